Context: an optimization exercise on an open-source flow, tuned for a short achievable clock period and few clock cycles. The choices shown serve that exercise and are no tape-out recipe. Only simulation tests tie the RTL to the original design; equivalence was not proved. The runs stand in the order in which they began. Some may have run side by side, so a run need not build on the results above it, and the first need not be the original design. The series may have gaps, and a smaller design here may also do less where the tests do not look. Power and IR drop assume default switching activity.

### flow/config.mk
export PLATFORM = sky130hd
export DESIGN_NAME = cpu_core
export DESIGN_NICKNAME = cpu_core
export VERILOG_FILES = /design/flow/design.v
export SDC_FILE = /design/flow/constraint.sdc
export NUM_CORES = 4
export LEC_CHECK = 0
export CAP_MARGIN = 20
export CORE_MARGIN = 2
export CORE_UTILIZATION = 45
export PLACE_DENSITY = 0.6
export SLEW_MARGIN = 20
### flow/constraint.sdc
create_clock -name core_clock -period 10.5 [get_ports {clk}]
set_input_delay 2.1000 -clock core_clock [delete_from_list [all_inputs] [get_ports {clk}]]
set_output_delay 2.1000 -clock core_clock [all_outputs]
set_load 0.01 [all_outputs]
### flow/design.v
`default_nettype none
module pc
#(
  parameter                                                     NB_PC         = 32               
) 
(
  output wire [NB_PC                                  - 1 : 0]  o_pc                                ,  
  input  wire [NB_PC                                  - 1 : 0]  i_pc                                ,  
  input  wire                                                   i_write_en                          ,  
  input  wire                                                   i_reset                             ,  
  input  wire                                                   clock     
)                                                                                                   ;
  reg       [NB_PC                                    - 1 : 0]  output_pc                           ; 
  always @(posedge clock) 
  begin
    if (i_reset) 
    begin
      output_pc  <= {NB_PC{1'b0}}                                                                   ;
    end
    else if (i_write_en) 
    begin
      output_pc  <= i_pc                                                                            ;
    end
  end
  assign o_pc    = output_pc                                                                         ;
endmodule
`default_nettype none
module adder
#(
  parameter                                                     NB_ADDER      = 32                
) 
(
  output wire [NB_ADDER                               - 1 : 0]  o_result                            ,
  input  wire [NB_ADDER                               - 1 : 0]  i_data_a                            ,  
  input  wire [NB_ADDER                               - 1 : 0]  i_data_b     
)                                                                                                   ;
  assign o_result = i_data_a + i_data_b                                                             ;
endmodule
`default_nettype none
module mux_2to1
#(
  parameter                                                     NB_MUX        = 32                
) 
(
  output wire [NB_MUX                                 - 1 : 0]  o_mux                               ,  
  input  wire [NB_MUX                                 - 1 : 0]  i_data_a                            , 
  input  wire [NB_MUX                                 - 1 : 0]  i_data_b                            , 
  input  wire                                                   i_data_sel  
)                                                                                                   ;
  localparam                                                    DATA_A        = 1'b0                ;
  localparam                                                    DATA_B        = 1'b1                ;
  reg       [NB_MUX                                   - 1 : 0]  output_mux                          ;
  always @(*) 
  begin
    output_mux = {NB_MUX{1'b0}}                                                                     ;
    case (i_data_sel)
      DATA_A                                                                                        : 
      begin
        output_mux = i_data_a                                                                       ; 
      end
      DATA_B                                                                                        : 
      begin
        output_mux = i_data_b                                                                       ; 
      end
    endcase
  end
  assign o_mux    = output_mux                                                                      ;
endmodule
`default_nettype none
module mux_3to1
#(
  parameter                                                     NB_MUX        = 32                  ,
  parameter                                                     NB_SELECT     = 2     
) 
(
  output wire [NB_MUX                                 - 1 : 0]  o_mux                               ,  
  input  wire [NB_MUX                                 - 1 : 0]  i_data_a                            , 
  input  wire [NB_MUX                                 - 1 : 0]  i_data_b                            , 
  input  wire [NB_MUX                                 - 1 : 0]  i_data_c                            , 
  input  wire [NB_SELECT                              - 1 : 0]  i_data_sel  
)                                                                                                   ;
  localparam                                                    DATA_A        = 2'b00               ;
  localparam                                                    DATA_B        = 2'b01               ;
  localparam                                                    DATA_C        = 2'b10               ;
  reg       [NB_MUX                                   - 1 : 0]  output_mux                          ;
  always @(*) 
  begin
    output_mux     = {NB_MUX{1'b0}}                                                                 ;
    case (i_data_sel)
      DATA_A                                                                                        : 
      begin
        output_mux = i_data_a                                                                       ; 
      end
      DATA_B                                                                                        : 
      begin
        output_mux = i_data_b                                                                       ; 
      end
      DATA_C                                                                                        :
      begin
        output_mux = i_data_c                                                                       ; 
      end
    endcase
  end
  assign o_mux     = output_mux                                                                     ;
endmodule
`default_nettype none
module mux_4to1
#(
  parameter                                                     NB_MUX        = 32                  ,
  parameter                                                     NB_SELECT     = 2     
) 
(
  output wire [NB_MUX                                 - 1 : 0]  o_mux                               ,  
  input  wire [NB_MUX                                 - 1 : 0]  i_data_a                            , 
  input  wire [NB_MUX                                 - 1 : 0]  i_data_b                            , 
  input  wire [NB_MUX                                 - 1 : 0]  i_data_c                            , 
  input  wire [NB_MUX                                 - 1 : 0]  i_data_d                            ,
  input  wire [NB_SELECT                              - 1 : 0]  i_data_sel  
)                                                                                                   ;
  localparam                                                    DATA_A        = 2'b00               ;
  localparam                                                    DATA_B        = 2'b01               ;
  localparam                                                    DATA_C        = 2'b10               ;
  localparam                                                    DATA_D        = 2'b11               ;
  reg       [NB_MUX                                   - 1 : 0]  output_mux                          ;
  always @(*) 
  begin
    output_mux     = {NB_MUX{1'b0}}                                                                 ;
    case (i_data_sel)
      DATA_A                                                                                        : 
      begin
        output_mux = i_data_a                                                                       ; 
      end
      DATA_B                                                                                        : 
      begin
        output_mux = i_data_b                                                                       ; 
      end
      DATA_C                                                                                        :
      begin
        output_mux = i_data_c                                                                       ; 
      end
      DATA_D                                                                                        :
      begin
        output_mux = i_data_d                                                                       ; 
      end
    endcase
  end
  assign o_mux     = output_mux                                                                     ;
endmodule
`default_nettype none
module if_id_reg
#(
  parameter                                                     NB_INSTR      = 32                  ,      
  parameter                                                     NB_PC         = 32                  ,
  parameter                                                     NB_OP_CODE    = 6                   ,
  parameter                                                     NB_ADDR       = $clog2(NB_INSTR)    ,
  parameter                                                     NB_FUNC3      = 3                   ,
  parameter                                                     NB_FUNC7      = 7                   
) 
(
  output wire [NB_PC                                  - 1 : 0]  o_pc                                , 
  output wire [NB_PC                                  - 1 : 0]  o_pc_next                           ,  
  output wire [NB_INSTR                               - 1 : 0]  o_instruction                       ,  
  output wire [NB_OP_CODE                             - 1 : 0]  o_opcode                            ,
  output wire [NB_ADDR                                - 1 : 0]  o_rd_addr                           ,
  output wire [NB_FUNC3                               - 1 : 0]  o_func3                             ,
  output wire [NB_ADDR                                - 1 : 0]  o_rs1_addr                          ,
  output wire [NB_ADDR                                - 1 : 0]  o_rs2_addr                          ,
  output wire [NB_FUNC7                               - 1 : 0]  o_func7                             ,
  input  wire [NB_INSTR                               - 1 : 0]  i_instruction                       ,       
  input  wire [NB_PC                                  - 1 : 0]  i_pc                                , 
  input  wire [NB_PC                                  - 1 : 0]  i_pc_next                           , 
  input  wire                                                   i_flush                             , 
  input  wire                                                   i_enable                            , 
  input  wire                                                   i_rst                               , 
  input  wire                                                   clock                                   
);
  localparam                                                    OP_CODE_INDEX    = 0                ;
  localparam                                                    RD_ADDR_INDEX    = 7                ;
  localparam                                                    FUNC3_INDEX      = 12               ;
  localparam                                                    RS1_ADDR_INDEX   = 15               ;
  localparam                                                    RS2_ADDR_INDEX   = 20               ;
  localparam                                                    FUNC7_INDEX      = 25               ;
  reg       [NB_PC                                    - 1 : 0]  pc_out                              ;
  reg       [NB_PC                                    - 1 : 0]  pc_next_out                         ;
  reg       [NB_INSTR                                 - 1 : 0]  instruction_out                     ;
  reg       [NB_OP_CODE                               - 1 : 0]  opcode_out                          ;
  reg       [NB_ADDR                                  - 1 : 0]  rd_addr_out                         ;
  reg       [NB_FUNC3                                 - 1 : 0]  func3_out                           ;
  reg       [NB_ADDR                                  - 1 : 0]  rs1_addr_out                        ;
  reg       [NB_ADDR                                  - 1 : 0]  rs2_addr_out                        ;
  reg       [NB_FUNC7                                 - 1 : 0]  func7_out                           ;
  always @(posedge clock) 
  begin
    if (i_rst || i_flush) 
    begin
      pc_out          <= {NB_PC{1'b0}}                                                              ;
      pc_next_out     <= {NB_PC{1'b0}}                                                              ;
      instruction_out <= {NB_INSTR{1'b0}}                                                           ;
      opcode_out      <= {NB_OP_CODE{1'b0}}                                                         ;
      rd_addr_out     <= {NB_ADDR{1'b0}}                                                            ;
      func3_out       <= {NB_FUNC3{1'b0}}                                                           ;
      rs1_addr_out    <= {NB_ADDR{1'b0}}                                                            ;
      rs2_addr_out    <= {NB_ADDR{1'b0}}                                                            ;
      func7_out       <= {NB_FUNC7{1'b0}}                                                           ;
    end
    else if (i_enable) 
    begin
      pc_out          <= i_pc                                                                       ;
      pc_next_out     <= i_pc_next                                                                  ;
      instruction_out <= i_instruction                                                              ;
      opcode_out      <= i_instruction[OP_CODE_INDEX  +: NB_OP_CODE ]                               ;
      rd_addr_out     <= i_instruction[RD_ADDR_INDEX  +: NB_ADDR    ]                               ;
      func3_out       <= i_instruction[FUNC3_INDEX    +: NB_FUNC3   ]                               ;
      rs1_addr_out    <= i_instruction[RS1_ADDR_INDEX +: NB_ADDR    ]                               ;
      rs2_addr_out    <= i_instruction[RS2_ADDR_INDEX +: NB_ADDR    ]                               ;
      func7_out       <= i_instruction[FUNC7_INDEX    +: NB_FUNC7   ]                               ;
    end
  end
  assign o_pc           = pc_out                                                                    ;
  assign o_pc_next      = pc_next_out                                                               ;
  assign o_instruction  = instruction_out                                                           ;
  assign o_opcode       = opcode_out                                                                ;
  assign o_rd_addr      = rd_addr_out                                                               ;
  assign o_func3        = func3_out                                                                 ;
  assign o_rs1_addr     = rs1_addr_out                                                              ;
  assign o_rs2_addr     = rs2_addr_out                                                              ;
  assign o_func7        = func7_out                                                                 ;
endmodule
`default_nettype none
module regfile
#(
  parameter                                                     NB_DATA       = 32                  ,
  parameter                                                     NB_ADDRESS    = $clog2(NB_DATA)
) 
(
  output wire [NB_DATA                                - 1 : 0]  o_data_a                            ,  
  output wire [NB_DATA                                - 1 : 0]  o_data_b                            ,
  input  wire [NB_ADDRESS                             - 1 : 0]  i_read_address_a                    ,
  input  wire [NB_ADDRESS                             - 1 : 0]  i_read_address_b                    , 
  input  wire [NB_ADDRESS                             - 1 : 0]  i_write_address                     , 
  input  wire [NB_DATA                                - 1 : 0]  i_write_data                        ,
  input  wire                                                   i_write_enable                      ,
  input  wire                                                   i_reset                             , 
  input  wire                                                   clock       
)                                                                                                   ;
  localparam                                                    REGFILE_DEPTH = 2**NB_ADDRESS       ;   
  reg       [NB_DATA                                  - 1 : 0]  regs    [REGFILE_DEPTH - 1 : 0]     ;
  integer                                                       index                               ;
  always @(posedge clock) 
  begin
    if (i_reset) 
    begin
      for (index = 0; index < REGFILE_DEPTH; index = index + 1)
      begin
        regs[index]                  <= {NB_DATA{1'b0}}                                          ;
      end
    end
    else 
    begin
      if (i_write_enable)
      begin
        if (i_write_address != {NB_ADDRESS{1'b0}}) 
        begin 
          regs[i_write_address]      <= i_write_data                                             ;
        end
      end
    end
  end
  assign o_data_a                           = regs[i_read_address_a]                             ;
  assign o_data_b                           = regs[i_read_address_b]                             ;
endmodule
`default_nettype none
module imm_gen
#(
  parameter                                                     NB_DATA       = 32                  
) 
(
  output wire [NB_DATA                                - 1 : 0]  o_immediate                        ,
  input wire  [NB_DATA                                - 1 : 0]  i_instruction 
)                                                                                                   ;
  localparam                                                    NB_OPCODE = 7                       ;
  localparam                                                    R_TYPE    = 7'b0110011              ;   
  localparam                                                    I_TYPE_1  = 7'b0010011              ;   
  localparam                                                    I_TYPE_2  = 7'b0000011              ;   
  localparam                                                    I_TYPE_3  = 7'b1100111              ;   
  localparam                                                    S_TYPE    = 7'b0100011              ;   
  localparam                                                    B_TYPE    = 7'b1100011              ;   
  localparam                                                    U_TYPE    = 7'b0110111              ;   
  localparam                                                    J_TYPE    = 7'b1101111              ;   
  reg       [NB_DATA                                  - 1 : 0]  output_immediate                    ;   
  always @(*) 
  begin
    case (i_instruction[NB_OPCODE - 1 : 0])
        R_TYPE                                                                                      :
        begin
          output_immediate = {NB_DATA{1'b0}}                                                        ; 
        end
        I_TYPE_1, I_TYPE_2, I_TYPE_3                                                                : 
        begin
          output_immediate = {{20{i_instruction[31]}}, i_instruction[31:20]}                        ;
        end
        S_TYPE                                                                                      : 
        begin
          output_immediate = {{20{i_instruction[31]}}, i_instruction[31:25], i_instruction[11:7]}   ;
        end
        B_TYPE                                                                                      : 
        begin
          output_immediate = {{19{i_instruction[31]}}, i_instruction[31], i_instruction[7], i_instruction[30:25], i_instruction[11:8], 1'b0}; 
        end
        U_TYPE, 7'b0010111                                                                          :
        begin
          output_immediate = {i_instruction[31:12], 12'b0}                                          ; 
        end
        J_TYPE                                                                                      :
        begin
          output_immediate = {{11{i_instruction[31]}}, i_instruction[31], i_instruction[19:12], i_instruction[20], i_instruction[30:21], 1'b0} ;  
        end
        default: 
        begin
          output_immediate = {NB_DATA{1'b0}}                                                        ; 
        end
    endcase
  end
  assign o_immediate = output_immediate                                                             ;
endmodule
`default_nettype none
module base_integer_ctrl_unit
#(
  parameter                                                     NB_CTRL       = 9                   ,  
  parameter                                                     NB_OPCODE     = 7                   ,  
  parameter                                                     NB_FUNC3      = 3                      
) 
(
  output wire [NB_CTRL                                - 1 : 0]  o_ctrl                              ,
  input wire  [NB_OPCODE                              - 1 : 0]  i_opcode                            ,
  input wire  [NB_FUNC3                               - 1 : 0]  i_func3                                
)                                                                                                   ;
  localparam                                                    I_TYPE_1          = 7'b0010011      ;  
  localparam                                                    I_TYPE_2          = 7'b0000011      ;  
  localparam                                                    I_TYPE_3          = 7'b1100111      ;  
  localparam                                                    R_TYPE            = 7'b0110011      ;  
  localparam                                                    J_TYPE            = 7'b1101111      ;  
  localparam                                                    S_TYPE            = 7'b0100011      ;  
  localparam                                                    B_TYPE            = 7'b1100011      ;  
  localparam                                                    U_TYPE_1          = 7'b0110111      ;  
  localparam                                                    U_TYPE_2          = 7'b0010111      ;  
  localparam                                                    REG_WRITE_INDEX   = 0               ; 
  localparam                                                    MEM_READ_INDEX    = 1               ;
  localparam                                                    MEM_WRITE_INDEX   = 2               ;
  localparam                                                    ALU_SRC_INDEX     = 3               ;
  localparam                                                    MEM_TO_REG_INDEX  = 4               ;
  localparam                                                    ALU_OP_INDEX      = 5               ;
  localparam                                                    DATA_SIZE_INDEX   = 7               ;
  localparam                                                    LB_SB            = 3'b000           ;
  localparam                                                    LH_SH            = 3'b001           ;
  localparam                                                    LW_SW            = 3'b010           ;
  localparam                                                    LBU              = 3'b100           ;
  localparam                                                    LHU              = 3'b101           ;
  localparam                                                    BYTE             = 2'b01            ;
  localparam                                                    HALF             = 2'b10            ;
  localparam                                                    WORD             = 2'b11            ;
  localparam                                                    NONE             = 2'b00            ;
  reg       [NB_CTRL                                  - 1 : 0]  ctrl_out                            ;
  always @(*) 
  begin
    ctrl_out = {NB_CTRL{1'b0}}                                                                      ;
    case (i_func3)
      LB_SB   : ctrl_out[DATA_SIZE_INDEX + 1 : DATA_SIZE_INDEX] = BYTE                              ;  
      LH_SH   : ctrl_out[DATA_SIZE_INDEX + 1 : DATA_SIZE_INDEX] = HALF                              ;  
      LW_SW   : ctrl_out[DATA_SIZE_INDEX + 1 : DATA_SIZE_INDEX] = WORD                              ;  
      LBU     : ctrl_out[DATA_SIZE_INDEX + 1 : DATA_SIZE_INDEX] = BYTE                              ;  
      LHU     : ctrl_out[DATA_SIZE_INDEX + 1 : DATA_SIZE_INDEX] = HALF                              ;  
      default : ctrl_out[DATA_SIZE_INDEX + 1 : DATA_SIZE_INDEX] = NONE                              ;  
    endcase 
    case (i_opcode)
      R_TYPE                                                                                        : 
      begin
        ctrl_out[REG_WRITE_INDEX                ] = 1'b1                                            ;  
        ctrl_out[ALU_OP_INDEX + 1 : ALU_OP_INDEX] = 2'b10                                           ;  
      end
      I_TYPE_1                                                                                      : 
      begin
        ctrl_out[REG_WRITE_INDEX                ] = 1'b1                                            ;  
        ctrl_out[ALU_SRC_INDEX                  ] = 1'b1                                            ;  
        ctrl_out[ALU_OP_INDEX + 1 : ALU_OP_INDEX] = 2'b11                                           ;  
      end
      I_TYPE_2                                                                                      : 
      begin
        ctrl_out[REG_WRITE_INDEX                ] = 1'b1                                            ;  
        ctrl_out[MEM_READ_INDEX                 ] = 1'b1                                            ;  
        ctrl_out[ALU_SRC_INDEX                  ] = 1'b1                                            ;  
        ctrl_out[MEM_TO_REG_INDEX               ] = 1'b1                                            ;  
      end
      S_TYPE                                                                                        : 
      begin
        ctrl_out[MEM_WRITE_INDEX                ] = 1'b1                                            ;  
        ctrl_out[ALU_SRC_INDEX                  ] = 1'b1                                            ;  
      end
      U_TYPE_1, U_TYPE_2                                                                            : 
      begin
        ctrl_out[REG_WRITE_INDEX                ] = 1'b1                                            ;  
        ctrl_out[ALU_SRC_INDEX                  ] = 1'b1                                            ;  
      end
      J_TYPE                                                                                        :
      begin
        ctrl_out[REG_WRITE_INDEX                ] = 1'b1                                            ;  
        ctrl_out[ALU_OP_INDEX + 1 : ALU_OP_INDEX] = 2'b00                                           ;  
      end
      I_TYPE_3                                                                                      :
      begin
        ctrl_out[REG_WRITE_INDEX                ] = 1'b1                                            ;  
        ctrl_out[ALU_SRC_INDEX                  ] = 1'b1                                            ;  
        ctrl_out[ALU_OP_INDEX + 1 : ALU_OP_INDEX] = 2'b00                                           ;  
      end
      default                                                                                       : 
      begin
        ctrl_out                                  = {NB_CTRL{1'b0}}                                 ;  
      end
    endcase
  end
  assign o_ctrl           = ctrl_out                                                                ;
endmodule
`default_nettype none
module hazard_detection_unit
#(
  parameter                                                     NB_ADDR       = 5                                            
) 
(
  output wire                                                   o_write_enable                      ,
  output wire                                                   o_control_mux                       ,
  input wire                                                    i_id_ex_mem_read                    ,
  input wire [NB_ADDR                                 - 1 : 0]  i_id_ex_rd                          ,
  input wire [NB_ADDR                                 - 1 : 0]  i_if_id_rs1                         ,
  input wire [NB_ADDR                                 - 1 : 0]  i_if_id_rs2                            
)                                                                                                   ;
  reg                                                           write_enable_out                    ;
  reg                                                           control_mux_out                     ;
  always @(*) 
  begin
    write_enable_out = 1'b1                                                                         ; 
    control_mux_out  = 1'b0                                                                         ;
    if (i_id_ex_mem_read && ((i_id_ex_rd == i_if_id_rs1) || (i_id_ex_rd == i_if_id_rs2))) 
    begin
      write_enable_out = 1'b0                                                                       ;
      control_mux_out  = 1'b1                                                                       ;
    end
  end
  assign o_write_enable   = write_enable_out                                                        ;
  assign o_control_mux    = control_mux_out                                                         ;
endmodule
`default_nettype none
module jump_hazard_detection_unit
#(
  parameter                                                     NB_OPCODE     = 7                   ,
  parameter                                                     NB_ADDR       = 5                                            
) 
(
  output wire                                                   o_write_enable                      ,
  input wire [NB_OPCODE                               - 1 : 0]  i_opcode                            ,
  input wire                                                    i_ex_reg_write                      ,
  input wire [NB_ADDR                                 - 1 : 0]  i_ex_rd                             ,
  input wire [NB_ADDR                                 - 1 : 0]  i_id_rs1                            ,
  input wire [NB_ADDR                                 - 1 : 0]  i_id_rs2                            ,
  input wire                                                    i_mem_mem_read                      ,  
  input wire [NB_ADDR                                 - 1 : 0]  i_mem_rd                            ,  
  input wire                                                    clock                                  
)                                                                                                   ;
  localparam                                                    I_TYPE_3      = 7'b1100111          ;
  localparam                                                    B_TYPE        = 7'b1100011          ;
  reg                                                           write_enable_out                    ;
  always @(*) 
  begin
    write_enable_out = 1'b1                                                                         ;
    if (i_opcode == I_TYPE_3) 
    begin
      if ((i_ex_reg_write && (i_ex_rd == i_id_rs1)) || (i_mem_mem_read && (i_mem_rd == i_id_rs1))) 
      begin
        write_enable_out = 1'b0                                                                     ;
      end
    end
    if (i_opcode == B_TYPE) 
    begin
      if ((i_ex_reg_write && ((i_ex_rd == i_id_rs1) || (i_ex_rd == i_id_rs2))) ||
          (i_mem_mem_read && ((i_mem_rd == i_id_rs1) || (i_mem_rd == i_id_rs2)))) 
      begin
        write_enable_out = 1'b0                                                                     ;
      end
    end
  end
  assign o_write_enable   = write_enable_out                                                        ;
endmodule
`default_nettype none
module jump_ctrl_unit
#(
  parameter                                                     NB_PC         = 32                  ,
  parameter                                                     NB_OPCODE     = 7                   ,
  parameter                                                     NB_PC_SRC     = 2                                            
) 
(
  output wire [NB_PC_SRC                              - 1 : 0]  o_pc_src                            ,
  output wire                                                   o_reg_write                         ,
  output wire                                                   o_flush                             ,
  input wire [NB_OPCODE                               - 1 : 0]  i_opcode                            ,
  input wire                                                    i_stall                                
)                                                                                                   ;
  localparam                                                    J_TYPE        = 7'b1101111          ;
  localparam                                                    I_TYPE_3      = 7'b1100111          ;
  reg       [NB_PC_SRC                                - 1 : 0]  pc_src_out                          ;
  reg                                                           reg_write_out                       ;
  reg                                                           flush_out                           ;
  always @(*) 
  begin
    pc_src_out          = 2'b00                                                                     ;
    reg_write_out       = 1'b0                                                                      ;
    flush_out           = 1'b0                                                                      ;
    if (~i_stall) 
    begin
      case (i_opcode)
        J_TYPE: 
        begin
          pc_src_out    = 2'b01                                                                     ;
          reg_write_out = 1'b1                                                                      ;
          flush_out     = 1'b1                                                                      ;
        end
        I_TYPE_3: 
        begin
          pc_src_out    = 2'b10                                                                     ;
          reg_write_out = 1'b1                                                                      ;
          flush_out     = 1'b1                                                                      ;
        end
        default: 
        begin
          pc_src_out    = 2'b00                                                                     ;
          reg_write_out = 1'b0                                                                      ;
          flush_out     = 1'b0                                                                      ;
        end
      endcase
    end
  end
  assign o_pc_src       = pc_src_out                                                                ;
  assign o_reg_write    = reg_write_out                                                             ;
  assign o_flush        = flush_out                                                                 ;
endmodule
`default_nettype none
module id_forwarding_unit
#(
  parameter                                                     NB_ADDR       = 5                   ,
  parameter                                                     NB_FORWARD    = 2                                            
) 
(
  output wire [NB_FORWARD                             - 1 : 0]  o_forward_a                         ,
  output wire [NB_FORWARD                             - 1 : 0]  o_forward_b                         ,
  input wire [NB_ADDR                                 - 1 : 0]  i_id_rs1                            ,
  input wire [NB_ADDR                                 - 1 : 0]  i_id_rs2                            ,
  input wire [NB_ADDR                                 - 1 : 0]  i_mem_rd                            ,
  input wire [NB_ADDR                                 - 1 : 0]  i_wb_rd                             ,
  input wire                                                    i_mem_reg_write                     ,
  input wire                                                    i_wb_reg_write                      ,
  input wire                                                    i_mem_mem_read                         
)                                                                                                   ;
  reg       [NB_FORWARD                               - 1 : 0]  forward_a_out                       ;
  reg       [NB_FORWARD                               - 1 : 0]  forward_b_out                       ;
  always @(*) 
  begin
    forward_a_out = 2'b00                                                                           ;
    forward_b_out = 2'b00                                                                           ;
    if (i_mem_reg_write && (i_mem_rd != 0) && (i_mem_rd == i_id_rs1) && ~i_mem_mem_read) 
    begin
      forward_a_out = 2'b01                                                                         ;
    end 
    else if (i_wb_reg_write && (i_wb_rd != 0) && (i_wb_rd == i_id_rs1)) 
    begin
      forward_a_out = 2'b10                                                                         ;
    end
    if (i_mem_reg_write && (i_mem_rd != 0) && (i_mem_rd == i_id_rs2) && ~i_mem_mem_read) 
    begin
      forward_b_out = 2'b01                                                                         ;
    end 
    else if (i_wb_reg_write && (i_wb_rd != 0) && (i_wb_rd == i_id_rs2)) 
    begin
      forward_b_out = 2'b10                                                                         ;
    end
  end
  assign o_forward_a      = forward_a_out                                                           ;
  assign o_forward_b      = forward_b_out                                                           ;
endmodule
`default_nettype none
module id_ex_reg
#(
  parameter                                                     NB_DATA       = 32                  ,               
  parameter                                                     NB_CTRL       = 9                   ,
  parameter                                                     NB_INSTR      = 32                  ,
  parameter                                                     NB_PC         = 32                  ,
  parameter                                                     NB_OP_CODE    = 6                   ,
  parameter                                                     NB_ADDR       = $clog2(NB_INSTR)    ,
  parameter                                                     NB_FUNC3      = 3                   ,
  parameter                                                     NB_FUNC7      = 7                   ,
  parameter                                                     NB_ALU_OP     = 2                   ,
  parameter                                                     NB_DATA_SIZE  = 6                                            
) 
(
  output wire                                                   o_reg_write                         ,
  output wire                                                   o_mem_read                          ,
  output wire                                                   o_mem_write                         ,
  output wire                                                   o_alu_source                        ,
  output wire                                                   o_mem_to_reg                        ,
  output wire [NB_ALU_OP                              - 1 : 0]  o_alu_op                            ,
  output wire [NB_DATA_SIZE                           - 1 : 0]  o_data_size                         , 
  output wire [NB_DATA                                - 1 : 0]  o_rs1_data                          ,  
  output wire [NB_DATA                                - 1 : 0]  o_rs2_data                          ,  
  output wire [NB_DATA                                - 1 : 0]  o_immediate                         ,  
  output wire [NB_ADDR                                - 1 : 0]  o_rd_addr                           ,
  output wire [NB_FUNC3                               - 1 : 0]  o_func3                             ,
  output wire [NB_ADDR                                - 1 : 0]  o_rs1_addr                          ,
  output wire [NB_ADDR                                - 1 : 0]  o_rs2_addr                          ,
  output wire [NB_FUNC7                               - 1 : 0]  o_func7                             ,
  input wire [NB_CTRL                                 - 1 : 0]  i_control                           , 
  input wire [NB_DATA                                 - 1 : 0]  i_rs1_data                          , 
  input wire [NB_DATA                                 - 1 : 0]  i_rs2_data                          , 
  input wire [NB_DATA                                 - 1 : 0]  i_immediate                         , 
  input wire [NB_ADDR                                 - 1 : 0]  i_rd_addr                           ,
  input wire [NB_FUNC3                                - 1 : 0]  i_func3                             ,
  input wire [NB_ADDR                                 - 1 : 0]  i_rs1_addr                          ,
  input wire [NB_ADDR                                 - 1 : 0]  i_rs2_addr                          ,
  input wire [NB_FUNC7                                - 1 : 0]  i_func7                             ,
  input wire                                                    i_flush                             ,
  input wire                                                    i_enable                            ,  
  input wire                                                    clock                                  
)                                                                                                   ;
  localparam                                                    REG_WRITE_INDEX   = 0               ;
  localparam                                                    MEM_READ_INDEX    = 1               ;
  localparam                                                    MEM_WRITE_INDEX   = 2               ;
  localparam                                                    ALU_SOURCE_INDEX  = 3               ;
  localparam                                                    MEM_TO_REG_INDEX  = 4               ;
  localparam                                                    ALU_OP_INDEX      = 5               ;
  localparam                                                    DATA_SIZE_INDEX   = 7               ;
  reg                                                           reg_write_out                       ;
  reg                                                           mem_read_out                        ;
  reg                                                           mem_write_out                       ;
  reg                                                           alu_source_out                      ;
  reg                                                           mem_to_reg_out                      ;
  (* fsm_encoding = "none" *) reg [NB_ALU_OP                                - 1 : 0]  alu_op_out                          ;
  reg       [NB_DATA_SIZE                             - 1 : 0]  data_size_out                       ; 
  reg       [NB_DATA                                  - 1 : 0]  rs1_data_out                        ;  
  reg       [NB_DATA                                  - 1 : 0]  rs2_data_out                        ;  
  reg       [NB_DATA                                  - 1 : 0]  immediate_out                       ;  
  reg       [NB_ADDR                                  - 1 : 0]  rd_addr_out                         ;
  reg       [NB_FUNC3                                 - 1 : 0]  func3_out                           ;
  reg       [NB_ADDR                                  - 1 : 0]  rs1_addr_out                        ;
  reg       [NB_ADDR                                  - 1 : 0]  rs2_addr_out                        ;
  reg       [NB_FUNC7                                 - 1 : 0]  func7_out                           ;
  always @(posedge clock) 
  begin
    if (i_flush) 
    begin
      reg_write_out       <= 1'b0                                                                   ;
      mem_read_out        <= 1'b0                                                                   ;
      mem_write_out       <= 1'b0                                                                   ;
      alu_source_out      <= 1'b0                                                                   ;
      mem_to_reg_out      <= 1'b0                                                                   ;
      alu_op_out          <= {NB_ALU_OP   {1'b0}}                                                   ;
      data_size_out       <= {NB_DATA_SIZE{1'b0}}                                                   ;
      rs1_data_out        <= {NB_DATA     {1'b0}}                                                   ;
      rs2_data_out        <= {NB_DATA     {1'b0}}                                                   ;
      immediate_out       <= {NB_DATA     {1'b0}}                                                   ;
      rd_addr_out         <= {NB_ADDR     {1'b0}}                                                   ;
      func3_out           <= {NB_FUNC3    {1'b0}}                                                   ;
      rs1_addr_out        <= {NB_ADDR     {1'b0}}                                                   ;
      rs2_addr_out        <= {NB_ADDR     {1'b0}}                                                   ;
      func7_out           <= {NB_FUNC7    {1'b0}}                                                   ;
    end
    else if (i_enable) 
    begin
      reg_write_out       <= i_control[REG_WRITE_INDEX                      ]                       ;
      mem_read_out        <= i_control[MEM_READ_INDEX                       ]                       ;
      mem_write_out       <= i_control[MEM_WRITE_INDEX                      ]                       ;
      alu_source_out      <= i_control[ALU_SOURCE_INDEX                     ]                       ;
      mem_to_reg_out      <= i_control[MEM_TO_REG_INDEX                     ]                       ;
      alu_op_out          <= i_control[ALU_OP_INDEX    + 1 : ALU_OP_INDEX   ]                       ;
      data_size_out       <= i_control[DATA_SIZE_INDEX + 1 : DATA_SIZE_INDEX]                       ;
      rs1_data_out        <= i_rs1_data                                                             ;
      rs2_data_out        <= i_rs2_data                                                             ;
      immediate_out       <= i_immediate                                                            ;
      rd_addr_out         <= i_rd_addr                                                              ;
      func3_out           <= i_func3                                                                ;
      rs1_addr_out        <= i_rs1_addr                                                             ;
      rs2_addr_out        <= i_rs2_addr                                                             ;
      func7_out           <= i_func7                                                                ;
    end
  end
  assign o_reg_write      = reg_write_out                                                           ;
  assign o_mem_read       = mem_read_out                                                            ;
  assign o_mem_write      = mem_write_out                                                           ;
  assign o_alu_source     = alu_source_out                                                          ;
  assign o_mem_to_reg     = mem_to_reg_out                                                          ;
  assign o_alu_op         = alu_op_out                                                              ;
  assign o_data_size      = data_size_out                                                           ;
  assign o_rs1_data       = rs1_data_out                                                            ;
  assign o_rs2_data       = rs2_data_out                                                            ;
  assign o_immediate      = immediate_out                                                           ;
  assign o_rd_addr        = rd_addr_out                                                             ;
  assign o_func3          = func3_out                                                               ;
  assign o_rs1_addr       = rs1_addr_out                                                            ;
  assign o_rs2_addr       = rs2_addr_out                                                            ;
  assign o_func7          = func7_out                                                               ;
endmodule
`default_nettype none
module alu_ctrl_unit
#(
  parameter                                                     NB_ALU_OP     = 2                   ,
  parameter                                                     NB_OP_CODE    = 6                   ,
  parameter                                                     NB_FUNCT7     = 7                   ,
  parameter                                                     NB_FUNCT3     = 3
)
(
  output wire [NB_OP_CODE                             - 1 : 0]  o_alu_op_code                       ,  
  input  wire [NB_ALU_OP                              - 1 : 0]  i_alu_op                            ,  
  input  wire [NB_FUNCT7                              - 1 : 0]  i_funct7                            ,  
  input  wire [NB_FUNCT3                              - 1 : 0]  i_funct3                               
)                                                                                                   ;                                                                                       
  localparam                                                    ADD_OP            = 6'b100000       ;   
  localparam                                                    SUB_OP            = 6'b100010       ;
  localparam                                                    AND_OP            = 6'b100100       ;
  localparam                                                    OR_OP             = 6'b100101       ;
  localparam                                                    XOR_OP            = 6'b100110       ;
  localparam                                                    SRA_OP            = 6'b000011       ;
  localparam                                                    SRL_OP            = 6'b000010       ;
  localparam                                                    NOR_OP            = 6'b100111       ;
  localparam                                                    SLL_OP            = 6'b000000       ;
  localparam                                                    SLT_OP            = 6'b000100       ;
  localparam                                                    SLTU_OP           = 6'b000101       ;
  localparam                                                    LD_ST_INSTR       = 2'b00           ;
  localparam                                                    BEQ_INSTR         = 2'b01           ;
  localparam                                                    R_TYPE_INSTR      = 2'b10           ;
  localparam                                                    I_TYPE_INSTR      = 2'b11           ;
  localparam                                                    FUNCT3R_ADD_SUB   = 3'b000          ;
  localparam                                                    FUNCT3R_SLL       = 3'b001          ;
  localparam                                                    FUNCT3R_SLT       = 3'b010          ;
  localparam                                                    FUNCT3R_SLTU      = 3'b011          ;
  localparam                                                    FUNCT3R_XOR       = 3'b100          ;
  localparam                                                    FUNCT3R_SRL_SRA   = 3'b101          ;
  localparam                                                    FUNCT3R_OR        = 3'b110          ;
  localparam                                                    FUNCT3R_AND       = 3'b111          ;
  localparam                                                    FUNCT7R_ADD_SRL   = 7'b0000000      ;
  localparam                                                    FUNCT7R_SUB_SRA   = 7'b0100000      ;
  localparam                                                    FUNCT3I_ADDI      = 3'b000          ;
  localparam                                                    FUNCT3I_SLTI      = 3'b010          ;
  localparam                                                    FUNCT3I_SLTIU     = 3'b011          ;
  localparam                                                    FUNCT3I_XORI      = 3'b100          ;
  localparam                                                    FUNCT3I_ORI       = 3'b110          ;
  localparam                                                    FUNCT3I_ANDI      = 3'b111          ;
  localparam                                                    FUNCT3I_SLLI      = 3'b001          ;
  localparam                                                    FUNCT3I_SRLI_SRAI = 3'b101          ;
  localparam                                                    FUNCT7I_SRLI      = 7'b0000000      ;
  localparam                                                    FUNCT7I_SRAI      = 7'b0100000      ;
  reg       [NB_OP_CODE                               - 1 : 0] output_alu_op                        ;
  always @(*) 
  begin
    output_alu_op     = ADD_OP                                                                      ;  
    case (i_alu_op)
      LD_ST_INSTR                                                                                   : 
      begin 
       output_alu_op  = ADD_OP                                                                      ;
      end
      BEQ_INSTR                                                                                     :
      begin 
       output_alu_op  = SUB_OP                                                                      ;
      end
      R_TYPE_INSTR                                                                                  : 
      begin  
        case (i_funct3)
           FUNCT3R_ADD_SUB : output_alu_op = (i_funct7 == FUNCT7R_ADD_SRL) ? ADD_OP : SUB_OP        ;
           FUNCT3R_SLL     : output_alu_op = SLL_OP                                                 ;
           FUNCT3R_SLT     : output_alu_op = SLT_OP                                                 ;  
           FUNCT3R_SLTU    : output_alu_op = SLTU_OP                                                ;
           FUNCT3R_XOR     : output_alu_op = XOR_OP                                                 ;
           FUNCT3R_SRL_SRA : output_alu_op = (i_funct7 == FUNCT7R_ADD_SRL) ? SRL_OP : SRA_OP        ;
           FUNCT3R_OR      : output_alu_op = OR_OP                                                  ;
           FUNCT3R_AND     : output_alu_op = AND_OP                                                 ;
        endcase
      end
      I_TYPE_INSTR                                                                                  :
      begin  
        case (i_funct3)
          FUNCT3I_ADDI      : output_alu_op = ADD_OP                                                ;
          FUNCT3I_SLTI      : output_alu_op = SLT_OP                                                ;
          FUNCT3I_SLTIU     : output_alu_op = SLTU_OP                                               ;
          FUNCT3I_XORI      : output_alu_op = XOR_OP                                                ;
          FUNCT3I_ORI       : output_alu_op = OR_OP                                                 ;
          FUNCT3I_ANDI      : output_alu_op = AND_OP                                                ;
          FUNCT3I_SLLI      : output_alu_op = SLL_OP                                                ;
          FUNCT3I_SRLI_SRAI : output_alu_op = (i_funct7 == FUNCT7I_SRLI) ? SRL_OP : SRA_OP          ;
        endcase
      end
    endcase
  end
  assign o_alu_op_code = output_alu_op                                                               ;
endmodule
`default_nettype none
module ex_forwarding_unit
#(
  parameter                                                     NB_ADDR       = 5                   ,
  parameter                                                     NB_FORWARD    = 2                                            
) 
(
  output wire [NB_FORWARD                             - 1 : 0]  o_forward_a                         ,
  output wire [NB_FORWARD                             - 1 : 0]  o_forward_b                         ,
  input wire  [NB_ADDR                                - 1 : 0]  i_ex_rs1                            ,
  input wire  [NB_ADDR                                - 1 : 0]  i_ex_rs2                            ,
  input wire  [NB_ADDR                                - 1 : 0]  i_mem_rd                            ,
  input wire  [NB_ADDR                                - 1 : 0]  i_wb_rd                             ,
  input wire                                                    i_mem_reg_write                     ,
  input wire                                                    i_wb_reg_write                         
)                                                                                                   ;
  reg         [NB_FORWARD                             - 1 : 0]  forward_a_out                       ;
  reg         [NB_FORWARD                             - 1 : 0]  forward_b_out                       ;
  always @(*) 
  begin
    forward_a_out = 2'b00                                                                           ;
    forward_b_out = 2'b00                                                                           ;
    if (i_mem_reg_write && (i_mem_rd != 0) && (i_mem_rd == i_ex_rs1)) 
    begin
      forward_a_out = 2'b01                                                                         ;
    end 
    else if (i_wb_reg_write && (i_wb_rd != 0) && !(i_mem_reg_write && (i_mem_rd != 0) && (i_mem_rd == i_ex_rs1)) && (i_wb_rd == i_ex_rs1)) 
    begin
      forward_a_out = 2'b10                                                                         ;
    end
    if (i_mem_reg_write && (i_mem_rd != 0) && (i_mem_rd == i_ex_rs2)) 
    begin
      forward_b_out = 2'b01                                                                         ;
    end 
    else if (i_wb_reg_write && (i_wb_rd != 0) && !(i_mem_reg_write && (i_mem_rd != 0) && (i_mem_rd == i_ex_rs2)) && (i_wb_rd == i_ex_rs2)) 
    begin
      forward_b_out = 2'b10                                                                         ;
    end
  end
  assign o_forward_a      = forward_a_out                                                           ;
  assign o_forward_b      = forward_b_out                                                           ;
endmodule
`default_nettype none
module alu 
#(
  parameter                                                     NB_DATA       = 32                  ,
  parameter                                                     NB_OP_CODE    = 6                      
)           
(       
  output wire [NB_DATA                                - 1 : 0]  o_result                            ,   
  output wire                                                   o_zero                              ,   
  output wire                                                   o_carry                             ,   
  input  wire [NB_DATA                                - 1 : 0]  i_data_a                            ,   
  input  wire [NB_DATA                                - 1 : 0]  i_data_b                            ,   
  input  wire [NB_OP_CODE                             - 1 : 0]  i_op_code                               
)                                                                                                   ;
  localparam                                                    ADD_OP = 6'b100000                  ;   
  localparam                                                    SUB_OP = 6'b100010                  ;
  localparam                                                    AND_OP = 6'b100100                  ;
  localparam                                                    OR_OP  = 6'b100101                  ;
  localparam                                                    XOR_OP = 6'b100110                  ;
  localparam                                                    SRA_OP = 6'b000011                  ;
  localparam                                                    SRL_OP = 6'b000010                  ;
  localparam                                                    NOR_OP = 6'b100111                  ;
  localparam                                                    SLL_OP = 6'b000000                  ;
  localparam                                                    SLT_OP = 6'b000100                  ;
  localparam                                                    SLTU_OP= 6'b000101                  ;
  reg       [NB_DATA                                      : 0]  result                              ;
  always @(*) 
  begin        
    case (i_op_code)
      ADD_OP  : result = {1'b0, i_data_a} + {1'b0, i_data_b}                                        ; 
      SUB_OP  : result = {1'b0, i_data_a} - {1'b0, i_data_b}                                        ; 
      AND_OP  : result = {1'b0, (i_data_a & i_data_b)}                                              ; 
      OR_OP   : result = {1'b0, (i_data_a | i_data_b)}                                              ; 
      XOR_OP  : result = {1'b0, (i_data_a ^ i_data_b)}                                              ; 
      SRA_OP  : result = {1'b0, ($signed(i_data_a) >>> i_data_b[$clog2(NB_DATA)-1:0])}              ; 
      SRL_OP  : result = {1'b0, (i_data_a >>  i_data_b[$clog2(NB_DATA)-1:0])}                       ; 
      NOR_OP  : result = {1'b0, ~(i_data_a | i_data_b)}                                             ; 
      SLL_OP  : result = {1'b0, (i_data_a << i_data_b[4:0])}                                        ; 
      SLT_OP  : result = {{NB_DATA{1'b0}}, ($signed(i_data_a) < $signed(i_data_b) ? 1'b1 : 1'b0)} ; 
      SLTU_OP : result = {{NB_DATA{1'b0}}, (i_data_a < i_data_b ? 1'b1 : 1'b0)}                   ; 
      default : result = {(NB_DATA+1){1'b0}}                                                        ; 
    endcase                             
  end
  assign o_zero   = ~(|result)                                                                      ;
  assign o_carry  = ((i_op_code == ADD_OP && result[NB_DATA])                                      || 
                     (i_op_code == SUB_OP && ~result[NB_DATA]))                                     ;
  assign o_result = result[NB_DATA - 1 : 0]                                                         ; 
endmodule
`default_nettype none
module ex_mem_reg
#(
  parameter                                                     NB_PC         = 32                  ,
  parameter                                                     NB_DATA       = 32                  ,
  parameter                                                     NB_ADDR       = 5                   ,
  parameter                                                     NB_FUNC3      = 3                   ,
  parameter                                                     NB_DATA_SIZE  = 2                                           
) 
(
  output wire                                                   o_reg_write                         ,
  output wire                                                   o_mem_read                          ,
  output wire                                                   o_mem_write                         ,
  output wire                                                   o_mem_to_reg                        ,
  output wire [NB_DATA_SIZE                           - 1 : 0]  o_data_size                         ,
  output wire [NB_DATA                                - 1 : 0]  o_alu                               ,
  output wire [NB_DATA                                - 1 : 0]  o_data2                             ,
  output wire [NB_ADDR                                - 1 : 0]  o_rd_addr                           ,
  output wire [NB_FUNC3                               - 1 : 0]  o_func3                             ,
  input wire                                                    i_reg_write                         ,
  input wire                                                    i_mem_read                          ,
  input wire                                                    i_mem_write                         ,
  input wire                                                    i_mem_to_reg                        ,
  input wire [NB_DATA_SIZE                            - 1 : 0]  i_data_size                         ,
  input wire [NB_DATA                                 - 1 : 0]  i_alu                               ,
  input wire [NB_DATA                                 - 1 : 0]  i_data2                             ,
  input wire [NB_ADDR                                 - 1 : 0]  i_rd_addr                           ,
  input wire [NB_FUNC3                                - 1 : 0]  i_func3                             ,
  input wire                                                    i_enable                            ,
  input wire                                                    i_flush                             ,
  input wire                                                    clock                                  
)                                                                                                   ;
  reg                                                           reg_write_out                       ;
  reg                                                           mem_read_out                        ;
  reg                                                           mem_write_out                       ;
  reg                                                           mem_to_reg_out                      ;
  reg        [NB_DATA_SIZE                            - 1 : 0]  data_size_out                       ;
  reg        [NB_DATA                                 - 1 : 0]  alu_out                             ;
  reg        [NB_DATA                                 - 1 : 0]  data2_out                           ;
  reg        [NB_ADDR                                 - 1 : 0]  rd_addr_out                         ;
  reg        [NB_FUNC3                                - 1 : 0]  func3_out                           ;
  always @(posedge clock) 
  begin
    if (i_flush) 
    begin
      reg_write_out       <= 1'b0                                                                   ;
      mem_read_out        <= 1'b0                                                                   ;
      mem_write_out       <= 1'b0                                                                   ;
      mem_to_reg_out      <= 1'b0                                                                   ;
      data_size_out       <= {NB_DATA_SIZE{1'b0}}                                                   ;
      alu_out             <= {NB_DATA     {1'b0}}                                                   ;
      data2_out           <= {NB_DATA     {1'b0}}                                                   ;
      rd_addr_out         <= {NB_ADDR     {1'b0}}                                                   ;
      func3_out           <= {NB_FUNC3    {1'b0}}                                                   ;
    end
    else if (i_enable) 
    begin
      reg_write_out       <= i_reg_write                                                            ;
      mem_read_out        <= i_mem_read                                                             ;
      mem_write_out       <= i_mem_write                                                            ;
      mem_to_reg_out      <= i_mem_to_reg                                                           ;
      data_size_out       <= i_data_size                                                            ;
      alu_out             <= i_alu                                                                  ;
      data2_out           <= i_data2                                                                ;
      rd_addr_out         <= i_rd_addr                                                              ;
      func3_out           <= i_func3                                                                ;
    end
  end
  assign o_reg_write      = reg_write_out                                                           ;
  assign o_mem_read       = mem_read_out                                                            ;
  assign o_mem_write      = mem_write_out                                                           ;
  assign o_mem_to_reg     = mem_to_reg_out                                                          ;
  assign o_data_size      = data_size_out                                                           ;
  assign o_alu            = alu_out                                                                 ;
  assign o_data2          = data2_out                                                               ;
  assign o_rd_addr        = rd_addr_out                                                             ;
  assign o_func3          = func3_out                                                               ;
endmodule
`default_nettype none
module mem_wb_reg
#(
  parameter                                                     NB_PC         = 32                  ,
  parameter                                                     NB_DATA       = 32                  ,
  parameter                                                     NB_ADDR       = 5                   ,
  parameter                                                     NB_FUNC3      = 3                                            
) 
(
  output wire                                                   o_reg_write                         ,
  output wire                                                   o_mem_to_reg                        ,
  output wire [NB_DATA                                - 1 : 0]  o_data                              ,
  output wire [NB_DATA                                - 1 : 0]  o_alu                               ,
  output wire [NB_ADDR                                - 1 : 0]  o_rd_addr                           ,
  output wire [NB_FUNC3                               - 1 : 0]  o_func3                             ,
  input wire                                                    i_reg_write                         ,
  input wire                                                    i_mem_to_reg                        ,
  input wire [NB_DATA                                 - 1 : 0]  i_data                              ,
  input wire [NB_DATA                                 - 1 : 0]  i_alu                               ,
  input wire [NB_ADDR                                 - 1 : 0]  i_rd_addr                           ,
  input wire [NB_FUNC3                                - 1 : 0]  i_func3                             ,
  input wire                                                    i_enable                            ,
  input wire                                                    i_rst                               ,
  input wire                                                    clock                                  
)                                                                                                   ;
  reg                                                           reg_write_out                       ;
  reg                                                           mem_to_reg_out                      ;
  reg       [NB_DATA                                  - 1 : 0]  data_out                            ;
  reg       [NB_DATA                                  - 1 : 0]  alu_out                             ;
  reg       [NB_ADDR                                  - 1 : 0]  rd_addr_out                         ;
  reg       [NB_FUNC3                                 - 1 : 0]  func3_out                           ;
  always @(posedge clock) 
  begin
    if (i_rst)
    begin
      reg_write_out  <= 1'b0                                                                        ;
      mem_to_reg_out <= 1'b0                                                                        ;
    end
    else if (i_enable) 
    begin
      reg_write_out       <= i_reg_write                                                            ;
      mem_to_reg_out      <= i_mem_to_reg                                                           ;
      data_out            <= i_data                                                                 ;
      alu_out             <= i_alu                                                                  ;
      rd_addr_out         <= i_rd_addr                                                              ;
      func3_out           <= i_func3                                                                ;
    end
  end
  assign o_reg_write      = reg_write_out                                                           ;
  assign o_mem_to_reg     = mem_to_reg_out                                                          ;
  assign o_data           = data_out                                                                ;
  assign o_alu            = alu_out                                                                 ;
  assign o_rd_addr        = rd_addr_out                                                             ;
  assign o_func3          = func3_out                                                               ;
endmodule
`default_nettype none
module data_mem_output_unit
#(
  parameter                                                     NB_DATA       = 32                  ,
  parameter                                                     NB_FUNC3      = 3                                            
) 
(
  output wire [NB_DATA                                - 1 : 0]  o_data                              ,
  input  wire [NB_DATA                                - 1 : 0]  i_data                              ,
  input  wire [NB_FUNC3                               - 1 : 0]  i_func3                                
)                                                                                                   ;
  localparam                                                    LB_SB            = 3'b000           ;
  localparam                                                    LH_SH            = 3'b001           ;
  localparam                                                    LW_SW            = 3'b010           ;
  localparam                                                    LBU              = 3'b100           ;
  localparam                                                    LHU              = 3'b101           ;
  localparam                                                    NB_BYTE          = 8                ;
  localparam                                                    NB_HALF          = 16               ;
  localparam                                                    NB_WORD          = 32               ;
  reg       [NB_DATA                                  - 1 : 0]  data_out                            ;
  always @(*) 
  begin
    data_out = i_data                                                                               ;
    case (i_func3)
      LB_SB   : data_out = {{(NB_DATA - NB_BYTE){i_data[7 ]}}, i_data[7  : 0]}                      ;
      LH_SH   : data_out = {{(NB_DATA - NB_HALF){i_data[15]}}, i_data[15 : 0]}                      ;
      LW_SW   : data_out = i_data                                                                   ;
      LBU     : data_out = {{(NB_DATA - NB_BYTE){1'b0      }}, i_data[7  : 0]}                      ;
      LHU     : data_out = {{(NB_DATA - NB_HALF){1'b0      }}, i_data[15 : 0]}                      ;
      default : data_out = i_data                                                                   ;
    endcase
  end
  assign o_data           = data_out                                                                ;
endmodule
module cpu_core
#(
  parameter                                                     NB_PC           = 32                ,  
  parameter                                                     NB_INSTRUCTION  = 32                ,  
  parameter                                                     NB_DATA         = 32                ,  
  parameter                                                     NB_REG          = 32                ,  
  parameter                                                     IMEM_ADDR_WIDTH = 10                ,  
  parameter                                                     DMEM_ADDR_WIDTH = 10                   
)
(
  output wire [IMEM_ADDR_WIDTH                        - 1 : 0]  o_imem_addr                         ,  
  output wire [DMEM_ADDR_WIDTH                        - 1 : 0]  o_dmem_addr                         ,  
  output wire                                                     o_dmem_we                           ,  
  output wire [NB_DATA                                - 1 : 0]  o_dmem_wdata                        ,  
  input wire  [NB_INSTRUCTION                         - 1 : 0]  i_imem_data                         ,  
  input wire  [NB_DATA                                - 1 : 0]  i_dmem_rdata                        ,  
  input wire                                                     i_en                                ,  
  input wire                                                     i_rst                               ,  
  input wire                                                     clk                                    
)                                                                                                    ;
  localparam                                                    NB_REGFILE_ADDR  = 5                ;
  localparam                                                    NB_CTRL          = 9                ;
  localparam                                                    NB_ALU_OP        = 2                ;
  localparam                                                    NB_ALU_OP_CODE   = 6                ;
  localparam                                                    NB_FUNC3         = 3                ;
  localparam                                                    NB_FUNC7         = 7                ;
  localparam                                                    NB_DATA_SIZE     = 6                ;  
  localparam                                                    NB_FORWARD       = 2                ;
  localparam                                                    B_TYPE           = 7'b1100011       ;  
  localparam                                                    BEQ              = 3'b000           ;
  localparam                                                    BNE              = 3'b001           ;
  localparam                                                    BLT              = 3'b100           ;
  localparam                                                    BGE              = 3'b101           ;
  localparam                                                    BLTU             = 3'b110           ;
  localparam                                                    BGEU             = 3'b111           ;
  localparam                                                    PC_SRC_PLUS4     = 2'b00            ;  
  localparam                                                    PC_SRC_JAL       = 2'b01            ;  
  localparam                                                    PC_SRC_JALR      = 2'b10            ;  
  localparam                                                    PC_SRC_BRANCH    = 2'b11            ;  
  wire [NB_PC          - 1 : 0]  pc_out                                                             ;  
  wire [NB_PC          - 1 : 0]  pc_plus4                                                           ;  
  wire [NB_PC          - 1 : 0]  pc_next_mux                                                        ;  
  wire [NB_INSTRUCTION - 1 : 0]  imem_rdata                                                         ;  
  wire [NB_PC          - 1 : 0]  ifid_pc                                                            ;
  wire [NB_PC          - 1 : 0]  ifid_pc_next                                                       ;
  wire [NB_INSTRUCTION - 1 : 0]  ifid_instr                                                         ;
  wire [NB_REGFILE_ADDR- 1 : 0]  ifid_rd_addr                                                       ;
  wire [NB_FUNC3       - 1 : 0]  ifid_func3                                                         ;
  wire [NB_REGFILE_ADDR- 1 : 0]  ifid_rs1_addr                                                      ;
  wire [NB_REGFILE_ADDR- 1 : 0]  ifid_rs2_addr                                                      ;
  wire [NB_FUNC7       - 1 : 0]  ifid_func7                                                         ;
  wire [6                   : 0]  ifid_opcode_7b                                                     ;
  assign ifid_opcode_7b = ifid_instr[6:0]                                                           ;
  wire [NB_REG         - 1 : 0]  rs1_data_raw                                                       ;  
  wire [NB_REG         - 1 : 0]  rs2_data_raw                                                       ;  
  wire [NB_DATA        - 1 : 0]  imm_ext                                                            ;  
  wire [NB_CTRL        - 1 : 0]  ctrl_signals                                                       ;  
  wire                            haz_write_enable                                                   ;  
  wire                            haz_ctrl_mux                                                       ;  
  wire                            jhaz_write_enable                                                  ;  
  wire                            stall                                                              ;  
  assign stall = ~haz_write_enable | ~jhaz_write_enable                                             ;
  wire [1                   : 0]  jump_pc_src                                                        ;
  wire                            jump_reg_write                                                     ;
  wire                            jump_flush                                                         ;
  wire [NB_PC          - 1 : 0]  id_pc_imm                                                          ;
  wire [NB_PC          - 1 : 0]  id_rs1_imm                                                         ;
  wire [NB_FORWARD     - 1 : 0]  id_fwd_a                                                           ;
  wire [NB_FORWARD     - 1 : 0]  id_fwd_b                                                           ;
  wire [NB_REG         - 1 : 0]  id_rs1_fwd                                                         ;  
  wire [NB_REG         - 1 : 0]  id_rs2_fwd                                                         ;  
  reg                             branch_taken_reg                                                   ;
  wire                            branch_taken                                                       ;
  assign branch_taken = branch_taken_reg                                                             ;
  wire [1                   : 0]  pc_src                                                             ;
  assign pc_src = branch_taken          ? PC_SRC_BRANCH :
                  (jump_pc_src == 2'b01) ? PC_SRC_JAL    :
                  (jump_pc_src == 2'b10) ? PC_SRC_JALR   :
                                           PC_SRC_PLUS4   ;
  wire                            flush_ifid                                                         ;
  assign flush_ifid = (branch_taken | jump_flush) & i_en                                            ;
  wire                            idex_reg_write                                                     ;
  wire                            idex_mem_read                                                      ;
  wire                            idex_mem_write                                                     ;
  wire                            idex_alu_source                                                    ;
  wire                            idex_mem_to_reg                                                    ;
  wire [NB_ALU_OP      - 1 : 0]  idex_alu_op                                                        ;
  wire [NB_DATA_SIZE   - 1 : 0]  idex_data_size                                                     ;
  wire [NB_DATA        - 1 : 0]  idex_rs1_data                                                      ;
  wire [NB_DATA        - 1 : 0]  idex_rs2_data                                                      ;
  wire [NB_DATA        - 1 : 0]  idex_immediate                                                     ;
  wire [NB_REGFILE_ADDR- 1 : 0]  idex_rd_addr                                                       ;
  wire [NB_FUNC3       - 1 : 0]  idex_func3                                                         ;
  wire [NB_REGFILE_ADDR- 1 : 0]  idex_rs1_addr                                                      ;
  wire [NB_REGFILE_ADDR- 1 : 0]  idex_rs2_addr                                                      ;
  wire [NB_FUNC7       - 1 : 0]  idex_func7                                                         ;
  wire                            idex_flush                                                         ;
  assign idex_flush = (stall & i_en) | i_rst                                                        ;  
  wire [NB_ALU_OP_CODE - 1 : 0]  alu_opcode                                                         ;  
  wire [NB_DATA        - 1 : 0]  alu_result                                                         ;  
  wire                            alu_zero                                                           ;  
  wire                            alu_carry                                                          ;  
  wire [NB_FORWARD     - 1 : 0]  ex_fwd_a                                                           ;  
  wire [NB_FORWARD     - 1 : 0]  ex_fwd_b                                                           ;  
  wire [NB_DATA        - 1 : 0]  ex_alu_a                                                           ;  
  wire [NB_DATA        - 1 : 0]  ex_alu_b_pre                                                       ;  
  wire [NB_DATA        - 1 : 0]  ex_alu_b                                                           ;  
  wire                            exmem_reg_write                                                    ;
  wire                            exmem_mem_read                                                     ;
  wire                            exmem_mem_write                                                    ;
  wire                            exmem_mem_to_reg                                                   ;
  wire [1                   : 0]  exmem_data_size                                                    ;  
  wire [NB_DATA        - 1 : 0]  exmem_alu                                                          ;
  wire [NB_DATA        - 1 : 0]  exmem_data2                                                        ;  
  wire [NB_REGFILE_ADDR- 1 : 0]  exmem_rd_addr                                                      ;
  wire [NB_FUNC3       - 1 : 0]  exmem_func3                                                        ;
  wire [NB_DATA        - 1 : 0]  dmem_rdata_cpu                                                     ;  
  wire                            memwb_reg_write                                                    ;
  wire                            memwb_mem_to_reg                                                   ;
  wire [NB_DATA        - 1 : 0]  memwb_data                                                         ;  
  wire [NB_DATA        - 1 : 0]  memwb_alu                                                          ;  
  wire [NB_REGFILE_ADDR- 1 : 0]  memwb_rd_addr                                                      ;
  wire [NB_FUNC3       - 1 : 0]  memwb_func3                                                        ;
  wire [NB_DATA        - 1 : 0]  wb_mem_data                                                        ;  
  wire [NB_DATA        - 1 : 0]  wb_result                                                          ;  
  wire                            regfile_wr_en                                                      ;
  wire [NB_REGFILE_ADDR- 1 : 0]  regfile_wr_addr                                                    ;
  wire [NB_DATA        - 1 : 0]  regfile_wr_data                                                    ;
  wire  pc_wen    = i_en & ~stall                                                                    ;  
  wire  ifid_en   = i_en & ~stall                                                                    ;  
  wire  idex_en   = ifid_en                                                                          ;  
  wire  exmem_en  = i_en                                                                             ;  
  wire  memwb_en  = i_en                                                                             ;  
  wire  reset_all = i_rst                                                                            ;
  pc #(
    .NB_PC        (NB_PC)
  ) u_pc (
    .o_pc         (pc_out),
    .i_pc         (pc_next_mux),
    .i_write_en   (pc_wen),
    .i_reset      (reset_all),
    .clock        (clk)
  );
  adder #(
    .NB_ADDER     (NB_PC)
  ) u_pc4_adder (
    .o_result     (pc_plus4),
    .i_data_a     (pc_out),
    .i_data_b     ({{(NB_PC-3){1'b0}}, 3'd4})
  );
  assign imem_rdata  = i_imem_data                                                                  ;
  assign o_imem_addr = pc_out[IMEM_ADDR_WIDTH+1:2]                                                  ;
  mux_4to1 #(
    .NB_MUX       (NB_PC)
  ) u_pc_mux (
    .o_mux        (pc_next_mux),
    .i_data_a     (pc_plus4),     
    .i_data_b     (id_pc_imm),    
    .i_data_c     (id_rs1_imm),   
    .i_data_d     (id_pc_imm),    
    .i_data_sel   (pc_src)
  );
  if_id_reg #(
    .NB_INSTR     (NB_INSTRUCTION),
    .NB_PC        (NB_PC)
  ) u_if_id (
    .o_pc         (ifid_pc),
    .o_pc_next    (ifid_pc_next),
    .o_instruction(ifid_instr),
    .o_opcode     (),             
    .o_rd_addr    (ifid_rd_addr),
    .o_func3      (ifid_func3),
    .o_rs1_addr   (ifid_rs1_addr),
    .o_rs2_addr   (ifid_rs2_addr),
    .o_func7      (ifid_func7),
    .i_instruction(imem_rdata),
    .i_pc         (pc_out),
    .i_pc_next    (pc_plus4),
    .i_flush      (flush_ifid),
    .i_enable     (ifid_en),
    .i_rst        (reset_all),
    .clock        (clk)
  );
  regfile #(
    .NB_DATA      (NB_REG)
  ) u_regfile (
    .o_data_a         (rs1_data_raw),
    .o_data_b         (rs2_data_raw),
    .i_read_address_a (ifid_rs1_addr),
    .i_read_address_b (ifid_rs2_addr),
    .i_write_address  (regfile_wr_addr),
    .i_write_data     (regfile_wr_data),
    .i_write_enable   (regfile_wr_en),
    .i_reset          (reset_all),
    .clock            (clk)
  );
  imm_gen #(
    .NB_DATA      (NB_DATA)
  ) u_imm_gen (
    .o_immediate  (imm_ext),
    .i_instruction(ifid_instr)
  );
  base_integer_ctrl_unit #(
    .NB_CTRL      (NB_CTRL),
    .NB_OPCODE    (7),
    .NB_FUNC3     (NB_FUNC3)
  ) u_ctrl_unit (
    .o_ctrl       (ctrl_signals),
    .i_opcode     (ifid_opcode_7b),
    .i_func3      (ifid_func3)
  );
  hazard_detection_unit #(
    .NB_ADDR      (NB_REGFILE_ADDR)
  ) u_hazard (
    .o_write_enable   (haz_write_enable),
    .o_control_mux    (haz_ctrl_mux),
    .i_id_ex_mem_read (idex_mem_read),
    .i_id_ex_rd       (idex_rd_addr),
    .i_if_id_rs1      (ifid_rs1_addr),
    .i_if_id_rs2      (ifid_rs2_addr)
  );
  jump_hazard_detection_unit #(
    .NB_OPCODE    (7),
    .NB_ADDR      (NB_REGFILE_ADDR)
  ) u_jump_hazard (
    .o_write_enable   (jhaz_write_enable),
    .i_opcode         (ifid_opcode_7b),
    .i_ex_reg_write   (idex_reg_write),
    .i_ex_rd          (idex_rd_addr),
    .i_id_rs1         (ifid_rs1_addr),
    .i_id_rs2         (ifid_rs2_addr),
    .i_mem_mem_read   (exmem_mem_read),
    .i_mem_rd         (exmem_rd_addr),
    .clock            (clk)
  );
  jump_ctrl_unit #(
    .NB_PC        (NB_PC),
    .NB_OPCODE    (7)
  ) u_jump_ctrl (
    .o_pc_src     (jump_pc_src),
    .o_reg_write  (jump_reg_write),
    .o_flush      (jump_flush),
    .i_opcode     (ifid_opcode_7b),
    .i_stall      (stall)
  );
  id_forwarding_unit #(
    .NB_ADDR      (NB_REGFILE_ADDR)
  ) u_id_fwd (
    .o_forward_a      (id_fwd_a),
    .o_forward_b      (id_fwd_b),
    .i_id_rs1         (ifid_rs1_addr),
    .i_id_rs2         (ifid_rs2_addr),
    .i_mem_rd         (exmem_rd_addr),
    .i_wb_rd          (memwb_rd_addr),
    .i_mem_reg_write  (exmem_reg_write),
    .i_wb_reg_write   (memwb_reg_write),
    .i_mem_mem_read   (exmem_mem_read)
  );
  mux_3to1 #(
    .NB_MUX       (NB_REG)
  ) u_id_fwd_mux_a (
    .o_mux        (id_rs1_fwd),
    .i_data_a     (rs1_data_raw),   
    .i_data_b     (exmem_alu),      
    .i_data_c     (wb_result),      
    .i_data_sel   (id_fwd_a)
  );
  mux_3to1 #(
    .NB_MUX       (NB_REG)
  ) u_id_fwd_mux_b (
    .o_mux        (id_rs2_fwd),
    .i_data_a     (rs2_data_raw),   
    .i_data_b     (exmem_alu),      
    .i_data_c     (wb_result),      
    .i_data_sel   (id_fwd_b)
  );
  adder #(
    .NB_ADDER     (NB_PC)
  ) u_branch_adder (
    .o_result     (id_pc_imm),
    .i_data_a     (ifid_pc),
    .i_data_b     (imm_ext)
  );
  adder #(
    .NB_ADDER     (NB_PC)
  ) u_jalr_adder (
    .o_result     (id_rs1_imm),
    .i_data_a     (id_rs1_fwd),
    .i_data_b     (imm_ext)
  );
  always @(*)
  begin
    branch_taken_reg = 1'b0                                                                         ;
    if (ifid_opcode_7b == B_TYPE && ~stall && i_en)
    begin
      case (ifid_func3)
        BEQ     : branch_taken_reg = (id_rs1_fwd == id_rs2_fwd)                                    ;
        BNE     : branch_taken_reg = (id_rs1_fwd != id_rs2_fwd)                                    ;
        BLT     : branch_taken_reg = ($signed(id_rs1_fwd) <  $signed(id_rs2_fwd))                  ;
        BGE     : branch_taken_reg = ($signed(id_rs1_fwd) >= $signed(id_rs2_fwd))                  ;
        BLTU    : branch_taken_reg = (id_rs1_fwd <  id_rs2_fwd)                                    ;
        BGEU    : branch_taken_reg = (id_rs1_fwd >= id_rs2_fwd)                                    ;
        default : branch_taken_reg = 1'b0                                                          ;
      endcase
    end
  end
  id_ex_reg #(
    .NB_DATA      (NB_DATA),
    .NB_CTRL      (NB_CTRL)
  ) u_id_ex (
    .o_reg_write  (idex_reg_write),
    .o_mem_read   (idex_mem_read),
    .o_mem_write  (idex_mem_write),
    .o_alu_source (idex_alu_source),
    .o_mem_to_reg (idex_mem_to_reg),
    .o_alu_op     (idex_alu_op),
    .o_data_size  (idex_data_size),
    .o_rs1_data   (idex_rs1_data),
    .o_rs2_data   (idex_rs2_data),
    .o_immediate  (idex_immediate),
    .o_rd_addr    (idex_rd_addr),
    .o_func3      (idex_func3),
    .o_rs1_addr   (idex_rs1_addr),
    .o_rs2_addr   (idex_rs2_addr),
    .o_func7      (idex_func7),
    .i_control    (((ifid_opcode_7b == 7'b1101111) || (ifid_opcode_7b == 7'b1100111)) ? (ctrl_signals | 9'b000001000) : ctrl_signals),  
    .i_rs1_data   ((ifid_opcode_7b == 7'b0010111 ||
                      ifid_opcode_7b == 7'b1101111 ||
                      ifid_opcode_7b == 7'b1100111) ? ifid_pc :
                     (ifid_opcode_7b == 7'b0110111) ? {NB_DATA{1'b0}} : id_rs1_fwd),  
    .i_rs2_data   (id_rs2_fwd),
    .i_immediate  ((ifid_opcode_7b == 7'b1101111 ||
                      ifid_opcode_7b == 7'b1100111) ? 32'd4 : imm_ext),  
    .i_rd_addr    (ifid_rd_addr),
    .i_func3      (ifid_func3),
    .i_rs1_addr   ((ifid_opcode_7b == 7'b0010111 || ifid_opcode_7b == 7'b0110111 ||
                      ifid_opcode_7b == 7'b1101111 || ifid_opcode_7b == 7'b1100111) ? {NB_REGFILE_ADDR{1'b0}} : ifid_rs1_addr),  
    .i_rs2_addr   (ifid_rs2_addr),
    .i_func7      (ifid_func7),
    .i_flush      (idex_flush),
    .i_enable     (idex_en),
    .clock        (clk)
  );
  alu_ctrl_unit #(
    .NB_ALU_OP    (NB_ALU_OP),
    .NB_OP_CODE   (NB_ALU_OP_CODE),
    .NB_FUNCT7    (NB_FUNC7),
    .NB_FUNCT3    (NB_FUNC3)
  ) u_alu_ctrl (
    .o_alu_op_code(alu_opcode),
    .i_alu_op     (idex_alu_op),
    .i_funct7     (idex_func7),
    .i_funct3     (idex_func3)
  );
  ex_forwarding_unit #(
    .NB_ADDR      (NB_REGFILE_ADDR)
  ) u_ex_fwd (
    .o_forward_a      (ex_fwd_a),
    .o_forward_b      (ex_fwd_b),
    .i_ex_rs1         (idex_rs1_addr),
    .i_ex_rs2         (idex_rs2_addr),
    .i_mem_rd         (exmem_rd_addr),
    .i_wb_rd          (memwb_rd_addr),
    .i_mem_reg_write  (exmem_reg_write),
    .i_wb_reg_write   (memwb_reg_write)
  );
  mux_3to1 #(
    .NB_MUX       (NB_DATA)
  ) u_ex_fwd_mux_a (
    .o_mux        (ex_alu_a),
    .i_data_a     (idex_rs1_data),   
    .i_data_b     (exmem_alu),       
    .i_data_c     (wb_result),       
    .i_data_sel   (ex_fwd_a)
  );
  mux_3to1 #(
    .NB_MUX       (NB_DATA)
  ) u_ex_fwd_mux_b (
    .o_mux        (ex_alu_b_pre),
    .i_data_a     (idex_rs2_data),   
    .i_data_b     (exmem_alu),       
    .i_data_c     (wb_result),       
    .i_data_sel   (ex_fwd_b)
  );
  mux_2to1 #(
    .NB_MUX       (NB_DATA)
  ) u_alu_src_mux (
    .o_mux        (ex_alu_b),
    .i_data_a     (ex_alu_b_pre),    
    .i_data_b     (idex_immediate),  
    .i_data_sel   (idex_alu_source)
  );
  alu #(
    .NB_DATA      (NB_DATA),
    .NB_OP_CODE   (NB_ALU_OP_CODE)
  ) u_alu (
    .o_result     (alu_result),
    .o_zero       (alu_zero),
    .o_carry      (alu_carry),
    .i_data_a     (ex_alu_a),
    .i_data_b     (ex_alu_b),
    .i_op_code    (alu_opcode)
  );
  ex_mem_reg #(
    .NB_DATA      (NB_DATA),
    .NB_ADDR      (NB_REGFILE_ADDR),
    .NB_FUNC3     (NB_FUNC3),
    .NB_DATA_SIZE (2)
  ) u_ex_mem (
    .o_reg_write  (exmem_reg_write),
    .o_mem_read   (exmem_mem_read),
    .o_mem_write  (exmem_mem_write),
    .o_mem_to_reg (exmem_mem_to_reg),
    .o_data_size  (exmem_data_size),
    .o_alu        (exmem_alu),
    .o_data2      (exmem_data2),
    .o_rd_addr    (exmem_rd_addr),
    .o_func3      (exmem_func3),
    .i_reg_write  (idex_reg_write),
    .i_mem_read   (idex_mem_read),
    .i_mem_write  (idex_mem_write),
    .i_mem_to_reg (idex_mem_to_reg),
    .i_data_size  (idex_data_size[1:0]),   
    .i_alu        (alu_result),
    .i_data2      (ex_alu_b_pre),          
    .i_rd_addr    (idex_rd_addr),
    .i_func3      (idex_func3),
    .i_enable     (exmem_en),
    .i_flush      (reset_all),
    .clock        (clk)
  );
  assign dmem_rdata_cpu = i_dmem_rdata                                                              ;
  assign o_dmem_addr    = exmem_alu[DMEM_ADDR_WIDTH-1:0]                                            ;
  assign o_dmem_we      = i_en & exmem_mem_write                                                    ;
  assign o_dmem_wdata   = exmem_data2                                                               ;
  mem_wb_reg #(
    .NB_DATA      (NB_DATA),
    .NB_ADDR      (NB_REGFILE_ADDR),
    .NB_FUNC3     (NB_FUNC3)
  ) u_mem_wb (
    .o_reg_write  (memwb_reg_write),
    .o_mem_to_reg (memwb_mem_to_reg),
    .o_data       (memwb_data),
    .o_alu        (memwb_alu),
    .o_rd_addr    (memwb_rd_addr),
    .o_func3      (memwb_func3),
    .i_reg_write  (exmem_reg_write),
    .i_mem_to_reg (exmem_mem_to_reg),
    .i_data       (dmem_rdata_cpu),
    .i_alu        (exmem_alu),
    .i_rd_addr    (exmem_rd_addr),
    .i_func3      (exmem_func3),
    .i_enable     (memwb_en),
    .i_rst        (reset_all),
    .clock        (clk)
  );
  data_mem_output_unit #(
    .NB_DATA      (NB_DATA),
    .NB_FUNC3     (NB_FUNC3)
  ) u_dmem_out (
    .o_data       (wb_mem_data),
    .i_data       (memwb_data),
    .i_func3      (memwb_func3)
  );
  mux_2to1 #(
    .NB_MUX       (NB_DATA)
  ) u_wb_mux (
    .o_mux        (wb_result),
    .i_data_a     (memwb_alu),     
    .i_data_b     (wb_mem_data),   
    .i_data_sel   (memwb_mem_to_reg)
  );
  assign regfile_wr_en   = memwb_reg_write & i_en                                                   ;
  assign regfile_wr_addr = memwb_rd_addr                                                            ;
  assign regfile_wr_data = wb_result                                                                ;
endmodule
### flow/run.sh
#!/bin/bash
# synth_recipe.tcl (not shown) runs the flow's synth.tcl, then flattens the netlist and writes it again
# the make line also repeats each setting of config.mk as NAME=value (left out here)
make -C /OpenROAD-flow-scripts/flow DESIGN_CONFIG=/design/flow/config.mk WORK_HOME=/design/flow/orfs CLKGATE_MAP_FILE= SYNTH_SCRIPT=/design/flow/synth_recipe.tcl finish
==> reports/metrics.yaml, run 1 <==
gpl.final_weighted_congestion: 1.02
design.die.area_mm2: 0.183
area_delta_synth_final_pct: 12.4
ctsResizeCount: 0
n_fill_cell: 15510
drive_above_1_share_pct: 19.8
crit_path_max_incr_delay_ps: 1040
relative_contribution_of_the_clock_network_to_total_power_pct: 39.2
floorplan.core_area_mm2: 0.178
worst_r2r_setup_slack_ps: 750
critPathLaunchType: "register"
chipHeight_um: 428
postCtsHoldBufs: 0
power_switching_share_pct: 29.2
finalHoldViolCount: 0
cell_accounting_for_the_most_synthesized_area: "edfxtp_1"
power.density_mw_per_mm2: 161
synth_area_leaders: "edfxtp_1, mux4_2, dfxtp_1"
htree_levels: 4
synth.yosys.seq_area_share_pct: 48.4
maxClockFrequency_ghz: 0.103
route.detailed.drc: 0
synthFlopType: "edfxtp_1"
routed-via-count: 64592
final_min_period_over_clock_period_pct: 92.9
area.sequential_mm2: 0.0392
timing.slew.headroom_pct: 16.1
global_route.overflow_total: 0
ant_nets: 0
wl_per_cell_um: 36.2
finalSetupTns_ps: 0
multi_input_area_mm2: 0.0396
clock_tree.buffer_depth: 3
worstPathMaxFanout: 47
design_power_total_w: 0.0147
timing.final.setup_violations: 0
worstPathArrival_ps: 10430
antenna_found_initial: 14
clk_pin_slew_ps: 70
dp_cells: 9122
drt_pass1_iterations: 8
wl_um: 341000
critical-path-top-cell-by-count: "a211oi_1"
tritoncts.num_buffers: 159
dp_hpwl_um: 221000
tightestPinTransition_ps: 1250
critPathSlowestCell: "a211oi_1"
starting_density_pct: 45.3
cts_tree: "yes"
worst_setup_path_end_kind: "register"
rsz_0062_raised_after_global_routing: "false"
timing.max_cap.violations: 0
netlist_instances: 7028
cts_setup_buffers: 0
via_per_inst: 6.86
yosysWarnings: 20
status: "no timing/DRC/antenna violations"
synth_top_cell_area_share_pct: 40.7
cts.sink_count: 1406
regToRegEndpoint: "u_pc.output_pc[26]"
io-pin-count: 120
final-instance-count-excl-fill: 9419
timing.hold.worst.start: "u_ex_mem.func3_out[0]"
finalCriticalPeriod_ps: 9750
postLayoutCoreUtil_pct: 50.9
grt_pass1_vias: 61952
worstSetupPathType: "reg2reg"
worst_ir_drop_vdd_mv: 0.186
number_of_placement_rows: 155
grt_first_pass_wirelength_um: 475000
switching_power_w: 0.00428
power.internal_w: 0.0104
ff2ff_path_depth: 30
hold_path.class: "reg2reg"
hold_path_depth: 0
number_of_nets_in_the_finished_design: 7159
synth.ff_latch_count: 1406
worst-endpoint-required_ps: 11180
post_synth_instance_area_mm2: 0.0809
synth_async_sr_flop_share_pct: 0
globalRouteTotalUtil_pct: 36.5
maximum_number_of_pins_on_one_net_before_global_route_repair: 156
drtIter0Drc: 10690
number_of_pins_with_negative_max_slew_slack_in_the_final_report: 0
combPwrFrac_pct: 17.0
min_to: "u_mem_wb.func3_out[0]"
yosysUniqueCellTypes: 95
synth-edff-count: 1096
relative_contribution_of_sequential_cells_to_total_power_pct: 43.8
dieWidth_um: 428
syn_avg_cell_area_um2: 11.5
clock-root-buffer: "clkbuf_16"
power.leakage_nw: 32.6
clock-skew-final_ps: 61.8
source_to_sink_clock_delay_at_the_later_pin_of_the_worst_skew_pair_ps: 850
port_buffers: 119
cell type report:
type	count	share of cell area (%)
inverter	138	0.571
timing repair buffer	368	3.76
clock inverter	83	1.05
clock buffer	210	4.78
multi-input combinational	4855	43.5
tap	2355	3.24
sequential	1406	43.1
antenna	4	0.0110
placed cells by master, fill, tap and decap left out, types with 31 or more instances in the layout:
master | synthesis | final
nor3_1 | 120 | 116
nand3_1 | 96 | 96
nand2_1 | 502 | 469
mux2i_1 | 220 | 212
dfxtp_1 | 310 | 299
nor2b_1 | 51 | 51
a31oi_1 | 33 | 32
a21oi_1 | 423 | 413
a211oi_1 | 130 | 130
mux4_2 | 646 | 646
nand2b_4 | 0 | 31
xnor2_1 | 69 | 69
clkbuf_16 | 0 | 164
clkbuf_1 | 509 | 39
ha_1 | 161 | 161
and3_1 | 42 | 42
mux2_2 | 79 | 79
inv_1 | 128 | 127
a221oi_1 | 47 | 46
edfxtp_1 | 1096 | 1096
clkdlybuf4s50_1 | 0 | 117
o21ai_0 | 244 | 243
o211ai_1 | 45 | 45
a21o_1 | 56 | 56
nor2_1 | 1391 | 1387
conb_1 | 1 | 32
buf_4 | 30 | 223
metal layers:
metal  vias up  GRT usage [%]  wire length (µm)
met3       989           9.66             44800
met1     32534           50.0            128000
met4        14           20.9             22500
li1      26101              -                 -
met5         -              0                87
met2      4954           52.6            145000
stage by stage:
step | hold WS, ps | cell area (µm²) | setup slack, ps
final | 416 | 90900 | 747
after detailed placement | 422 | 85600 | 1060
after global routing | 431 | 90900 | 203
after CTS | 426 | 90900 | 994
after floorplan | 403 | 81000 | 1510
after global placement | 418 | 85500 | 987
cell usage after synthesis, drive strengths merged, types with 17 or more instances:
| cell type | instances |
|---|---|
| a211oi | 130 |
| a21o | 56 |
| a21oi | 423 |
| a221oi | 54 |
| a22oi | 21 |
| a31oi | 34 |
| and3 | 42 |
| buf | 151 |
| clkbuf | 509 |
| dfxtp | 310 |
| edfxtp | 1096 |
| ha | 161 |
| inv | 135 |
| mux2 | 79 |
| mux2i | 221 |
| mux4 | 646 |
| nand2 | 503 |
| nand2b | 60 |
| nand3 | 96 |
| nand4 | 24 |
| nor2 | 1392 |
| nor2b | 51 |
| nor3 | 120 |
| o211ai | 48 |
| o21ai | 249 |
| o21bai | 27 |
| o221ai | 28 |
| o22ai | 17 |
| o31ai | 19 |
| xnor2 | 69 |
| xor2 | 29 |
power by group through the flow:
stage / combinational (W) / clock (W) / sequential (W)
after floorplan: 0.00152 / 0 / 0.00640
after global placement: 0.00239 / 0 / 0.00651
after CTS: 0.00242 / 0.00576 / 0.00641
after global routing: 0.00258 / 0.00596 / 0.00643
final: 0.00250 / 0.00574 / 0.00642
after detailed placement: 0.00241 / 0 / 0.00653
worst max path at each step:
stage | startpoint | endpoint | slack, ps | cells after the start
after floorplan | register | u_pc.output_pc[26] | 1510 | 33
after global placement | register | u_pc.output_pc[26] | 990 | 30
after detailed placement | register | u_pc.output_pc[26] | 1060 | 30
after CTS | register | u_pc.output_pc[26] | 990 | 30
after global routing | register | u_pc.output_pc[26] | 200 | 31
final | register | u_pc.output_pc[26] | 750 | 30
flip-flops by register name (all words and copies together) (netlist names), 32 cells and up, named ones only:
signal	cells
u_pc.output_pc	32
u_id_ex.rs2_data_out	32
u_mem_wb.alu_out	32
u_id_ex.immediate_out	32
u_ex_mem.data2_out	32
u_if_id.pc_out	32
u_regfile.regs	1024
u_mem_wb.data_out	32
u_if_id.instruction_out	32
u_id_ex.rs1_data_out	32
u_ex_mem.alu_out	32
logic make-up after synthesis:
logic type	after synthesis	synth area share, %
multiplexers	946	21.8
buffers and inverters	798	3.96
adder cells (fa/ha/maj)	164	2.57
AO/OA/AOI/OAI	1245	9.95
flip-flops	1406	48.4
other	1	0.00464
AND/OR/NAND/NOR	2369	12.2
XOR/XNOR	99	1.09
worst max-delay path, delay by kind of cell (launching register included):
| family | cells | cell delay (ps) |
|---|---|---|
| buffers and inverters | 4 | 1200 |
| muxes | 3 | 1380 |
| xor gates and xnor gates | 1 | 60 |
| AOI/OAI and AO/OA | 15 | 4610 |
| adders and majority gates | 2 | 650 |
| DFF | 1 | 580 |
| and+or+nand+nor | 5 | 1050 |
Testbench counts, summed over its fixed seeds: cycles 14,381.
==> inputs of run 2 (changes only) <==
==> flow/design.v (replaced) <==
`default_nettype none
module cpu_core
(
  output wire [9:0]   o_imem_addr ,
  output wire [9:0]   o_dmem_addr ,
  output wire         o_dmem_we   ,
  output wire [31:0]  o_dmem_wdata,
  input  wire [31:0]  i_imem_data ,
  input  wire [31:0]  i_dmem_rdata,
  input  wire         i_en        ,
  input  wire         i_rst       ,
  input  wire         clk
);
  reg  [31:0] pc_f;                        
  reg  [31:0] ex_a, ex_b;                  
  reg  [31:0] ex_sd;                       
  reg  [31:0] ex_pre;                      
  reg  [31:0] ex_tgt;                      
  reg  [4:0]  ex_rd;
  reg         ex_wen;                      
  reg  [31:1] ex_wsel;                     
  reg         ex_st;
  reg         ex_ld_b, ex_ld_h, ex_ld_w, ex_ld_bu, ex_ld_hu;
  reg         ex_use_pre;
  reg         ex_jal, ex_jalr;
  reg         ex_beq, ex_bne, ex_blt, ex_bge, ex_bltu, ex_bgeu;
  reg         op_add, op_sub, op_sll, op_slt, op_sltu, op_xor, op_srl, op_sra, op_or, op_and;
  reg  [31:0] regs [1:31];
  wire        eq     = (ex_a == ex_b);
  wire        ltu    = (ex_a <  ex_b);
  wire        lt     = ($signed(ex_a) < $signed(ex_b));
  wire        taken  = ex_jal | ex_jalr |
                       (ex_beq  &  eq ) | (ex_bne  & ~eq ) |
                       (ex_blt  &  lt ) | (ex_bge  & ~lt ) |
                       (ex_bltu &  ltu) | (ex_bgeu & ~ltu);
  wire [31:0] sum    = ex_a + ex_b;
  wire [31:0] diff   = ex_a - ex_b;
  wire [31:0] shl    = ex_a << ex_b[4:0];
  wire [31:0] shr    = ex_a >> ex_b[4:0];
  wire [31:0] sha    = $signed(ex_a) >>> ex_b[4:0];
  wire [31:0] alu    = ({32{op_add }} & sum        ) |
                       ({32{op_sub }} & diff       ) |
                       ({32{op_sll }} & shl        ) |
                       ({32{op_srl }} & shr        ) |
                       ({32{op_sra }} & sha        ) |
                       ({32{op_xor }} & (ex_a ^ ex_b)) |
                       ({32{op_or  }} & (ex_a | ex_b)) |
                       ({32{op_and }} & (ex_a & ex_b)) |
                       {31'd0, (op_slt & lt) | (op_sltu & ltu)};
  wire [31:0] rdw    = i_dmem_rdata;
  wire [31:0] ldv    = ({32{ex_ld_w }} & rdw                          ) |
                       ({32{ex_ld_b }} & {{24{rdw[7]}},  rdw[7:0]}    ) |
                       ({32{ex_ld_h }} & {{16{rdw[15]}}, rdw[15:0]}   ) |
                       ({32{ex_ld_bu}} & {24'd0,         rdw[7:0]}    ) |
                       ({32{ex_ld_hu}} & {16'd0,         rdw[15:0]}   );
  wire [31:0] res    = ldv | alu | ({32{ex_use_pre}} & ex_pre);
  wire [31:0] tgt    = ex_jalr ? sum : ex_tgt;
  wire [31:0] fa     = taken ? tgt : pc_f;
  wire [11:0] jlo    = ex_a[11:0] + ex_b[11:0];
  assign o_imem_addr = taken ? (ex_jalr ? jlo[11:2] : ex_tgt[11:2]) : pc_f[11:2];
  assign o_dmem_addr  = ex_a[9:0] + ex_b[9:0];
  assign o_dmem_we    = i_en & ex_st;
  assign o_dmem_wdata = ex_sd;
  wire [31:0] ins    = i_imem_data;
  wire [4:0]  opc    = ins[6:2];
  wire [2:0]  f3     = ins[14:12];
  wire [4:0]  rd     = ins[11:7];
  wire [4:0]  rs1    = ins[19:15];
  wire [4:0]  rs2    = ins[24:20];
  wire        alt    = ins[30];
  wire        is_lui   = (opc == 5'b01101);
  wire        is_auipc = (opc == 5'b00101);
  wire        is_jal   = (opc == 5'b11011);
  wire        is_jalr  = (opc == 5'b11001);
  wire        is_br    = (opc == 5'b11000);
  wire        is_ld    = (opc == 5'b00000);
  wire        is_st    = (opc == 5'b01000);
  wire        is_opi   = (opc == 5'b00100);
  wire        is_op    = (opc == 5'b01100);
  wire        is_alu   = is_op | is_opi;
  wire [31:0] imm_i  = {{20{ins[31]}}, ins[31:20]};
  wire [31:0] imm_s  = {{20{ins[31]}}, ins[31:25], ins[11:7]};
  wire [31:0] imm_b  = {{19{ins[31]}}, ins[31], ins[7], ins[30:25], ins[11:8], 1'b0};
  wire [31:0] imm_u  = {ins[31:12], 12'd0};
  wire [31:0] imm_j  = {{11{ins[31]}}, ins[31], ins[19:12], ins[20], ins[30:21], 1'b0};
  wire        writes = is_lui | is_auipc | is_jal | is_jalr | is_ld | is_alu;
  wire        wen    = writes & (rd != 5'd0);
  wire [31:0] rf [0:31];
  assign rf[0] = 32'd0;
  genvar gi;
  generate
    for (gi = 1; gi < 32; gi = gi + 1) begin : g_rf
      assign rf[gi] = regs[gi];
    end
  endgenerate
  wire        fwd1   = ex_wen & (ex_rd == rs1);
  wire        fwd2   = ex_wen & (ex_rd == rs2);
  wire [31:0] rv1    = fwd1 ? res : rf[rs1];
  wire [31:0] rv2    = fwd2 ? res : rf[rs2];
  wire [31:0] fa_imm = is_br ? imm_b : is_jal ? imm_j : imm_u;
  wire [31:0] fa_rel = fa + fa_imm;
  wire [31:0] fa_4   = fa + 32'd4;
  integer k;
  always @(posedge clk) begin
    if (i_rst) begin
      pc_f       <= 32'd0;
      ex_wen     <= 1'b0;
      ex_wsel    <= 31'd0;
      ex_st      <= 1'b0;
      ex_ld_b    <= 1'b0;
      ex_ld_h    <= 1'b0;
      ex_ld_w    <= 1'b0;
      ex_ld_bu   <= 1'b0;
      ex_ld_hu   <= 1'b0;
      ex_use_pre <= 1'b0;
      ex_jal     <= 1'b0;
      ex_jalr    <= 1'b0;
      ex_beq     <= 1'b0;
      ex_bne     <= 1'b0;
      ex_blt     <= 1'b0;
      ex_bge     <= 1'b0;
      ex_bltu    <= 1'b0;
      ex_bgeu    <= 1'b0;
      op_add     <= 1'b0;
      op_sub     <= 1'b0;
      op_sll     <= 1'b0;
      op_slt     <= 1'b0;
      op_sltu    <= 1'b0;
      op_xor     <= 1'b0;
      op_srl     <= 1'b0;
      op_sra     <= 1'b0;
      op_or      <= 1'b0;
      op_and     <= 1'b0;
    end else if (i_en) begin
      pc_f       <= fa_4;
      ex_wen     <= wen;
      for (k = 1; k < 32; k = k + 1)
        ex_wsel[k] <= wen & (rd == k);
      ex_st      <= is_st;
      ex_ld_b    <= is_ld & (f3 == 3'b000);
      ex_ld_h    <= is_ld & (f3 == 3'b001);
      ex_ld_w    <= is_ld & (f3 == 3'b010);
      ex_ld_bu   <= is_ld & (f3 == 3'b100);
      ex_ld_hu   <= is_ld & (f3 == 3'b101);
      ex_use_pre <= is_lui | is_auipc | is_jal | is_jalr;
      ex_jal     <= is_jal;
      ex_jalr    <= is_jalr;
      ex_beq     <= is_br & (f3 == 3'b000);
      ex_bne     <= is_br & (f3 == 3'b001);
      ex_blt     <= is_br & (f3 == 3'b100);
      ex_bge     <= is_br & (f3 == 3'b101);
      ex_bltu    <= is_br & (f3 == 3'b110);
      ex_bgeu    <= is_br & (f3 == 3'b111);
      op_add     <= (is_opi & (f3 == 3'b000)) | (is_op & (f3 == 3'b000) & ~alt);
      op_sub     <= is_op & (f3 == 3'b000) & alt;
      op_sll     <= is_alu & (f3 == 3'b001);
      op_slt     <= is_alu & (f3 == 3'b010);
      op_sltu    <= is_alu & (f3 == 3'b011);
      op_xor     <= is_alu & (f3 == 3'b100);
      op_srl     <= is_alu & (f3 == 3'b101) & ~alt;
      op_sra     <= is_alu & (f3 == 3'b101) & alt;
      op_or      <= is_alu & (f3 == 3'b110);
      op_and     <= is_alu & (f3 == 3'b111);
    end
  end
  always @(posedge clk) begin
    if (i_en) begin
      ex_rd  <= rd;
      ex_a   <= rv1;
      ex_b   <= (is_op | is_br) ? rv2 : (is_st ? imm_s : imm_i);
      ex_sd  <= rv2;
      ex_pre <= is_lui ? imm_u : is_auipc ? fa_rel : fa_4;
      ex_tgt <= fa_rel;
    end
  end
  always @(posedge clk) begin
    for (k = 1; k < 32; k = k + 1) begin
      if (i_rst)
        regs[k] <= 32'd0;
      else if (i_en & ex_wsel[k])
        regs[k] <= res;
    end
  end
endmodule
--- a/flow/config.mk
+++ b/flow/config.mk
@@ -7,2 +7,3 @@
 export LEC_CHECK = 0
+export ABC_CLOCK_PERIOD_IN_PS = 4000
 export CAP_MARGIN = 20
@@ -11,2 +12,4 @@
 export PLACE_DENSITY = 0.6
+export SETUP_SLACK_MARGIN = 5
 export SLEW_MARGIN = 20
+export TNS_END_PERCENT = 100
==> reports/metrics.yaml, run 2 <==
worst-path-buf-inv: 6  # +2
number_of_nets_in_the_finished_design: 7767  # +8.5%
critPathLaunchType: "register"
worst_ir_drop_vdd_mv: 0.173  # -6.9%
post_synth_xor_area_fraction_pct: 1.60  # +0.51 points
routed-via-count: 70837  # +9.7%
switching_power_w: 0.00363  # -15%
synth_top_cell_area_share_pct: 32.8  # -7.9 points
synth_area_leaders: "dfxtp_1, a211oi_1, edfxtp_1"
dp_cells: 9098  # -0.26%
synth.yosys.seq_area_share_pct: 40.3  # -8.1 points
io-pin-count: 120  # unchanged
dp_hpwl_um: 222000  # +0.58%
wl_um: 367000  # +7.6%
ant_nets: 0  # unchanged
maxClockFrequency_ghz: 0.165  # +61%
clock-skew-final_ps: 32.7  # -29.1 ps
via_per_inst: 7.37  # +7.4%
design.die.area_mm2: 0.150  # -18%
grt_first_pass_wirelength_um: 502000  # +5.7%
dpl_cell_area_mm2: 0.0694  # -19%
critPathSlowestCell: "or4_4"
globalRoute.busiestLayer: "met2"
final_cell_mix: "nor2_1, dfxtp_1, a211oi_1"
crit_path_max_incr_delay_ps: 590  # -450 ps
tritoncts.num_buffers: 141  # -11%
worst_setup_path_end_kind: "primary output"
number_of_pins_with_negative_max_slew_slack_in_the_final_report: 0  # unchanged
number_of_placement_rows: 140  # -9.7%
worst_r2r_setup_slack_ps: 4470  # +3720 ps
relative_contribution_of_sequential_cells_to_total_power_pct: 41.5  # -2.3 points
path_cells: "inv_2 -> ha_4 -> or4_4 -> nor2_4 -> and4_4 -> mux2_4 -> a31oi_4 -> buf_6 -> buf_6 -> nor2_8 -> buf_4 -> buf_6 -> nand2_2 -> nand2_2 -> buf_6"
critical-path-top-delay-family: "simple AND/OR/NAND/NOR gates"
post_synth_most_frequent_cells: "nor2_1, dfxtp_1, a211oi_1, clkbuf_1, a22oi_1"
synth_compound_gate_area_share_pct: 32.2  # +22 points
tightestPinTransition_ps: 1350  # +99.6 ps
global_route.overflow_total: 0  # unchanged
cts_tree: "yes"
drive_above_1_share_pct: 16.1  # -3.8 points
n_fill_cell: 13455  # -13%
layout_commonest_cell: "nor2_1"
dieWidth_um: 387  # -9.6%
synth-edff-count: 165  # -85%
min_to: "ex_st"
worstSetupPathType: "reg2out"
power.internal_w: 0.00845  # -19%
netlist_instances: 7651  # +8.9%
hold_path.class: "reg2reg"
ff2ff_path_depth: 25  # -17%
maximum_number_of_pins_on_one_net_before_global_route_repair: 222  # +42%
timing.final.setup_violations: 0  # unchanged
cell_accounting_for_the_most_synthesized_area: "dfxtp_1"
timing.hold.worst.start: "ex_st"
clock_tree.buffer_depth: 3  # unchanged
post_synth_instance_area_mm2: 0.0660  # -18%
final_min_period_over_clock_period_pct: 57.9  # -35 points
grt.met1_usage_pct: 55.6  # +5.6 points
worstPathArrival_ps: 3980  # -6450 ps
finalHoldViolCount: 0  # unchanged
drtIter0Drc: 13738  # +29%
clk_pin_slew_ps: 60  # about the same
area_delta_synth_final_pct: 18.3
regToRegStartpoint: "ex_b[0]"
power_switching_share_pct: 30.1  # +0.89 points
post_route_cell_area_mm2: 0.0781  # -14%
hold_path_depth: 2  # +2
antenna_found_initial: 20  # +6
route.detailed.drc: 0  # unchanged
timing.max_cap.violations: 0  # unchanged
synth.area.mux_share_pct: 3.24  # -19 points
power.leakage_nw: 25.9  # -20%
finalSetupTns_ps: 0  # unchanged
chipHeight_um: 387  # -9.6%
synth_top_family_by_area: "compound AO/OA/AOI/OAI gates"
combPwrFrac_pct: 17.1  # about the same
syn_avg_cell_area_um2: 8.62  # -25%
postCtsHoldBufs: 0  # unchanged
synthSimpleGateAreaFrac_pct: 14.6  # +2.4 points
final-instance-count-excl-fill: 9615  # +2.1%
yosysWarnings: 2  # -90%
grt.met3_usage_pct: 16.5  # +6.8 points
starting_density_pct: 45.3  # about the same
relative_contribution_of_the_clock_network_to_total_power_pct: 41.4  # +2.2 points
synthFlopType: "dfxtp_1"
timing.slew.headroom_pct: 10.0  # -6.1 points
worst-endpoint-required_ps: 8400  # -2780 ps
regMostFlops: "regs"
synth_async_sr_flop_share_pct: 0  # unchanged
critical-path-top-cell-by-count: "buf_6"
port_buffers: 117  # -1.7%
cts.sink_count: 1246  # -11%
rsz_0062_raised_after_global_routing: "true"
most_numerous_cell_in_the_yosys_netlist: "nor2_1"
met2_usage_grt_pct: 67.4  # +15 points
htree_levels: 4  # unchanged
worstPathMaxFanout: 5  # -89%
clock-root-buffer: "clkbuf_16"
grt_pass1_vias: 63808  # +3.0%
yosys.area_share.adder_pct: 2.44  # -0.13 points
drt_pass1_iterations: 12  # +4
source_to_sink_clock_delay_at_the_later_pin_of_the_worst_skew_pair_ps: 800  # -50 ps
largest_register_ff_count: 992  # -3.1%
status: "no timing/DRC/antenna violations"
gpl.final_weighted_congestion: 1.02  # +0.13%
finalCriticalPeriod_ps: 6080  # -3680 ps
regToRegEndpoint: "ex_pre[31]"
yosysUniqueCellTypes: 109  # +15%
synth.ff_latch_count: 1246  # -11%
globalRouteTotalUtil_pct: 46.5  # +10 points
design_power_total_w: 0.0121  # -18%
power.density_mw_per_mm2: 155  # -4.1%
floorplan.core_area_mm2: 0.146  # -18%
wl_per_cell_um: 38.1  # +5.4%
==> run 2: metal layers <==
layer  up-vias  wire length (µm)
met5         -                91
met4        10             39500
met3      2038             51500
met2      6165            147000
met1     33589            129000
li1      29035                 -
==> run 2: cell type report <==
| type | count | area [µm²] | share of cell area (%) |
|---|---|---|---|
| Timing Repair inverter | 1 | 5.00 | 0.00641 |
| Inverter | 139 | 536 | 0.686 |
| Antenna cell | 17 | 42.5 | 0.0545 |
| Timing Repair Buffer | 608 | 5310 | 6.80 |
| Clock buffer | 201 | 4000 | 5.12 |
| Multi-Input combinational cell | 5437 | 38600 | 49.5 |
| Sequential cell | 1246 | 26600 | 34.1 |
| Clock inverter | 49 | 572 | 0.732 |
| Tap cell | 1917 | 2400 | 3.07 |
==> run 2: worst max path at each step <==
stage                  start  slack, ps  cells after the start              to
floorplan            ex_b[2]       4690                     30      ex_pre[29]
global placement    ex_a[31]       3160                     21      ex_pre[31]
detailed placement  ex_a[31]       3080                     21      ex_pre[31]
CTS                  ex_b[0]       4330                     14  o_imem_addr[2]
global route         ex_b[0]       4370                     12  o_imem_addr[5]
finish              ex_a[12]       4420                     15  o_imem_addr[4]
==> run 2: metrics by stage <==
step	setup WS [ps]	utilization, %	hold slack (ps)
floorplan	4690	-	432
global placement	3160	47.6	440
detailed placement	3080	47.7	458
CTS	4330	52.5	466
global route	4370	53.6	492
finish	4420	53.6	461
==> run 2: kinds of logic (layout without fill, tap and decap cells) <==
logic type	Yosys count	count (layout)
compound gates	2821	2821
xor+xnor	119	119
fa+ha+maj	127	127
buf+inv	972	998
flops	1246	1246
mux	184	184
other cells	0	17
simple gates	2182	2186
==> run 2: timing repair <==
action | CTS | global route
buffers inserted | 139 | 101
gates resized for setup | 316 | 168
cloned | 8 | 2
pin swaps | 91 | 109
setup endpoints to repair | 419 | 140
==> run 2: power by group through the flow <==
stage	logic (W)	registers [W]	clock network (W)
finish	0.00207	0.00502	0.00500
global route	0.00212	0.00502	0.00518
CTS	0.00181	0.00501	0.00498
detailed placement	0.00156	0.00512	0
global placement	0.00155	0.00512	0
floorplan	0.000960	0.00507	0
==> run 2: tightest hold or removal path, delay by kind of cell (launching register included) <==
| family | cells | cell delay (ps) |
|---|---|---|
| AOI/OAI and AO/OA | 1 | 50 |
| DFF | 1 | 310 |
| and+or+nand+nor | 1 | 50 |
Testbench counts for the RTL of run 2, summed over its fixed seeds: cycles 11,918.
==> inputs of run 3 (changes only) <==
==> flow/design.v (replaced) <==
`default_nettype none
module add_w
#(
  parameter W = 32
)
(
  output wire [W-1:0] o_sum,
  input  wire [W-1:0] i_a  ,
  input  wire [W-1:0] i_b
);
  assign o_sum = i_a + i_b;
endmodule
`default_nettype none
module rf_read
(
  output wire [31:0]      o_data,
  input  wire [31*32-1:0] i_regs,    
  input  wire [4:0]       i_sel
);
  wire [31:0] rf [0:31];
  assign rf[0] = 32'd0;
  genvar gi;
  generate
    for (gi = 1; gi < 32; gi = gi + 1) begin : g_rf
      assign rf[gi] = i_regs[gi*32-1 -: 32];
    end
  endgenerate
  assign o_data = rf[i_sel];
endmodule
`default_nettype none
module ex_cmp
(
  output wire        o_eq ,
  output wire        o_lt ,
  output wire        o_ltu,
  input  wire [31:0] i_a  ,
  input  wire [31:0] i_b
);
  assign o_eq  = (i_a == i_b);
  assign o_ltu = (i_a <  i_b);
  assign o_lt  = ($signed(i_a) < $signed(i_b));
endmodule
module ex_alu
(
  output wire [31:0] o_y   ,
  output wire [31:0] o_sum ,
  input  wire [31:0] i_a   ,
  input  wire [31:0] i_b   ,
  input  wire        i_lt  ,
  input  wire        i_ltu ,
  input  wire        i_add , i_sub, i_sll, i_slt, i_sltu, i_xor, i_srl, i_sra, i_or, i_and
);
  wire [31:0] sum  = i_a + i_b;
  wire [31:0] diff = i_a - i_b;
  wire [31:0] shl  = i_a << i_b[4:0];
  wire [31:0] shr  = i_a >> i_b[4:0];
  wire [31:0] sha  = $signed(i_a) >>> i_b[4:0];
  assign o_sum = sum;
  assign o_y   = ({32{i_add }} & sum          ) |
                 ({32{i_sub }} & diff         ) |
                 ({32{i_sll }} & shl          ) |
                 ({32{i_srl }} & shr          ) |
                 ({32{i_sra }} & sha          ) |
                 ({32{i_xor }} & (i_a ^ i_b)  ) |
                 ({32{i_or  }} & (i_a | i_b)  ) |
                 ({32{i_and }} & (i_a & i_b)  ) |
                 {31'd0, (i_slt & i_lt) | (i_sltu & i_ltu)};
endmodule
`default_nettype none
module cpu_core
(
  output wire [9:0]   o_imem_addr ,
  output wire [9:0]   o_dmem_addr ,
  output wire         o_dmem_we   ,
  output wire [31:0]  o_dmem_wdata,
  input  wire [31:0]  i_imem_data ,
  input  wire [31:0]  i_dmem_rdata,
  input  wire         i_en        ,
  input  wire         i_rst       ,
  input  wire         clk
);
  reg  [31:0] pc_f;                        
  reg  [31:0] ex_a, ex_b;                  
  reg  [31:0] ex_sd;                       
  reg  [9:0]  ex_abase;                    
  reg  [9:0]  ex_aoff;                     
  reg  [31:0] ex_pre;                      
  reg  [31:0] ex_alt;                      
  reg  [4:0]  ex_rd;
  reg         ex_wen;                      
  reg  [31:1] ex_wsel;                     
  reg         ex_st;
  reg         ex_ld_b, ex_ld_h, ex_ld_w, ex_ld_bu, ex_ld_hu;
  reg         ex_use_pre;
  reg         ex_jalr;
  reg         ex_jslow;                    
  reg         ex_pt;                       
  reg         ex_beq, ex_bne, ex_blt, ex_bge, ex_bltu, ex_bgeu;
  reg         op_add, op_sub, op_sll, op_slt, op_sltu, op_xor, op_srl, op_sra, op_or, op_and;
  reg  [31:0] regs [1:31];
  reg  [63:0] bh_v;                        
  reg  [63:0] bh_t;                        
  reg  [5:0]  ex_bidx;                     
  reg         ex_br;                       
  wire        eq, lt, ltu;
  ex_cmp u_cmp (.o_eq(eq), .o_lt(lt), .o_ltu(ltu), .i_a(ex_a), .i_b(ex_b));
  wire        cond   = (ex_beq  &  eq ) | (ex_bne  & ~eq ) |
                       (ex_blt  &  lt ) | (ex_bge  & ~lt ) |
                       (ex_bltu &  ltu) | (ex_bgeu & ~ltu);
  wire        mispred = ex_jslow | (cond ^ ex_pt);
  wire [31:0] sum, alu;
  ex_alu u_alu (.o_y(alu), .o_sum(sum), .i_a(ex_a), .i_b(ex_b), .i_lt(lt), .i_ltu(ltu),
                .i_add(op_add), .i_sub(op_sub), .i_sll(op_sll), .i_slt(op_slt), .i_sltu(op_sltu),
                .i_xor(op_xor), .i_srl(op_srl), .i_sra(op_sra), .i_or(op_or), .i_and(op_and));
  wire [31:0] rdw    = i_dmem_rdata;
  wire [31:0] ldv    = ({32{ex_ld_w }} & rdw                          ) |
                       ({32{ex_ld_b }} & {{24{rdw[7]}},  rdw[7:0]}    ) |
                       ({32{ex_ld_h }} & {{16{rdw[15]}}, rdw[15:0]}   ) |
                       ({32{ex_ld_bu}} & {24'd0,         rdw[7:0]}    ) |
                       ({32{ex_ld_hu}} & {16'd0,         rdw[15:0]}   );
  wire [31:0] res    = ldv | alu | ({32{ex_use_pre}} & ex_pre);
  wire [31:0] fix_pc = ex_jalr ? sum : ex_alt;
  assign o_imem_addr  = pc_f[11:2];
  add_w #(.W(10)) u_dadd (.o_sum(o_dmem_addr), .i_a(ex_abase), .i_b(ex_aoff));
  assign o_dmem_we    = i_en & ex_st;
  assign o_dmem_wdata = ex_sd;
  wire [31:0] ins    = i_imem_data;
  wire [4:0]  opc    = ins[6:2];
  wire [2:0]  f3     = ins[14:12];
  wire [4:0]  rd     = ins[11:7];
  wire [4:0]  rs1    = ins[19:15];
  wire [4:0]  rs2    = ins[24:20];
  wire        alt    = ins[30];
  wire        is_lui   = (opc == 5'b01101);
  wire        is_auipc = (opc == 5'b00101);
  wire        is_jal   = (opc == 5'b11011);
  wire        is_jalr  = (opc == 5'b11001);
  wire        is_br    = (opc == 5'b11000);
  wire        is_ld    = (opc == 5'b00000);
  wire        is_st    = (opc == 5'b01000);
  wire        is_opi   = (opc == 5'b00100);
  wire        is_op    = (opc == 5'b01100);
  wire        is_alu   = is_op | is_opi;
  wire [31:0] imm_i  = {{20{ins[31]}}, ins[31:20]};
  wire [31:0] imm_s  = {{20{ins[31]}}, ins[31:25], ins[11:7]};
  wire [31:0] imm_b  = {{19{ins[31]}}, ins[31], ins[7], ins[30:25], ins[11:8], 1'b0};
  wire [31:0] imm_u  = {ins[31:12], 12'd0};
  wire [31:0] imm_j  = {{11{ins[31]}}, ins[31], ins[19:12], ins[20], ins[30:21], 1'b0};
  wire        writes = is_lui | is_auipc | is_jal | is_jalr | is_ld | is_alu;
  wire        wen    = writes & (rd != 5'd0);
  wire        v      = ~mispred;           
  wire [31*32-1:0] rflat;
  genvar gi;
  generate
    for (gi = 1; gi < 32; gi = gi + 1) begin : g_rf
      assign rflat[gi*32-1 -: 32] = regs[gi];
    end
  endgenerate
  wire [31:0] rf1, rf2;
  rf_read u_rd1 (.o_data(rf1), .i_regs(rflat), .i_sel(rs1));
  rf_read u_rd2 (.o_data(rf2), .i_regs(rflat), .i_sel(rs2));
  wire        fwd1   = ex_wen & (ex_rd == rs1);
  wire        fwd2   = ex_wen & (ex_rd == rs2);
  wire [31:0] rv1    = fwd1 ? res : rf1;
  wire [31:0] rv2    = fwd2 ? res : rf2;
  wire [31:0] pc_4, pc_b, pc_j, pc_u, pc_jr;
  assign pc_4 = pc_f + 32'd4;
  add_w #(.W(32)) u_pcb (.o_sum(pc_b), .i_a(pc_f), .i_b(imm_b));
  add_w #(.W(32)) u_pcj (.o_sum(pc_j), .i_a(pc_f), .i_b(imm_j));
  add_w #(.W(32)) u_pcu (.o_sum(pc_u), .i_a(pc_f), .i_b(imm_u));
  wire        br_st  = ins[31] | (f3 == 3'b001) | (f3 == 3'b101) | (f3 == 3'b111);
  wire [5:0]  bidx   = pc_f[7:2];
  wire        br_pt  = is_br & (bh_v[bidx] ? bh_t[bidx] : br_st);
  wire        jfast  = is_jalr & fwd1 & ex_use_pre;
  add_w #(.W(32)) u_pcjr (.o_sum(pc_jr), .i_a(ex_pre), .i_b(imm_i));
  wire [31:0] pc_pred = is_jal ? pc_j : br_pt ? pc_b : jfast ? pc_jr : pc_4;
  wire [31:0] pc_next = mispred ? fix_pc : pc_pred;
  wire [9:0]  ls_off = is_st ? {ins[29:25], ins[11:7]} : ins[29:20];
  integer k;
  always @(posedge clk) begin
    if (i_rst) begin
      pc_f       <= 32'd0;
      ex_wen     <= 1'b0;
      ex_wsel    <= 31'd0;
      ex_st      <= 1'b0;
      ex_ld_b    <= 1'b0;
      ex_ld_h    <= 1'b0;
      ex_ld_w    <= 1'b0;
      ex_ld_bu   <= 1'b0;
      ex_ld_hu   <= 1'b0;
      ex_use_pre <= 1'b0;
      ex_jalr    <= 1'b0;
      ex_jslow   <= 1'b0;
      ex_pt      <= 1'b0;
      ex_br      <= 1'b0;
      ex_beq     <= 1'b0;
      ex_bne     <= 1'b0;
      ex_blt     <= 1'b0;
      ex_bge     <= 1'b0;
      ex_bltu    <= 1'b0;
      ex_bgeu    <= 1'b0;
      op_add     <= 1'b0;
      op_sub     <= 1'b0;
      op_sll     <= 1'b0;
      op_slt     <= 1'b0;
      op_sltu    <= 1'b0;
      op_xor     <= 1'b0;
      op_srl     <= 1'b0;
      op_sra     <= 1'b0;
      op_or      <= 1'b0;
      op_and     <= 1'b0;
    end else if (i_en) begin
      pc_f       <= pc_next;
      ex_wen     <= v & wen;
      for (k = 1; k < 32; k = k + 1)
        ex_wsel[k] <= v & wen & (rd == k);
      ex_st      <= v & is_st;
      ex_ld_b    <= v & is_ld & (f3 == 3'b000);
      ex_ld_h    <= v & is_ld & (f3 == 3'b001);
      ex_ld_w    <= v & is_ld & (f3 == 3'b010);
      ex_ld_bu   <= v & is_ld & (f3 == 3'b100);
      ex_ld_hu   <= v & is_ld & (f3 == 3'b101);
      ex_use_pre <= v & (is_lui | is_auipc | is_jal | is_jalr);
      ex_jalr    <= v & is_jalr;
      ex_jslow   <= v & is_jalr & ~jfast;
      ex_pt      <= v & br_pt;
      ex_br      <= v & is_br;
      ex_beq     <= v & is_br & (f3 == 3'b000);
      ex_bne     <= v & is_br & (f3 == 3'b001);
      ex_blt     <= v & is_br & (f3 == 3'b100);
      ex_bge     <= v & is_br & (f3 == 3'b101);
      ex_bltu    <= v & is_br & (f3 == 3'b110);
      ex_bgeu    <= v & is_br & (f3 == 3'b111);
      op_add     <= v & ((is_opi & (f3 == 3'b000)) | (is_op & (f3 == 3'b000) & ~alt));
      op_sub     <= v & is_op & (f3 == 3'b000) & alt;
      op_sll     <= v & is_alu & (f3 == 3'b001);
      op_slt     <= v & is_alu & (f3 == 3'b010);
      op_sltu    <= v & is_alu & (f3 == 3'b011);
      op_xor     <= v & is_alu & (f3 == 3'b100);
      op_srl     <= v & is_alu & (f3 == 3'b101) & ~alt;
      op_sra     <= v & is_alu & (f3 == 3'b101) & alt;
      op_or      <= v & is_alu & (f3 == 3'b110);
      op_and     <= v & is_alu & (f3 == 3'b111);
    end
  end
  always @(posedge clk) begin
    if (i_en) begin
      ex_rd   <= rd;
      ex_a    <= rv1;
      ex_b    <= (is_op | is_br) ? rv2 : imm_i;
      ex_sd   <= rv2;
      ex_pre  <= is_lui ? imm_u : is_auipc ? pc_u : pc_4;
      ex_alt  <= br_pt ? pc_4 : pc_b;
      ex_bidx <= bidx;
    end
  end
  always @(posedge clk) begin
    for (k = 0; k < 64; k = k + 1) begin
      if (i_rst) begin
        bh_v[k] <= 1'b0;
        bh_t[k] <= 1'b0;
      end else if (i_en & ex_br & (ex_bidx == k)) begin
        bh_v[k] <= 1'b1;
        bh_t[k] <= cond;
      end
    end
  end
  always @(posedge clk) begin
    if (i_en & (is_ld | is_st)) begin
      ex_abase <= rv1[9:0];
      ex_aoff  <= ls_off;
    end
  end
  always @(posedge clk) begin
    for (k = 1; k < 32; k = k + 1) begin
      if (i_rst)
        regs[k] <= 32'd0;
      else if (i_en & ex_wsel[k])
        regs[k] <= res;
    end
  end
endmodule
==> flow/flow/run.sh (new file) <==
#!/bin/bash
# Standard ORFS layout (standard.sh, unchanged synthesis), with a larger setup-slack
# margin for the resizer's repair_timing steps so that timing is optimised past the 10.5 ns
# constraint. The clock period and I/O constraints are the design's.
set -euo pipefail
bash standard.sh SETUP_SLACK_MARGIN=6 finish > run_standard.log 2>&1
==> flow/standard.sh (new file) <==
#!/bin/bash
# synth_recipe.tcl (not shown) runs the flow's synth.tcl, then flattens the netlist and writes it again
# the make line also repeats each setting of config.mk as NAME=value (left out here)
make -C /OpenROAD-flow-scripts/flow DESIGN_CONFIG=/design/flow/config.mk WORK_HOME=/design/flow/orfs CLKGATE_MAP_FILE= SYNTH_SCRIPT=/design/flow/synth_recipe.tcl "${@:-finish}"
--- a/flow/config.mk
+++ b/flow/config.mk
@@ -7,9 +7,8 @@
 export LEC_CHECK = 0
-export ABC_CLOCK_PERIOD_IN_PS = 4000
 export CAP_MARGIN = 20
 export CORE_MARGIN = 2
-export CORE_UTILIZATION = 45
+export CORE_UTILIZATION = 60
 export PLACE_DENSITY = 0.6
-export SETUP_SLACK_MARGIN = 5
 export SLEW_MARGIN = 20
+export SYNTH_HIERARCHICAL = 1
 export TNS_END_PERCENT = 100
removed: flow/run.sh
==> reports/metrics.yaml, run 3 <==
synth_top_cell_area_share_pct: 28.9  # -3.9 points
global_route.overflow_total: 0  # unchanged
clock_tree.buffer_depth: 3  # unchanged
worst_r2r_setup_slack_ps: 5520  # +1050 ps
worst-path-buf-inv: 3  # -3
number_of_nets_in_the_finished_design: 10326  # +33%
biggestRegsByFlops: "regs x992, bh_t x64, bh_v x64"
netlist_instances: 10085  # +32%
worstSetupPathDepth: 10  # -5
grt_pass1_vias: 82968  # +30%
finalCriticalPeriod_ps: 4990  # -1090 ps
critPathLaunchType: "primary input"
synth.yosys.seq_area_share_pct: 35.7  # -4.6 points
dp_cells: 11236  # +23%
number_of_placement_rows: 137  # -2.1%
path_cells: "dlymetal6s2s_1 -> clkbuf_16 -> and3b_4 -> buf_4 -> nand3_1 -> nand4_1 -> nor4_2 -> nand4_1 -> nor2_1 -> a21oi_4"
io-pin-count: 120  # unchanged
power.density_mw_per_mm2: 134  # -13%
final-instance-count-excl-fill: 12042  # +25%
wl_per_cell_um: 34.7  # -9.0%
drt_pass1_iterations: 12  # unchanged
tritoncts.num_buffers: 151  # +7.1%
synth_async_sr_flop_share_pct: 0  # unchanged
dp_hpwl_um: 223000  # +0.73%
switching_power_w: 0.00413  # +14%
layout_commonest_cell: "nor2_1"
chipHeight_um: 378  # -2.3%
ant_nets: 0  # unchanged
finalSetupTns_ps: 0  # unchanged
syn_avg_cell_area_um2: 8.33  # -3.4%
combPwrFrac_pct: 18.2  # +1.1 points
number_of_pins_with_negative_max_slew_slack_in_the_final_report: 2  # +2
worst_ir_drop_vdd_mv: 0.146  # -16%
rsz_0062_raised_after_global_routing: "true"
worstSetupPathType: "in2reg"
timing.final.setup_violations: 0  # unchanged
drive_above_1_share_pct: 18.9  # +2.9 points
regToRegStartpoint: "ex_b[14]"
via_per_inst: 7.73  # +4.9%
worst-endpoint-required_ps: 11050  # +2650 ps
wl_um: 418000  # +14%
maxClockFrequency_ghz: 0.201  # +22%
floorplan.core_area_mm2: 0.139  # -4.4%
port_buffers: 117  # unchanged
critPathLaunch: "i_imem_data[15]"
regMostFlops: "regs"
power.internal_w: 0.00949  # +12%
power_switching_share_pct: 30.3  # +0.28 points
worstPathMaxFanout: 18  # +13
timing.slew.headroom_pct: -16.7  # -27 points
clock-skew-final_ps: 51.5  # +18.8 ps
clock-root-buffer: "clkbuf_16"
dpl_cell_area_mm2: 0.0854  # +23%
maximum_number_of_pins_on_one_net_before_global_route_repair: 212  # -4.5%
yosysUniqueCellTypes: 112  # +2.8%
design.die.area_mm2: 0.143  # -4.5%
post_route_cell_area_mm2: 0.102  # +30%
worst_setup_path_end_kind: "register"
worstPathArrival_ps: 5540  # +1560 ps
grt_first_pass_wirelength_um: 570000  # +14%
critical-path-top-delay-family: "simple AND/OR/NAND/NOR gates"
clk_pin_slew_ps: 60  # about the same
post_synth_most_frequent_cells: "nor2_1, dfxtp_1, a211oi_1, clkbuf_1, a21oi_1"
design_power_total_w: 0.0136  # +13%
route.detailed.drc: 0  # unchanged
timing.hold.worst.start: "bh_v[49]"
relative_contribution_of_the_clock_network_to_total_power_pct: 40.9  # -0.5 points
cts.sink_count: 1402  # +13%
starting_density_pct: 60.3  # +15 points
drtIter0Drc: 18037  # +31%
status: "failed layout checks"
synth_area_leaders: "dfxtp_1, a211oi_1, nor2_1"
cts_tree: "yes"
critical-path-top-cell-by-count: "nand4_1"
timing.max_cap.violations: 1  # +1
critPathSlowestCell: "nor4_2"
dieWidth_um: 378  # -2.3%
crit_end: "ex_a[18]"
finalHoldViolCount: 0  # unchanged
htree_levels: 4  # unchanged
layout.failed_checks: "capacitance limit, slew limit"
relative_contribution_of_sequential_cells_to_total_power_pct: 40.9  # -0.6 points
gpl.final_weighted_congestion: 1.01  # -1.3%
final_cell_mix: "nor2_1, dfxtp_1, a211oi_1"
hold_path.class: "reg2reg"
post_synth_instance_area_mm2: 0.0840  # +27%
most_numerous_cell_in_the_yosys_netlist: "nor2_1"
synth-edff-count: 191  # +16%
ff2ff_path_depth: 22  # -12%
crit_path_max_incr_delay_ps: 1050  # +460 ps
antenna_found_initial: 48  # +140%
source_to_sink_clock_delay_at_the_later_pin_of_the_worst_skew_pair_ps: 850  # +50 ps
synth.ff_latch_count: 1402  # +13%
area_delta_synth_final_pct: 21.1
yosysWarnings: 9  # +7
power.leakage_nw: 37.7  # +46%
cell_accounting_for_the_most_synthesized_area: "dfxtp_1"
regToRegEndpoint: "pc_f[7]"
final_min_period_over_clock_period_pct: 47.5  # -10 points
routed-via-count: 93055  # +31%
globalRouteTotalUtil_pct: 54.4  # +7.9 points
synthFlopType: "dfxtp_1"
largest_register_ff_count: 992  # unchanged
tightestPinTransition_ps: 1720  # +374 ps
[run 3: area by class of cell]
cell class,count,area [µm²]
multi-input cells,7476,53700
fillers,10371,37500
flip-flops and latches,1402,30000
repair buffers,789,9690
clock buffers,217,4350
well taps,1876,2350
clock inverters,54,748
inverters,170,668
diodes,58,145
[run 3: per-stage QoR]
step	util, %	hold slack [ps]	setup WS [ps]
3_5_place_dp	61.4	450	3630
5_1_grt	72.9	479	5520
6_report	73.0	460	5510
2_1_floorplan	-	428	5610
4_1_cts	69.6	464	5730
3_3_place_gp	61.4	440	3670
[run 3: cell families after synthesis]
group / count (synthesis) / synth area share, %
buffers and inverters: 1237 / 5.86
AO/OA/AOI/OAI: 3208 / 28.4
other: 1 / 0.00447
multiplexers: 254 / 4.22
flip-flops: 1402 / 35.7
XOR/XNOR: 201 / 2.10
adder cells (fa/ha/maj): 269 / 4.07
AND/OR/NAND/NOR: 3513 / 19.7
[run 3: how the worst min path moves through the flow]
stage	to	slack (ps)	depth (start not counted)
6_report	bh_v[49]	460	2
3_3_place_gp	bh_v[43]	440	2
4_1_cts	bh_v[49]	460	2
3_5_place_dp	ex_ld_bu	450	2
5_1_grt	bh_v[55]	480	2
2_1_floorplan	bh_v[43]	430	2
[run 3: Yosys stat by module (local to each module, per instance), excerpt]
module | cells | flip-flops and latches
cpu_core | 5583 | 1402
rf_read | 1034 | 0
ex_cmp | 115 | 0
ex_alu | 1304 | 0
[run 3: tightest hold or removal path, stage by stage (launching register included)]
cell     delay (ps)
dfxtp_1         320
a21oi_1          40
nor2_1           70
[run 3: power groups by stage]
stage	clock network [W]	logic (W)	registers [W]
4_1_cts	0.00551	0.00207	0.00557
2_1_floorplan	0	0.00109	0.00566
3_5_place_dp	0	0.00172	0.00569
5_1_grt	0.00574	0.00249	0.00557
3_3_place_gp	0	0.00171	0.00569
6_report	0.00557	0.00248	0.00557
[run 3: metal layers]
metal	routed length, µm	track usage [%]	up-vias	part of all wire, %
li1	-	-	37752	-
met1	137000	63.3	43211	33
met2	163000	75.0	8920	39
met3	68200	23.9	3141	16
met4	49300	48.4	31	12
met5	613	1.17	-	0.15
[run 3: timing repair]
action | in CTS | in global routing
pin swaps | 146 | 229
gates resized for setup | 754 | 612
cloned | 59 | 27
endpoints found under the setup margin | 1003 | 527
hold buffers | 0 | 0
setup buffers | 249 | 139
Testbench counts for the RTL of run 3, summed over its fixed seeds: cycles 12,234.
==> inputs of run 4 (changes only) <==
--- a/flow/design.v
+++ b/flow/design.v
@@ -3,6 +3,7 @@
 #(
-  parameter W = 32
+  parameter W  = 5,
+  parameter CI = 0
 )
 (
-  output wire [W-1:0] o_sum,
+  output wire [W:0]   o_sum,       
   input  wire [W-1:0] i_a  ,
@@ -10,27 +11,19 @@
 );
-  assign o_sum = i_a + i_b;
-endmodule
-`default_nettype none
-module rf_read
-(
-  output wire [31:0]      o_data,
-  input  wire [31*32-1:0] i_regs,    
-  input  wire [4:0]       i_sel
-);
-  wire [31:0] rf [0:31];
-  assign rf[0] = 32'd0;
-  genvar gi;
-  generate
-    for (gi = 1; gi < 32; gi = gi + 1) begin : g_rf
-      assign rf[gi] = i_regs[gi*32-1 -: 32];
-    end
-  endgenerate
-  assign o_data = rf[i_sel];
-endmodule
-`default_nettype none
-module ex_cmp
-(
-  output wire        o_eq ,
-  output wire        o_lt ,
-  output wire        o_ltu,
+  assign o_sum = {1'b0, i_a} + {1'b0, i_b} + CI;
+endmodule
+module add_cs10
+(
+  output wire [9:0] o_sum,
+  input  wire [9:0] i_a  ,
+  input  wire [9:0] i_b
+);
+  wire [5:0] lo, hi0, hi1;
+  add_w #(.W(5), .CI(0)) u_lo  (.o_sum(lo),  .i_a(i_a[4:0]), .i_b(i_b[4:0]));
+  add_w #(.W(5), .CI(0)) u_hi0 (.o_sum(hi0), .i_a(i_a[9:5]), .i_b(i_b[9:5]));
+  add_w #(.W(5), .CI(1)) u_hi1 (.o_sum(hi1), .i_a(i_a[9:5]), .i_b(i_b[9:5]));
+  assign o_sum = {lo[5] ? hi1[4:0] : hi0[4:0], lo[4:0]};
+endmodule
+module add_32
+(
+  output wire [31:0] o_sum,
   input  wire [31:0] i_a  ,
@@ -38,31 +31,3 @@
 );
-  assign o_eq  = (i_a == i_b);
-  assign o_ltu = (i_a <  i_b);
-  assign o_lt  = ($signed(i_a) < $signed(i_b));
-endmodule
-module ex_alu
-(
-  output wire [31:0] o_y   ,
-  output wire [31:0] o_sum ,
-  input  wire [31:0] i_a   ,
-  input  wire [31:0] i_b   ,
-  input  wire        i_lt  ,
-  input  wire        i_ltu ,
-  input  wire        i_add , i_sub, i_sll, i_slt, i_sltu, i_xor, i_srl, i_sra, i_or, i_and
-);
-  wire [31:0] sum  = i_a + i_b;
-  wire [31:0] diff = i_a - i_b;
-  wire [31:0] shl  = i_a << i_b[4:0];
-  wire [31:0] shr  = i_a >> i_b[4:0];
-  wire [31:0] sha  = $signed(i_a) >>> i_b[4:0];
-  assign o_sum = sum;
-  assign o_y   = ({32{i_add }} & sum          ) |
-                 ({32{i_sub }} & diff         ) |
-                 ({32{i_sll }} & shl          ) |
-                 ({32{i_srl }} & shr          ) |
-                 ({32{i_sra }} & sha          ) |
-                 ({32{i_xor }} & (i_a ^ i_b)  ) |
-                 ({32{i_or  }} & (i_a | i_b)  ) |
-                 ({32{i_and }} & (i_a & i_b)  ) |
-                 {31'd0, (i_slt & i_lt) | (i_sltu & i_ltu)};
+  assign o_sum = i_a + i_b;
 endmodule
@@ -104,4 +69,5 @@
   reg         ex_br;                       
-  wire        eq, lt, ltu;
-  ex_cmp u_cmp (.o_eq(eq), .o_lt(lt), .o_ltu(ltu), .i_a(ex_a), .i_b(ex_b));
+  wire        eq     = (ex_a == ex_b);
+  wire        ltu    = (ex_a <  ex_b);
+  wire        lt     = ($signed(ex_a) < $signed(ex_b));
   wire        cond   = (ex_beq  &  eq ) | (ex_bne  & ~eq ) |
@@ -110,6 +76,16 @@
   wire        mispred = ex_jslow | (cond ^ ex_pt);
-  wire [31:0] sum, alu;
-  ex_alu u_alu (.o_y(alu), .o_sum(sum), .i_a(ex_a), .i_b(ex_b), .i_lt(lt), .i_ltu(ltu),
-                .i_add(op_add), .i_sub(op_sub), .i_sll(op_sll), .i_slt(op_slt), .i_sltu(op_sltu),
-                .i_xor(op_xor), .i_srl(op_srl), .i_sra(op_sra), .i_or(op_or), .i_and(op_and));
+  wire [31:0] sum    = ex_a + ex_b;
+  wire [31:0] diff   = ex_a - ex_b;
+  wire [31:0] shl    = ex_a << ex_b[4:0];
+  wire [31:0] shr    = ex_a >> ex_b[4:0];
+  wire [31:0] sha    = $signed(ex_a) >>> ex_b[4:0];
+  wire [31:0] alu    = ({32{op_add }} & sum        ) |
+                       ({32{op_sub }} & diff       ) |
+                       ({32{op_sll }} & shl        ) |
+                       ({32{op_srl }} & shr        ) |
+                       ({32{op_sra }} & sha        ) |
+                       ({32{op_xor }} & (ex_a ^ ex_b)) |
+                       ({32{op_or  }} & (ex_a | ex_b)) |
+                       ({32{op_and }} & (ex_a & ex_b)) |
+                       {31'd0, (op_slt & lt) | (op_sltu & ltu)};
   wire [31:0] rdw    = i_dmem_rdata;
@@ -123,3 +99,3 @@
   assign o_imem_addr  = pc_f[11:2];
-  add_w #(.W(10)) u_dadd (.o_sum(o_dmem_addr), .i_a(ex_abase), .i_b(ex_aoff));
+  add_cs10 u_dadd (.o_sum(o_dmem_addr), .i_a(ex_abase), .i_b(ex_aoff));
   assign o_dmem_we    = i_en & ex_st;
@@ -151,3 +127,4 @@
   wire        v      = ~mispred;           
-  wire [31*32-1:0] rflat;
+  wire [31:0] rf [0:31];
+  assign rf[0] = 32'd0;
   genvar gi;
@@ -155,17 +132,14 @@
     for (gi = 1; gi < 32; gi = gi + 1) begin : g_rf
-      assign rflat[gi*32-1 -: 32] = regs[gi];
+      assign rf[gi] = regs[gi];
     end
   endgenerate
-  wire [31:0] rf1, rf2;
-  rf_read u_rd1 (.o_data(rf1), .i_regs(rflat), .i_sel(rs1));
-  rf_read u_rd2 (.o_data(rf2), .i_regs(rflat), .i_sel(rs2));
   wire        fwd1   = ex_wen & (ex_rd == rs1);
   wire        fwd2   = ex_wen & (ex_rd == rs2);
-  wire [31:0] rv1    = fwd1 ? res : rf1;
-  wire [31:0] rv2    = fwd2 ? res : rf2;
-  wire [31:0] pc_4, pc_b, pc_j, pc_u, pc_jr;
-  assign pc_4 = pc_f + 32'd4;
-  add_w #(.W(32)) u_pcb (.o_sum(pc_b), .i_a(pc_f), .i_b(imm_b));
-  add_w #(.W(32)) u_pcj (.o_sum(pc_j), .i_a(pc_f), .i_b(imm_j));
-  add_w #(.W(32)) u_pcu (.o_sum(pc_u), .i_a(pc_f), .i_b(imm_u));
+  wire [31:0] rv1    = fwd1 ? res : rf[rs1];
+  wire [31:0] rv2    = fwd2 ? res : rf[rs2];
+  wire [31:0] pc_4   = pc_f + 32'd4;
+  wire [31:0] pc_b, pc_j, pc_u, pc_jr;
+  add_32 u_pcb (.o_sum(pc_b), .i_a(pc_f), .i_b(imm_b));
+  add_32 u_pcj (.o_sum(pc_j), .i_a(pc_f), .i_b(imm_j));
+  add_32 u_pcu (.o_sum(pc_u), .i_a(pc_f), .i_b(imm_u));
   wire        br_st  = ins[31] | (f3 == 3'b001) | (f3 == 3'b101) | (f3 == 3'b111);
@@ -174,3 +148,3 @@
   wire        jfast  = is_jalr & fwd1 & ex_use_pre;
-  add_w #(.W(32)) u_pcjr (.o_sum(pc_jr), .i_a(ex_pre), .i_b(imm_i));
+  add_32 u_pcjr (.o_sum(pc_jr), .i_a(ex_pre), .i_b(imm_i));
   wire [31:0] pc_pred = is_jal ? pc_j : br_pt ? pc_b : jfast ? pc_jr : pc_4;
--- a/flow/config.mk
+++ b/flow/config.mk
@@ -7,3 +7,3 @@
 export LEC_CHECK = 0
-export CAP_MARGIN = 20
+export CAP_MARGIN = 40
 export CORE_MARGIN = 2
@@ -11,3 +11,3 @@
 export PLACE_DENSITY = 0.6
-export SLEW_MARGIN = 20
+export SLEW_MARGIN = 40
 export SYNTH_HIERARCHICAL = 1
==> reports/metrics.yaml, run 4 <==
relative_contribution_of_sequential_cells_to_total_power_pct: 42.2  # +1.3 points
relative_contribution_of_the_clock_network_to_total_power_pct: 41.8  # +0.9 points
cts.sink_count: 1402  # unchanged
worst-endpoint-required_ps: 8400  # -2650 ps
port_buffers: 117  # unchanged
dpl_cell_area_mm2: 0.0819  # -4.2%
status: "no timing/DRC/antenna violations"
wl_um: 380000  # -9.0%
maximum_number_of_pins_on_one_net_before_global_route_repair: 139  # -34%
number_of_placement_rows: 132  # -3.6%
clock-skew-final_ps: 59.1  # +7.60 ps
worstSetupPathType: "reg2out"
grt_pass1_vias: 76851  # -7.4%
postCtsHoldBufs: 0  # unchanged
post_route_cell_area_mm2: 0.0906  # -11%
gpl.final_weighted_congestion: 1.03  # +2.5%
global_route.overflow_total: 0  # unchanged
grt_first_pass_wirelength_um: 535000  # -6.0%
clock_tree.buffer_depth: 3  # unchanged
finalCriticalPeriod_ps: 4820  # -170 ps
worst_ir_drop_vdd_mv: 0.185  # +27%
worstPathArrival_ps: 2720  # -2820 ps
floorplan.core_area_mm2: 0.130  # -6.7%
regMostFlops: "regs"
final_min_period_over_clock_period_pct: 45.9  # -1.6 points
dp_hpwl_um: 227000  # +1.5%
htree_levels: 4  # unchanged
source_to_sink_clock_delay_at_the_later_pin_of_the_worst_skew_pair_ps: 840  # about the same
via_per_inst: 7.79  # +0.83%
netlist_instances: 9179  # -9.0%
drive_above_1_share_pct: 13.5  # -5.4 points
critPathSlowestCell: "edfxtp_1"
number_of_pins_with_negative_max_slew_slack_in_the_final_report: 0  # -2
combPwrFrac_pct: 16.1  # -2.1 points
crit_path_max_incr_delay_ps: 430  # -620 ps
design.die.area_mm2: 0.134  # -6.2%
post_synth_instance_area_mm2: 0.0787  # -6.3%
n_fill_cell: 10363  # -0.077%
regToRegStartpoint: "ex_b[12]"
globalRouteTotalUtil_pct: 53.8  # -0.57 points
clock-root-buffer: "clkbuf_16"
critPathLaunch: "ex_aoff[5]"
io-pin-count: 120  # unchanged
power.density_mw_per_mm2: 147  # +10%
yosysWarnings: 8  # -1
worst_setup_path_end_kind: "primary output"
route.detailed.drc: 0  # unchanged
timing.max_cap.violations: 0  # -1
cts_tree: "yes"
finalSetupTns_ps: 0  # unchanged
layout_commonest_cell: "nor2_1"
power_switching_share_pct: 29.2  # -1.2 points
tritoncts.num_buffers: 148  # -2.0%
routed-via-count: 84250  # -9.5%
area.sequential_mm2: 0.0300  # about the same
starting_density_pct: 60.6  # +0.29 points
largest_register_ff_count: 992  # unchanged
number_of_nets_in_the_finished_design: 9250  # -10%
timing.slew.headroom_pct: 32.6  # +49 points
ant_nets: 0  # unchanged
power.internal_w: 0.00946  # -0.34%
design_power_total_w: 0.0134  # -2.0%
biggestRegsByFlops: "regs x992, bh_t x64, bh_v x64"
path_cells: "inv_1 -> ha_2 -> inv_2 -> fa_2 -> a21o_1 -> a21oi_2 -> xnor2_1 -> mux2_4 -> buf_6"
hold_path.class: "reg2reg"
chipHeight_um: 366  # -3.2%
drt_pass1_iterations: 17  # +5
multi_input_area_mm2: 0.0472  # -12%
area_delta_synth_final_pct: 15.1
worstPathMaxFanout: 2  # -16
rsz_0062_raised_after_global_routing: "true"
wl_per_cell_um: 35.1  # +1.3%
timing.hold.worst.start: "ex_ld_bu"
maxClockFrequency_ghz: 0.208  # +3.5%
final_cell_mix: "nor2_1, dfxtp_1, a211oi_1"
switching_power_w: 0.00389  # -5.8%
power.leakage_nw: 31.6  # -16%
critPathLaunchType: "register"
tightestPinTransition_ps: 1010  # -712 ps
syn_avg_cell_area_um2: 8.57  # +3.0%
antenna_found_initial: 26  # -46%
clk_pin_slew_ps: 60  # about the same
drtIter0Drc: 19421  # +7.7%
timing.final.setup_violations: 0  # unchanged
dieWidth_um: 366  # -3.2%
finalHoldViolCount: 0  # unchanged
run 4: path summary, 6_finish.rpt:
| check | slack, ps | to | cells past startpoint |
|---|---|---|---|
| setup / recovery | 5680 | o_dmem_addr[9] | 9 |
| hold / removal | 450 | ex_ld_bu | 2 |
| setup reg to reg | 5980 | regs[13][22] | 14 |
| hold reg to reg | 450 | ex_ld_bu | 2 |
run 4: routing by layer:
layer | vias to the layer above | wire length (µm) | track usage (%)
met5 | - | 430 | 1.53
met4 | 26 | 42500 | 44.7
met3 | 2870 | 63100 | 23.6
met2 | 7994 | 147000 | 73.4
met1 | 39014 | 127000 | 64.7
li1 | 34346 | - | -
run 4: cell type report:
cell class / count / share of cell area [%]
sequential: 1402 / 33.1
clock inverter: 56 / 0.949
multi-input combinational: 6722 / 52.1
clock buffer: 218 / 4.73
inverter: 146 / 0.661
timing repair buffer: 516 / 6.01
tap: 1742 / 2.41
antenna: 11 / 0.0304
run 4: critical path, delay by kind of cell, from the launching register on:
kind / cells / cell delay [ps]
AO/OA/AOI/OAI: 2 / 320
buffers and inverters: 3 / 250
flip-flops: 1 / 430
multiplexers: 1 / 270
XOR/XNOR: 1 / 80
adder cells (fa/ha/maj): 2 / 540
run 4: stage by stage:
| stage | worst slack [ps] | cells | hold slack (ps) | util, % |
|---|---|---|---|---|
| after global routing | 5600 | 10804 | 478 | 69.8 |
| after detailed placement | 4030 | 10345 | 443 | 63.1 |
| after floorplan | 5620 | 9193 | 417 | - |
| final | 5680 | 10813 | 453 | 69.8 |
| after CTS | 5680 | 10732 | 451 | 68.6 |
| after global placement | 3820 | 10318 | 435 | 62.4 |
run 4: timing repair:
item | 4_1_cts | 5_1_grt
setup buffers | 103 | 59
endpoints found under the setup margin | 949 | 376
pin swaps | 52 | 51
gates resized for setup | 316 | 206
gates cloned | 10 | 6
run 4: power groups by stage:
stage	sequential [W]	combinational, W	clock [W]
2_1_floorplan	0.00569	0.00122	0
3_3_place_gp	0.00575	0.00181	0
3_5_place_dp	0.00575	0.00185	0
4_1_cts	0.00563	0.00195	0.00553
5_1_grt	0.00563	0.00222	0.00576
6_report	0.00563	0.00214	0.00558
Testbench counts for the RTL of run 4, summed over its fixed seeds: cycles 12,234.
==> inputs of run 5 (changes only) <==
--- a/flow/design.v
+++ b/flow/design.v
@@ -47,2 +47,5 @@
   reg  [31:0] pc_f;                        
+  reg         was_dis;                     
+  reg  [31:0] ex_pc;                       
+  reg         ex_valid;                    
   reg  [31:0] ex_a, ex_b;                  
@@ -57,2 +60,3 @@
   reg         ex_st;
+  reg         ex_st_ok;                    
   reg         ex_ld_b, ex_ld_h, ex_ld_w, ex_ld_bu, ex_ld_hu;
@@ -75,3 +79,5 @@
                        (ex_bltu &  ltu) | (ex_bgeu & ~ltu);
-  wire        mispred = ex_jslow | (cond ^ ex_pt);
+  wire        kill    = was_dis;
+  wire        mispred = ~kill & (ex_jslow | (cond ^ ex_pt));
+  wire [31:0] replay_pc = ex_valid ? ex_pc : pc_f;
   wire [31:0] sum    = ex_a + ex_b;
@@ -100,3 +106,3 @@
   add_cs10 u_dadd (.o_sum(o_dmem_addr), .i_a(ex_abase), .i_b(ex_aoff));
-  assign o_dmem_we    = i_en & ex_st;
+  assign o_dmem_we    = i_en & ex_st_ok;
   assign o_dmem_wdata = ex_sd;
@@ -126,3 +132,3 @@
   wire        wen    = writes & (rd != 5'd0);
-  wire        v      = ~mispred;           
+  wire        v      = ~mispred & ~kill;   
   wire [31:0] rf [0:31];
@@ -150,3 +156,3 @@
   wire [31:0] pc_pred = is_jal ? pc_j : br_pt ? pc_b : jfast ? pc_jr : pc_4;
-  wire [31:0] pc_next = mispred ? fix_pc : pc_pred;
+  wire [31:0] pc_next = kill ? replay_pc : mispred ? fix_pc : pc_pred;
   wire [9:0]  ls_off = is_st ? {ins[29:25], ins[11:7]} : ins[29:20];
@@ -156,2 +162,14 @@
       pc_f       <= 32'd0;
+      ex_valid   <= 1'b0;
+    end else if (i_en) begin
+      pc_f       <= pc_next;
+      ex_valid   <= v;
+      ex_pc      <= pc_f;
+    end
+  end
+  always @(posedge clk) begin
+    was_dis <= ~i_rst & ~i_en;
+  end
+  always @(posedge clk) begin
+    if (i_rst) begin
       ex_wen     <= 1'b0;
@@ -159,2 +177,3 @@
       ex_st      <= 1'b0;
+      ex_st_ok   <= 1'b0;
       ex_ld_b    <= 1'b0;
@@ -185,4 +204,3 @@
       op_and     <= 1'b0;
-    end else if (i_en) begin
-      pc_f       <= pc_next;
+    end else begin
       ex_wen     <= v & wen;
@@ -191,2 +209,3 @@
       ex_st      <= v & is_st;
+      ex_st_ok   <= v & is_st & i_en;      
       ex_ld_b    <= v & is_ld & (f3 == 3'b000);
@@ -220,11 +239,11 @@
   always @(posedge clk) begin
-    if (i_en) begin
-      ex_rd   <= rd;
-      ex_a    <= rv1;
-      ex_b    <= (is_op | is_br) ? rv2 : imm_i;
-      ex_sd   <= rv2;
-      ex_pre  <= is_lui ? imm_u : is_auipc ? pc_u : pc_4;
-      ex_alt  <= br_pt ? pc_4 : pc_b;
-      ex_bidx <= bidx;
-    end
+    ex_rd    <= rd;
+    ex_a     <= rv1;
+    ex_b     <= (is_op | is_br) ? rv2 : imm_i;
+    ex_sd    <= rv2;
+    ex_pre   <= is_lui ? imm_u : is_auipc ? pc_u : pc_4;
+    ex_alt   <= br_pt ? pc_4 : pc_b;
+    ex_bidx  <= bidx;
+    ex_abase <= rv1[9:0];
+    ex_aoff  <= ls_off;
   end
@@ -235,3 +254,3 @@
         bh_t[k] <= 1'b0;
-      end else if (i_en & ex_br & (ex_bidx == k)) begin
+      end else if (i_en & ~kill & ex_br & (ex_bidx == k)) begin
         bh_v[k] <= 1'b1;
@@ -242,8 +261,2 @@
   always @(posedge clk) begin
-    if (i_en & (is_ld | is_st)) begin
-      ex_abase <= rv1[9:0];
-      ex_aoff  <= ls_off;
-    end
-  end
-  always @(posedge clk) begin
     for (k = 1; k < 32; k = k + 1) begin
@@ -251,3 +264,3 @@
         regs[k] <= 32'd0;
-      else if (i_en & ex_wsel[k])
+      else if (i_en & ~kill & ex_wsel[k])
         regs[k] <= res;
--- a/flow/config.mk
+++ b/flow/config.mk
@@ -9,3 +9,3 @@
 export CORE_MARGIN = 2
-export CORE_UTILIZATION = 60
+export CORE_UTILIZATION = 50
 export PLACE_DENSITY = 0.6
==> reports/metrics.yaml, run 5 <==
timing.hold.worst.start: "bh_v[0]"
hold_path_depth: 2  # unchanged
met3_length_um: 66700  # +5.7%
status: "no timing/DRC/antenna violations"
regToRegEndpoint: "pc_f[22]"
timing.slew.headroom_pct: 25.4  # -7.1 points
power.density_mw_per_mm2: 149  # +1.3%
drtIter0Drc: 16804  # -13%
combPwrFrac_pct: 15.3  # -0.8 points
gpl.final_weighted_congestion: 1.01  # -2.1%
htree_levels: 4  # unchanged
grt_pass1_vias: 74328  # -3.3%
clock_tree.buffer_depth: 3  # unchanged
dp_hpwl_um: 248000  # +9.4%
area_delta_synth_final_pct: 17.4
tightestPinTransition_ps: 1110  # +97.2 ps
finalSetupTns_ps: 0  # unchanged
design.die.area_mm2: 0.159  # +19%
antenna_found_initial: 27  # +3.8%
clock-root-buffer: "clkbuf_16"
hold_path.class: "reg2reg"
number_of_pins_with_negative_max_slew_slack_in_the_final_report: 0  # unchanged
post_route_cell_area_mm2: 0.0917  # +1.2%
postCtsHoldBufs: 0  # unchanged
dp_cells: 10736  # +3.8%
routed-via-count: 83063  # -1.4%
finalHoldViolCount: 0  # unchanged
post_synth_instance_area_mm2: 0.0781  # -0.70%
dieWidth_um: 399  # +9.1%
critPathLaunchType: "register"
global_route.overflow_total: 0  # unchanged
starting_density_pct: 50.2  # -10 points
path_cells: "ha_4 -> a211o_1 -> o211ai_1 -> a21oi_4 -> buf_12 -> buf_6 -> mux2_4 -> buf_6"
dpl_cell_area_mm2: 0.0818  # -0.12%
maxClockFrequency_ghz: 0.207  # -0.23%
layout_commonest_cell: "nor2_1"
syn_avg_cell_area_um2: 8.47  # -1.3%
critical-path-top-cell-by-count: "buf_6"
floorplan.core_area_mm2: 0.156  # +20%
worstPathMaxFanout: 5  # +3
crit_path_max_incr_delay_ps: 390  # -40 ps
clk_pin_slew_ps: 60  # about the same
finalCriticalPeriod_ps: 4830  # +11.3 ps
ff2ff_path_depth: 13  # -1
worstSetupPathType: "reg2out"
design_power_total_w: 0.0137  # +2.6%
power.internal_w: 0.00968  # +2.3%
postLayoutSetupSlackWorst_ps: 5670  # -11.3 ps
largest_register_ff_count: 992  # unchanged
worst_setup_path_end_kind: "primary output"
pre_cts_slack_ps: 3910  # -119 ps
relative_contribution_of_sequential_cells_to_total_power_pct: 41.1  # -1.1 points
source_to_sink_clock_delay_at_the_later_pin_of_the_worst_skew_pair_ps: 840  # about the same
wl_um: 407000  # +7.1%
globalRouteTotalUtil_pct: 48.4  # -5.4 points
via_per_inst: 7.41  # -4.9%
biggestRegsByFlops: "regs x992, bh_t x64, bh_v x64"
clock-skew-final_ps: 54.1  # -5.03 ps
port_buffers: 117  # unchanged
cts_tree: "yes"
final-instance-count-excl-fill: 11211  # +3.7%
number_of_nets_in_the_finished_design: 9322  # +0.78%
power.leakage_nw: 31.6  # about the same
power_switching_share_pct: 29.3  # +0.15 points
worst-endpoint-required_ps: 8400  # about the same
worst_r2r_setup_slack_ps: 5950  # -30 ps
ant_nets: 0  # unchanged
tritoncts.num_buffers: 155  # +4.7%
io-pin-count: 120  # unchanged
yosysWarnings: 8  # unchanged
cts.sink_count: 1426  # +1.7%
n_fill_cell: 13819  # +33%
drt_pass1_iterations: 10  # -7
rsz_0062_raised_after_global_routing: "true"
worstPathArrival_ps: 2730  # about the same
chipHeight_um: 399  # +9.1%
switching_power_w: 0.00401  # +3.1%
min_to: "bh_v[0]"
timing.max_cap.violations: 0  # unchanged
relative_contribution_of_the_clock_network_to_total_power_pct: 43.5  # +1.7 points
grt_first_pass_wirelength_um: 556000  # +3.9%
netlist_instances: 9231  # +0.57%
wl_per_cell_um: 36.3  # +3.3%
top_signal_layer_used: "met5"
maximum_number_of_pins_on_one_net_before_global_route_repair: 185  # +33%
met1_length_um: 153000  # +20%
drive_above_1_share_pct: 15.3  # +1.7 points
worst_ir_drop_vdd_mv: 0.166  # -10%
number_of_placement_rows: 145  # +9.8%
route.detailed.drc: 0  # unchanged
final_min_period_over_clock_period_pct: 46.0  # +0.11 points
final_cell_mix: "nor2_1, dfxtp_1, a211oi_1"
routed-wl-met2_um: 155000  # +5.7%
regToRegStartpoint: "ex_b[3]"
timing.final.setup_violations: 0  # unchanged
critPathSlowestCell: "dfxtp_4"
regMostFlops: "regs"
## run 5: final cells by class
type	instances	area, µm²	share of cell area [%]
multi-input cells	6714	48300	52.7
diodes	17	42.5	0.0464
clock inverters	62	961	1.05
inverters	175	677	0.738
clock buffers	222	4530	4.94
repair buffers	537	5670	6.19
well taps	2058	2570	2.81
flip-flops and latches	1426	28900	31.5
## run 5: metrics by stage
stage               hold slack, ps  util (%)
floorplan                      425         -
finish                         461      58.9
detailed placement             454      52.5
global placement               437      52.3
CTS                            467      57.7
global route                   487      58.9
## run 5: per-layer routing
metal	vias up	global-route usage, %
li1	34513	-
met1	39378	64.2
met2	7264	64.5
met3	1886	20.2
met4	22	28.8
met5	-	1.79
## run 5: power by group through the flow
stage | logic (W) | registers (W) | clock network, W
2_1_floorplan | 0.00115 | 0.00569 | 0
3_3_place_gp | 0.00172 | 0.00574 | 0
3_5_place_dp | 0.00174 | 0.00574 | 0
4_1_cts | 0.00188 | 0.00563 | 0.00593
5_1_grt | 0.00216 | 0.00564 | 0.00615
6_report | 0.00210 | 0.00563 | 0.00596
## run 5: worst max-delay path: cells and delay by family, from the launching register on
kind            cells  cell delay (ps)
flops               1              390
buf+inv             3              410
mux                 1              340
fa+ha+maj           1              170
compound gates      3              620
## run 5: worst max path at each step
| stage | cells after the start | to | slack (ps) | from |
|---|---|---|---|---|
| after floorplan | 12 | pc_f[21] | 5990 | i_imem_data[16] |
| after global placement | 13 | ex_b[30] | 3780 | i_imem_data[24] |
| after detailed placement | 14 | ex_wsel[25] | 3910 | ex_b[4] |
| after CTS | 7 | o_dmem_addr[5] | 5730 | ex_abase[1] |
| after global routing | 8 | o_dmem_addr[6] | 5660 | ex_abase[0] |
| final | 8 | o_dmem_addr[7] | 5670 | ex_abase[0] |
## run 5: what timing repair did
item                       4_1_cts  5_1_grt
resized for setup              465      224
cloned                          15       10
setup endpoints to repair     1102      443
setup buffers                   79       63
pin swaps                       65       84
Testbench counts for the RTL of run 5, summed over its fixed seeds: cycles 12,234.
==> inputs of run 6 (changes only) <==
--- a/flow/config.mk
+++ b/flow/config.mk
@@ -9,3 +9,3 @@
 export CORE_MARGIN = 2
-export CORE_UTILIZATION = 50
+export CORE_UTILIZATION = 45
 export PLACE_DENSITY = 0.6
==> reports/metrics.yaml, run 6 <==
number_of_pins_with_negative_max_slew_slack_in_the_final_report: 0  # unchanged
worstSetupPathType: "in2reg"
clock-skew-final_ps: 66.1  # +12.1 ps
timing.max_cap.violations: 0  # unchanged
number_of_nets_in_the_finished_design: 9384  # +0.67%
io-pin-count: 120  # unchanged
ant_nets: 0  # unchanged
drive_above_1_share_pct: 15.8  # +0.56 points
finalCriticalPeriod_ps: 4810  # -18.5 ps
chipHeight_um: 421  # +5.4%
htree_levels: 4  # unchanged
post_synth_instance_area_mm2: 0.0781  # unchanged
drtIter0Drc: 16926  # +0.73%
floorplan.core_area_mm2: 0.172  # +11%
final_min_period_over_clock_period_pct: 45.8  # -0.18 points
regMostFlops: "regs"
worst_ir_drop_vdd_mv: 0.139  # -16%
drt_pass1_iterations: 14  # +4
wl_um: 409000  # +0.55%
routed-via-count: 83136  # +0.088%
clock_tree.buffer_depth: 3  # unchanged
worstPathArrival_ps: 5480  # +2750 ps
area_delta_synth_final_pct: 18.5
final_cell_mix: "nor2_1, dfxtp_1, a211oi_1"
critPathLaunchType: "primary input"
hold_path.class: "reg2reg"
grt_pass1_vias: 74598  # +0.36%
biggestRegsByFlops: "regs x992, bh_t x64, bh_v x64"
timing.final.setup_violations: 0  # unchanged
antenna_found_initial: 20  # -26%
source_to_sink_clock_delay_at_the_later_pin_of_the_worst_skew_pair_ps: 860  # +20 ps
tritoncts.num_buffers: 159  # +2.6%
number_of_placement_rows: 152  # +4.8%
via_per_inst: 7.21  # -2.7%
wl_per_cell_um: 35.5  # -2.2%
layout_commonest_cell: "nor2_1"
status: "no timing/DRC/antenna violations"
netlist_instances: 9231  # unchanged
design.die.area_mm2: 0.177  # +11%
globalRouteTotalUtil_pct: 44.1  # -4.3 points
power.density_mw_per_mm2: 148  # -1.0%
clock-root-buffer: "clkbuf_16"
global_route.overflow_total: 0  # unchanged
grt_first_pass_wirelength_um: 564000  # +1.4%
yosysWarnings: 8  # unchanged
rsz_0062_raised_after_global_routing: "true"
timing.slew.headroom_pct: 31.2  # +5.8 points
gpl.final_weighted_congestion: 1.01  # +0.51%
worst_setup_path_end_kind: "register"
finalHoldViolCount: 0  # unchanged
power.leakage_nw: 31.9  # +1.1%
syn_avg_cell_area_um2: 8.47  # unchanged
final-instance-count-excl-fill: 11527  # +2.8%
largest_register_ff_count: 992  # unchanged
tightestPinTransition_ps: 1030  # -77.1 ps
starting_density_pct: 45.4  # -4.8 points
port_buffers: 117  # unchanged
route.detailed.drc: 0  # unchanged
cts.sink_count: 1426  # unchanged
dp_cells: 10999  # +2.4%
worst-endpoint-required_ps: 11170  # +2770 ps
worstPathMaxFanout: 31  # +26
clk_pin_slew_ps: 60  # about the same
finalSetupTns_ps: 0  # unchanged
maxClockFrequency_ghz: 0.208  # +0.38%
maximum_number_of_pins_on_one_net_before_global_route_repair: 208  # +12%
dieWidth_um: 421  # +5.4%
cts_tree: "yes"
dp_hpwl_um: 249000  # about the same
run 6: per-layer routing:
| metal | GRT usage, % | part of all wire, % | vias up |
|---|---|---|---|
| li1 | - | - | 34651 |
| met1 | 58.7 | 38 | 39806 |
| met2 | 59.3 | 38 | 6855 |
| met3 | 16.5 | 15 | 1814 |
| met4 | 28.0 | 8.1 | 10 |
| met5 | 0 | 0.017 | - |
run 6: what timing repair did:
| action | in CTS | in global routing |
|---|---|---|
| pin swaps | 86 | 108 |
| setup buffers | 106 | 87 |
| hold buffers | 0 | 0 |
| gates resized for setup | 422 | 242 |
| setup endpoints to repair | 942 | 458 |
| gates cloned | 11 | 7 |
run 6: power breakdown:
| part | switching [W] | internal [W] | total (W) | leakage [nW] |
|---|---|---|---|---|
| logic | 0.00140 | 0.000758 | 0.00216 | 17.6 |
| clock network | 0.00250 | 0.00337 | 0.00588 | 2.68 |
| registers | 0.000133 | 0.00552 | 0.00565 | 11.6 |
| total | 0.00404 | 0.00965 | 0.0137 | 31.9 |
run 6: critical path: stages:
cell,delay [ps]
buf_6,200
buf_6,350
nand2_4,300
nor2_4,160
buf_4,440
a22o_1,350
a221oi_1,360
nand4_1,230
nor3_4,780
o22ai_1,120
run 6: area by class of cell:
class / instances / area [µm²]
clock inverter: 51 / 689
clock buffer: 240 / 4750
tap: 2310 / 2890
timing repair buffer: 593 / 6140
multi-input combinational: 6716 / 48500
fill: 15810 / 79500
inverter: 175 / 673
sequential: 1426 / 28900
antenna: 16 / 40.0
run 6: final timing paths:
kind                   startpoint          end  slack (ps)  cells past startpoint
setup / recovery  i_imem_data[19]  ex_abase[4]        5690                     10
setup reg to reg      ex_abase[0]   ex_wsel[4]        5970                     19
hold reg to reg           bh_v[0]      bh_v[0]         450                      2
hold / removal            bh_v[0]      bh_v[0]         450                      2
run 6: metrics by stage:
step	power (W)	util, %	worst slack, ps	area, µm²	hold slack [ps]
after floorplan	0.00684	-	5990	78500	425
after global routing	0.0140	53.8	5730	92600	479
after global placement	0.00751	47.5	3830	81700	444
after detailed placement	0.00753	47.8	4000	82300	447
final	0.0137	53.8	5690	92600	452
after CTS	0.0134	52.6	5790	90500	455
==> inputs of run 7 (changes only) <==
--- a/flow/config.mk
+++ b/flow/config.mk
@@ -9,3 +9,3 @@
 export CORE_MARGIN = 2
-export CORE_UTILIZATION = 45
+export CORE_UTILIZATION = 55
 export PLACE_DENSITY = 0.6
==> reports/metrics.yaml, run 7 <==
power_switching_share_pct: 28.8  # -0.69 points
tightestPinTransition_ps: 1080  # +52.9 ps
min_to: "bh_v[0]"
grt_first_pass_wirelength_um: 547000  # -3.0%
htree_levels: 4  # unchanged
regMostFlops: "regs"
worst_r2r_setup_slack_ps: 5990  # +20 ps
top_signal_layer_used: "met5"
n_fill_cell: 11944  # -24%
io-pin-count: 120  # unchanged
power.internal_w: 0.00964  # -0.10%
post_synth_instance_area_mm2: 0.0781  # unchanged
gpl.final_weighted_congestion: 1.04  # +3.0%
clk_pin_slew_ps: 60  # about the same
finalSetupTns_ps: 0  # unchanged
route.detailed.drc: 0  # unchanged
status: "no timing/DRC/antenna violations"
final_cell_mix: "nor2_1, dfxtp_1, a211oi_1"
starting_density_pct: 55.3  # +9.9 points
wl_per_cell_um: 35.5  # about the same
finalHoldViolCount: 0  # unchanged
regToRegStartpoint: "ex_a[26]"
clock-skew-final_ps: 59.7  # -6.47 ps
number_of_placement_rows: 138  # -9.2%
clock-root-buffer: "clkbuf_16"
worst_ir_drop_vdd_mv: 0.157  # +13%
ff2ff_path_depth: 14  # -5
area_delta_synth_final_pct: 16.4
multi_input_area_mm2: 0.0481  # -0.80%
timing.final.setup_violations: 0  # unchanged
critPathLaunchType: "primary input"
yosysWarnings: 8  # unchanged
floorplan.core_area_mm2: 0.141  # -18%
antenna_found_initial: 33  # +65%
final_min_period_over_clock_period_pct: 45.4  # -0.43 points
cts_tree: "yes"
timing.max_cap.violations: 0  # unchanged
dp_hpwl_um: 235000  # -5.4%
largest_register_ff_count: 992  # unchanged
rsz_0062_raised_after_global_routing: "true"
drt_pass1_iterations: 14  # unchanged
drtIter0Drc: 17403  # +2.8%
via_per_inst: 7.59  # +5.2%
number_of_pins_with_negative_max_slew_slack_in_the_final_report: 0  # unchanged
area.sequential_mm2: 0.0289  # about the same
dieWidth_um: 381  # -9.5%
worstPathMaxFanout: 30  # -3.2%
worstSetupPathType: "in2reg"
grt_pass1_vias: 75628  # +1.4%
number_of_nets_in_the_finished_design: 9294  # -0.96%
cts.sink_count: 1426  # unchanged
timing.slew.headroom_pct: 27.7  # -3.5 points
drive_above_1_share_pct: 14.7  # -1.1 points
timing.hold.worst.start: "bh_v[0]"
switching_power_w: 0.00390  # -3.4%
design_power_total_w: 0.0135  # -1.1%
finalCriticalPeriod_ps: 4760  # -44.7 ps
ant_nets: 0  # unchanged
worst_setup_path_end_kind: "register"
met3_length_um: 68800  # +10%
postLayoutSetupSlackWorst_ps: 5740  # +44.7 ps
maximum_number_of_pins_on_one_net_before_global_route_repair: 157  # -25%
port_buffers: 117  # unchanged
design.die.area_mm2: 0.145  # -18%
globalRouteTotalUtil_pct: 51.2  # +7.1 points
regToRegEndpoint: "ex_st_ok"
layout_commonest_cell: "nor2_1"
power.leakage_nw: 31.3  # -1.9%
clock_tree.buffer_depth: 3  # unchanged
relative_contribution_of_the_clock_network_to_total_power_pct: 43.3  # +0.4 points
global_route.overflow_total: 0  # unchanged
worst-endpoint-required_ps: 11120  # -50 ps
relative_contribution_of_sequential_cells_to_total_power_pct: 41.6  # +0.3 points
source_to_sink_clock_delay_at_the_later_pin_of_the_worst_skew_pair_ps: 830  # -30 ps
routed-via-count: 83563  # +0.51%
combPwrFrac_pct: 15.1  # -0.7 points
power.density_mw_per_mm2: 149  # +0.75%
worstPathArrival_ps: 5390  # -90 ps
chipHeight_um: 381  # -9.5%
postCtsHoldBufs: 0  # unchanged
syn_avg_cell_area_um2: 8.47  # unchanged
met1_length_um: 143000  # -8.3%
routed-wl-met2_um: 146000  # -7.1%
maxClockFrequency_ghz: 0.210  # +0.94%
netlist_instances: 9231  # unchanged
pre_cts_slack_ps: 3910  # -93.9 ps
biggestRegsByFlops: "regs x992, bh_t x64, bh_v x64"
hold_path.class: "reg2reg"
wl_um: 391000  # -4.5%
tritoncts.num_buffers: 157  # -1.3%
hold_path_depth: 2  # unchanged
run 7: cell count changes in the layout (fill, tap and decap cells not counted), sizes merged:
cell / before / now
buf: 481 / 399
bufbuf: 3 / 9
bufinv: 9 / 14
clkbuf: 253 / 243
clkdlybuf4s15: 4 / 2
clkdlybuf4s50: 78 / 81
clkinv: 35 / 34
clkinvlp: 4 / 5
diode: 16 / 18
dlygate4sd2: 9 / 4
dlymetal6s2s: 5 / 2
inv: 178 / 176
nand3: 193 / 191
nand4bb: 2 / 1
run 7: what timing repair did:
item,in CTS,in global routing
setup endpoints to repair,817,418
pin swaps,76,77
buffers inserted,83,50
gates resized for setup,440,193
gates cloned,14,6
run 7: worst max-delay path by stage:
| stage | start | to | slack, ps |
|---|---|---|---|
| CTS | ex_abase[1] | o_dmem_addr[9] | 5750 |
| floorplan | i_imem_data[16] | pc_f[21] | 5990 |
| global route | ex_abase[5] | o_dmem_addr[9] | 5730 |
| finish | i_imem_data[19] | ex_a[12] | 5740 |
| detailed placement | i_imem_data[24] | ex_b[18] | 3910 |
| global placement | i_imem_data[24] | ex_b[18] | 3920 |
run 7: cell type report:
cell class / instances / area share [%]
multi-input cells: 6713 / 52.9
flip-flops and latches: 1426 / 31.8
repair buffers: 508 / 5.97
clock buffers: 232 / 5.04
well taps: 1890 / 2.60
clock inverters: 54 / 0.918
inverters: 175 / 0.732
diodes: 18 / 0.0495
run 7: worst max-delay path: stages:
cell      delay, ps
clkbuf_8        290
buf_16          300
or2_4           370
nor2_4          690
buf_4           680
a221oi_1        190
nand4_1         150
nor3_1          110
o22ai_1         430
run 7: routing by layer:
metal,global-route usage (%),vias to the layer above
met3,24.9,2211
met1,66.9,39122
met2,66.3,7724
met4,32.2,50
met5,0.860,-
li1,-,34456
run 7: metrics by stage:
stage	std cells	hold slack [ps]	util, %	cell area (µm²)
floorplan	9245	425	-	78500
global placement	10539	439	57.4	81000
detailed placement	10554	448	57.7	81500
CTS	10937	457	63.4	89500
global route	11000	483	64.4	90900
finish	11016	456	64.4	90900
run 7: power by group through the flow:
stage          registers [W]  clock network (W)  logic, W
2_1_floorplan        0.00569                  0   0.00115
3_3_place_gp         0.00574                  0   0.00170
3_5_place_dp         0.00574                  0   0.00172
4_1_cts              0.00563            0.00582   0.00188
5_1_grt              0.00564            0.00605   0.00212
6_report             0.00563            0.00586   0.00205

-- port drivers added, routing unchanged --
How much do the figures lean on ideal ports? The routed layouts below were timed once more, with nothing changed but the port constraints. Step 1 assumes that a clkbuf_16 drives the clock port and a buf_2 every other input. Step 2 moves the port delays by t, midway between the first and last clock arrival at a register: inputs arrive t later, outputs are due t later. That takes back most of the time a late clock gives input paths. a / b / c = ideal / step 1 / step 2; a / b = the first two.
| run | t (ns) | slack for setup (ns) | slew at the worst register clock pin (ns) | cell pins on the clock port's net |
|---|---|---|---|---|
| run 1 | 0.912 | 0.747 / 0.747 / 0.747 | 0.07 / 0.07 | 1 |
| run 2 | 0.880 | 4.424 / 4.334 / 3.776 | 0.07 / 0.07 | 1 |
| run 3 | 0.919 | 5.514 / 5.524 / 4.663 | 0.09 / 0.09 | 1 |
| run 4 | 0.898 | 5.684 / 5.601 / 4.928 | 0.07 / 0.07 | 1 |
| run 5 | 0.895 | 5.673 / 5.594 / 4.939 | 0.08 / 0.08 | 1 |
| run 6 | 0.916 | 5.691 / 5.722 / 4.826 | 0.07 / 0.07 | 1 |
| run 7 | 0.887 | 5.736 / 5.686 / 4.908 | 0.07 / 0.07 | 1 |
For run 6, which loses most, drivers alone change the setup slack by +0.031 ns; drivers and shift together by -0.865 ns.
